Source: an optimization exercise on an open RTL-to-GDS flow (aim: small area, a short achievable clock period and few clock cycles per item). Production flows keep margins and buffers that such runs may drop.
Where RTL was checked, it was by simulation tests only, not by an equivalence proof against the original.
Runs are listed by start time; runs that overlapped did not see each other's results, and the first one shown may already differ from the original design.
Not every run is shown, and edits may drop behaviour that the tests do not exercise.
No functional check of the RTL was part of runs 2 to 6, 8, 9, 16, 18 and 22.

===== design/flow/run.sh =====
#!/bin/bash
# synth_recipe.tcl (not shown) runs the flow's synth.tcl, then flattens the netlist and writes it again
# the make line also repeats each setting of config.mk as NAME=value (left out here)
make -C /OpenROAD-flow-scripts/flow DESIGN_CONFIG=/design/flow/config.mk WORK_HOME=/design/flow/orfs CLKGATE_MAP_FILE= SYNTH_SCRIPT=/design/flow/synth_recipe.tcl finish

===== design/flow/config.mk =====
export PLATFORM = sky130hd
export DESIGN_NAME = divider_400bit
export DESIGN_NICKNAME = divider_400bit
export VERILOG_FILES = /design/flow/design.v
export SDC_FILE = /design/flow/constraint.sdc
export NUM_CORES = 4
export LEC_CHECK = 0
export CAP_MARGIN = 20
export CORE_MARGIN = 2
export CORE_UTILIZATION = 40
export SLEW_MARGIN = 20

===== design/flow/constraint.sdc =====
create_clock -name core_clock -period 40.0 [get_ports {clk}]
set_input_delay 8.0000 -clock core_clock [delete_from_list [all_inputs] [get_ports {clk}]]
set_output_delay 8.0000 -clock core_clock [all_outputs]
set_load 0.01 [all_outputs]

===== design/flow/design.v =====
module divider_400bit (
    input wire clk,
    input wire rst,
    input wire start,
    input wire [399:0] dividend,
    input wire [7:0] divisor,
    output reg [399:0] quotient,
    output reg done
);
    reg [7:0] residue;     
    reg [5:0] index;        
    reg working;            
    reg [15:0] current;     
    always @(posedge clk or posedge rst) begin
        if (rst) begin
            quotient <= 400'd0;
            residue <= 8'd0;
            index <= 0;
            working <= 0;
            done <= 0;
        end else begin
            if (start && !working) begin
                quotient <= 400'd0;
                residue <= 8'd0;
                index <= 0;
                working <= 1;
                done <= 0;
            end else if (working) begin
                current = {residue, dividend[399 - 8*index -: 8]};
                quotient[399 - 8*index -: 8] <= current / divisor;
                residue <= current % divisor;   
                if (index == 49) begin
                    working <= 0;
                    done <= 1;
                end else begin
                    index <= index + 1;
                end
            end else begin
                done <= 0;
            end
        end
    end
endmodule

==> results.toml, run 1 <==
[place]
placed_area_sq_um = 35900
hpwl_mm = 95.0
gp_congestion = 0.982
preCtsSetupSlack_ps = -490
numPortBuffers = 811

[worst_setup_path]
arrival_ps = 38680
cp.required_ps = 40480
setup.worst_path.start_class = "primary input"
r2r_slack_ps = 9480
max_stage_delay_ps = 600
endpoint_kind = "flip-flop"
worst-setup-path-type = "primary input to flip-flop"
crit_slowest_cell = "or4_4"
cp_max_fo = 11
cpMostUsedCell = "o21a_1"
worstReg2RegStart = "residue[7]$_DFFE_PP0P_"
critPathLaunch = "divisor[7]"

[finish]
drive_gt1_frac = 0.0990
multi_input_comb_area_sq_um = 15900
syn_to_final_growth_pct = 41.1
finalCoreUtilization = 0.573
nets = 4318
fillerInstances = 5811
layout.area.seq_sq_um = 10400
design_area_sq_um = 37900

[synth]
yosysTopAreaCellShare = 0.388
ys_types = 99
synth_fp_nets = 3575
synth-edff-count = 0
synth_top_cell_by_area = "dfrtp_1"
synth-simple-area-share = 0.181
ys_ff_latch = 416
ys_async_sr_fraction = 1.00
synth_xor_area_frac = 0.0176
yosysSeqAreaShare = 0.388
synthMuxAreaShare = 0.117
ys.flop_type = "dfrtp_1"
synthCells = 3049
synthAdderAreaFrac = 0.0539
synth_compound_area_frac = 0.206
netlist_area_sq_um = 26800
ys_warn_count = 1
yosys-top-cells-area = "dfrtp_1 (39%), mux4_2 (8.6%), nand2_1 (8.4%)"
synth.avg_cell_area_sq_um = 8.80
synth_top_family_by_area = "compound AO/OA/AOI/OAI gates"

[drt]
viasPerCell = 5.90
drt-initial-drc-count = 2666
final_antenna_net_count = 0
routed_wirelength_mm = 124
vias = 27741
drc = 0
wl_per_cell_microns = 26.4
first_pass_iters = 6

[global_routing]
grt_pass1_wl_mm = 181
antenna_found_initial = 12
gr-total-overflow = 0
grt_pass1_vias = 27090
grtUsageTotal = 0.349
grt_max_degree = 145

[floorplan]
die-area_sq_um = 69200
ios = 812
core_sq_um = 66100
start_util = 0.406
row_count = 94
die_x_microns = 263
die_h_microns = 263

[timing]
finalSetupViolations = 0
drv_slew = 0
hold_viol_final = 0
relSlewSlack = 0.260
period_minus_slack_ps = 38210
fin_worst_skew_ps = 53.4
setup_slack_ps = 1790
clock.fmax_mhz = 26.2
tightest_slew_ps = 1100
fin_crit_sh = 0.955

[clock_tree]
cts-buffers-inserted = 47
clk_root_buffer_cell = "clkbuf_16"
cts_buffer_depth = 3
clkSinkCount = 416
clk_latency_ps = 630
path_clk_slew_ps = 60
cts.htree.levels = 2
cts_tree = "done"

[hold_path]
min-delay-start = "quotient[344]$_DFFE_PP0P_"
hold_class = "flip-flop to flip-flop"

[outcome]
outcome = "finished clean"

[run]
cap_violations = 0
worst max-delay path: cells and delay by family:
kind	cells	cell delay, ps
fa+ha+maj	15	4830
compound gates	75	15320
mux	9	2930
buf+inv	7	1230
simple gates	31	6280
registers in the layout, summed over array words and instances (netlist names):
| register | flops |
|---|---|
| index | 6 |
| done | 1 |
| residue | 8 |
| working | 1 |
| quotient | 400 |
stage by stage:
step,setup TNS [ps],instances,hold slack [ps]
2_1_floorplan,0,3049,501
3_3_place_gp,0,4599,460
3_5_place_dp,-22020,4599,466
4_1_cts,0,4686,479
5_1_grt,-5370,4705,500
6_report,0,4705,478
path summary, 6_finish.rpt:
path / endpoint / cells after the start
max in group asynchronous: quotient[80]$_DFFE_PP0P_ / 5
max: residue[4]$_DFFE_PP0P_ / 137
min in group asynchronous: quotient[277]$_DFFE_PP0P_ / 2
min reg2reg: quotient[344]$_DFFE_PP0P_ / 2
min: quotient[344]$_DFFE_PP0P_ / 2
max reg2reg: residue[4]$_DFFE_PP0P_ / 136
layout make-up:
cell class | instances | share of cell area
well taps | 864 | 0.0285
repair buffers | 874 | 0.228
clock inverters | 20 | 0.00714
clock buffers | 67 | 0.0362
inverters | 53 | 0.00571
multi-input cells | 2400 | 0.419
flip-flops and latches | 416 | 0.275
diodes | 11 | 0.000727
placed cells by master (no fill, tap or decap), drive strengths merged, types with 11 or more instances in the layout:
cell type,netlist,final
buf,47,63
nand3,56,56
nor3,58,58
nor4,12,12
o22ai,11,11
mux4,102,102
o21a,47,47
or3,16,16
and3,11,11
nand2b,19,19
nand2,605,605
o211ai,23,23
clkdlybuf4s50,0,810
mux2,36,36
o21ai,415,415
nor2b,16,16
dfrtp,416,416
inv,52,55
a21o,18,18
xnor2,31,31
a21oi,232,232
or2,11,11
a211oi,16,16
clkinv,1,14
o311ai,30,30
and2,13,13
diode,0,11
nor2,259,259
mux2i,44,44
clkbuf,133,67
nand4,17,17
ha,114,114
xor2,22,22
o31ai,47,47
what timing repair did:
action	CTS	global route
gates resized for setup	0	56
setup buffers	0	8
endpoints found under the hold margin	0	0
setup endpoints to repair	0	105
hold buffers	0	0
synth_stat cells, drive strengths merged (13+ instances only):
| master | number |
|---|---|
| and2 | 13 |
| o311ai | 30 |
| o31ai | 47 |
| mux2i | 44 |
| o21a | 47 |
| buf | 47 |
| mux2 | 36 |
| nand2 | 605 |
| nor2 | 259 |
| nand2b | 19 |
| dfrtp | 416 |
| ha | 114 |
| nor3 | 58 |
| a21oi | 232 |
| nand3 | 56 |
| xnor2 | 31 |
| nand4 | 17 |
| o211ai | 23 |
| o21ai | 415 |
| or3 | 16 |
| clkbuf | 133 |
| a21o | 18 |
| xor2 | 22 |
| mux4 | 102 |
| nor2b | 16 |
| a211oi | 16 |
| inv | 52 |
kinds of logic (layout without fill, tap and decap cells):
logic type      count (synthesis)  in the layout
simple gates                 1126           1126
compound gates                924            924
flops                         416            416
buf+inv                       233           1014
mux                           182            182
fa+ha+maj                     115            115
xor+xnor                       53             53
other cells                     0             11
routing by layer:
| metal | part of all wire | vias up | track usage | wire, microns |
|---|---|---|---|---|
| li1 | - | 12511 | - | - |
| met1 | 0.38 | 13691 | 0.417 | 47700 |
| met2 | 0.48 | 1247 | 0.590 | 59300 |
| met3 | 0.061 | 292 | 0.0510 | 7590 |
| met4 | 0.077 | 0 | 0.222 | 9600 |
| met5 | 0 | - | 0 | 0 |
Testbench counts, summed over its fixed seeds: cycles 16,320, items 320.
Power of run 1 is left out: the tool's default activity adds up to more than one toggle a clock period on the data nets, which glitch-free logic cannot reach.
==> run 2: changes to the inputs <==
==> design/flow/design.v (replaced) <==
module divider_400bit (
    input wire clk,
    input wire rst,
    input wire start,
    input wire [399:0] dividend,
    input wire [7:0] divisor,
    output reg [399:0] quotient,
    output reg done
);
    reg busy;
    reg [5:0] idx;           
    reg [8:0] chunk;          
    reg [7:0] rem;                
    reg [10:0] m1;           
    reg [10:0] m2;           
    reg [10:0] m3;           
    reg [10:0] m4;           
    reg [10:0] m5;           
    reg [10:0] m6;           
    reg [10:0] m7;           
    wire [404:0] dpad = {{5{1'b0}}, dividend};
    reg [8:0] nchunk;
    integer j;
    always @* begin
        nchunk = 9'd0;
        for (j = 0; j < 45; j = j + 1)
            if (idx == j) nchunk = nchunk | dpad[404 - 9*j -: 9];
    end
    wire [7:0] dv = divisor;
    wire [7:0] r0 = rem;
    wire [10:0] t0 = {r0, chunk[8:6]};
    wire [11:0] df0_1 = {1'b0, t0} - {1'b0, m1};
    wire [11:0] df0_2 = {1'b0, t0} - {1'b0, m2};
    wire [11:0] df0_3 = {1'b0, t0} - {1'b0, m3};
    wire [11:0] df0_4 = {1'b0, t0} - {1'b0, m4};
    wire [11:0] df0_5 = {1'b0, t0} - {1'b0, m5};
    wire [11:0] df0_6 = {1'b0, t0} - {1'b0, m6};
    wire [11:0] df0_7 = {1'b0, t0} - {1'b0, m7};
    reg [7:0] r1; reg [2:0] q0;
    always @* begin
        r1 = t0[7:0]; q0 = 3'd0;
        if (!df0_1[11]) begin r1 = df0_1[7:0]; q0 = 3'd1; end
        if (!df0_2[11]) begin r1 = df0_2[7:0]; q0 = 3'd2; end
        if (!df0_3[11]) begin r1 = df0_3[7:0]; q0 = 3'd3; end
        if (!df0_4[11]) begin r1 = df0_4[7:0]; q0 = 3'd4; end
        if (!df0_5[11]) begin r1 = df0_5[7:0]; q0 = 3'd5; end
        if (!df0_6[11]) begin r1 = df0_6[7:0]; q0 = 3'd6; end
        if (!df0_7[11]) begin r1 = df0_7[7:0]; q0 = 3'd7; end
    end
    wire [10:0] t1 = {r1, chunk[5:3]};
    wire [11:0] df1_1 = {1'b0, t1} - {1'b0, m1};
    wire [11:0] df1_2 = {1'b0, t1} - {1'b0, m2};
    wire [11:0] df1_3 = {1'b0, t1} - {1'b0, m3};
    wire [11:0] df1_4 = {1'b0, t1} - {1'b0, m4};
    wire [11:0] df1_5 = {1'b0, t1} - {1'b0, m5};
    wire [11:0] df1_6 = {1'b0, t1} - {1'b0, m6};
    wire [11:0] df1_7 = {1'b0, t1} - {1'b0, m7};
    reg [7:0] r2; reg [2:0] q1;
    always @* begin
        r2 = t1[7:0]; q1 = 3'd0;
        if (!df1_1[11]) begin r2 = df1_1[7:0]; q1 = 3'd1; end
        if (!df1_2[11]) begin r2 = df1_2[7:0]; q1 = 3'd2; end
        if (!df1_3[11]) begin r2 = df1_3[7:0]; q1 = 3'd3; end
        if (!df1_4[11]) begin r2 = df1_4[7:0]; q1 = 3'd4; end
        if (!df1_5[11]) begin r2 = df1_5[7:0]; q1 = 3'd5; end
        if (!df1_6[11]) begin r2 = df1_6[7:0]; q1 = 3'd6; end
        if (!df1_7[11]) begin r2 = df1_7[7:0]; q1 = 3'd7; end
    end
    wire [10:0] t2 = {r2, chunk[2:0]};
    wire [11:0] df2_1 = {1'b0, t2} - {1'b0, m1};
    wire [11:0] df2_2 = {1'b0, t2} - {1'b0, m2};
    wire [11:0] df2_3 = {1'b0, t2} - {1'b0, m3};
    wire [11:0] df2_4 = {1'b0, t2} - {1'b0, m4};
    wire [11:0] df2_5 = {1'b0, t2} - {1'b0, m5};
    wire [11:0] df2_6 = {1'b0, t2} - {1'b0, m6};
    wire [11:0] df2_7 = {1'b0, t2} - {1'b0, m7};
    reg [7:0] r3; reg [2:0] q2;
    always @* begin
        r3 = t2[7:0]; q2 = 3'd0;
        if (!df2_1[11]) begin r3 = df2_1[7:0]; q2 = 3'd1; end
        if (!df2_2[11]) begin r3 = df2_2[7:0]; q2 = 3'd2; end
        if (!df2_3[11]) begin r3 = df2_3[7:0]; q2 = 3'd3; end
        if (!df2_4[11]) begin r3 = df2_4[7:0]; q2 = 3'd4; end
        if (!df2_5[11]) begin r3 = df2_5[7:0]; q2 = 3'd5; end
        if (!df2_6[11]) begin r3 = df2_6[7:0]; q2 = 3'd6; end
        if (!df2_7[11]) begin r3 = df2_7[7:0]; q2 = 3'd7; end
    end
    wire [8:0] qk = {q0, q1, q2};
    always @(posedge clk) begin
        if (busy) begin
            quotient <= {quotient[390:0], qk};
            rem <= r3;
            chunk <= nchunk;
        end else if (start) begin
            rem <= 8'd0;
            chunk <= nchunk;
            m1 <= (11'd1 * {{3{1'b0}}, dv});
            m2 <= (11'd2 * {{3{1'b0}}, dv});
            m3 <= (11'd3 * {{3{1'b0}}, dv});
            m4 <= (11'd4 * {{3{1'b0}}, dv});
            m5 <= (11'd5 * {{3{1'b0}}, dv});
            m6 <= (11'd6 * {{3{1'b0}}, dv});
            m7 <= (11'd7 * {{3{1'b0}}, dv});
        end
    end
    always @(posedge clk or posedge rst) begin
        if (rst) begin
            busy <= 1'b0; done <= 1'b0; idx <= 0;
        end else begin
            done <= 1'b0;
            if (busy) begin
                if (idx == 6'd45) begin busy <= 1'b0; done <= 1'b1; idx <= 0; end
                else idx <= idx + 1'b1;
            end else if (start) begin
                busy <= 1'b1; idx <= 1;
            end
        end
    end
endmodule
==> run 2 against run 1 <==
Effect of this change: flip-flop and latch count is 44 higher; first-iteration DRC count up 2.4%; still clean; utilization is 0.88 points higher; register-to-register slack gained 21000 ps; setup slack better by 28000 ps; synthesized area fell by 4.8%; maximum frequency increased to 3.7 times the previous value; synthesized cell count down 32%.
==> results.toml, run 2 <==
[floorplan]
start_util = 0.405
die-area_sq_um = 65900
core_sq_um = 63100
row_count = 92
die_x_microns = 257
ios = 812
die_h_microns = 257

[synth]
ys.flop_type = "edfxtp_1"
yosys-top-cells-area = "edfxtp_1 (53%), ha_1 (10%), a22oi_1 (2.9%)"
synth.most_common_cell = "edfxtp_1"
synth_top_cell_by_area = "edfxtp_1"
synth-edff-count = 452
ys_ff_latch = 460
yosysTopAreaCellShare = 0.531
synthCells = 2062
synth_common_cells = "edfxtp_1 (452), ha_1 (213), nor2_1 (123)"
yosysSeqAreaShare = 0.539
synth_fp_nets = 2711
ys_warn_count = 1
ys_types = 83
netlist_area_sq_um = 25600
synth.avg_cell_area_sq_um = 12.4
ys_async_sr_fraction = 0.0174

[global_routing]
grt_pass1_wl_mm = 172
grt_max_degree = 214
gr-total-overflow = 0
antenna_found_initial = 28
grtUsageTotal = 0.367
grt_pass1_vias = 22447

[finish]
final_cell_mix = "clkdlybuf4s50_1 (811), edfxtp_1 (452), ha_1 (213)"
largest_reg_flops = 400
fillerInstances = 5283
syn_to_final_growth_pct = 43.6
multi_input_comb_area_sq_um = 11300
regMostFlops = "quotient"
nets = 3595
layout_commonest_cell = "clkdlybuf4s50_1"
top_regs = "quotient x400, m7 x11, m5 x10"
drive_gt1_frac = 0.0516
layout.area.seq_sq_um = 13800

[timing]
tightest_slew_ps = 1130
relSlewSlack = 0.247
fin_worst_skew_ps = 31.3
rsz0062_at_grt = "no"
period_minus_slack_ps = 10430
finalSetupViolations = 0
fin_crit_sh = 0.261
hold_viol_final = 0
clock.fmax_mhz = 95.9
drv_slew = 0
fin_setup_tns_ps = 0

[drt]
drc = 0
wl_met3_mm = 11.8
top_layer = "met5"
drt-initial-drc-count = 2729
final_antenna_net_count = 0
routed_wirelength_mm = 125
wl_met2_mm = 58.9
vias = 23289
wl_per_cell_microns = 32.4
viasPerCell = 6.04
met1Wirelength_mm = 47.5
first_pass_iters = 6

[clock_tree]
cts.htree.levels = 2
hold_buffers = 0
cts_buffer_depth = 3
clk_root_buffer_cell = "clkbuf_16"
clkSinkCount = 460
path_clk_slew_ps = 60
cts_tree = "done"
ctsResizeCount = 0
cts-buffers-inserted = 48
cts_setup_buffers = 0
clk_latency_ps = 610

[place]
hpwl_mm = 101
gp_congestion = 1.06
numPortBuffers = 811

[worst_setup_path]
worst-setup-path-type = "primary input to flip-flop"
cp.required_ps = 40460
critPathLaunch = "divisor[2]"
endpoint_kind = "flip-flop"
path_cells = "clkdlybuf4s50_1 > fa_1 > ha_1 > inv_1 > fa_1 > inv_1 > a21oi_1 > o21ai_0 > a21oi_1 > o21bai_1 > a21o_1 > a21o_1"
timing.rr.end = "rem[6]$_SDFFCE_PN0P_"
arrival_ps = 10890
setup.worst_path.start_class = "primary input"
r2r_slack_ps = 30040
crit_slowest_cell = "clkdlybuf4s50_1"
cp-endpoint = "m7[10]$_DFFE_PP_"
worstReg2RegStart = "m5[1]$_DFFE_PP_"
r2r_cells = 32
max_stage_delay_ps = 630
cp_max_fo = 9

[outcome]
outcome = "finished clean"

[run]
cap_violations = 0

[hold_path]
hold_class = "flip-flop to flip-flop"
-- run 2: cell types whose count changed after synthesis, sizes merged, moves of 40 or more --
cell    previous run  this run
a21oi            232       102
a221oi             6        54
a22o               3        50
a22oi              4       100
buf               47         7
clkbuf           133        21
dfrtp            416         8
edfxtp             0       452
ha               114       213
inv               52       105
mux4             102         0
nand2            605        80
nor2             259       123
o21ai            415       101
-- run 2: how the worst min path moves through the flow --
stage,cells after the start,from,endpoint,slack [ps]
after floorplan,1,idx[5]$_DFFE_PP0P_,idx[5]$_DFFE_PP0P_,480
after global placement,0,quotient[56]$_DFFE_PP_,quotient[65]$_DFFE_PP_,430
after detailed placement,0,quotient[224]$_DFFE_PP_,quotient[233]$_DFFE_PP_,430
after CTS,0,quotient[255]$_DFFE_PP_,quotient[264]$_DFFE_PP_,440
after global routing,0,quotient[255]$_DFFE_PP_,quotient[264]$_DFFE_PP_,450
final,0,quotient[255]$_DFFE_PP_,quotient[264]$_DFFE_PP_,430
-- run 2: stage by stage --
step                      instances  cell area, sq um   util  hold WS (ps)  setup slack, ps
after floorplan                2062             25600      -           484            28570
after global placement         3741             35000  0.555           429            28940
after detailed placement       3741             35000  0.555           430            28990
after CTS                      3830             36600  0.580           436            29580
after global routing           3850             36700  0.582           448            29360
final                          3854             36700  0.582           426            29570
-- run 2: kinds of logic after synthesis --
kind of cell / count (synthesis) / share of synthesized area
DFF: 460 / 0.539
adders and majority gates: 238 / 0.124
buffers and inverters: 134 / 0.0206
muxes: 19 / 0.00788
and+or+nand+nor: 441 / 0.0858
AOI/OAI and AO/OA: 673 / 0.190
xor gates and xnor gates: 97 / 0.0332
-- run 2: layer usage --
metal / vias up / track usage
li1: 9985 / -
met3: 282 / 0.0889
met5: - / 0
met1: 11587 / 0.453
met4: 4 / 0.176
met2: 1431 / 0.603
-- run 2: area by class of cell --
type                    instances  area share
flip-flops and latches        460       0.375
clock buffers                  54      0.0339
repair buffers                862       0.233
diodes                         23     0.00157
multi-input cells            1468       0.307
clock inverters                35     0.00961
well taps                     846      0.0288
inverters                     106      0.0108
-- run 2: critical path: cells and delay by family --
kind	cells	cell delay, ps
AO/OA/AOI/OAI	6	890
buffers and inverters	3	780
adder cells (fa/ha/maj)	3	1220
Power of run 2 is left out for the same reason.
==> run 3: changes to the inputs <==
==> design/flow/flow/run.sh (new file) <==
#!/bin/bash
# Own layout flow: the standard flow (standard.sh) with smaller port buffers,
# a lighter clock tree and a timing-repair margin. Every tool's output goes to a log
# file in this folder (make_*.log) and ORFS's own logs under orfs/logs/.
set -euo pipefail
cd "$(dirname "$0")/.."
# Port buffers: one small buffer on every input and output port.
export BUFFER_PORTS_ARGS="-buffer_cell sky130_fd_sc_hd__buf_2"
# Clock tree: smaller clock buffers, bigger sink clusters, no dummy loads.
export CTS_ARGS="-sink_clustering_enable -repair_clock_nets -buf_list {sky130_fd_sc_hd__clkbuf_4 sky130_fd_sc_hd__clkbuf_8} -sink_clustering_size 20 -sink_clustering_max_diameter 100 -dont_use_dummy_load"
# Timing repair aims for this much setup slack (ns) at the design's clock period.
export SETUP_SLACK_MARGIN=0
export TNS_END_PERCENT=100
bash standard.sh finish > make_finish.log 2>&1
==> design/flow/standard.sh (new file) <==
#!/bin/bash
# synth_recipe.tcl (not shown) runs the flow's synth.tcl, then flattens the netlist and writes it again
# the make line also repeats each setting of config.mk as NAME=value (left out here)
make -C /OpenROAD-flow-scripts/flow DESIGN_CONFIG=/design/flow/config.mk WORK_HOME=/design/flow/orfs CLKGATE_MAP_FILE= SYNTH_SCRIPT=/design/flow/synth_recipe.tcl "${@:-finish}"
removed: design/flow/run.sh
==> run 3 against run 2 <==
Effect of this change: still clean; first-iteration DRC count shrank 10%; flip-flop and latch count is the same; cell count shrank 1.3%; setup slack gained 500 ps; routed wire length shrank 2.9%; utilization shrank 8.3 points; clock skew grew 50 ps; highest routed layer unchanged.
==> results.toml, run 3 <==
[synth]
yosys-top-cells-area = "edfxtp_1 (53%), ha_1 (10%), a22oi_1 (2.9%)"
synth_common_cells = "edfxtp_1 (452), ha_1 (213), nor2_1 (123)"
synth-edff-count = 452
synth.most_common_cell = "edfxtp_1"
yosysSeqAreaShare = 0.539
ys_types = 83
synth_fp_nets = 2711
ys_async_sr_fraction = 0.0174
yosysTopAreaCellShare = 0.531
ys.flop_type = "edfxtp_1"
netlist_area_sq_um = 25600
synth_top_cell_by_area = "edfxtp_1"
synthCells = 2062
synth.avg_cell_area_sq_um = 12.4
ys_ff_latch = 460
ys_warn_count = 1

[clock_tree]
clk_root_buffer_cell = "clkbuf_8"
path_clk_slew_ps = 120
cts_setup_buffers = 0
ctsResizeCount = 0
cts.htree.levels = 1
hold_buffers = 0
cts-buffers-inserted = 30
clkSinkCount = 460
cts_tree = "done"
clk_latency_ps = 660
cts_buffer_depth = 3

[timing]
drv_slew = 0
fin_setup_tns_ps = 0
fin_crit_sh = 0.248
fin_worst_skew_ps = 81.0
hold_viol_final = 0
tightest_slew_ps = 1160
clock.fmax_mhz = 101
finalSetupViolations = 0
period_minus_slack_ps = 9930
rsz0062_at_grt = "no"
setup_slack_ps = 30070
relSlewSlack = 0.222

[worst_setup_path]
arrival_ps = 10300
crit_slowest_cell = "edfxtp_1"
cpMostUsedCell = "a21o_1"
setup.worst_path.start_class = "flip-flop"
crit_buf_inv = 4
max_stage_delay_ps = 920
cp_max_fo = 13
cpLargestDelayFamily = "compound AO/OA/AOI/OAI gates"
worst-setup-path-type = "flip-flop to flip-flop"
endpoint_kind = "flip-flop"
cp.required_ps = 40370

[finish]
syn_to_final_growth_pct = 23.1
final_cell_mix = "buf_2 (811), edfxtp_1 (452), ha_1 (213)"
layout_commonest_cell = "buf_2"
drive_gt1_frac = 0.316
fillerInstances = 5832
nets = 3579
largest_reg_flops = 400
top_regs = "quotient x400, m7 x11, m5 x10"
regMostFlops = "quotient"

[drt]
routed_wirelength_mm = 121
viasPerCell = 5.97
wl_per_cell_microns = 31.9
first_pass_iters = 8
final_antenna_net_count = 0
drc = 0
drt-initial-drc-count = 2454
vias = 22709

[global_routing]
grt_max_degree = 176
antenna_found_initial = 38
grtUsageTotal = 0.355
grt_pass1_vias = 22173
gr-total-overflow = 0
grt_pass1_wl_mm = 167

[floorplan]
core_sq_um = 63100
die-area_sq_um = 65900
start_util = 0.405
row_count = 92
die_x_microns = 257
die_h_microns = 257
ios = 812

[place]
numPortBuffers = 811
hpwl_mm = 99.8
preCtsSetupSlack_ps = 29570
gp_congestion = 1.09

[run]
cap_violations = 0

[hold_path]
hold_class = "flip-flop to flip-flop"

[outcome]
outcome = "finished clean"
run 3: final timing paths:
path	endpoint	slack (ps)	depth (start not counted)	from
hold reg to reg	quotient[94]$_DFFE_PP_	410	0	quotient[85]$_DFFE_PP_
setup / recovery	rem[4]$_SDFFCE_PN0P_	30070	32	m7[0]$_DFFE_PP_
max in group asynchronous	busy$_DFF_PP0_	32360	2	rst
min in group asynchronous	idx[5]$_DFFE_PP0P_	7380	2	rst
setup reg to reg	rem[4]$_SDFFCE_PN0P_	30070	32	m7[0]$_DFFE_PP_
hold / removal	quotient[94]$_DFFE_PP_	410	0	quotient[85]$_DFFE_PP_
run 3: cells by family after synthesis:
kind of cell    synth area share
fa+ha+maj                  0.124
xor+xnor                  0.0332
mux                      0.00788
simple gates              0.0858
compound gates             0.190
buf+inv                   0.0206
flops                      0.539
run 3: routing by layer:
layer  global-route usage  share of wire  routed length [microns]
met5                    0        0.00050                       61
met4                0.204          0.066                     8050
met3               0.0957           0.10                    12300
met2                0.564           0.45                    55000
met1                0.436           0.38                    46000
run 3: per-stage QoR:
stage                     instances  area, sq um  utilization  hold slack, ps
final                          3805        31500        0.499             410
after global routing           3797        31500        0.499             413
after CTS                      3773        31400        0.497             399
after detailed placement       3743        31000        0.491             426
after global placement         3743        31000        0.491             425
after floorplan                2062        25600            -             484
run 3: cell type report:
class	instances	area, sq um	share of cell area
diodes	31	77.6	0.00246
clock buffers	30	413	0.0131
repair buffers	864	4480	0.142
multi-input cells	1468	11300	0.358
inverters	106	398	0.0126
well taps	846	1060	0.0336
flip-flops and latches	460	13800	0.438
Power of run 3 is left out for the same reason.
==> run 4: changes to the inputs <==
==> design/flow/flow/run.sh (replaced) <==
#!/bin/bash
# Own layout flow: the standard flow (standard.sh) with smaller port buffers,
# a lighter clock tree and a timing-repair margin. Every tool's output goes to a log
# file in this folder (make_*.log) and ORFS's own logs under orfs/logs/.
set -euo pipefail
cd "$(dirname "$0")/.."
# Port buffers: one small buffer on every input and output port.
export BUFFER_PORTS_ARGS="-buffer_cell sky130_fd_sc_hd__buf_2"
# Clock tree: smaller clock buffers, bigger sink clusters, no dummy loads.
export CTS_ARGS="-sink_clustering_enable -repair_clock_nets -buf_list {sky130_fd_sc_hd__clkbuf_8} -sink_clustering_size 12 -sink_clustering_max_diameter 60 -dont_use_dummy_load"
# Timing repair aims for this much setup slack (ns) at the design's clock period.
export SETUP_SLACK_MARGIN=32
export TNS_END_PERCENT=100
bash standard.sh finish > make_finish.log 2>&1
==> run 4 against run 3 <==
Effect of this change: synthesized cell count unchanged; sequential share of layout area shrank 7.3 points; first-iteration DRC count up 11%; maximum frequency increased by 4.5%; cell count is 12% higher; critical endpoint is now m7[10]$_DFFE_PP_.
==> results.toml, run 4 <==
[floorplan]
row_count = 92
die_h_microns = 257
ios = 812
die-area_sq_um = 65900
start_util = 0.405
die_x_microns = 257
core_sq_um = 63100

[timing]
fin_crit_sh = 0.238
clock.fmax_mhz = 105
period_minus_slack_ps = 9500
rsz0062_at_grt = "yes"
finalSetupViolations = 0
drv_slew = 0
hold_viol_final = 0
tightest_slew_ps = 1250
fin_worst_skew_ps = 74.1
fin_setup_tns_ps = 0
relSlewSlack = 0.165
setup_slack_ps = 30500
holdWs_ps = 423

[finish]
layout_commonest_cell = "buf_2"
syn_to_final_growth_pct = 47.7
regMostFlops = "quotient"
largest_reg_flops = 400
nets = 4060
drive_gt1_frac = 0.475
final_cell_mix = "buf_2 (694), buf_4 (458), edfxtp_1 (452)"
finalCoreUtilization = 0.599
top_regs = "quotient x400, m7 x11, m5 x10"

[drt]
final_antenna_net_count = 0
drt-initial-drc-count = 2713
first_pass_iters = 7
drc = 0
vias = 25361
routed_wirelength_mm = 134
wl_per_cell_microns = 31.3
viasPerCell = 5.93

[global_routing]
antenna_found_initial = 28
grt_pass1_wl_mm = 179
grtUsageTotal = 0.381
grt_max_degree = 172
gr-total-overflow = 0
grt_pass1_vias = 24357

[synth]
ys_ff_latch = 460
yosys-top-cells-area = "edfxtp_1 (53%), ha_1 (10%), a22oi_1 (2.9%)"
synth_compound_area_frac = 0.190
synth_common_cells = "edfxtp_1 (452), ha_1 (213), nor2_1 (123)"
synth_top_cell_by_area = "edfxtp_1"
synthMuxAreaShare = 0.00788
synthCells = 2062
ys_async_sr_fraction = 0.0174
yosysSeqAreaShare = 0.539
ys_warn_count = 1
ys.flop_type = "edfxtp_1"
synth.most_common_cell = "edfxtp_1"
synthAdderAreaFrac = 0.124
yosysTopAreaCellShare = 0.531
netlist_area_sq_um = 25600
synth.avg_cell_area_sq_um = 12.4
synth-simple-area-share = 0.0858
synth_top_family_by_area = "compound AO/OA/AOI/OAI gates"
synth_fp_nets = 2711
synth-edff-count = 452
ys_types = 83
synth_xor_area_frac = 0.0332

[hold_path]
min-delay-start = "quotient[136]$_DFFE_PP_"
hold_class = "flip-flop to flip-flop"
hold_end = "quotient[145]$_DFFE_PP_"
hold_path_depth = 0

[worst_setup_path]
crit_buf_inv = 3
cp_max_fo = 3
max_stage_delay_ps = 520
path_depth = 12
cp.required_ps = 40420
crit_slowest_cell = "fa_1"
worst-setup-path-type = "primary input to flip-flop"
setup.worst_path.start_class = "primary input"
arrival_ps = 9920
r2r_cells = 33
cpLargestDelayFamily = "adder cells"
worstReg2RegStart = "rem[1]$_SDFFCE_PN0P_"
timing.rr.end = "rem[5]$_SDFFCE_PN0P_"
path_cells = "buf_12 > fa_1 > ha_4 > inv_2 > fa_2 > inv_2 > a21oi_2 > o21ai_2 > a21oi_2 > o21bai_2 > a21o_1 > a21o_1"
r2r_slack_ps = 32220
endpoint_kind = "flip-flop"

[place]
hpwl_mm = 102
preCtsSetupSlack_ps = 29500
gp_congestion = 1.10
numPortBuffers = 811

[clock_tree]
cts-buffers-inserted = 49
cts_tree = "done"
cts.htree.levels = 2
cts_buffer_depth = 3
clk_latency_ps = 650
clk_root_buffer_cell = "clkbuf_8"
clkSinkCount = 460
path_clk_slew_ps = 90

[run]
cap_violations = 0

[outcome]
outcome = "finished clean"
run 4: cell count changes in the layout (fill, tap and decap cells not counted), sizes merged:
cell      previous run  this run
buf                864      1322
clkbuf              30        50
clkinvlp             0        11
diode               31        22
inv                105        97
clkinv               1         0
nor2b               37        38
run 4: metrics by stage:
stage                     cell area [sq um]  cells
after floorplan                       25900   2062
after global placement                31300   3742
after detailed placement              31300   3742
after CTS                             35400   4092
after global routing                  37700   4266
final                                 37800   4277
run 4: worst max path at each step:
stage / slack (ps) / end / from
after global routing: 30420 / m7[10]$_DFFE_PP_ / divisor[2]
after detailed placement: 29500 / m7[9]$_DFFE_PP_ / divisor[1]
final: 30500 / m7[10]$_DFFE_PP_ / divisor[2]
after floorplan: 30040 / m7[10]$_DFFE_PP_ / divisor[2]
after CTS: 30520 / m7[10]$_DFFE_PP_ / divisor[0]
after global placement: 29560 / m7[9]$_DFFE_PP_ / divisor[1]
run 4: cells by family after synthesis:
logic type	after synthesis
and+or+nand+nor	441
AOI/OAI and AO/OA	673
DFF	460
xor gates and xnor gates	97
muxes	19
buffers and inverters	134
adders and majority gates	238
run 4: repair_timing:
item	4_1_cts	5_1_grt
cloned	6	1
pin swaps	75	83
buffers inserted	295	161
hold buffers	0	0
gates resized for setup	259	233
setup endpoints to repair	506	507
run 4: cell type report:
type	count	area [sq um]
Fill cell	5119	25300
Sequential cell	460	13800
Multi-Input combinational cell	1469	12600
Timing Repair Buffer	1323	9070
Tap cell	846	1060
Clock buffer	49	674
Inverter	106	460
Antenna cell	22	55.1
Timing Repair inverter	2	22.5
run 4: routing by layer:
layer,GRT usage,wire [microns]
met5,0,71
met4,0.262,11300
met3,0.109,13100
met2,0.619,62100
met1,0.436,47100
run 4: worst register-to-register path: cells and delay by family (launching register included):
family,cells,cell delay [ps]
AO/OA/AOI/OAI,20,4380
AND/OR/NAND/NOR,5,830
buffers and inverters,4,710
flip-flops,1,570
multiplexers,1,270
adder cells (fa/ha/maj),3,900
Power of run 4 is left out for the same reason.
==> run 5: changes to the inputs <==
==> design/flow/flow/run.sh (replaced) <==
#!/bin/bash
# Own layout flow: the standard flow (standard.sh) with smaller port buffers,
# a lighter clock tree and a timing-repair margin. Every tool's output goes to a log
# file in this folder (make_*.log) and ORFS's own logs under orfs/logs/.
set -euo pipefail
cd "$(dirname "$0")/.."
# Port buffers: one small buffer on every input and output port.
export BUFFER_PORTS_ARGS="-buffer_cell sky130_fd_sc_hd__buf_1"
# Clock tree: smaller clock buffers, bigger sink clusters, no dummy loads.
export CTS_ARGS="-sink_clustering_enable -repair_clock_nets -buf_list {sky130_fd_sc_hd__clkbuf_8} -sink_clustering_size 15 -sink_clustering_max_diameter 80 -dont_use_dummy_load"
# Timing repair aims for this much setup slack (ns) at the design's clock period.
export SETUP_SLACK_MARGIN=31
export TNS_END_PERCENT=100
bash standard.sh finish > make_finish.log 2>&1
==> run 5 against run 4 <==
Effect of this change: still clean on timing, DRC and antenna; clock skew increased by 22 ps; critical path depth stayed put; flip-flop and latch count stayed put; cell area shrank 7.3%; critical endpoint unchanged.
==> results.toml, run 5 <==
[outcome]
outcome = "finished clean"

[synth]
synth.avg_cell_area_sq_um = 12.4
ys_types = 83
synth_fp_nets = 2711
ys.flop_type = "edfxtp_1"
yosysTopAreaCellShare = 0.531
yosys-top-cells-area = "edfxtp_1 (53%), ha_1 (10%), a22oi_1 (2.9%)"
ys_warn_count = 1
synth_top_cell_by_area = "edfxtp_1"
synthCells = 2062
ys_ff_latch = 460
synth_common_cells = "edfxtp_1 (452), ha_1 (213), nor2_1 (123)"
yosysSeqAreaShare = 0.539
ys_async_sr_fraction = 0.0174
netlist_area_sq_um = 25600
synth.most_common_cell = "edfxtp_1"
synth-edff-count = 452

[worst_setup_path]
setup.worst_path.start_class = "primary input"
arrival_ps = 10000
r2r_cells = 33
crit_slowest_cell = "fa_1"
max_stage_delay_ps = 570
cp.required_ps = 40530
cp_max_fo = 4
endpoint_kind = "flip-flop"
worstReg2RegStart = "m3[5]$_DFFE_PP_"
cpLargestDelayFamily = "adder cells"
worst-setup-path-type = "primary input to flip-flop"
crit_buf_inv = 3
critPathLaunch = "divisor[1]"
path_cells = "buf_12 > fa_1 > ha_4 > inv_2 > fa_2 > inv_2 > a21oi_2 > o21ai_2 > a21oi_2 > o21bai_2 > a21o_1 > a21o_1"
path_depth = 12

[floorplan]
core_sq_um = 63100
die_h_microns = 257
row_count = 92
die-area_sq_um = 65900
die_x_microns = 257
start_util = 0.405
ios = 812

[global_routing]
grtUsageTotal = 0.368
grt_pass1_vias = 23567
grt_max_degree = 91
gr-total-overflow = 0
grt_pass1_wl_mm = 173
antenna_found_initial = 35

[drt]
routed_wirelength_mm = 129
wl_per_cell_microns = 30.9
vias = 24895
first_pass_iters = 9
viasPerCell = 5.94
drc = 0
final_antenna_net_count = 0
drt-initial-drc-count = 2992

[hold_path]
hold_class = "flip-flop to flip-flop"
hold_path_depth = 0
min-delay-start = "quotient[220]$_DFFE_PP_"

[clock_tree]
cts_tree = "done"
cts_buffer_depth = 3
clkSinkCount = 460
clk_latency_ps = 650
hold_buffers = 0
path_clk_slew_ps = 100
clk_root_buffer_cell = "clkbuf_8"
cts.htree.levels = 2
cts-buffers-inserted = 41

[finish]
drive_gt1_frac = 0.293
final_cell_mix = "edfxtp_1 (452), buf_1 (432), buf_4 (411)"
nets = 3965
syn_to_final_growth_pct = 36.9
layout_commonest_cell = "edfxtp_1"
regMostFlops = "quotient"
top_regs = "quotient x400, m7 x11, m5 x10"
largest_reg_flops = 400

[place]
gp_congestion = 1.06
numPortBuffers = 811
hpwl_mm = 101

[timing]
rsz0062_at_grt = "yes"
hold_viol_final = 0
period_minus_slack_ps = 9470
drv_slew = 0
fin_setup_tns_ps = 0
clock.fmax_mhz = 106
relSlewSlack = 0.187
fin_worst_skew_ps = 96.3
finalSetupViolations = 0
fin_crit_sh = 0.237
tightest_slew_ps = 1220

[run]
cap_violations = 0
run 5: cells by family after synthesis:
| kind of cell | synth area share |
|---|---|
| xor+xnor | 0.0332 |
| fa+ha+maj | 0.124 |
| flops | 0.539 |
| simple gates | 0.0858 |
| compound gates | 0.190 |
| buf+inv | 0.0206 |
| mux | 0.00788 |
run 5: path summary, 6_finish.rpt:
path	to	slack, ps
setup reg to reg	rem[2]$_SDFFCE_PN0P_	31170
min in group asynchronous	busy$_DFF_PP0_	7480
hold reg to reg	quotient[229]$_DFFE_PP_	440
hold / removal	quotient[229]$_DFFE_PP_	440
max in group asynchronous	done$_DFF_PP0_	32220
setup / recovery	m7[10]$_DFFE_PP_	30530
run 5: repair_timing:
item / in CTS / in global routing
pin swaps: 40 / 25
resized for setup: 283 / 324
endpoints found under the hold margin: 0 / 0
cloned: 0 / 1
buffers inserted: 252 / 125
setup endpoints to repair: 436 / 436
run 5: per-stage QoR:
stage               worst slack [ps]   util  hold WS, ps  area [sq um]  cells
floorplan                      30040      -          484         25800   2062
global placement               29280  0.478          428         30100   3741
detailed placement             29290  0.478          432         30100   3741
CTS                            30540  0.528          439         33300   4034
global route                   30450  0.554          454         35000   4184
finish                         30530  0.555          438         35000   4189
run 5: area by class of cell:
class,instances,area (sq um)
Antenna cell,29,72.6
Timing Repair Buffer,1238,7310
Sequential cell,460,13800
Inverter,106,445
Multi-Input combinational cell,1469,11800
Tap cell,846,1060
Fill cell,5368,28100
Clock buffer,41,564
run 5: per-layer routing:
metal  track usage  part of all wire
met5             0           0.00046
met4         0.208             0.066
met3        0.0989              0.10
met2         0.577              0.45
met1         0.460              0.38
Power of run 5 is left out for the same reason.
==> run 6: changes to the inputs <==
==> design/flow/design.v (replaced) <==
module divider_400bit (
    input wire clk,
    input wire rst,
    input wire start,
    input wire [399:0] dividend,
    input wire [7:0] divisor,
    output reg [399:0] quotient,
    output reg done
);
    reg busy;                     
    reg setup;                    
    reg [5:0] idx;             
    reg [8:0] chunk;            
    reg [7:0] rem;                
    reg [7:0] dvs;                
    reg [10:0] mul3;            
    reg [10:0] mul5;            
    reg [10:0] mul7;            
    wire [404:0] dpad = {5'd0, dividend};
    reg [8:0] nchunk;
    integer j;
    always @* begin
        nchunk = 9'd0;
        for (j = 0; j < 45; j = j + 1)
            nchunk = nchunk | (dpad[404 - 9*j -: 9] & {9{idx == j}});
    end
    wire [7:0] r0 = rem;
    wire [10:0] t0 = {r0, chunk[8:6]};
    wire [11:0] df0_1 = {1'b0, t0} - {1'b0, {3'd0, dvs}};
    wire [11:0] df0_2 = {1'b0, t0} - {1'b0, ({3'd0, dvs} << 1)};
    wire [11:0] df0_3 = {1'b0, t0} - {1'b0, mul3};
    wire [11:0] df0_4 = {1'b0, t0} - {1'b0, ({3'd0, dvs} << 2)};
    wire [11:0] df0_5 = {1'b0, t0} - {1'b0, mul5};
    wire [11:0] df0_6 = {1'b0, t0} - {1'b0, (mul3 << 1)};
    wire [11:0] df0_7 = {1'b0, t0} - {1'b0, mul7};
    reg [7:0] r1;
    reg [2:0] q0;
    always @* begin
        r1 = t0[7:0];
        q0 = 3'd0;
        if (!df0_1[11]) begin r1 = df0_1[7:0]; q0 = 3'd1; end
        if (!df0_2[11]) begin r1 = df0_2[7:0]; q0 = 3'd2; end
        if (!df0_3[11]) begin r1 = df0_3[7:0]; q0 = 3'd3; end
        if (!df0_4[11]) begin r1 = df0_4[7:0]; q0 = 3'd4; end
        if (!df0_5[11]) begin r1 = df0_5[7:0]; q0 = 3'd5; end
        if (!df0_6[11]) begin r1 = df0_6[7:0]; q0 = 3'd6; end
        if (!df0_7[11]) begin r1 = df0_7[7:0]; q0 = 3'd7; end
    end
    wire [10:0] t1 = {r1, chunk[5:3]};
    wire [11:0] df1_1 = {1'b0, t1} - {1'b0, {3'd0, dvs}};
    wire [11:0] df1_2 = {1'b0, t1} - {1'b0, ({3'd0, dvs} << 1)};
    wire [11:0] df1_3 = {1'b0, t1} - {1'b0, mul3};
    wire [11:0] df1_4 = {1'b0, t1} - {1'b0, ({3'd0, dvs} << 2)};
    wire [11:0] df1_5 = {1'b0, t1} - {1'b0, mul5};
    wire [11:0] df1_6 = {1'b0, t1} - {1'b0, (mul3 << 1)};
    wire [11:0] df1_7 = {1'b0, t1} - {1'b0, mul7};
    reg [7:0] r2;
    reg [2:0] q1;
    always @* begin
        r2 = t1[7:0];
        q1 = 3'd0;
        if (!df1_1[11]) begin r2 = df1_1[7:0]; q1 = 3'd1; end
        if (!df1_2[11]) begin r2 = df1_2[7:0]; q1 = 3'd2; end
        if (!df1_3[11]) begin r2 = df1_3[7:0]; q1 = 3'd3; end
        if (!df1_4[11]) begin r2 = df1_4[7:0]; q1 = 3'd4; end
        if (!df1_5[11]) begin r2 = df1_5[7:0]; q1 = 3'd5; end
        if (!df1_6[11]) begin r2 = df1_6[7:0]; q1 = 3'd6; end
        if (!df1_7[11]) begin r2 = df1_7[7:0]; q1 = 3'd7; end
    end
    wire [10:0] t2 = {r2, chunk[2:0]};
    wire [11:0] df2_1 = {1'b0, t2} - {1'b0, {3'd0, dvs}};
    wire [11:0] df2_2 = {1'b0, t2} - {1'b0, ({3'd0, dvs} << 1)};
    wire [11:0] df2_3 = {1'b0, t2} - {1'b0, mul3};
    wire [11:0] df2_4 = {1'b0, t2} - {1'b0, ({3'd0, dvs} << 2)};
    wire [11:0] df2_5 = {1'b0, t2} - {1'b0, mul5};
    wire [11:0] df2_6 = {1'b0, t2} - {1'b0, (mul3 << 1)};
    wire [11:0] df2_7 = {1'b0, t2} - {1'b0, mul7};
    reg [7:0] r3;
    reg [2:0] q2;
    always @* begin
        r3 = t2[7:0];
        q2 = 3'd0;
        if (!df2_1[11]) begin r3 = df2_1[7:0]; q2 = 3'd1; end
        if (!df2_2[11]) begin r3 = df2_2[7:0]; q2 = 3'd2; end
        if (!df2_3[11]) begin r3 = df2_3[7:0]; q2 = 3'd3; end
        if (!df2_4[11]) begin r3 = df2_4[7:0]; q2 = 3'd4; end
        if (!df2_5[11]) begin r3 = df2_5[7:0]; q2 = 3'd5; end
        if (!df2_6[11]) begin r3 = df2_6[7:0]; q2 = 3'd6; end
        if (!df2_7[11]) begin r3 = df2_7[7:0]; q2 = 3'd7; end
    end
    wire [8:0] qk = {q0, q1, q2};
    always @(posedge clk) begin
        if (start && !busy) begin
            dvs <= divisor;
            rem <= 8'd0;
        end
        if (setup) begin
            mul3 <= 11'd3 * {3'd0, dvs};
            mul5 <= 11'd5 * {3'd0, dvs};
            mul7 <= 11'd7 * {3'd0, dvs};
        end
        if (setup || busy) chunk <= nchunk;
        if (busy && !setup) begin
            quotient <= {quotient[390:0], qk};
            rem <= r3;
        end
    end
    always @(posedge clk or posedge rst) begin
        if (rst) begin
            busy <= 1'b0;
            setup <= 1'b0;
            done <= 1'b0;
            idx <= 6'd0;
        end else begin
            done <= 1'b0;
            setup <= 1'b0;
            if (busy) begin
                if (idx == 6'd45) begin
                    busy <= 1'b0;
                    done <= 1'b1;
                    idx <= 6'd0;
                end else begin
                    idx <= idx + 1'b1;
                end
            end else if (start) begin
                busy <= 1'b1;
                setup <= 1'b1;
            end
        end
    end
endmodule
--- a/design/flow/flow/run.sh
+++ b/design/flow/flow/run.sh
@@ -9,6 +9,6 @@
 # Clock tree: smaller clock buffers, bigger sink clusters, no dummy loads.
 export CTS_ARGS="-sink_clustering_enable -repair_clock_nets -buf_list {sky130_fd_sc_hd__clkbuf_8} -sink_clustering_size 15 -sink_clustering_max_diameter 80 -dont_use_dummy_load"
 # Timing repair aims for this much setup slack (ns) at the design's clock period.
-export SETUP_SLACK_MARGIN=31
-export TNS_END_PERCENT=100
+export SETUP_SLACK_MARGIN=30
+export TNS_END_PERCENT=20
 bash standard.sh finish > make_finish.log 2>&1
==> run 6 against run 5 <==
Effect of this change: utilization shrank 7.0 points; clock skew fell by 39 ps; highest routed layer is now met4; first-iteration DRC count is 9.8% lower; synthesized cell count is 2.9% higher; die area rose by 2.1%; still clean on timing, DRC and antenna; routed wire length is 7.7% lower; critical path type unchanged; clock-buffer cell count unchanged; via count is 5.9% lower; synthesized area rose by 2.1%; flip-flop and latch count up 3.
==> results.toml, run 6 <==
[outcome]
outcome = "finished clean"

[clock_tree]
cts_tree = "done"
hold_buffers = 0
clkSinkCount = 463
cts_buffer_depth = 3
cts-buffers-inserted = 41
path_clk_slew_ps = 90
clk_latency_ps = 610
cts.htree.levels = 2
clk_root_buffer_cell = "clkbuf_8"

[floorplan]
ios = 812
start_util = 0.405
die_h_microns = 259
row_count = 93
die-area_sq_um = 67300
core_sq_um = 64500
die_x_microns = 259

[drt]
wl_met3_mm = 11.5
wl_per_cell_microns = 30.8
drc = 0
first_pass_iters = 8
drt-initial-drc-count = 2699
met1Wirelength_mm = 44.4
viasPerCell = 6.02
vias = 23417
routed_wirelength_mm = 120
wl_met2_mm = 54.1
final_antenna_net_count = 0
top_layer = "met4"

[synth]
yosys-top-cells-area = "edfxtp_1 (52%), ha_1 (11%), a22oi_1 (3.3%)"
ys_types = 91
ys_warn_count = 1
synth_fp_nets = 2781
synth.avg_cell_area_sq_um = 12.3
yosysTopAreaCellShare = 0.522
ys_async_sr_fraction = 0.0194
yosysSeqAreaShare = 0.531
ys_ff_latch = 463
ys.flop_type = "edfxtp_1"
netlist_area_sq_um = 26100
synth_common_cells = "edfxtp_1 (454), ha_1 (221), nor2_1 (123)"
synth-edff-count = 454
synth_top_cell_by_area = "edfxtp_1"
synth.most_common_cell = "edfxtp_1"
synthCells = 2121

[global_routing]
grt_max_degree = 194
grtUsageTotal = 0.343
grt_pass1_vias = 22724
gr-total-overflow = 0
antenna_found_initial = 18
grt_pass1_wl_mm = 164

[finish]
final_cell_mix = "buf_1 (811), edfxtp_1 (454), ha_1 (221)"
nets = 3677
regMostFlops = "quotient"
top_regs = "quotient x400, mul7 x11, mul5 x10"
largest_reg_flops = 400
drive_gt1_frac = 0.0504
syn_to_final_growth_pct = 19.8
layout_commonest_cell = "buf_1"

[worst_setup_path]
setup.worst_path.start_class = "primary input"
cp_max_fo = 1
worstReg2RegStart = "mul7[1]$_DFFE_PP_"
endpoint_kind = "flip-flop"
cp.required_ps = 40220
worst-setup-path-type = "primary input to flip-flop"
r2r_cells = 35
r2r_slack_ps = 30510
timing.rr.end = "quotient[0]$_SDFFCE_PN1P_"
arrival_ps = 10140
critPathLaunch = "dividend[277]"

[timing]
clock.fmax_mhz = 101
fin_worst_skew_ps = 57.6
finalSetupViolations = 0
drv_slew = 0
hold_viol_final = 0
fin_setup_tns_ps = 0
rsz0062_at_grt = "no"
period_minus_slack_ps = 9920
relSlewSlack = 0.120
tightest_slew_ps = 1320
fin_crit_sh = 0.248

[hold_path]
hold_path_depth = 0
hold_end = "quotient[33]$_DFFE_PP_"
hold_class = "flip-flop to flip-flop"
min-delay-start = "quotient[24]$_DFFE_PP_"

[place]
hpwl_mm = 96.6
gp_congestion = 1.10
numPortBuffers = 811

[run]
cap_violations = 0
run 6: cell count changes after synthesis, sizes merged, moves of 7 or more:
| cell | change |
|---|---|
| a21oi | +16 |
| and3 | +8 |
| nand2 | +12 |
| o21a | -15 |
| nand3b | +8 |
| a22oi | +15 |
| nor3 | +12 |
| ha | +8 |
| mux2i | -10 |
| nor2b | +7 |
run 6: layer usage:
metal | vias up | track usage
li1 | 10222 | -
met2 | 1461 | 0.543
met5 | - | 0
met3 | 353 | 0.0870
met1 | 11381 | 0.410
met4 | 0 | 0.238
run 6: layout make-up:
class,instances,area [sq um]
antenna,17,42.5
clock buffer,41,564
fill,6046,33200
inverter,102,405
multi-input combinational,1533,11800
sequential,463,13900
tap,855,1070
timing repair buffer,876,3530
run 6: cells by family (layout without fill, tap and decap cells):
group | after synthesis | after routing | synth area share
simple gates | 488 | 488 | 0.0968
compound gates | 692 | 692 | 0.191
buf+inv | 125 | 1019 | 0.0185
xor+xnor | 95 | 95 | 0.0319
flops | 463 | 463 | 0.531
other cells | 0 | 17 | 0
mux | 9 | 9 | 0.00359
fa+ha+maj | 249 | 249 | 0.127
run 6: what timing repair did:
| action | in CTS | in global routing |
|---|---|---|
| buffers inserted | 0 | 2 |
| setup endpoints to repair | 0 | 8 |
| gates resized for setup | 0 | 4 |
run 6: how the worst max path moves through the flow:
stage | cells past startpoint | endpoint
floorplan | 4 | chunk[2]$_DFFE_PP_
global placement | 5 | chunk[8]$_DFFE_PP_
detailed placement | 6 | chunk[7]$_DFFE_PP_
CTS | 5 | chunk[8]$_DFFE_PP_
global route | 35 | rem[7]$_SDFFCE_PN0P_
finish | 6 | chunk[7]$_DFFE_PP_
run 6: per-stage QoR:
stage	setup WS (ps)	util	hold WS (ps)	cells	instance area, sq um
floorplan	30750	-	484	2121	26100
global placement	29650	0.475	429	3825	30600
detailed placement	29700	0.475	429	3825	30600
CTS	30350	0.484	420	3866	31200
global route	30020	0.485	436	3883	31300
finish	30080	0.485	424	3887	31300
run 6: worst max-delay path: stages:
cell      delay, ps
buf_1            90
a22o_1          220
a221oi_1        230
nand3_1         200
nor4_1          970
nand4_1         420
Power of run 6 is left out for the same reason.
==> run 7: changes to the inputs <==
--- a/design/flow/design.v
+++ b/design/flow/design.v
@@ -90,20 +90,14 @@
     end
     wire [8:0] qk = {q0, q1, q2};
     always @(posedge clk) begin
-        if (start && !busy) begin
-            dvs <= divisor;
-            rem <= 8'd0;
-        end
-        if (setup) begin
-            mul3 <= 11'd3 * {3'd0, dvs};
-            mul5 <= 11'd5 * {3'd0, dvs};
-            mul7 <= 11'd7 * {3'd0, dvs};
-        end
-        if (setup || busy) chunk <= nchunk;
-        if (busy && !setup) begin
+        dvs <= divisor;
+        mul3 <= 11'd3 * {3'd0, dvs};
+        mul5 <= 11'd5 * {3'd0, dvs};
+        mul7 <= 11'd7 * {3'd0, dvs};
+        chunk <= nchunk;
+        rem <= (busy && !setup) ? r3 : 8'd0;
+        if (busy)
             quotient <= {quotient[390:0], qk};
-            rem <= r3;
-        end
     end
     always @(posedge clk or posedge rst) begin
         if (rst) begin
==> run 7 against run 6 <==
Effect of this change: routed wire length up 2.8%; maximum frequency grew 3.3%; non-clock buffer count down 4; critical path depth unchanged; first-iteration DRC count shrank 3.7%; worst hold slack worse by 22 ps; register-to-register slack better by 130 ps; cell count about the same; cell area is 2.2% lower; highest routed layer is now met5.
==> results.toml, run 7 <==
[worst_setup_path]
setup.worst_path.start_class = "primary input"
critPathLaunch = "dividend[216]"
cpLargestDelayFamily = "simple AND/OR/NAND/NOR gates"
worstReg2RegStart = "dvs[7]$_DFF_P_"
arrival_ps = 10040
max_stage_delay_ps = 930
crit_buf_inv = 1
path_cells = "buf_1 > a22o_1 > a221oi_1 > nand4_1 > nor3_1 > nand2_1"
crit_slowest_cell = "nor3_1"
cp_max_fo = 1
endpoint_kind = "flip-flop"
cp.required_ps = 40430
worst-setup-path-type = "primary input to flip-flop"

[floorplan]
die-area_sq_um = 65800
die_x_microns = 257
core_sq_um = 63100
die_h_microns = 257
row_count = 92
start_util = 0.405
ios = 812

[finish]
syn_to_final_growth_pct = 19.8
top_regs = "quotient x400, mul7 x11, mul5 x10"
nets = 3692
largest_reg_flops = 400
layout.area.seq_sq_um = 13300
final_cell_mix = "buf_1 (811), edfxtp_1 (400), ha_1 (221)"
fillerInstances = 5995
layout_commonest_cell = "buf_1"
design_area_sq_um = 30600
regMostFlops = "quotient"
drive_gt1_frac = 0.0488
final_cells = 3884
multi_input_comb_area_sq_um = 11800

[clock_tree]
cts_buffer_depth = 3
cts.htree.levels = 2
clkSinkCount = 463
clk_root_buffer_cell = "clkbuf_8"
cts-buffers-inserted = 37
cts_tree = "done"
path_clk_slew_ps = 100
clk_latency_ps = 610

[drt]
routed_wirelength_mm = 123
viasPerCell = 6.01
final_antenna_net_count = 0
first_pass_iters = 6
drc = 0
vias = 23338
wl_per_cell_microns = 31.7
drt-initial-drc-count = 2598

[global_routing]
antenna_found_initial = 13
gr-total-overflow = 0
grt_pass1_vias = 23094
grtUsageTotal = 0.361
grt_max_degree = 92
grt_pass1_wl_mm = 169

[synth]
ys_warn_count = 1
synth.avg_cell_area_sq_um = 11.9
ys.flop_type = "edfxtp_1"
yosys-top-cells-area = "edfxtp_1 (47%), ha_1 (11%), dfxtp_1 (4.2%)"
ys_types = 88
synthCells = 2150
yosysTopAreaCellShare = 0.471
synth_top_cell_by_area = "edfxtp_1"
yosysSeqAreaShare = 0.522
synth-edff-count = 400
synth_common_cells = "edfxtp_1 (400), ha_1 (221), nor2_1 (146)"
netlist_area_sq_um = 25500
ys_ff_latch = 463
ys_async_sr_fraction = 0.0194
synth_fp_nets = 2810
synth.most_common_cell = "edfxtp_1"

[timing]
fin_worst_skew_ps = 66.8
drv_slew = 0
clock.fmax_mhz = 104
fin_crit_sh = 0.240
period_minus_slack_ps = 9600
relSlewSlack = 0.183
finalSetupViolations = 0
hold_viol_final = 0
rsz0062_at_grt = "no"
tightest_slew_ps = 1220
fin_setup_tns_ps = 0

[hold_path]
min-delay-start = "quotient[147]$_DFFE_PP_"
hold_class = "flip-flop to flip-flop"

[place]
gp_congestion = 1.11
hpwl_mm = 100
dpl.cell_count = 3835
numPortBuffers = 811
placed_area_sq_um = 30000

[run]
cap_violations = 0

[outcome]
outcome = "finished clean"
[run 7: changes by cell type in the layout (fill, tap and decap cells not counted), sizes merged, moves of 10 or more]
cell | before | now
dfxtp | 0 | 54
a221oi | 51 | 35
a21oi | 118 | 108
nand2 | 92 | 109
a22o | 44 | 31
nor2 | 125 | 147
edfxtp | 454 | 400
xnor2 | 62 | 52
a22oi | 115 | 137
a21o | 56 | 46
o21ai | 96 | 115
[run 7: cell type report]
class,instances,area share
sequential,463,0.436
multi-input combinational,1556,0.385
timing repair buffer,872,0.115
tap,846,0.0346
clock buffer,37,0.0167
inverter,102,0.0126
antenna,8,0.000655
[run 7: cell families (layout without fill, tap and decap cells)]
family / Yosys count / in the layout / share of synthesized area
simple gates: 526 / 526 / 0.104
buf+inv: 131 / 1011 / 0.0199
xor+xnor: 80 / 80 / 0.0275
mux: 15 / 15 / 0.00598
fa+ha+maj: 249 / 249 / 0.130
compound gates: 686 / 686 / 0.190
other cells: 0 / 8 / 0
flops: 463 / 463 / 0.522
[run 7: metal layers]
layer  routed length (microns)  global-route usage
met3                     12200               0.102
met1                     44500               0.415
met4                      9510               0.237
met2                     56700               0.590
met5                        31                   0
[run 7: metrics by stage]
step | hold WS (ps) | worst slack [ps] | util
3_5_place_dp | 432 | 30080 | 0.475
3_3_place_gp | 426 | 30000 | 0.475
6_report | 403 | 30400 | 0.485
5_1_grt | 421 | 30050 | 0.485
4_1_cts | 405 | 30420 | 0.483
2_1_floorplan | 484 | 30030 | -
[run 7: final timing paths]
kind                                            to  slack [ps]  depth (start not counted)
max in group asynchronous           busy$_DFF_PP0_       32270                          2
max                               chunk[0]$_DFF_P_       30400                          6
min                        quotient[156]$_DFFE_PP_         400                          0
min in group asynchronous          setup$_DFF_PP0_        7370                          2
min reg2reg                quotient[156]$_DFFE_PP_         400                          0
max reg2reg                      rem[5]$_SDFF_PN0_       30640                         34
[run 7: repair_timing]
item | CTS | global route
hold buffers | 0 | 0
resized for setup | 0 | 8
buffers inserted | 0 | 4
endpoints found under the setup margin | 0 | 11
Testbench counts for the RTL of run 7, summed over its fixed seeds: cycles 15,040, items 320.
Power of run 7 is left out for the same reason.
==> run 8: changes to the inputs <==
==> design/flow/design.v (replaced) <==
module divider_400bit (
    input wire clk,
    input wire rst,
    input wire start,
    input wire [399:0] dividend,
    input wire [7:0] divisor,
    output reg [399:0] quotient,
    output reg done
);
    reg busy;                     
    reg setup;                    
    reg [4:0] idx;             
    reg [13:0] chunk;            
    reg [7:0] rem;                
    reg [7:0] dvs;                
    reg [9:0] mul3;            
    wire [405:0] dpad = {6'd0, dividend};
    reg [13:0] nchunk;
    integer j;
    always @* begin
        nchunk = 14'd0;
        for (j = 0; j < 29; j = j + 1)
            nchunk = nchunk | (dpad[405 - 14*j -: 14] & {14{idx == j}});
    end
    wire [7:0] r0 = rem;
    wire [9:0] t0 = {r0, chunk[13:12]};
    wire [10:0] df0_1 = {1'b0, t0} - {1'b0, {2'd0, dvs}};
    wire [10:0] df0_2 = {1'b0, t0} - {1'b0, ({2'd0, dvs} << 1)};
    wire [10:0] df0_3 = {1'b0, t0} - {1'b0, mul3};
    reg [7:0] r1;
    reg [1:0] q0;
    always @* begin
        r1 = t0[7:0];
        q0 = 2'd0;
        if (!df0_1[10]) begin r1 = df0_1[7:0]; q0 = 2'd1; end
        if (!df0_2[10]) begin r1 = df0_2[7:0]; q0 = 2'd2; end
        if (!df0_3[10]) begin r1 = df0_3[7:0]; q0 = 2'd3; end
    end
    wire [9:0] t1 = {r1, chunk[11:10]};
    wire [10:0] df1_1 = {1'b0, t1} - {1'b0, {2'd0, dvs}};
    wire [10:0] df1_2 = {1'b0, t1} - {1'b0, ({2'd0, dvs} << 1)};
    wire [10:0] df1_3 = {1'b0, t1} - {1'b0, mul3};
    reg [7:0] r2;
    reg [1:0] q1;
    always @* begin
        r2 = t1[7:0];
        q1 = 2'd0;
        if (!df1_1[10]) begin r2 = df1_1[7:0]; q1 = 2'd1; end
        if (!df1_2[10]) begin r2 = df1_2[7:0]; q1 = 2'd2; end
        if (!df1_3[10]) begin r2 = df1_3[7:0]; q1 = 2'd3; end
    end
    wire [9:0] t2 = {r2, chunk[9:8]};
    wire [10:0] df2_1 = {1'b0, t2} - {1'b0, {2'd0, dvs}};
    wire [10:0] df2_2 = {1'b0, t2} - {1'b0, ({2'd0, dvs} << 1)};
    wire [10:0] df2_3 = {1'b0, t2} - {1'b0, mul3};
    reg [7:0] r3;
    reg [1:0] q2;
    always @* begin
        r3 = t2[7:0];
        q2 = 2'd0;
        if (!df2_1[10]) begin r3 = df2_1[7:0]; q2 = 2'd1; end
        if (!df2_2[10]) begin r3 = df2_2[7:0]; q2 = 2'd2; end
        if (!df2_3[10]) begin r3 = df2_3[7:0]; q2 = 2'd3; end
    end
    wire [9:0] t3 = {r3, chunk[7:6]};
    wire [10:0] df3_1 = {1'b0, t3} - {1'b0, {2'd0, dvs}};
    wire [10:0] df3_2 = {1'b0, t3} - {1'b0, ({2'd0, dvs} << 1)};
    wire [10:0] df3_3 = {1'b0, t3} - {1'b0, mul3};
    reg [7:0] r4;
    reg [1:0] q3;
    always @* begin
        r4 = t3[7:0];
        q3 = 2'd0;
        if (!df3_1[10]) begin r4 = df3_1[7:0]; q3 = 2'd1; end
        if (!df3_2[10]) begin r4 = df3_2[7:0]; q3 = 2'd2; end
        if (!df3_3[10]) begin r4 = df3_3[7:0]; q3 = 2'd3; end
    end
    wire [9:0] t4 = {r4, chunk[5:4]};
    wire [10:0] df4_1 = {1'b0, t4} - {1'b0, {2'd0, dvs}};
    wire [10:0] df4_2 = {1'b0, t4} - {1'b0, ({2'd0, dvs} << 1)};
    wire [10:0] df4_3 = {1'b0, t4} - {1'b0, mul3};
    reg [7:0] r5;
    reg [1:0] q4;
    always @* begin
        r5 = t4[7:0];
        q4 = 2'd0;
        if (!df4_1[10]) begin r5 = df4_1[7:0]; q4 = 2'd1; end
        if (!df4_2[10]) begin r5 = df4_2[7:0]; q4 = 2'd2; end
        if (!df4_3[10]) begin r5 = df4_3[7:0]; q4 = 2'd3; end
    end
    wire [9:0] t5 = {r5, chunk[3:2]};
    wire [10:0] df5_1 = {1'b0, t5} - {1'b0, {2'd0, dvs}};
    wire [10:0] df5_2 = {1'b0, t5} - {1'b0, ({2'd0, dvs} << 1)};
    wire [10:0] df5_3 = {1'b0, t5} - {1'b0, mul3};
    reg [7:0] r6;
    reg [1:0] q5;
    always @* begin
        r6 = t5[7:0];
        q5 = 2'd0;
        if (!df5_1[10]) begin r6 = df5_1[7:0]; q5 = 2'd1; end
        if (!df5_2[10]) begin r6 = df5_2[7:0]; q5 = 2'd2; end
        if (!df5_3[10]) begin r6 = df5_3[7:0]; q5 = 2'd3; end
    end
    wire [9:0] t6 = {r6, chunk[1:0]};
    wire [10:0] df6_1 = {1'b0, t6} - {1'b0, {2'd0, dvs}};
    wire [10:0] df6_2 = {1'b0, t6} - {1'b0, ({2'd0, dvs} << 1)};
    wire [10:0] df6_3 = {1'b0, t6} - {1'b0, mul3};
    reg [7:0] r7;
    reg [1:0] q6;
    always @* begin
        r7 = t6[7:0];
        q6 = 2'd0;
        if (!df6_1[10]) begin r7 = df6_1[7:0]; q6 = 2'd1; end
        if (!df6_2[10]) begin r7 = df6_2[7:0]; q6 = 2'd2; end
        if (!df6_3[10]) begin r7 = df6_3[7:0]; q6 = 2'd3; end
    end
    wire [13:0] qk = {q0, q1, q2, q3, q4, q5, q6};
    always @(posedge clk) begin
        dvs <= divisor;
        mul3 <= 10'd3 * {2'd0, dvs};
        chunk <= nchunk;
        rem <= (busy && !setup) ? r7 : 8'd0;
        if (busy)
            quotient <= {quotient[385:0], qk};
    end
    always @(posedge clk or posedge rst) begin
        if (rst) begin
            busy <= 1'b0;
            setup <= 1'b0;
            done <= 1'b0;
            idx <= 5'd0;
        end else begin
            done <= 1'b0;
            setup <= 1'b0;
            if (busy) begin
                if (idx == 5'd29) begin
                    busy <= 1'b0;
                    done <= 1'b1;
                    idx <= 5'd0;
                end else begin
                    idx <= idx + 1'b1;
                end
            end else if (start) begin
                busy <= 1'b1;
                setup <= 1'b1;
            end
        end
    end
endmodule
--- a/design/flow/flow/run.sh
+++ b/design/flow/flow/run.sh
@@ -9,6 +9,9 @@
 # Clock tree: smaller clock buffers, bigger sink clusters, no dummy loads.
 export CTS_ARGS="-sink_clustering_enable -repair_clock_nets -buf_list {sky130_fd_sc_hd__clkbuf_8} -sink_clustering_size 15 -sink_clustering_max_diameter 80 -dont_use_dummy_load"
 # Timing repair aims for this much setup slack (ns) at the design's clock period.
-export SETUP_SLACK_MARGIN=30
+export SETUP_SLACK_MARGIN=30.5
 export TNS_END_PERCENT=20
+# Synthesis: leave adders as plain gates for ABC (no full/half-adder cells); the
+# registers are the standard synthesis's.
+export ADDER_MAP_FILE=
 bash standard.sh finish > make_finish.log 2>&1
--- a/design/flow/config.mk
+++ b/design/flow/config.mk
@@ -5,6 +5,7 @@
 export SDC_FILE = /design/flow/constraint.sdc
 export NUM_CORES = 4
 export LEC_CHECK = 0
+export ABC_AREA = 1
 export CAP_MARGIN = 20
 export CORE_MARGIN = 2
 export CORE_UTILIZATION = 40
==> run 8 against run 7 <==
Effect of this change: cell count up 32%; flip-flop and latch count is 15 lower; die area grew 3.9%; worst hold slack worse by 14 ps; clock-buffer cell count increased by 4; global-route usage shrank 5.6 points; synthesized cell count increased by 52%; setup slack lost 840 ps; utilization rose by 6.1 points.
==> results.toml, run 8 <==
[timing]
setup_slack_ps = 29560
fin_setup_tns_ps = 0
fin_worst_skew_ps = 79.0
relSlewSlack = 0.280
drv_slew = 0
period_minus_slack_ps = 10440
hold_viol_final = 0
rsz0062_at_grt = "yes"
clock.fmax_mhz = 95.8
finalSetupViolations = 0
tightest_slew_ps = 1080
fin_crit_sh = 0.261

[worst_setup_path]
max_stage_delay_ps = 370
path_cells = "buf_6 > nand2_2 > nand2_1 > a221oi_2 > nand2_1 > a221oi_2 > nand3_2 > a221oi_4 > nand2_1 > a221oi_2 > nand4_1 > a221oi_2 > nand4_1 > a221oi_2 > nand3_1 > a221oi_2 > nand2_1"
cpLargestDelayFamily = "compound AO/OA/AOI/OAI gates"
arrival_ps = 10960
crit_slowest_cell = "nand4_1"
setup.worst_path.start_class = "primary input"
cp_max_fo = 1
worst-setup-path-type = "primary input to flip-flop"
r2r_slack_ps = 30710
cpMostUsedCell = "a221oi_2"
endpoint_kind = "flip-flop"
cp.required_ps = 40520
crit_buf_inv = 1

[floorplan]
row_count = 94
ios = 812
die_h_microns = 262
die-area_sq_um = 68400
core_sq_um = 65700
start_util = 0.404
die_x_microns = 262

[finish]
layout_commonest_cell = "nand2_1"
fillerInstances = 6266
nets = 4682
layout.area.seq_sq_um = 13100
multi_input_comb_area_sq_um = 14800
drive_gt1_frac = 0.241
final_cell_mix = "nand2_1 (932), buf_1 (809), edfxtp_1 (400)"
largest_reg_flops = 400
top_regs = "quotient x400, chunk x14, mul3 x10"
finalCoreUtilization = 0.546
regMostFlops = "quotient"
syn_to_final_growth_pct = 35.3

[run]
cap_violations = 0

[synth]
yosysTopAreaCellShare = 0.453
synthCells = 3262
ys_async_sr_fraction = 0.0179
synth-edff-count = 400
yosys-top-cells-area = "edfxtp_1 (45%), nand2_1 (16%), nand3_1 (7.3%)"
ys_ff_latch = 448
synth_common_cells = "nand2_1 (1118), edfxtp_1 (400), nand3_1 (389)"
netlist_area_sq_um = 26500
ys.flop_type = "edfxtp_1"
synth_fp_nets = 3673
ys_types = 53
synth.avg_cell_area_sq_um = 8.13
yosysSeqAreaShare = 0.490
synth.most_common_cell = "nand2_1"
ys_warn_count = 1
synth_top_cell_by_area = "edfxtp_1"

[drt]
final_antenna_net_count = 0
first_pass_iters = 6
drc = 0
viasPerCell = 5.48
vias = 28164
routed_wirelength_mm = 115
wl_per_cell_microns = 22.5
drt-initial-drc-count = 2948

[clock_tree]
cts.htree.levels = 2
cts-buffers-inserted = 41
clk_root_buffer_cell = "clkbuf_8"
cts_tree = "done"
hold_buffers = 0
clkSinkCount = 448
path_clk_slew_ps = 90
cts_buffer_depth = 3
clk_latency_ps = 640

[place]
numPortBuffers = 811
gp_congestion = 1.06
preCtsSetupSlack_ps = 28280
hpwl_mm = 84.6

[global_routing]
grtUsageTotal = 0.305
antenna_found_initial = 10
top_usage_layer = "met2"
gr-total-overflow = 0
grt_pass1_vias = 24752
met3_usage = 0.0661
grt_pass1_wl_mm = 155
grt_max_degree = 163
grtUsageMet1 = 0.397
use_met2 = 0.488

[outcome]
outcome = "finished clean"

[hold_path]
hold_class = "flip-flop to flip-flop"
[run 8: changes by cell type in the layout (fill, tap and decap cells not counted), sizes merged, moves of 28 or more]
cell,delta
nand2,+1132
nand3,+413
ha,-221
inv,+189
buf,+154
a22oi,-136
nor2,+118
a21o,-45
nor2b,-45
a221oi,+40
nand2b,-31
o21ai,-31
o21a,-30
fa,-28
[run 8: logic make-up (layout without fill, tap and decap cells)]
logic type	after synthesis	count (layout)	synth area share
xor gates and xnor gates	74	74	0.0244
DFF	448	448	0.490
other	0	9	0
and+or+nand+nor	2041	2058	0.348
buffers and inverters	380	1370	0.0603
AOI/OAI and AO/OA	319	319	0.0769
[run 8: layer usage]
layer / part of all wire / up-vias
met5: 0.00030 / -
li1: - / 13099
met2: 0.45 / 1566
met1: 0.38 / 13140
met4: 0.058 / 6
met3: 0.10 / 353
[run 8: what timing repair did]
| item | in CTS | in global routing |
|---|---|---|
| cloned | 0 | 23 |
| buffers inserted | 0 | 173 |
| endpoints found under the setup margin | 23 | 25 |
| resized for setup | 70 | 696 |
| pin swaps | 25 | 177 |
[run 8: worst reg2reg max path: cells and delay by family, from the launching register on]
family / cells / cell delay, ps
AND/OR/NAND/NOR: 67 / 7280
buffers and inverters: 13 / 1460
flip-flops: 1 / 340
AO/OA/AOI/OAI: 2 / 160
[run 8: through the flow]
step           instances  area, sq um  hold WS, ps
2_1_floorplan       3262        26600          359
3_5_place_dp        4896        30600          429
3_3_place_gp        4896        30600          426
4_1_cts             4937        31500          383
6_report            5142        35900          389
5_1_grt             5136        35900          386
[run 8: worst paths after layout]
path | start | endpoint | depth (start not counted)
setup / recovery | dividend[385] | chunk[7]$_DFF_P_ | 17
hold / removal | quotient[21]$_DFFE_PP_ | quotient[35]$_DFFE_PP_ | 0
setup reg to reg | dvs[7]$_DFF_P_ | rem[5]$_SDFF_PN0_ | 82
hold reg to reg | quotient[21]$_DFFE_PP_ | quotient[35]$_DFFE_PP_ | 0
max in group asynchronous | rst | busy$_DFF_PP0_ | 2
min in group asynchronous | rst | done$_DFF_PP0_ | 2
[run 8: final cells by class]
cell class / count / share of cell area
clock buffer: 41 / 0.0157
multi-input combinational: 2451 / 0.413
antenna: 9 / 0.000627
inverter: 297 / 0.0364
timing repair inverter: 1 / 0.000314
timing repair buffer: 1031 / 0.139
sequential: 448 / 0.364
tap: 864 / 0.0301
Power of run 8 is left out for the same reason.
==> run 9: changes to the inputs <==
==> design/flow/design.v (replaced) <==
module divider_400bit (
    input wire clk,
    input wire rst,
    input wire start,
    input wire [399:0] dividend,
    input wire [7:0] divisor,
    output reg [399:0] quotient,
    output reg done
);
    reg busy;                     
    reg setup;                    
    reg [4:0] idx;             
    reg [14:0] chunk;            
    reg [7:0] rem;                
    reg [7:0] dvs;                
    reg [10:0] mul3;            
    reg [10:0] mul5;            
    reg [10:0] mul7;            
    wire [404:0] dpad = {5'd0, dividend};
    reg [14:0] nchunk;
    integer j;
    always @* begin
        nchunk = 15'd0;
        for (j = 0; j < 27; j = j + 1)
            nchunk = nchunk | (dpad[404 - 15*j -: 15] & {15{idx == j}});
    end
    wire [7:0] r0 = rem;
    wire [10:0] t0 = {r0, chunk[14:12]};
    wire [11:0] df0_1 = {1'b0, t0} - {1'b0, {3'd0, dvs}};
    wire [11:0] df0_2 = {1'b0, t0} - {1'b0, ({3'd0, dvs} << 1)};
    wire [11:0] df0_3 = {1'b0, t0} - {1'b0, mul3};
    wire [11:0] df0_4 = {1'b0, t0} - {1'b0, ({3'd0, dvs} << 2)};
    wire [11:0] df0_5 = {1'b0, t0} - {1'b0, mul5};
    wire [11:0] df0_6 = {1'b0, t0} - {1'b0, (mul3 << 1)};
    wire [11:0] df0_7 = {1'b0, t0} - {1'b0, mul7};
    reg [7:0] r1;
    reg [2:0] q0;
    always @* begin
        r1 = t0[7:0];
        q0 = 3'd0;
        if (!df0_1[11]) begin r1 = df0_1[7:0]; q0 = 3'd1; end
        if (!df0_2[11]) begin r1 = df0_2[7:0]; q0 = 3'd2; end
        if (!df0_3[11]) begin r1 = df0_3[7:0]; q0 = 3'd3; end
        if (!df0_4[11]) begin r1 = df0_4[7:0]; q0 = 3'd4; end
        if (!df0_5[11]) begin r1 = df0_5[7:0]; q0 = 3'd5; end
        if (!df0_6[11]) begin r1 = df0_6[7:0]; q0 = 3'd6; end
        if (!df0_7[11]) begin r1 = df0_7[7:0]; q0 = 3'd7; end
    end
    wire [10:0] t1 = {r1, chunk[11:9]};
    wire [11:0] df1_1 = {1'b0, t1} - {1'b0, {3'd0, dvs}};
    wire [11:0] df1_2 = {1'b0, t1} - {1'b0, ({3'd0, dvs} << 1)};
    wire [11:0] df1_3 = {1'b0, t1} - {1'b0, mul3};
    wire [11:0] df1_4 = {1'b0, t1} - {1'b0, ({3'd0, dvs} << 2)};
    wire [11:0] df1_5 = {1'b0, t1} - {1'b0, mul5};
    wire [11:0] df1_6 = {1'b0, t1} - {1'b0, (mul3 << 1)};
    wire [11:0] df1_7 = {1'b0, t1} - {1'b0, mul7};
    reg [7:0] r2;
    reg [2:0] q1;
    always @* begin
        r2 = t1[7:0];
        q1 = 3'd0;
        if (!df1_1[11]) begin r2 = df1_1[7:0]; q1 = 3'd1; end
        if (!df1_2[11]) begin r2 = df1_2[7:0]; q1 = 3'd2; end
        if (!df1_3[11]) begin r2 = df1_3[7:0]; q1 = 3'd3; end
        if (!df1_4[11]) begin r2 = df1_4[7:0]; q1 = 3'd4; end
        if (!df1_5[11]) begin r2 = df1_5[7:0]; q1 = 3'd5; end
        if (!df1_6[11]) begin r2 = df1_6[7:0]; q1 = 3'd6; end
        if (!df1_7[11]) begin r2 = df1_7[7:0]; q1 = 3'd7; end
    end
    wire [10:0] t2 = {r2, chunk[8:6]};
    wire [11:0] df2_1 = {1'b0, t2} - {1'b0, {3'd0, dvs}};
    wire [11:0] df2_2 = {1'b0, t2} - {1'b0, ({3'd0, dvs} << 1)};
    wire [11:0] df2_3 = {1'b0, t2} - {1'b0, mul3};
    wire [11:0] df2_4 = {1'b0, t2} - {1'b0, ({3'd0, dvs} << 2)};
    wire [11:0] df2_5 = {1'b0, t2} - {1'b0, mul5};
    wire [11:0] df2_6 = {1'b0, t2} - {1'b0, (mul3 << 1)};
    wire [11:0] df2_7 = {1'b0, t2} - {1'b0, mul7};
    reg [7:0] r3;
    reg [2:0] q2;
    always @* begin
        r3 = t2[7:0];
        q2 = 3'd0;
        if (!df2_1[11]) begin r3 = df2_1[7:0]; q2 = 3'd1; end
        if (!df2_2[11]) begin r3 = df2_2[7:0]; q2 = 3'd2; end
        if (!df2_3[11]) begin r3 = df2_3[7:0]; q2 = 3'd3; end
        if (!df2_4[11]) begin r3 = df2_4[7:0]; q2 = 3'd4; end
        if (!df2_5[11]) begin r3 = df2_5[7:0]; q2 = 3'd5; end
        if (!df2_6[11]) begin r3 = df2_6[7:0]; q2 = 3'd6; end
        if (!df2_7[11]) begin r3 = df2_7[7:0]; q2 = 3'd7; end
    end
    wire [10:0] t3 = {r3, chunk[5:3]};
    wire [11:0] df3_1 = {1'b0, t3} - {1'b0, {3'd0, dvs}};
    wire [11:0] df3_2 = {1'b0, t3} - {1'b0, ({3'd0, dvs} << 1)};
    wire [11:0] df3_3 = {1'b0, t3} - {1'b0, mul3};
    wire [11:0] df3_4 = {1'b0, t3} - {1'b0, ({3'd0, dvs} << 2)};
    wire [11:0] df3_5 = {1'b0, t3} - {1'b0, mul5};
    wire [11:0] df3_6 = {1'b0, t3} - {1'b0, (mul3 << 1)};
    wire [11:0] df3_7 = {1'b0, t3} - {1'b0, mul7};
    reg [7:0] r4;
    reg [2:0] q3;
    always @* begin
        r4 = t3[7:0];
        q3 = 3'd0;
        if (!df3_1[11]) begin r4 = df3_1[7:0]; q3 = 3'd1; end
        if (!df3_2[11]) begin r4 = df3_2[7:0]; q3 = 3'd2; end
        if (!df3_3[11]) begin r4 = df3_3[7:0]; q3 = 3'd3; end
        if (!df3_4[11]) begin r4 = df3_4[7:0]; q3 = 3'd4; end
        if (!df3_5[11]) begin r4 = df3_5[7:0]; q3 = 3'd5; end
        if (!df3_6[11]) begin r4 = df3_6[7:0]; q3 = 3'd6; end
        if (!df3_7[11]) begin r4 = df3_7[7:0]; q3 = 3'd7; end
    end
    wire [10:0] t4 = {r4, chunk[2:0]};
    wire [11:0] df4_1 = {1'b0, t4} - {1'b0, {3'd0, dvs}};
    wire [11:0] df4_2 = {1'b0, t4} - {1'b0, ({3'd0, dvs} << 1)};
    wire [11:0] df4_3 = {1'b0, t4} - {1'b0, mul3};
    wire [11:0] df4_4 = {1'b0, t4} - {1'b0, ({3'd0, dvs} << 2)};
    wire [11:0] df4_5 = {1'b0, t4} - {1'b0, mul5};
    wire [11:0] df4_6 = {1'b0, t4} - {1'b0, (mul3 << 1)};
    wire [11:0] df4_7 = {1'b0, t4} - {1'b0, mul7};
    reg [7:0] r5;
    reg [2:0] q4;
    always @* begin
        r5 = t4[7:0];
        q4 = 3'd0;
        if (!df4_1[11]) begin r5 = df4_1[7:0]; q4 = 3'd1; end
        if (!df4_2[11]) begin r5 = df4_2[7:0]; q4 = 3'd2; end
        if (!df4_3[11]) begin r5 = df4_3[7:0]; q4 = 3'd3; end
        if (!df4_4[11]) begin r5 = df4_4[7:0]; q4 = 3'd4; end
        if (!df4_5[11]) begin r5 = df4_5[7:0]; q4 = 3'd5; end
        if (!df4_6[11]) begin r5 = df4_6[7:0]; q4 = 3'd6; end
        if (!df4_7[11]) begin r5 = df4_7[7:0]; q4 = 3'd7; end
    end
    wire [14:0] qk = {q0, q1, q2, q3, q4};
    always @(posedge clk) begin
        dvs <= divisor;
        mul3 <= 11'd3 * {3'd0, dvs};
        mul5 <= 11'd5 * {3'd0, dvs};
        mul7 <= 11'd7 * {3'd0, dvs};
        chunk <= nchunk;
        rem <= (busy && !setup) ? r5 : 8'd0;
        if (busy)
            quotient <= {quotient[384:0], qk};
    end
    always @(posedge clk or posedge rst) begin
        if (rst) begin
            busy <= 1'b0;
            setup <= 1'b0;
            done <= 1'b0;
            idx <= 5'd0;
        end else begin
            done <= 1'b0;
            setup <= 1'b0;
            if (busy) begin
                if (idx == 5'd27) begin
                    busy <= 1'b0;
                    done <= 1'b1;
                    idx <= 5'd0;
                end else begin
                    idx <= idx + 1'b1;
                end
            end else if (start) begin
                busy <= 1'b1;
                setup <= 1'b1;
            end
        end
    end
endmodule
==> run 9 against run 8 <==
Effect of this change: still clean on timing, DRC and antenna; cell area up 6.9%; routed wire length up 28%; die area increased by 22%; sequential share of layout area is 1.4 points lower; clock-buffer cell count decreased by 3; setup slack improved by 180 ps.
==> results.toml, run 9 <==
[timing]
drv_slew = 0
fin_worst_skew_ps = 79.4
relSlewSlack = 0.260
finalSetupViolations = 0
fin_setup_tns_ps = 0
rsz0062_at_grt = "yes"
clock.fmax_mhz = 97.4
period_minus_slack_ps = 10270
fin_crit_sh = 0.257
tightest_slew_ps = 1110
hold_viol_final = 0

[clock_tree]
cts_buffer_depth = 3
cts-buffers-inserted = 38
path_clk_slew_ps = 100
hold_buffers = 0
cts.htree.levels = 2
clk_latency_ps = 660
clk_root_buffer_cell = "clkbuf_8"
cts_tree = "done"
clkSinkCount = 468

[synth]
synthAdderAreaFrac = 0.000347
netlist_area_sq_um = 32500
synth_common_cells = "nand2_1 (1467), nor2_1 (410), nand3_1 (402)"
synth.most_common_cell = "nand2_1"
ys_types = 66
synthMuxAreaShare = 0
ys.flop_type = "edfxtp_1"
yosys-top-cells-area = "edfxtp_1 (37%), nand2_1 (17%), nand3_1 (6.2%)"
synth-simple-area-share = 0.363
synth.avg_cell_area_sq_um = 7.45
synth_top_family_by_area = "simple AND/OR/NAND/NOR gates"
synth_top_cell_by_area = "edfxtp_1"
yosysSeqAreaShare = 0.413
yosysTopAreaCellShare = 0.370
ys_warn_count = 1
synth-edff-count = 400
synthCells = 4358
synth_fp_nets = 4769
ys_ff_latch = 468
ys_async_sr_fraction = 0.0171
synth_compound_area_frac = 0.104
synth_xor_area_frac = 0.0494

[worst_setup_path]
cp_max_fo = 1
worst-setup-path-type = "primary input to flip-flop"
arrival_ps = 10810
r2r_slack_ps = 31030
crit_buf_inv = 1
r2r_cells = 60
cpLargestDelayFamily = "compound AO/OA/AOI/OAI gates"
cp.required_ps = 40540
worstReg2RegStart = "mul3[3]$_DFF_P_"
path_cells = "buf_4 > a221oi_2 > nand4_1 > a31oi_1 > nand3_1 > a221oi_2 > nand4_1 > a221o_1 > a221oi_2 > nand4_1 > a221oi_2 > nand4_1"
timing.rr.end = "rem[5]$_SDFF_PN0_"
max_stage_delay_ps = 410
crit_slowest_cell = "a221o_1"
endpoint_kind = "flip-flop"
setup.worst_path.start_class = "primary input"

[place]
gp_congestion = 1.01
numPortBuffers = 811
hpwl_mm = 114
placed_area_sq_um = 36500

[floorplan]
core_sq_um = 80400
ios = 812
die-area_sq_um = 83500
row_count = 104
die_x_microns = 289
start_util = 0.404
die_h_microns = 289

[finish]
top_regs = "quotient x400, chunk x15, mul7 x11"
layout_commonest_cell = "nand2_1"
syn_to_final_growth_pct = 18.2
fillerInstances = 8324
design_area_sq_um = 38400
nets = 5586
drive_gt1_frac = 0.119
regMostFlops = "quotient"
final_cell_mix = "nand2_1 (1455), buf_1 (807), edfxtp_1 (400)"
largest_reg_flops = 400
multi_input_comb_area_sq_um = 17600
layout.area.seq_sq_um = 13500

[drt]
wl_per_cell_microns = 23.7
final_antenna_net_count = 0
first_pass_iters = 8
routed_wirelength_mm = 148
drc = 0
viasPerCell = 5.54
vias = 34611
drt-initial-drc-count = 3378

[global_routing]
grtUsageTotal = 0.336
grt_pass1_vias = 31620
antenna_found_initial = 20
gr-total-overflow = 0
grt_max_degree = 84
grt_pass1_wl_mm = 206

[hold_path]
hold_path_depth = 0
hold_class = "flip-flop to flip-flop"
hold_end = "quotient[306]$_DFFE_PP_"
min-delay-start = "quotient[291]$_DFFE_PP_"

[run]
cap_violations = 0

[outcome]
outcome = "finished clean"
[run 9: cell families after synthesis]
kind of cell | after synthesis
AO/OA/AOI/OAI | 545
buffers and inverters | 514
XOR/XNOR | 183
flip-flops | 468
adder cells (fa/ha/maj) | 1
AND/OR/NAND/NOR | 2647
[run 9: how the worst max path moves through the flow]
stage,startpoint,endpoint,slack (ps),cells past startpoint
2_1_floorplan,dividend[373],chunk[13]$_DFF_P_,29880,14
3_3_place_gp,dividend[390],chunk[0]$_DFF_P_,28960,14
3_5_place_dp,dividend[375],chunk[0]$_DFF_P_,28900,12
4_1_cts,dividend[390],chunk[0]$_DFF_P_,29910,14
5_1_grt,dividend[360],chunk[0]$_DFF_P_,29580,14
6_report,dividend[375],chunk[0]$_DFF_P_,29730,12
[run 9: repair_timing]
action	CTS	global route
pin swaps	29	22
cloned	0	7
buffers inserted	0	42
resized for setup	49	177
setup endpoints to repair	26	26
[run 9: final cells by class]
class                           count  area share
Tap cell                         1060      0.0345
Clock buffer                       38      0.0136
Multi-Input combinational cell   3381       0.458
Antenna cell                       14    0.000913
Timing Repair Buffer              908       0.103
Sequential cell                   468       0.350
Inverter                          378      0.0397
[run 9: stage by stage]
stage                     setup WS [ps]  hold WS, ps  utilization  std cells
after floorplan                   29880          351            -       4358
after global placement            28960          425        0.453       6146
after detailed placement          28900          430        0.453       6146
after CTS                         29910          424        0.463       6184
after global routing              29580          434        0.477       6244
final                             29730          422        0.477       6247
[run 9: layer usage]
metal  GRT usage  vias up  wire, microns
met5           0        -             11
met4       0.209        2          10300
met3      0.0695      367          15200
met2       0.537     1860          66400
met1       0.415    16143          56100
li1            -    16239              -
Power of run 9 is left out for the same reason.
==> run 10: changes to the inputs <==
==> design/flow/design.v (replaced) <==
module divider_400bit (
    input wire clk,
    input wire rst,
    input wire start,
    input wire [399:0] dividend,
    input wire [7:0] divisor,
    output reg [399:0] quotient,
    output reg done
);
    reg busy;                     
    reg [4:0] idx;             
    reg [13:0] chunk;            
    reg [7:0] rem;                
    reg [7:0] dvs;                
    reg [9:0] mul3;            
    wire [13:0] nchunk;
    wire [28:0] sel;             
    genvar g;
    for (g = 0; g < 29; g = g + 1) begin : sel_
        assign sel[g] = idx == g;
    end
    div400_chunk_mux chunk_mux (.dividend(dividend), .sel(sel), .chunk(nchunk));
    wire [7:0] r0 = rem;
    wire [9:0] t0 = {r0, chunk[13:12]};
    wire [10:0] df0_1 = {1'b0, t0} - {1'b0, {2'd0, dvs}};
    wire [10:0] df0_2 = {1'b0, t0} - {1'b0, ({2'd0, dvs} << 1)};
    wire [10:0] df0_3 = {1'b0, t0} - {1'b0, mul3};
    reg [7:0] r1;
    reg [1:0] q0;
    always @* begin
        r1 = t0[7:0];
        q0 = 2'd0;
        if (!df0_1[10]) begin r1 = df0_1[7:0]; q0 = 2'd1; end
        if (!df0_2[10]) begin r1 = df0_2[7:0]; q0 = 2'd2; end
        if (!df0_3[10]) begin r1 = df0_3[7:0]; q0 = 2'd3; end
    end
    wire [9:0] t1 = {r1, chunk[11:10]};
    wire [10:0] df1_1 = {1'b0, t1} - {1'b0, {2'd0, dvs}};
    wire [10:0] df1_2 = {1'b0, t1} - {1'b0, ({2'd0, dvs} << 1)};
    wire [10:0] df1_3 = {1'b0, t1} - {1'b0, mul3};
    reg [7:0] r2;
    reg [1:0] q1;
    always @* begin
        r2 = t1[7:0];
        q1 = 2'd0;
        if (!df1_1[10]) begin r2 = df1_1[7:0]; q1 = 2'd1; end
        if (!df1_2[10]) begin r2 = df1_2[7:0]; q1 = 2'd2; end
        if (!df1_3[10]) begin r2 = df1_3[7:0]; q1 = 2'd3; end
    end
    wire [9:0] t2 = {r2, chunk[9:8]};
    wire [10:0] df2_1 = {1'b0, t2} - {1'b0, {2'd0, dvs}};
    wire [10:0] df2_2 = {1'b0, t2} - {1'b0, ({2'd0, dvs} << 1)};
    wire [10:0] df2_3 = {1'b0, t2} - {1'b0, mul3};
    reg [7:0] r3;
    reg [1:0] q2;
    always @* begin
        r3 = t2[7:0];
        q2 = 2'd0;
        if (!df2_1[10]) begin r3 = df2_1[7:0]; q2 = 2'd1; end
        if (!df2_2[10]) begin r3 = df2_2[7:0]; q2 = 2'd2; end
        if (!df2_3[10]) begin r3 = df2_3[7:0]; q2 = 2'd3; end
    end
    wire [9:0] t3 = {r3, chunk[7:6]};
    wire [10:0] df3_1 = {1'b0, t3} - {1'b0, {2'd0, dvs}};
    wire [10:0] df3_2 = {1'b0, t3} - {1'b0, ({2'd0, dvs} << 1)};
    wire [10:0] df3_3 = {1'b0, t3} - {1'b0, mul3};
    reg [7:0] r4;
    reg [1:0] q3;
    always @* begin
        r4 = t3[7:0];
        q3 = 2'd0;
        if (!df3_1[10]) begin r4 = df3_1[7:0]; q3 = 2'd1; end
        if (!df3_2[10]) begin r4 = df3_2[7:0]; q3 = 2'd2; end
        if (!df3_3[10]) begin r4 = df3_3[7:0]; q3 = 2'd3; end
    end
    wire [9:0] t4 = {r4, chunk[5:4]};
    wire [10:0] df4_1 = {1'b0, t4} - {1'b0, {2'd0, dvs}};
    wire [10:0] df4_2 = {1'b0, t4} - {1'b0, ({2'd0, dvs} << 1)};
    wire [10:0] df4_3 = {1'b0, t4} - {1'b0, mul3};
    reg [7:0] r5;
    reg [1:0] q4;
    always @* begin
        r5 = t4[7:0];
        q4 = 2'd0;
        if (!df4_1[10]) begin r5 = df4_1[7:0]; q4 = 2'd1; end
        if (!df4_2[10]) begin r5 = df4_2[7:0]; q4 = 2'd2; end
        if (!df4_3[10]) begin r5 = df4_3[7:0]; q4 = 2'd3; end
    end
    wire [9:0] t5 = {r5, chunk[3:2]};
    wire [10:0] df5_1 = {1'b0, t5} - {1'b0, {2'd0, dvs}};
    wire [10:0] df5_2 = {1'b0, t5} - {1'b0, ({2'd0, dvs} << 1)};
    wire [10:0] df5_3 = {1'b0, t5} - {1'b0, mul3};
    reg [7:0] r6;
    reg [1:0] q5;
    always @* begin
        r6 = t5[7:0];
        q5 = 2'd0;
        if (!df5_1[10]) begin r6 = df5_1[7:0]; q5 = 2'd1; end
        if (!df5_2[10]) begin r6 = df5_2[7:0]; q5 = 2'd2; end
        if (!df5_3[10]) begin r6 = df5_3[7:0]; q5 = 2'd3; end
    end
    wire [9:0] t6 = {r6, chunk[1:0]};
    wire [10:0] df6_1 = {1'b0, t6} - {1'b0, {2'd0, dvs}};
    wire [10:0] df6_2 = {1'b0, t6} - {1'b0, ({2'd0, dvs} << 1)};
    wire [10:0] df6_3 = {1'b0, t6} - {1'b0, mul3};
    reg [7:0] r7;
    reg [1:0] q6;
    always @* begin
        r7 = t6[7:0];
        q6 = 2'd0;
        if (!df6_1[10]) begin r7 = df6_1[7:0]; q6 = 2'd1; end
        if (!df6_2[10]) begin r7 = df6_2[7:0]; q6 = 2'd2; end
        if (!df6_3[10]) begin r7 = df6_3[7:0]; q6 = 2'd3; end
    end
    wire [13:0] qk = {q0, q1, q2, q3, q4, q5, q6};
    always @(posedge clk) begin
        dvs <= divisor;
        mul3 <= 10'd3 * {2'd0, divisor};
        chunk <= nchunk;
        rem <= busy ? r7 : 8'd0;
        if (busy)
            quotient <= {quotient[385:0], qk};
    end
    always @(posedge clk or posedge rst) begin
        if (rst) begin
            busy <= 1'b0;
            done <= 1'b0;
            idx <= 5'd0;
        end else begin
            done <= 1'b0;
            if (busy) begin
                if (idx == 5'd29) begin
                    busy <= 1'b0;
                    done <= 1'b1;
                    idx <= 5'd0;
                end else begin
                    idx <= idx + 1'b1;
                end
            end else if (start) begin
                busy <= 1'b1;
                idx <= 5'd1;
            end
        end
    end
endmodule
module div400_chunk_mux (
    input wire [399:0] dividend,
    input wire [28:0] sel,
    output wire [13:0] chunk
);
    wire [405:0] dpad = {6'd0, dividend};
    genvar b, j;
    generate
        for (b = 0; b < 14; b = b + 1) begin : bit_
            wire [28:0] hit;
            for (j = 0; j < 29; j = j + 1) begin : chunk_
                assign hit[j] = dpad[405 - 14*j - (13 - b)] & sel[j];
            end
            assign chunk[b] = |hit;
        end
    endgenerate
endmodule
--- a/design/flow/flow/run.sh
+++ b/design/flow/flow/run.sh
@@ -9,8 +9,8 @@
 # Clock tree: smaller clock buffers, bigger sink clusters, no dummy loads.
 export CTS_ARGS="-sink_clustering_enable -repair_clock_nets -buf_list {sky130_fd_sc_hd__clkbuf_8} -sink_clustering_size 15 -sink_clustering_max_diameter 80 -dont_use_dummy_load"
 # Timing repair aims for this much setup slack (ns) at the design's clock period.
-export SETUP_SLACK_MARGIN=30.5
-export TNS_END_PERCENT=20
+export SETUP_SLACK_MARGIN=30.2
+export TNS_END_PERCENT=10
 # Synthesis: leave adders as plain gates for ABC (no full/half-adder cells); the
 # registers are the standard synthesis's.
 export ADDER_MAP_FILE=
--- a/design/flow/config.mk
+++ b/design/flow/config.mk
@@ -10,3 +10,4 @@
 export CORE_MARGIN = 2
 export CORE_UTILIZATION = 40
 export SLEW_MARGIN = 20
+export SYNTH_HIERARCHICAL = 1
==> run 10 against run 9 <==
Effect of this change: still clean; synthesized cell count is 18% lower; clock-buffer cell count up 2; utilization increased by 1.7 points; register-to-register slack worse by 310 ps; critical path type is now flip-flop to output pin; highest routed layer unchanged.
==> results.toml, run 10 <==
[timing]
relSlewSlack = 0.226
fin_setup_tns_ps = 0
clock.fmax_mhz = 107
finalSetupViolations = 0
fin_crit_sh = 0.234
hold_viol_final = 0
rsz0062_at_grt = "yes"
fin_worst_skew_ps = 62.5
holdWs_ps = 431
period_minus_slack_ps = 9360
tightest_slew_ps = 1160
drv_slew = 0

[place]
hpwl_mm = 85.8
numPortBuffers = 811
gp_congestion = 0.993
placed_area_sq_um = 31600

[synth]
ys.flop_type = "edfxtp_1"
synthCells = 3560
ys_async_sr_fraction = 0.0157
ys_types = 57
synth_top_cell_by_area = "edfxtp_1"
synth.avg_cell_area_sq_um = 7.79
synth-edff-count = 400
synth_common_cells = "nand2_1 (1436), edfxtp_1 (400), nand3_1 (352)"
yosysTopAreaCellShare = 0.433
ys_warn_count = 7
synth_fp_nets = 3971
yosys-top-cells-area = "edfxtp_1 (43%), nand2_1 (19%), nand3_1 (6.3%)"
netlist_area_sq_um = 27700
synth.most_common_cell = "nand2_1"
yosysSeqAreaShare = 0.467
ys_ff_latch = 446

[finish]
top_regs = "quotient x400, chunk x14, mul3 x10"
multi_input_comb_area_sq_um = 14000
layout_commonest_cell = "nand2_1"
final_cell_mix = "nand2_1 (1360), buf_1 (811), edfxtp_1 (400)"
design_area_sq_um = 33900
drive_gt1_frac = 0.161
layout.area.seq_sq_um = 13000
nets = 4872
syn_to_final_growth_pct = 22.3
largest_reg_flops = 400
regMostFlops = "quotient"
fillerInstances = 7048

[drt]
first_pass_iters = 8
routed_wirelength_mm = 110
final_antenna_net_count = 0
drt-initial-drc-count = 2599
viasPerCell = 5.16
wl_per_cell_microns = 20.5
drc = 0
vias = 27831

[worst_setup_path]
cp.required_ps = 32000
worst-setup-path-type = "flip-flop to output pin"
max_stage_delay_ps = 540
crit_buf_inv = 1
setup.worst_path.start_class = "flip-flop"
cp_max_fo = 2
arrival_ps = 1360
endpoint_kind = "output pin"
crit_slowest_cell = "edfxtp_1"
path_cells = "buf_1"
cpLargestDelayFamily = "flip-flops"

[global_routing]
antenna_found_initial = 6
grtUsageTotal = 0.293
grt_max_degree = 83
grt_pass1_vias = 25595
grt_pass1_wl_mm = 156
gr-total-overflow = 0

[outcome]
outcome = "finished clean"

[clock_tree]
cts_buffer_depth = 3
hold_buffers = 0
cts.htree.levels = 2
cts-buffers-inserted = 40
cts_tree = "done"
clk_root_buffer_cell = "clkbuf_8"
clk_latency_ps = 620
path_clk_slew_ps = 90
clkSinkCount = 446

[floorplan]
ios = 812
die-area_sq_um = 71500
start_util = 0.405
die_h_microns = 267
core_sq_um = 68600
die_x_microns = 267
row_count = 96

[hold_path]
hold_class = "flip-flop to flip-flop"

[run]
cap_violations = 0
## run 10: worst paths after layout
check,from,end,slack (ps),depth (start not counted)
worst max-delay path,quotient[0]$_SDFFCE_PN1P_,quotient[0],30640,1
worst min-delay path,quotient[226]$_DFFE_PP_,quotient[240]$_DFFE_PP_,430,0
min in group asynchronous,rst,done$_DFF_PP0_,7330,2
worst min register to register,quotient[226]$_DFFE_PP_,quotient[240]$_DFFE_PP_,430,0
worst max register to register,mul3[6]$_DFF_P_,rem[3]$_SDFF_PN0_,30720,79
max in group asynchronous,rst,idx[2]$_DFFE_PP0P_,32340,2
## run 10: layer usage
metal  wire length (microns)  up-vias  track usage
met5                      27        -            0
met4                    4920        4        0.128
met3                    9210      199       0.0514
met2                   52700     1300        0.495
met1                   43600    12944        0.367
li1                        -    13384            -
## run 10: area by class of cell
class / count / area share
clock buffers: 40 / 0.0162
diodes: 3 / 0.000221
inverters: 274 / 0.0336
flip-flops and latches: 446 / 0.383
well taps: 931 / 0.0343
repair buffers: 918 / 0.119
multi-input cells: 2781 / 0.414
## run 10: timing repair
action | CTS | global route
endpoints found under the setup margin | 10 | 10
pin swaps | 0 | 79
resized for setup | 24 | 283
setup buffers | 0 | 69
gates cloned | 0 | 10
## run 10: Yosys stat by module (local to each module, per instance)
module            cells inside  copies in the design  area [sq um]
divider_400bit            2723                     1         24400
div400_chunk_mux           837                     1          3370
## run 10: cell families (layout without fill, tap and decap cells)
logic type | Yosys count | after routing | synth area share
AOI/OAI and AO/OA | 218 | 218 | 0.0450
xor gates and xnor gates | 68 | 68 | 0.0215
buffers and inverters | 343 | 1232 | 0.0619
DFF | 446 | 446 | 0.467
other | 0 | 3 | 0
and+or+nand+nor | 2485 | 2495 | 0.404
## run 10: metrics by stage
step / std cells / utilization / setup WS, ps
6_report: 5393 / 0.495 / 30640
5_1_grt: 5393 / 0.495 / 30080
4_1_cts: 5311 / 0.470 / 30210
3_5_place_dp: 5271 / 0.461 / 29520
3_3_place_gp: 5270 / 0.461 / 29440
2_1_floorplan: 3560 / - / 30910
## run 10: worst register-to-register path, delay by kind of cell, from the launching register on
family	cells	cell delay [ps]
simple gates	64	7070
compound gates	2	310
buf+inv	13	1430
flops	1	470
Testbench counts for the RTL of run 10, summed over its fixed seeds: cycles 9,600, items 320.
Power of run 10 is left out for the same reason.
==> run 11: changes to the inputs <==
==> design/flow/design.v (replaced) <==
module divider_400bit (
    input wire clk,
    input wire rst,
    input wire start,
    input wire [399:0] dividend,
    input wire [7:0] divisor,
    output reg [399:0] quotient,
    output reg done
);
    reg busy;                     
    reg [5:0] idx;             
    reg [11:0] chunk;            
    reg [7:0] rem;                
    reg [7:0] dvs;                
    reg [9:0] mul3;            
    wire [11:0] nchunk;
    wire [33:0] sel;             
    genvar g;
    for (g = 0; g < 34; g = g + 1) begin : sel_
        assign sel[g] = idx == g;
    end
    div400_chunk_mux chunk_mux (.dividend(dividend), .sel(sel), .chunk(nchunk));
    wire [7:0] r0 = rem;
    wire [9:0] t0 = {r0, chunk[11:10]};
    wire [10:0] df0_1 = {1'b0, t0} - {1'b0, {2'd0, dvs}};
    wire [10:0] df0_2 = {1'b0, t0} - {1'b0, ({2'd0, dvs} << 1)};
    wire [10:0] df0_3 = {1'b0, t0} - {1'b0, mul3};
    reg [7:0] r1;
    reg [1:0] q0;
    always @* begin
        r1 = t0[7:0];
        q0 = 2'd0;
        if (!df0_1[10]) begin r1 = df0_1[7:0]; q0 = 2'd1; end
        if (!df0_2[10]) begin r1 = df0_2[7:0]; q0 = 2'd2; end
        if (!df0_3[10]) begin r1 = df0_3[7:0]; q0 = 2'd3; end
    end
    wire [9:0] t1 = {r1, chunk[9:8]};
    wire [10:0] df1_1 = {1'b0, t1} - {1'b0, {2'd0, dvs}};
    wire [10:0] df1_2 = {1'b0, t1} - {1'b0, ({2'd0, dvs} << 1)};
    wire [10:0] df1_3 = {1'b0, t1} - {1'b0, mul3};
    reg [7:0] r2;
    reg [1:0] q1;
    always @* begin
        r2 = t1[7:0];
        q1 = 2'd0;
        if (!df1_1[10]) begin r2 = df1_1[7:0]; q1 = 2'd1; end
        if (!df1_2[10]) begin r2 = df1_2[7:0]; q1 = 2'd2; end
        if (!df1_3[10]) begin r2 = df1_3[7:0]; q1 = 2'd3; end
    end
    wire [9:0] t2 = {r2, chunk[7:6]};
    wire [10:0] df2_1 = {1'b0, t2} - {1'b0, {2'd0, dvs}};
    wire [10:0] df2_2 = {1'b0, t2} - {1'b0, ({2'd0, dvs} << 1)};
    wire [10:0] df2_3 = {1'b0, t2} - {1'b0, mul3};
    reg [7:0] r3;
    reg [1:0] q2;
    always @* begin
        r3 = t2[7:0];
        q2 = 2'd0;
        if (!df2_1[10]) begin r3 = df2_1[7:0]; q2 = 2'd1; end
        if (!df2_2[10]) begin r3 = df2_2[7:0]; q2 = 2'd2; end
        if (!df2_3[10]) begin r3 = df2_3[7:0]; q2 = 2'd3; end
    end
    wire [9:0] t3 = {r3, chunk[5:4]};
    wire [10:0] df3_1 = {1'b0, t3} - {1'b0, {2'd0, dvs}};
    wire [10:0] df3_2 = {1'b0, t3} - {1'b0, ({2'd0, dvs} << 1)};
    wire [10:0] df3_3 = {1'b0, t3} - {1'b0, mul3};
    reg [7:0] r4;
    reg [1:0] q3;
    always @* begin
        r4 = t3[7:0];
        q3 = 2'd0;
        if (!df3_1[10]) begin r4 = df3_1[7:0]; q3 = 2'd1; end
        if (!df3_2[10]) begin r4 = df3_2[7:0]; q3 = 2'd2; end
        if (!df3_3[10]) begin r4 = df3_3[7:0]; q3 = 2'd3; end
    end
    wire [9:0] t4 = {r4, chunk[3:2]};
    wire [10:0] df4_1 = {1'b0, t4} - {1'b0, {2'd0, dvs}};
    wire [10:0] df4_2 = {1'b0, t4} - {1'b0, ({2'd0, dvs} << 1)};
    wire [10:0] df4_3 = {1'b0, t4} - {1'b0, mul3};
    reg [7:0] r5;
    reg [1:0] q4;
    always @* begin
        r5 = t4[7:0];
        q4 = 2'd0;
        if (!df4_1[10]) begin r5 = df4_1[7:0]; q4 = 2'd1; end
        if (!df4_2[10]) begin r5 = df4_2[7:0]; q4 = 2'd2; end
        if (!df4_3[10]) begin r5 = df4_3[7:0]; q4 = 2'd3; end
    end
    wire [9:0] t5 = {r5, chunk[1:0]};
    wire [10:0] df5_1 = {1'b0, t5} - {1'b0, {2'd0, dvs}};
    wire [10:0] df5_2 = {1'b0, t5} - {1'b0, ({2'd0, dvs} << 1)};
    wire [10:0] df5_3 = {1'b0, t5} - {1'b0, mul3};
    reg [7:0] r6;
    reg [1:0] q5;
    always @* begin
        r6 = t5[7:0];
        q5 = 2'd0;
        if (!df5_1[10]) begin r6 = df5_1[7:0]; q5 = 2'd1; end
        if (!df5_2[10]) begin r6 = df5_2[7:0]; q5 = 2'd2; end
        if (!df5_3[10]) begin r6 = df5_3[7:0]; q5 = 2'd3; end
    end
    wire [11:0] qk = {q0, q1, q2, q3, q4, q5};
    always @(posedge clk) begin
        dvs <= divisor;
        mul3 <= 10'd3 * {2'd0, divisor};
        chunk <= nchunk;
        rem <= busy ? r6 : 8'd0;
        if (busy)
            quotient <= {quotient[387:0], qk};
    end
    always @(posedge clk or posedge rst) begin
        if (rst) begin
            busy <= 1'b0;
            done <= 1'b0;
            idx <= 6'd0;
        end else begin
            done <= 1'b0;
            if (busy) begin
                if (idx == 6'd34) begin
                    busy <= 1'b0;
                    done <= 1'b1;
                    idx <= 6'd0;
                end else begin
                    idx <= idx + 1'b1;
                end
            end else if (start) begin
                busy <= 1'b1;
                idx <= 6'd1;
            end
        end
    end
endmodule
module div400_chunk_mux (
    input wire [399:0] dividend,
    input wire [33:0] sel,
    output wire [11:0] chunk
);
    wire [407:0] dpad = {8'd0, dividend};
    genvar b, j;
    generate
        for (b = 0; b < 12; b = b + 1) begin : bit_
            wire [33:0] hit;
            for (j = 0; j < 34; j = j + 1) begin : chunk_
                assign hit[j] = dpad[407 - 12*j - (11 - b)] & sel[j];
            end
            assign chunk[b] = |hit;
        end
    endgenerate
endmodule
--- a/design/flow/flow/run.sh
+++ b/design/flow/flow/run.sh
@@ -9,7 +9,7 @@
 # Clock tree: smaller clock buffers, bigger sink clusters, no dummy loads.
 export CTS_ARGS="-sink_clustering_enable -repair_clock_nets -buf_list {sky130_fd_sc_hd__clkbuf_8} -sink_clustering_size 15 -sink_clustering_max_diameter 80 -dont_use_dummy_load"
 # Timing repair aims for this much setup slack (ns) at the design's clock period.
-export SETUP_SLACK_MARGIN=30.2
+export SETUP_SLACK_MARGIN=30.4
 export TNS_END_PERCENT=10
 # Synthesis: leave adders as plain gates for ABC (no full/half-adder cells); the
 # registers are the standard synthesis's.
==> run 11 against run 10 <==
Effect of this change: synthesized cell count shrank 11%; die area shrank 7.4%; cell count shrank 10%; non-clock buffer count shrank 73; routed wire length shrank 3.5%; global-route usage grew 1.7 points; sequential share of layout area grew 4.8 points; via count shrank 9.2%; clock skew is essentially flat; synthesized area shrank 7.5%; utilization shrank 2.0 points; cell area shrank 11%; critical endpoint is now quotient[46]; highest routed layer is now met4.
==> results.toml, run 11 <==
[outcome]
outcome = "finished clean"

[timing]
tightest_slew_ps = 1180
hold_viol_final = 0
rsz0062_at_grt = "no"
clock.fmax_mhz = 106
fin_crit_sh = 0.236
period_minus_slack_ps = 9420
fin_worst_skew_ps = 62.2
setup_slack_ps = 30580
relSlewSlack = 0.213
fin_setup_tns_ps = 0
drv_slew = 0
finalSetupViolations = 0

[place]
gp_congestion = 0.990
preCtsSetupSlack_ps = 30170
dpl.cell_count = 4800
hpwl_mm = 86.3
numPortBuffers = 811

[synth]
synth.avg_cell_area_sq_um = 8.09
yosysSeqAreaShare = 0.505
ys_async_sr_fraction = 0.0180
synth_fp_nets = 3585
yosys-top-cells-area = "edfxtp_1 (47%), nand2_1 (19%), nand3_1 (5.9%)"
ys_warn_count = 7
synthCells = 3174
synth_common_cells = "nand2_1 (1273), edfxtp_1 (400), nor2_1 (312)"
ys.flop_type = "edfxtp_1"
ys_types = 53
ys_ff_latch = 445
synth-edff-count = 400
yosysTopAreaCellShare = 0.468
synth_top_cell_by_area = "edfxtp_1"
synth.most_common_cell = "nand2_1"
netlist_area_sq_um = 25700

[worst_setup_path]
crit_slowest_cell = "edfxtp_1"
path_depth = 1
arrival_ps = 1420
crit_buf_inv = 1
path_cells = "buf_1"
cpLargestDelayFamily = "flip-flops"
setup.worst_path.start_class = "flip-flop"
cp.required_ps = 32000
r2r_slack_ps = 31030
worst-setup-path-type = "flip-flop to output pin"
cp_max_fo = 2
endpoint_kind = "output pin"
max_stage_delay_ps = 590
r2r_cells = 60

[drt]
wl_per_cell_microns = 22.0
vias = 25275
first_pass_iters = 6
viasPerCell = 5.22
final_antenna_net_count = 0
drt-initial-drc-count = 2420
routed_wirelength_mm = 107
drc = 0

[hold_path]
hold_path_depth = 0
hold_class = "flip-flop to flip-flop"

[finish]
regMostFlops = "quotient"
final_cell_mix = "nand2_1 (1273), buf_1 (811), edfxtp_1 (400)"
layout_commonest_cell = "nand2_1"
nets = 4408
top_regs = "quotient x400, chunk x12, mul3 x10"
drive_gt1_frac = 0.0901
fillerInstances = 6529
largest_reg_flops = 400
final_cells = 4844
syn_to_final_growth_pct = 17.1

[clock_tree]
hold_buffers = 0
path_clk_slew_ps = 90
cts-buffers-inserted = 37
cts.htree.levels = 2
cts_tree = "done"
clkSinkCount = 445
cts_buffer_depth = 3
clk_root_buffer_cell = "clkbuf_8"
clk_latency_ps = 620

[floorplan]
die-area_sq_um = 66200
core_sq_um = 63300
die_x_microns = 257
ios = 812
row_count = 92
start_util = 0.406
die_h_microns = 257

[global_routing]
grt_pass1_vias = 23191
grtUsageTotal = 0.310
grt_max_degree = 204
antenna_found_initial = 2
grt_pass1_wl_mm = 152
gr-total-overflow = 0

[run]
cap_violations = 0
run 11: repair_timing:
item,4_1_cts,5_1_grt
endpoints found under the setup margin,0,10
buffers inserted,0,4
gates resized for setup,0,15
hold endpoints to repair,0,0
run 11: path summary, 6_finish.rpt:
| path | startpoint | to |
|---|---|---|
| setup reg to reg | mul3[4]$_DFF_P_ | rem[0]$_SDFF_PN0_ |
| setup / recovery | quotient[46]$_DFFE_PP_ | quotient[46] |
| max in group asynchronous | rst | busy$_DFF_PP0_ |
| hold / removal | quotient[368]$_DFFE_PP_ | quotient[380]$_DFFE_PP_ |
| min in group asynchronous | rst | idx[0]$_DFFE_PP0P_ |
| hold reg to reg | quotient[368]$_DFFE_PP_ | quotient[380]$_DFFE_PP_ |
run 11: per-module statistics from Yosys, one instance, submodules excluded:
module            times used  area [sq um]  cells  flops+latches
div400_chunk_mux           1          3390    816              0
divider_400bit             1         22300   2358            445
run 11: layout make-up:
type                    instances  area [sq um]  area share
flip-flops and latches        445         13000       0.431
multi-input cells            2425         11300       0.375
repair buffers                845          3320       0.110
well taps                     846          1060      0.0352
inverters                     243           926      0.0308
clock buffers                  37           509      0.0169
diodes                          3          7.51    0.000250
run 11: metal layers:
metal  vias up  wire length [microns]  GRT usage
met3       213                   9620     0.0605
met4         0                   5680      0.144
li1      12002                      -          -
met2      1323                  49400      0.512
met5         -                      0          0
met1     11737                  42000      0.392
run 11: metrics by stage:
stage / utilization / instance area, sq um / hold slack (ps)
2_1_floorplan: - / 25700 / 475
3_3_place_gp: 0.465 / 29500 / 426
3_5_place_dp: 0.465 / 29500 / 429
4_1_cts: 0.473 / 30000 / 398
5_1_grt: 0.475 / 30100 / 418
6_report: 0.475 / 30100 / 405
run 11: logic make-up (layout without fill, tap and decap cells):
logic type,count (synthesis),after routing,synth area share
and+or+nand+nor,2162,2162,0.372
DFF,445,445,0.505
buffers and inverters,304,1125,0.0574
AOI/OAI and AO/OA,198,198,0.0438
xor gates and xnor gates,65,65,0.0222
other,0,3,0
Testbench counts for the RTL of run 11, summed over its fixed seeds: cycles 11,200, items 320.
Power of run 11 is left out for the same reason.
==> run 12: changes to the inputs <==
--- a/design/flow/config.mk
+++ b/design/flow/config.mk
@@ -8,6 +8,6 @@
 export ABC_AREA = 1
 export CAP_MARGIN = 20
 export CORE_MARGIN = 2
-export CORE_UTILIZATION = 40
+export CORE_UTILIZATION = 65
 export SLEW_MARGIN = 20
 export SYNTH_HIERARCHICAL = 1
==> run 12 against run 11 <==
Effect of this change: the flow now stops in 3_2_place_iop; synthesized area stayed put; synthesized cell count is the same.
==> results.toml, run 12 <==
[synth]
synth.avg_cell_area_sq_um = 8.09
yosysTopAreaCellShare = 0.468
synthCells = 3174
synth_top_family_by_area = "simple AND/OR/NAND/NOR gates"
ys_types = 53
synth_fp_nets = 3585
ys_warn_count = 7
synth.most_common_cell = "nand2_1"
yosysSeqAreaShare = 0.505
synth_compound_area_frac = 0.0438
synth-edff-count = 400
ys_ff_latch = 445
ys_async_sr_fraction = 0.0180
yosys-top-cells-area = "edfxtp_1 (47%), nand2_1 (19%), nand3_1 (5.9%)"
synth_xor_area_frac = 0.0222
ys.flop_type = "edfxtp_1"
synthAdderAreaFrac = 0
synth-simple-area-share = 0.372
netlist_area_sq_um = 25700
synthMuxAreaShare = 0
synth_common_cells = "nand2_1 (1273), edfxtp_1 (400), nor2_1 (312)"
synth_top_cell_by_area = "edfxtp_1"

[outcome]
outcome = "stopped before the end"
haltStage = "3_2_place_iop"
stop_error = "[ERROR PPL-0024] Number of IO pins (812) exceeds maximum number of available positions (728). Increase the die perimeter from 810.96um to 1104.32um."

[floorplan]
die_h_microns = 203
die_x_microns = 203
start_util = 0.661
row_count = 72
[run 12: cell counts after synthesis]
No cell type changed its count.
[run 12: logic make-up after synthesis]
group / after synthesis
simple gates: 2162
compound gates: 198
buf+inv: 304
flops: 445
xor+xnor: 65
[run 12: per-module statistics from Yosys (local to each module, per instance)]
| module | flip-flops and latches | times used |
|---|---|---|
| divider_400bit | 445 | 1 |
| div400_chunk_mux | 0 | 1 |
==> run 13: changes to the inputs <==
==> design/flow/design.v: back to that of run 10 <==
==> design/flow/flow/run.sh (replaced) <==
#!/bin/bash
# Own layout flow: the standard flow (standard.sh) with smaller port buffers, a
# lighter clock tree, adders left as plain gates for ABC, and a timing-repair margin
# up to clock tree synthesis only. Every tool's output goes to a log file in this
# folder (make_*.log) and ORFS's own logs under orfs/logs/.
set -euo pipefail
cd "$(dirname "$0")/.."
# Port buffers: one small buffer on every input and output port.
export BUFFER_PORTS_ARGS="-buffer_cell sky130_fd_sc_hd__buf_1"
# Clock tree: smaller clock buffers, bigger sink clusters, no dummy loads.
export CTS_ARGS="-sink_clustering_enable -repair_clock_nets -buf_list {sky130_fd_sc_hd__clkbuf_8} -sink_clustering_size 15 -sink_clustering_max_diameter 80 -dont_use_dummy_load"
# Synthesis: leave adders as plain gates for ABC (no full/half-adder cells); the
# registers are the standard synthesis's.
export ADDER_MAP_FILE=
export TNS_END_PERCENT=10
# Up to and including clock tree synthesis, timing repair aims for this much setup
# slack (ns) at the design's clock period; after it, for none beyond the constraints.
SETUP_SLACK_MARGIN=30.4 bash standard.sh cts > make_cts.log 2>&1
SETUP_SLACK_MARGIN=0 bash standard.sh finish > make_finish.log 2>&1
--- a/design/flow/config.mk
+++ b/design/flow/config.mk
@@ -8,6 +8,6 @@
 export ABC_AREA = 1
 export CAP_MARGIN = 20
 export CORE_MARGIN = 2
-export CORE_UTILIZATION = 65
+export CORE_UTILIZATION = 40
 export SLEW_MARGIN = 20
 export SYNTH_HIERARCHICAL = 1
==> run 13 against run 12 <==
Effect of this change: now clean on timing, DRC and antenna; synthesized cell count up 12%; synthesized area up 8.1%.
==> results.toml, run 13 <==
[global_routing]
grt_max_degree = 83
grtUsageTotal = 0.293
antenna_found_initial = 6
gr-total-overflow = 0
grt_pass1_vias = 25615
grt_pass1_wl_mm = 157

[timing]
fin_worst_skew_ps = 60.5
fin_crit_sh = 0.246
relSlewSlack = 0.231
finalSetupViolations = 0
rsz0062_at_grt = "no"
clock.fmax_mhz = 101
period_minus_slack_ps = 9850
drv_slew = 0
tightest_slew_ps = 1150
hold_viol_final = 0
fin_setup_tns_ps = 0

[finish]
layout_commonest_cell = "nand2_1"
top_regs = "quotient x400, chunk x14, mul3 x10"
syn_to_final_growth_pct = 16.7
regMostFlops = "quotient"
fillerInstances = 7163
nets = 4800
drive_gt1_frac = 0.112
largest_reg_flops = 400
final_cell_mix = "nand2_1 (1434), buf_1 (811), edfxtp_1 (400)"

[run]
cap_violations = 0

[worst_setup_path]
worst-setup-path-type = "flip-flop to flip-flop"
endpoint_kind = "flip-flop"
cp_max_fo = 16
cp.required_ps = 40480
cpMostUsedCell = "nand2_1"
setup.worst_path.start_class = "flip-flop"
crit_slowest_cell = "dfxtp_1"
max_stage_delay_ps = 370
arrival_ps = 10330

[synth]
synth-edff-count = 400
synth_common_cells = "nand2_1 (1436), edfxtp_1 (400), nand3_1 (352)"
synthCells = 3560
ys_async_sr_fraction = 0.0157
yosysSeqAreaShare = 0.467
synth_top_cell_by_area = "edfxtp_1"
ys_types = 57
ys_ff_latch = 446
netlist_area_sq_um = 27700
synth_fp_nets = 3971
ys_warn_count = 7
synth.most_common_cell = "nand2_1"
synth.avg_cell_area_sq_um = 7.79
yosysTopAreaCellShare = 0.433
yosys-top-cells-area = "edfxtp_1 (43%), nand2_1 (19%), nand3_1 (6.3%)"
ys.flop_type = "edfxtp_1"

[floorplan]
core_sq_um = 68600
die_h_microns = 267
row_count = 96
die-area_sq_um = 71500
die_x_microns = 267
ios = 812
start_util = 0.405

[clock_tree]
path_clk_slew_ps = 100
cts.htree.levels = 2
clk_latency_ps = 610
cts_tree = "done"
clk_root_buffer_cell = "clkbuf_8"
clkSinkCount = 446
cts_buffer_depth = 3
cts-buffers-inserted = 40

[place]
numPortBuffers = 811
hpwl_mm = 85.8
gp_congestion = 0.993

[drt]
vias = 27218
drt-initial-drc-count = 2470
viasPerCell = 5.12
drc = 0
wl_per_cell_microns = 20.4
final_antenna_net_count = 0
first_pass_iters = 8
routed_wirelength_mm = 108

[hold_path]
hold_class = "flip-flop to flip-flop"

[outcome]
outcome = "finished clean"
[run 13: area by class of cell]
cell class	instances	area (sq um)	area share
flip-flops and latches	446	13000	0.401
clock buffers	40	551	0.0170
inverters	274	1080	0.0333
repair buffers	856	3430	0.106
multi-input cells	2771	13200	0.407
diodes	3	7.51	0.000232
well taps	931	1160	0.0360
[run 13: Yosys stat by module, one instance, submodules excluded]
module | cells inside | flip-flops and latches | times used | area, sq um
divider_400bit | 2723 | 446 | 1 | 24400
div400_chunk_mux | 837 | 0 | 1 | 3370
[run 13: cell families (layout without fill, tap and decap cells)]
group / Yosys count / after routing / share of synthesized area
and+or+nand+nor: 2485 / 2485 / 0.404
xor gates and xnor gates: 68 / 68 / 0.0215
other: 0 / 3 / 0
AOI/OAI and AO/OA: 218 / 218 / 0.0450
buffers and inverters: 343 / 1170 / 0.0619
DFF: 446 / 446 / 0.467
[run 13: path summary, 6_finish.rpt]
path                                         startpoint                       to  slack [ps]  cells after the start
min in group asynchronous                           rst           done$_DFF_PP0_        7340                      2
max in group asynchronous                           rst       idx[2]$_DFFE_PP0P_       32330                      2
worst min register to register  quotient[226]$_DFFE_PP_  quotient[240]$_DFFE_PP_         430                      0
worst min-delay path            quotient[226]$_DFFE_PP_  quotient[240]$_DFFE_PP_         430                      0
worst max register to register           dvs[1]$_DFF_P_        rem[7]$_SDFF_PN0_       30150                     74
worst max-delay path                     dvs[1]$_DFF_P_        rem[7]$_SDFF_PN0_       30150                     74
[run 13: worst max-delay path, delay by kind of cell, from the launching register on]
kind,cells,cell delay (ps)
simple gates,64,7860
buf+inv,7,910
compound gates,3,500
flops,1,370
[run 13: metrics by stage]
stage	instances	utilization	cell area [sq um]	setup WS [ps]	hold WS (ps)
3_3_place_gp	5270	0.461	31600	29440	426
6_report	5321	0.472	32400	30150	429
3_5_place_dp	5271	0.461	31600	29520	429
2_1_floorplan	3560	-	27700	30910	475
5_1_grt	5321	0.472	32400	29160	432
4_1_cts	5318	0.472	32400	30410	428
[run 13: what timing repair did]
| item | in CTS | in global routing |
|---|---|---|
| hold buffers | 0 | 0 |
| gates resized for setup | 31 | 0 |
| setup endpoints to repair | 10 | 0 |
| setup buffers | 7 | 0 |
[run 13: per-layer routing]
metal,vias to the layer above,part of all wire,GRT usage
li1,13196,-,-
met1,12582,0.40,0.368
met2,1229,0.48,0.497
met3,207,0.082,0.0508
met4,4,0.046,0.125
met5,-,0.00025,0
Testbench counts for the RTL of run 13, summed over its fixed seeds: cycles 9,600, items 320.
Power of run 13 is left out for the same reason.
==> run 14: changes to the inputs <==
==> design/flow/flow/run.sh (replaced) <==
#!/bin/bash
# Own layout flow: the standard flow (standard.sh) with smaller port buffers,
# a lighter clock tree and a timing-repair margin. Every tool's output goes to a log
# file in this folder (make_*.log) and ORFS's own logs under orfs/logs/.
set -euo pipefail
cd "$(dirname "$0")/.."
# Port buffers: one small buffer on every input and output port.
export BUFFER_PORTS_ARGS="-buffer_cell sky130_fd_sc_hd__buf_1"
# Clock tree: smaller clock buffers, bigger sink clusters, no dummy loads.
export CTS_ARGS="-sink_clustering_enable -repair_clock_nets -buf_list {sky130_fd_sc_hd__clkbuf_8} -sink_clustering_size 15 -sink_clustering_max_diameter 80 -dont_use_dummy_load"
# Timing repair aims for this much setup slack (ns) at the design's clock period.
export SETUP_SLACK_MARGIN=30.2
export TNS_END_PERCENT=10
# Synthesis: leave adders as plain gates for ABC (no full/half-adder cells); the
# registers are the standard synthesis's.
export ADDER_MAP_FILE=
bash standard.sh finish > make_finish.log 2>&1
--- a/design/flow/config.mk
+++ b/design/flow/config.mk
@@ -10,4 +10,3 @@
 export CORE_MARGIN = 2
 export CORE_UTILIZATION = 40
 export SLEW_MARGIN = 20
-export SYNTH_HIERARCHICAL = 1
==> run 14 against run 13 <==
Effect of this change: still clean; synthesized area is 5.0% lower; sequential share of layout area is 1.3 points lower; worst hold slack worse by 38 ps; cell count is 8.3% lower; critical path type is now primary input to flip-flop.
==> results.toml, run 14 <==
[outcome]
outcome = "finished clean"

[place]
preCtsSetupSlack_ps = 29750
gp_congestion = 0.999
hpwl_mm = 88.8
numPortBuffers = 811

[floorplan]
die_h_microns = 261
die-area_sq_um = 68000
core_sq_um = 65500
ios = 812
row_count = 94
die_x_microns = 261
start_util = 0.402

[synth]
synthAdderAreaFrac = 0
synth_fp_nets = 3481
synth-simple-area-share = 0.335
synth_compound_area_frac = 0.0979
synth-edff-count = 400
ys.flop_type = "edfxtp_1"
yosys-top-cells-area = "edfxtp_1 (46%), nand2_1 (13%), nand3_1 (6.6%)"
synth.most_common_cell = "nand2_1"
synth_xor_area_frac = 0.0233
ys_ff_latch = 446
synth_top_family_by_area = "simple AND/OR/NAND/NOR gates"
synth_common_cells = "nand2_1 (931), edfxtp_1 (400), nand3_1 (349)"
yosysTopAreaCellShare = 0.456
ys_types = 59
synthCells = 3070
netlist_area_sq_um = 26400
yosysSeqAreaShare = 0.492
synth_top_cell_by_area = "edfxtp_1"
synthMuxAreaShare = 0
synth.avg_cell_area_sq_um = 8.58
ys_warn_count = 1
ys_async_sr_fraction = 0.0157

[global_routing]
grt_max_degree = 87
grtUsageTotal = 0.315
antenna_found_initial = 12
gr-total-overflow = 0
grt_pass1_vias = 24180
grt_pass1_wl_mm = 157

[worst_setup_path]
arrival_ps = 9880
critPathLaunch = "dividend[29]"
worstReg2RegStart = "mul3[6]$_DFF_P_"
setup.worst_path.start_class = "primary input"
r2r_cells = 78
r2r_slack_ps = 30590
crit_slowest_cell = "a221oi_1"
path_depth = 7
endpoint_kind = "flip-flop"
timing.rr.end = "rem[7]$_SDFF_PN0_"
cpLargestDelayFamily = "compound AO/OA/AOI/OAI gates"
worst-setup-path-type = "primary input to flip-flop"
max_stage_delay_ps = 820
cp-endpoint = "chunk[1]$_DFF_P_"
cp.required_ps = 40410
crit_buf_inv = 2
cp_max_fo = 1
path_cells = "buf_1 > inv_1 > nor2_1 > a221oi_1 > nand4_1 > nor4_1 > nand3_1"

[hold_path]
hold_class = "flip-flop to flip-flop"

[drt]
drc = 0
final_antenna_net_count = 0
viasPerCell = 5.53
routed_wirelength_mm = 115
vias = 26956
drt-initial-drc-count = 2652
wl_per_cell_microns = 23.7
first_pass_iters = 6

[finish]
layout_commonest_cell = "buf_1"
regMostFlops = "quotient"
syn_to_final_growth_pct = 27.4
fillerInstances = 6406
top_regs = "quotient x400, chunk x14, mul3 x10"
final_cell_mix = "buf_1 (811), nand2_1 (807), edfxtp_1 (400)"
nets = 4415
drive_gt1_frac = 0.194
largest_reg_flops = 400

[clock_tree]
clk_latency_ps = 620
cts.htree.levels = 2
clkSinkCount = 446
clk_root_buffer_cell = "clkbuf_8"
path_clk_slew_ps = 90
cts_buffer_depth = 3
cts-buffers-inserted = 38
hold_buffers = 0
cts_tree = "done"

[timing]
fin_worst_skew_ps = 68.3
hold_viol_final = 0
clock.fmax_mhz = 106
relSlewSlack = 0.272
period_minus_slack_ps = 9470
rsz0062_at_grt = "no"
drv_slew = 0
setup_slack_ps = 30530
fin_setup_tns_ps = 0
tightest_slew_ps = 1090
fin_crit_sh = 0.237
finalSetupViolations = 0

[run]
cap_violations = 0
-- run 14: area by class of cell --
type,count,area [sq um],area share
repair buffers,953,4360,0.130
multi-input cells,2309,13400,0.400
well taps,864,1080,0.0322
clock buffers,38,523,0.0156
diodes,11,27.5,0.000820
inverters,255,1140,0.0340
repair inverters,1,11.3,0.000335
flip-flops and latches,446,13000,0.388
-- run 14: worst min path at each step --
stage / start / to / slack (ps) / cells after the start
6_report: quotient[342]$_DFFE_PP_ / quotient[356]$_DFFE_PP_ / 390 / 0
5_1_grt: quotient[342]$_DFFE_PP_ / quotient[356]$_DFFE_PP_ / 410 / 0
4_1_cts: quotient[342]$_DFFE_PP_ / quotient[356]$_DFFE_PP_ / 400 / 0
3_5_place_dp: quotient[270]$_DFFE_PP_ / quotient[284]$_DFFE_PP_ / 430 / 0
3_3_place_gp: quotient[241]$_DFFE_PP_ / quotient[255]$_DFFE_PP_ / 420 / 0
2_1_floorplan: chunk[0]$_DFF_P_ / rem[0]$_SDFF_PN0_ / 470 / 2
-- run 14: per-layer routing --
| layer | vias up | global-route usage | wire length [microns] |
|---|---|---|---|
| met5 | - | 0 | 0 |
| met4 | 0 | 0.185 | 7590 |
| met3 | 298 | 0.0515 | 9220 |
| li1 | 12489 | - | - |
| met2 | 1410 | 0.526 | 54500 |
| met1 | 12759 | 0.386 | 44200 |
-- run 14: kinds of logic (layout without fill, tap and decap cells) --
family / Yosys count / in the layout
compound gates: 372 / 372
other cells: 0 / 11
flops: 446 / 446
simple gates: 1857 / 1867
buf+inv: 325 / 1247
xor+xnor: 70 / 70
-- run 14: stage by stage --
step	hold WS, ps	area [sq um]	utilization	std cells
after global routing	410	33600	0.513	4876
after floorplan	475	26400	-	3070
final	391	33600	0.513	4877
after detailed placement	430	30400	0.464	4715
after CTS	398	31100	0.475	4756
after global placement	425	30400	0.464	4714
-- run 14: timing repair --
item                                   CTS  global route
buffers inserted                         3            98
endpoints found under the hold margin    0             0
pin swaps                                1            94
gates cloned                             0            12
setup endpoints to repair               10            10
gates resized for setup                 45           394
Power of run 14 is left out for the same reason.
==> run 15: changes to the inputs <==
--- a/design/flow/flow/run.sh
+++ b/design/flow/flow/run.sh
@@ -7,7 +7,7 @@
 # Port buffers: one small buffer on every input and output port.
 export BUFFER_PORTS_ARGS="-buffer_cell sky130_fd_sc_hd__buf_1"
 # Clock tree: smaller clock buffers, bigger sink clusters, no dummy loads.
-export CTS_ARGS="-sink_clustering_enable -repair_clock_nets -buf_list {sky130_fd_sc_hd__clkbuf_8} -sink_clustering_size 15 -sink_clustering_max_diameter 80 -dont_use_dummy_load"
+export CTS_ARGS="-sink_clustering_enable -repair_clock_nets -buf_list {sky130_fd_sc_hd__clkbuf_16} -sink_clustering_size 30 -sink_clustering_max_diameter 100 -dont_use_dummy_load"
 # Timing repair aims for this much setup slack (ns) at the design's clock period.
 export SETUP_SLACK_MARGIN=30.2
 export TNS_END_PERCENT=10
==> run 15 against run 14 <==
Effect of this change: still clean on timing, DRC and antenna; non-clock buffer count up 7; clock-buffer cell count down 17; first-iteration DRC count increased by 0.34%; critical path type unchanged; critical endpoint unchanged.
==> results.toml, run 15 <==
[outcome]
outcome = "finished clean"

[finish]
layout_commonest_cell = "buf_1"
nets = 4404
final_cell_mix = "buf_1 (811), nand2_1 (808), edfxtp_1 (400)"
syn_to_final_growth_pct = 27.4
regMostFlops = "quotient"
finalCoreUtilization = 0.512
design_area_sq_um = 33600
top_regs = "quotient x400, chunk x14, mul3 x10"
largest_reg_flops = 400
drive_gt1_frac = 0.192
layout.area.seq_sq_um = 13000
multi_input_comb_area_sq_um = 13400
fillerInstances = 6357

[timing]
rsz0062_at_grt = "no"
fin_worst_skew_ps = 59.4
hold_viol_final = 0
period_minus_slack_ps = 9530
holdWs_ps = 409
clock.fmax_mhz = 105
drv_slew = 0
tightest_slew_ps = 1090
finalSetupViolations = 0
fin_crit_sh = 0.238
fin_setup_tns_ps = 0
relSlewSlack = 0.274

[clock_tree]
path_clk_slew_ps = 100
clk_latency_ps = 580
hold_buffers = 0
cts_tree = "done"
clkSinkCount = 446
clk_root_buffer_cell = "clkbuf_16"
cts_buffer_depth = 3
cts.htree.levels = 1
cts-buffers-inserted = 21

[worst_setup_path]
critPathLaunch = "dividend[99]"
setup.worst_path.start_class = "primary input"
timing.rr.end = "rem[7]$_SDFF_PN0_"
cp_max_fo = 1
cp.required_ps = 40390
worst-setup-path-type = "primary input to flip-flop"
endpoint_kind = "flip-flop"
arrival_ps = 9920
r2r_cells = 81
r2r_slack_ps = 30550
worstReg2RegStart = "dvs[6]$_DFF_P_"

[run]
cap_violations = 0

[hold_path]
hold_end = "quotient[162]$_DFFE_PP_"
min-delay-start = "quotient[148]$_DFFE_PP_"
hold_path_depth = 0
hold_class = "flip-flop to flip-flop"

[global_routing]
grt_pass1_vias = 23964
grt_pass1_wl_mm = 156
grt_max_degree = 87
gr-total-overflow = 0
grtUsageTotal = 0.312
antenna_found_initial = 14

[synth]
yosysTopAreaCellShare = 0.456
synth.most_common_cell = "nand2_1"
yosys-top-cells-area = "edfxtp_1 (46%), nand2_1 (13%), nand3_1 (6.6%)"
ys_async_sr_fraction = 0.0157
synth-edff-count = 400
ys_ff_latch = 446
netlist_area_sq_um = 26400
ys_types = 59
synth_common_cells = "nand2_1 (931), edfxtp_1 (400), nand3_1 (349)"
synth_top_cell_by_area = "edfxtp_1"
ys.flop_type = "edfxtp_1"
synth_fp_nets = 3481
synthCells = 3070
ys_warn_count = 1
yosysSeqAreaShare = 0.492
synth.avg_cell_area_sq_um = 8.58

[drt]
wl_per_cell_microns = 23.6
first_pass_iters = 5
drt-initial-drc-count = 2661
routed_wirelength_mm = 115
final_antenna_net_count = 0
drc = 0
viasPerCell = 5.52
vias = 26850

[floorplan]
die_h_microns = 261
die-area_sq_um = 68000
row_count = 94
die_x_microns = 261
core_sq_um = 65500
start_util = 0.402
ios = 812

[place]
numPortBuffers = 811
gp_congestion = 0.999
hpwl_mm = 88.8
placed_area_sq_um = 30400
==> run 15: cell type report <==
class	instances	share of cell area
Antenna cell	9	0.000671
Clock buffer	21	0.0157
Inverter	255	0.0341
Multi-Input combinational cell	2308	0.399
Sequential cell	446	0.388
Tap cell	864	0.0322
Timing Repair Buffer	960	0.130
Timing Repair inverter	1	0.000336
==> run 15: layer usage <==
metal  global-route usage  part of all wire
met2                0.522              0.47
met4                0.176             0.066
met1                0.382              0.38
met5                    0           0.00045
met3               0.0533             0.080
==> run 15: kinds of logic (layout without fill, tap and decap cells) <==
kind of cell / after synthesis / count (layout) / share of synthesized area
flip-flops: 446 / 446 / 0.492
buffers and inverters: 325 / 1237 / 0.0515
other: 0 / 9 / 0
AND/OR/NAND/NOR: 1857 / 1866 / 0.335
AO/OA/AOI/OAI: 372 / 372 / 0.0979
XOR/XNOR: 70 / 70 / 0.0233
==> run 15: critical path: stages <==
cell	delay (ps)
buf_1	100
a22oi_1	720
nand3_1	470
nor4_1	450
nand3_1	160
==> run 15: worst max-delay path by stage <==
stage                                     end  slack [ps]  cells after the start
finish                       chunk[1]$_DFF_P_       30470                      5
global route                rem[7]$_SDFF_PN0_       30110                     88
CTS                 quotient[1]$_SDFFCE_PN1P_       30200                     79
detailed placement  quotient[1]$_SDFFCE_PN1P_       29750                     71
global placement            rem[7]$_SDFF_PN0_       29790                     75
floorplan                    chunk[6]$_DFF_P_       30860                      4
==> run 15: timing repair <==
action	in CTS	in global routing
gates resized for setup	24	416
cloned	0	11
pin swaps	0	93
setup buffers	0	108
setup endpoints to repair	10	10
==> run 15: per-stage QoR <==
| step | instances | worst slack [ps] |
|---|---|---|
| finish | 4864 | 30470 |
| global route | 4863 | 30110 |
| CTS | 4736 | 30200 |
| detailed placement | 4715 | 29750 |
| global placement | 4714 | 29790 |
| floorplan | 3070 | 30860 |
Power of run 15 is left out for the same reason.
==> run 16: changes to the inputs <==
==> design/flow/design.v (replaced) <==
module divider_400bit (
    input wire clk,
    input wire rst,
    input wire start,
    input wire [399:0] dividend,
    input wire [7:0] divisor,
    output reg [399:0] quotient,
    output reg done
);
    reg busy;                     
    reg [4:0] idx;             
    reg [14:0] chunk;            
    reg [7:0] rem;                
    reg [7:0] dvs;                
    reg [10:0] mul3;            
    reg [10:0] mul5;            
    reg [10:0] mul7;            
    wire [14:0] nchunk;
    wire [26:0] sel;             
    genvar g;
    for (g = 0; g < 27; g = g + 1) begin : sel_
        assign sel[g] = idx == g;
    end
    div400_chunk_mux chunk_mux (.dividend(dividend), .sel(sel), .chunk(nchunk));
    wire [7:0] r0 = rem;
    wire [10:0] t0 = {r0, chunk[14:12]};
    wire [11:0] df0_1 = {1'b0, t0} - {1'b0, {3'd0, dvs}};
    wire [11:0] df0_2 = {1'b0, t0} - {1'b0, ({3'd0, dvs} << 1)};
    wire [11:0] df0_3 = {1'b0, t0} - {1'b0, mul3};
    wire [11:0] df0_4 = {1'b0, t0} - {1'b0, ({3'd0, dvs} << 2)};
    wire [11:0] df0_5 = {1'b0, t0} - {1'b0, mul5};
    wire [11:0] df0_6 = {1'b0, t0} - {1'b0, (mul3 << 1)};
    wire [11:0] df0_7 = {1'b0, t0} - {1'b0, mul7};
    reg [7:0] r1;
    reg [2:0] q0;
    always @* begin
        r1 = t0[7:0];
        q0 = 3'd0;
        if (!df0_1[11]) begin r1 = df0_1[7:0]; q0 = 3'd1; end
        if (!df0_2[11]) begin r1 = df0_2[7:0]; q0 = 3'd2; end
        if (!df0_3[11]) begin r1 = df0_3[7:0]; q0 = 3'd3; end
        if (!df0_4[11]) begin r1 = df0_4[7:0]; q0 = 3'd4; end
        if (!df0_5[11]) begin r1 = df0_5[7:0]; q0 = 3'd5; end
        if (!df0_6[11]) begin r1 = df0_6[7:0]; q0 = 3'd6; end
        if (!df0_7[11]) begin r1 = df0_7[7:0]; q0 = 3'd7; end
    end
    wire [10:0] t1 = {r1, chunk[11:9]};
    wire [11:0] df1_1 = {1'b0, t1} - {1'b0, {3'd0, dvs}};
    wire [11:0] df1_2 = {1'b0, t1} - {1'b0, ({3'd0, dvs} << 1)};
    wire [11:0] df1_3 = {1'b0, t1} - {1'b0, mul3};
    wire [11:0] df1_4 = {1'b0, t1} - {1'b0, ({3'd0, dvs} << 2)};
    wire [11:0] df1_5 = {1'b0, t1} - {1'b0, mul5};
    wire [11:0] df1_6 = {1'b0, t1} - {1'b0, (mul3 << 1)};
    wire [11:0] df1_7 = {1'b0, t1} - {1'b0, mul7};
    reg [7:0] r2;
    reg [2:0] q1;
    always @* begin
        r2 = t1[7:0];
        q1 = 3'd0;
        if (!df1_1[11]) begin r2 = df1_1[7:0]; q1 = 3'd1; end
        if (!df1_2[11]) begin r2 = df1_2[7:0]; q1 = 3'd2; end
        if (!df1_3[11]) begin r2 = df1_3[7:0]; q1 = 3'd3; end
        if (!df1_4[11]) begin r2 = df1_4[7:0]; q1 = 3'd4; end
        if (!df1_5[11]) begin r2 = df1_5[7:0]; q1 = 3'd5; end
        if (!df1_6[11]) begin r2 = df1_6[7:0]; q1 = 3'd6; end
        if (!df1_7[11]) begin r2 = df1_7[7:0]; q1 = 3'd7; end
    end
    wire [10:0] t2 = {r2, chunk[8:6]};
    wire [11:0] df2_1 = {1'b0, t2} - {1'b0, {3'd0, dvs}};
    wire [11:0] df2_2 = {1'b0, t2} - {1'b0, ({3'd0, dvs} << 1)};
    wire [11:0] df2_3 = {1'b0, t2} - {1'b0, mul3};
    wire [11:0] df2_4 = {1'b0, t2} - {1'b0, ({3'd0, dvs} << 2)};
    wire [11:0] df2_5 = {1'b0, t2} - {1'b0, mul5};
    wire [11:0] df2_6 = {1'b0, t2} - {1'b0, (mul3 << 1)};
    wire [11:0] df2_7 = {1'b0, t2} - {1'b0, mul7};
    reg [7:0] r3;
    reg [2:0] q2;
    always @* begin
        r3 = t2[7:0];
        q2 = 3'd0;
        if (!df2_1[11]) begin r3 = df2_1[7:0]; q2 = 3'd1; end
        if (!df2_2[11]) begin r3 = df2_2[7:0]; q2 = 3'd2; end
        if (!df2_3[11]) begin r3 = df2_3[7:0]; q2 = 3'd3; end
        if (!df2_4[11]) begin r3 = df2_4[7:0]; q2 = 3'd4; end
        if (!df2_5[11]) begin r3 = df2_5[7:0]; q2 = 3'd5; end
        if (!df2_6[11]) begin r3 = df2_6[7:0]; q2 = 3'd6; end
        if (!df2_7[11]) begin r3 = df2_7[7:0]; q2 = 3'd7; end
    end
    wire [10:0] t3 = {r3, chunk[5:3]};
    wire [11:0] df3_1 = {1'b0, t3} - {1'b0, {3'd0, dvs}};
    wire [11:0] df3_2 = {1'b0, t3} - {1'b0, ({3'd0, dvs} << 1)};
    wire [11:0] df3_3 = {1'b0, t3} - {1'b0, mul3};
    wire [11:0] df3_4 = {1'b0, t3} - {1'b0, ({3'd0, dvs} << 2)};
    wire [11:0] df3_5 = {1'b0, t3} - {1'b0, mul5};
    wire [11:0] df3_6 = {1'b0, t3} - {1'b0, (mul3 << 1)};
    wire [11:0] df3_7 = {1'b0, t3} - {1'b0, mul7};
    reg [7:0] r4;
    reg [2:0] q3;
    always @* begin
        r4 = t3[7:0];
        q3 = 3'd0;
        if (!df3_1[11]) begin r4 = df3_1[7:0]; q3 = 3'd1; end
        if (!df3_2[11]) begin r4 = df3_2[7:0]; q3 = 3'd2; end
        if (!df3_3[11]) begin r4 = df3_3[7:0]; q3 = 3'd3; end
        if (!df3_4[11]) begin r4 = df3_4[7:0]; q3 = 3'd4; end
        if (!df3_5[11]) begin r4 = df3_5[7:0]; q3 = 3'd5; end
        if (!df3_6[11]) begin r4 = df3_6[7:0]; q3 = 3'd6; end
        if (!df3_7[11]) begin r4 = df3_7[7:0]; q3 = 3'd7; end
    end
    wire [10:0] t4 = {r4, chunk[2:0]};
    wire [11:0] df4_1 = {1'b0, t4} - {1'b0, {3'd0, dvs}};
    wire [11:0] df4_2 = {1'b0, t4} - {1'b0, ({3'd0, dvs} << 1)};
    wire [11:0] df4_3 = {1'b0, t4} - {1'b0, mul3};
    wire [11:0] df4_4 = {1'b0, t4} - {1'b0, ({3'd0, dvs} << 2)};
    wire [11:0] df4_5 = {1'b0, t4} - {1'b0, mul5};
    wire [11:0] df4_6 = {1'b0, t4} - {1'b0, (mul3 << 1)};
    wire [11:0] df4_7 = {1'b0, t4} - {1'b0, mul7};
    reg [7:0] r5;
    reg [2:0] q4;
    always @* begin
        r5 = t4[7:0];
        q4 = 3'd0;
        if (!df4_1[11]) begin r5 = df4_1[7:0]; q4 = 3'd1; end
        if (!df4_2[11]) begin r5 = df4_2[7:0]; q4 = 3'd2; end
        if (!df4_3[11]) begin r5 = df4_3[7:0]; q4 = 3'd3; end
        if (!df4_4[11]) begin r5 = df4_4[7:0]; q4 = 3'd4; end
        if (!df4_5[11]) begin r5 = df4_5[7:0]; q4 = 3'd5; end
        if (!df4_6[11]) begin r5 = df4_6[7:0]; q4 = 3'd6; end
        if (!df4_7[11]) begin r5 = df4_7[7:0]; q4 = 3'd7; end
    end
    wire [14:0] qk = {q0, q1, q2, q3, q4};
    always @(posedge clk) begin
        dvs <= divisor;
        mul3 <= 11'd3 * {3'd0, divisor};
        mul5 <= 11'd5 * {3'd0, divisor};
        mul7 <= 11'd7 * {3'd0, divisor};
        chunk <= nchunk;
        rem <= busy ? r5 : 8'd0;
        if (busy)
            quotient <= {quotient[384:0], qk};
    end
    always @(posedge clk or posedge rst) begin
        if (rst) begin
            busy <= 1'b0;
            done <= 1'b0;
            idx <= 5'd0;
        end else begin
            done <= 1'b0;
            if (busy) begin
                if (idx == 5'd27) begin
                    busy <= 1'b0;
                    done <= 1'b1;
                    idx <= 5'd0;
                end else begin
                    idx <= idx + 1'b1;
                end
            end else if (start) begin
                busy <= 1'b1;
                idx <= 5'd1;
            end
        end
    end
endmodule
module div400_chunk_mux (
    input wire [399:0] dividend,
    input wire [26:0] sel,
    output wire [14:0] chunk
);
    wire [404:0] dpad = {5'd0, dividend};
    genvar b, j;
    generate
        for (b = 0; b < 15; b = b + 1) begin : bit_
            wire [26:0] hit;
            for (j = 0; j < 27; j = j + 1) begin : chunk_
                assign hit[j] = dpad[404 - 15*j - (14 - b)] & sel[j];
            end
            assign chunk[b] = |hit;
        end
    endgenerate
endmodule
--- a/design/flow/flow/run.sh
+++ b/design/flow/flow/run.sh
@@ -7,7 +7,7 @@
 # Port buffers: one small buffer on every input and output port.
 export BUFFER_PORTS_ARGS="-buffer_cell sky130_fd_sc_hd__buf_1"
 # Clock tree: smaller clock buffers, bigger sink clusters, no dummy loads.
-export CTS_ARGS="-sink_clustering_enable -repair_clock_nets -buf_list {sky130_fd_sc_hd__clkbuf_16} -sink_clustering_size 30 -sink_clustering_max_diameter 100 -dont_use_dummy_load"
+export CTS_ARGS="-sink_clustering_enable -repair_clock_nets -buf_list {sky130_fd_sc_hd__clkbuf_8} -sink_clustering_size 15 -sink_clustering_max_diameter 80 -dont_use_dummy_load"
 # Timing repair aims for this much setup slack (ns) at the design's clock period.
 export SETUP_SLACK_MARGIN=30.2
 export TNS_END_PERCENT=10
==> run 16 against run 15 <==
Effect of this change: first-iteration DRC count is 18% higher; highest routed layer unchanged; cell area is 9.4% higher; non-clock buffer count is 94 lower; critical path type unchanged; critical path depth is 2 higher; synthesized area is 20% higher; via count is 23% higher; sequential share of layout area is 2.4 points lower; clock-buffer cell count is 17 higher; still clean on timing, DRC and antenna; critical endpoint is now chunk[7]$_DFF_P_.
==> results.toml, run 16 <==
[place]
numPortBuffers = 811
preCtsSetupSlack_ps = 29700
dpl.cell_count = 5937
placed_area_sq_um = 35800
gp_congestion = 1.07
hpwl_mm = 105

[floorplan]
die_h_microns = 286
ios = 812
start_util = 0.403
die-area_sq_um = 81600
row_count = 103
die_x_microns = 286
core_sq_um = 78700

[timing]
fin_worst_skew_ps = 78.5
setup_slack_ps = 30310
fin_setup_tns_ps = 0
finalSetupViolations = 0
clock.fmax_mhz = 103
relSlewSlack = 0.280
drv_slew = 0
tightest_slew_ps = 1080
hold_viol_final = 0
fin_crit_sh = 0.242
period_minus_slack_ps = 9690
rsz0062_at_grt = "yes"

[synth]
yosys-top-cells-area = "edfxtp_1 (38%), nand2_1 (17%), nand3_1 (5.3%)"
ys.flop_type = "edfxtp_1"
netlist_area_sq_um = 31700
synth.avg_cell_area_sq_um = 7.65
synth-edff-count = 400
synth_top_cell_by_area = "edfxtp_1"
synthCells = 4147
ys_warn_count = 1
ys_async_sr_fraction = 0.0151
synth_common_cells = "nand2_1 (1402), edfxtp_1 (400), nor2_1 (360)"
ys_types = 74
yosysSeqAreaShare = 0.421
ys_ff_latch = 465
synth.most_common_cell = "nand2_1"
synth_fp_nets = 4558
yosysTopAreaCellShare = 0.379

[worst_setup_path]
arrival_ps = 10180
r2r_slack_ps = 30930
endpoint_kind = "flip-flop"
worstReg2RegStart = "dvs[4]$_DFF_P_"
path_cells = "buf_1 > a22o_1 > a221oi_1 > nand3_1 > a2111oi_0 > buf_4 > nand4_1"
cp.required_ps = 40490
setup.worst_path.start_class = "primary input"
crit_slowest_cell = "a2111oi_0"
timing.rr.end = "quotient[1]$_SDFFCE_PN1P_"
cp_max_fo = 1
worst-setup-path-type = "primary input to flip-flop"
max_stage_delay_ps = 920
r2r_cells = 66

[global_routing]
grt_pass1_wl_mm = 194
antenna_found_initial = 8
grt_pass1_vias = 30069
grtUsageTotal = 0.320
gr-total-overflow = 0
grt_max_degree = 171

[finish]
regMostFlops = "quotient"
final_cells = 5985
layout_commonest_cell = "nand2_1"
nets = 5342
fillerInstances = 8097
drive_gt1_frac = 0.0994
top_regs = "quotient x400, chunk x15, mul7 x11"
design_area_sq_um = 36700
largest_reg_flops = 400
final_cell_mix = "nand2_1 (1398), buf_1 (808), edfxtp_1 (400)"
syn_to_final_growth_pct = 15.8

[hold_path]
min-delay-start = "quotient[9]$_SDFFCE_PN1P_"
hold_class = "flip-flop to flip-flop"
hold_end = "quotient[24]$_DFFE_PP_"
hold_path_depth = 0

[drt]
wl_per_cell_microns = 22.9
vias = 32931
first_pass_iters = 9
final_antenna_net_count = 0
drt-initial-drc-count = 3142
routed_wirelength_mm = 137
viasPerCell = 5.50
drc = 0

[clock_tree]
cts.htree.levels = 2
clk_latency_ps = 640
cts_buffer_depth = 3
clk_root_buffer_cell = "clkbuf_8"
clkSinkCount = 465
cts-buffers-inserted = 38
cts_tree = "done"
path_clk_slew_ps = 100

[outcome]
outcome = "finished clean"

[run]
cap_violations = 0
## run 16: cell count changes in the layout (fill, tap and decap cells not counted), moves of 30 or more
cell / delta
nand2_1: +590
nor2_1: +167
nand2_2: -128
a21oi_1: +122
buf_4: -85
xor2_1: +85
inv_1: +62
inv_2: +46
clkbuf_8: +41
nand2_4: -36
xnor2_1: +32
dfxtp_1: +31
o21ai_0: +30
## run 16: critical path, delay by kind of cell
kind / cells / cell delay, ps
and+or+nand+nor: 2 / 400
AOI/OAI and AO/OA: 3 / 1450
buffers and inverters: 2 / 330
## run 16: area by class of cell
class | instances | area, sq um | share of cell area
multi-input combinational | 3199 | 16500 | 0.450
antenna | 6 | 15.0 | 0.000409
clock buffer | 38 | 523 | 0.0142
timing repair buffer | 866 | 3550 | 0.0967
inverter | 361 | 1420 | 0.0386
tap | 1050 | 1310 | 0.0358
sequential | 465 | 13400 | 0.364
## run 16: kinds of logic (layout without fill, tap and decap cells)
kind of cell / Yosys count / in the layout / share of synthesized area
buf+inv: 483 / 1265 / 0.0659
flops: 465 / 465 / 0.421
xor+xnor: 190 / 190 / 0.0534
simple gates: 2463 / 2463 / 0.349
fa+ha+maj: 4 / 4 / 0.00134
other cells: 0 / 6 / 0
compound gates: 542 / 542 / 0.110
## run 16: per-layer routing
metal  track usage  vias to the layer above  share of wire
met5             0                        -        0.00027
met4         0.209                        6          0.073
met3        0.0595                      409          0.092
met2         0.530                     1821           0.46
met1         0.380                    15209           0.37
li1              -                    15486              -
## run 16: what timing repair did
action,in CTS,in global routing
resized for setup,0,90
hold buffers,0,0
setup endpoints to repair,0,12
buffers inserted,0,4
## run 16: per-stage QoR
| stage | utilization | hold WS [ps] |
|---|---|---|
| detailed placement | 0.455 | 430 |
| global route | 0.466 | 418 |
| CTS | 0.461 | 413 |
| global placement | 0.455 | 425 |
| floorplan | - | 475 |
| finish | 0.466 | 416 |
## run 16: worst max-delay path by stage
stage | from | end | slack (ps) | cells past startpoint
floorplan | divisor[3] | mul7[9]$_DFF_P_ | 30130 | 15
global placement | dividend[112] | chunk[7]$_DFF_P_ | 29790 | 7
finish | dividend[112] | chunk[7]$_DFF_P_ | 30310 | 7
CTS | mul5[1]$_DFF_P_ | quotient[1]$_SDFFCE_PN1P_ | 30280 | 62
detailed placement | dividend[112] | chunk[7]$_DFF_P_ | 29700 | 7
global route | mul7[10]$_DFF_P_ | rem[5]$_SDFF_PN0_ | 30050 | 69
Power of run 16 is left out for the same reason.
==> run 17: changes to the inputs <==
==> design/flow/design.v: back to that of run 10 <==
--- a/design/flow/config.mk
+++ b/design/flow/config.mk
@@ -8,5 +8,6 @@
 export ABC_AREA = 1
 export CAP_MARGIN = 20
 export CORE_MARGIN = 2
-export CORE_UTILIZATION = 40
+export CORE_UTILIZATION = 50
+export PLACE_DENSITY = 0.75
 export SLEW_MARGIN = 20
==> run 17 against run 16 <==
Effect of this change: still clean on timing, DRC and antenna; setup slack gained 32 ps; clock skew shrank 32 ps; maximum frequency grew 0.34%; flip-flop and latch count shrank 19; worst hold slack gained 2.3 ps; critical path depth shrank 2; cell area shrank 14%; non-clock buffer count grew 9; global-route usage grew 8.1 points; via count shrank 18%; utilization grew 13 points; largest cell class is now registers; highest routed layer unchanged.
==> results.toml, run 17 <==
[outcome]
outcome = "finished clean"

[floorplan]
row_count = 84
ios = 812
die_h_microns = 234
start_util = 0.504
core_sq_um = 52300
die-area_sq_um = 54600
die_x_microns = 234

[timing]
hold_viol_final = 0
rsz0062_at_grt = "yes"
finalSetupViolations = 0
fin_crit_sh = 0.241
fin_setup_tns_ps = 0
fin_worst_skew_ps = 46.1
tightest_slew_ps = 1130
holdWs_ps = 418
relSlewSlack = 0.243
clock.fmax_mhz = 104
drv_slew = 0
period_minus_slack_ps = 9660

[synth]
ys_async_sr_fraction = 0.0157
ys_ff_latch = 446
ys.flop_type = "edfxtp_1"
synth.avg_cell_area_sq_um = 8.58
synth_fp_nets = 3481
synthCells = 3070
synth_common_cells = "nand2_1 (931), edfxtp_1 (400), nand3_1 (349)"
yosysTopAreaCellShare = 0.456
yosysSeqAreaShare = 0.492
synth-edff-count = 400
ys_types = 59
yosys-top-cells-area = "edfxtp_1 (46%), nand2_1 (13%), nand3_1 (6.6%)"
netlist_area_sq_um = 26400
ys_warn_count = 1
synth.most_common_cell = "nand2_1"
synth_top_cell_by_area = "edfxtp_1"

[global_routing]
antenna_found_initial = 18
grtUsageTotal = 0.401
grt_max_degree = 82
grt_pass1_wl_mm = 158
gr-total-overflow = 0
grt_pass1_vias = 24112

[worst_setup_path]
endpoint_kind = "flip-flop"
arrival_ps = 10130
cp.required_ps = 40470
cp_max_fo = 1
worst-setup-path-type = "primary input to flip-flop"
setup.worst_path.start_class = "primary input"

[clock_tree]
cts.htree.levels = 2
path_clk_slew_ps = 100
clkSinkCount = 446
hold_buffers = 0
cts_buffer_depth = 3
cts-buffers-inserted = 37
cts_tree = "done"
clk_root_buffer_cell = "clkbuf_8"
clk_latency_ps = 600

[place]
numPortBuffers = 811
placed_area_sq_um = 30200
gp_congestion = 1.08
hpwl_mm = 90.8

[finish]
final_cell_mix = "nand2_1 (915), buf_1 (811), edfxtp_1 (400)"
fillerInstances = 4830
top_regs = "quotient x400, chunk x14, mul3 x10"
layout_commonest_cell = "nand2_1"
nets = 4328
largest_reg_flops = 400
drive_gt1_frac = 0.130
syn_to_final_growth_pct = 19.3
layout.area.seq_sq_um = 13000
regMostFlops = "quotient"
design_area_sq_um = 31400
multi_input_comb_area_sq_um = 12300

[drt]
first_pass_iters = 9
vias = 26893
final_antenna_net_count = 0
drc = 0
wl_per_cell_microns = 24.8
routed_wirelength_mm = 115
drt-initial-drc-count = 3037
viasPerCell = 5.82

[run]
cap_violations = 0

[hold_path]
hold_class = "flip-flop to flip-flop"
==> run 17: metrics by stage <==
step | std cells | util | worst slack [ps]
5_1_grt | 4608 | 0.600 | 29700
3_5_place_dp | 4537 | 0.577 | 29850
3_3_place_gp | 4536 | 0.576 | 29340
6_report | 4621 | 0.601 | 30340
2_1_floorplan | 3070 | - | 30860
4_1_cts | 4574 | 0.587 | 30210
==> run 17: final timing paths <==
path / end / slack, ps / start / cells after the start
min in group asynchronous: done$_DFF_PP0_ / 7480 / rst / 2
worst max-delay path: chunk[13]$_DFF_P_ / 30340 / dividend[125] / 5
worst max register to register: quotient[1]$_SDFFCE_PN1P_ / 30360 / dvs[6]$_DFF_P_ / 77
max in group asynchronous: busy$_DFF_PP0_ / 32280 / rst / 2
worst min register to register: quotient[22]$_DFFE_PP_ / 420 / quotient[8]$_SDFFCE_PN1P_ / 0
worst min-delay path: quotient[22]$_DFFE_PP_ / 420 / quotient[8]$_SDFFCE_PN1P_ / 0
==> run 17: repair_timing <==
action | CTS | global route
setup endpoints to repair | 10 | 10
resized for setup | 19 | 118
hold endpoints to repair | 0 | 0
gates cloned | 0 | 4
pin swaps | 0 | 12
setup buffers | 0 | 23
==> run 17: cells by family after synthesis <==
kind of cell | after synthesis | share of synthesized area
XOR/XNOR | 70 | 0.0233
AO/OA/AOI/OAI | 372 | 0.0979
flip-flops | 446 | 0.492
buffers and inverters | 325 | 0.0515
AND/OR/NAND/NOR | 1857 | 0.335
==> run 17: per-layer routing <==
metal | vias up | GRT usage | share of wire | routed length [microns]
met5 | - | 0 | 0.00067 | 77
met1 | 12413 | 0.483 | 0.36 | 41000
li1 | 12326 | - | - | -
met3 | 409 | 0.111 | 0.11 | 12700
met4 | 10 | 0.299 | 0.086 | 9840
met2 | 1735 | 0.613 | 0.44 | 50900
==> run 17: worst max-delay path, stage by stage <==
cell      delay (ps)
buf_1            210
a22o_1           300
a221oi_1         840
nand4_1          220
or4_1            540
==> run 17: cell type report <==
type                       instances  share of cell area
tap                              688              0.0274
sequential                       446               0.414
multi-input combinational       2302               0.392
clock buffer                      37              0.0162
timing repair buffer             875               0.115
antenna                           18             0.00143
inverter                         255              0.0334
Testbench counts for the RTL of run 17, summed over its fixed seeds: cycles 9,600, items 320.
Power of run 17 is left out for the same reason.
==> run 18: changes to the inputs <==
--- a/design/flow/design.v
+++ b/design/flow/design.v
@@ -152,11 +152,25 @@
     genvar b, j;
     generate
         for (b = 0; b < 14; b = b + 1) begin : bit_
-            wire [28:0] hit;
-            for (j = 0; j < 29; j = j + 1) begin : chunk_
-                assign hit[j] = dpad[405 - 14*j - (13 - b)] & sel[j];
+            wire [29:0] hit;
+            wire [14:0] pn;
+            wire [15:0] pnx;
+            wire [3:0] gp;
+            for (j = 0; j < 30; j = j + 1) begin : chunk_
+                if (j < 29) begin : real_
+                    assign hit[j] = dpad[405 - 14*j - (13 - b)] & sel[j];
+                end else begin : none_
+                    assign hit[j] = 1'b0;
+                end
             end
-            assign chunk[b] = |hit;
+            for (j = 0; j < 15; j = j + 1) begin : pair_
+                assign pn[j] = ~(hit[2*j] | hit[2*j+1]);
+            end
+            assign pnx = {{1{1'b1}}, pn};
+            for (j = 0; j < 4; j = j + 1) begin : grp_
+                assign gp[j] = ~&pnx[4*j +: 4];
+            end
+            assign chunk[b] = |gp;
         end
     endgenerate
 endmodule
--- a/design/flow/config.mk
+++ b/design/flow/config.mk
@@ -8,6 +8,6 @@
 export ABC_AREA = 1
 export CAP_MARGIN = 20
 export CORE_MARGIN = 2
-export CORE_UTILIZATION = 50
-export PLACE_DENSITY = 0.75
+export CORE_UTILIZATION = 46
+export PLACE_DENSITY = 0.7
 export SLEW_MARGIN = 20
==> run 18 against run 17 <==
Effect of this change: still clean on timing, DRC and antenna; synthesized cell count up 1.7%; sequential share of layout area fell by 1.3 points; clock skew grew 8.0 ps; utilization down 2.4 points; global-route usage shrank 3.7 points; die area up 7.9%; routed wire length grew 0.15%; register-to-register slack improved by 200 ps; critical path type unchanged; critical endpoint is now chunk[11]$_DFF_P_; highest routed layer unchanged.
==> results.toml, run 18 <==
[place]
gp_congestion = 1.06
hpwl_mm = 89.5
placed_area_sq_um = 30100
numPortBuffers = 811

[finish]
fillerInstances = 5238
nets = 4432
top_regs = "quotient x400, chunk x14, mul3 x10"
final_cell_mix = "nand2_1 (941), buf_1 (811), edfxtp_1 (400)"
syn_to_final_growth_pct = 24.1
regMostFlops = "quotient"
drive_gt1_frac = 0.157
layout_commonest_cell = "nand2_1"
design_area_sq_um = 32500
largest_reg_flops = 400

[timing]
fin_crit_sh = 0.243
hold_viol_final = 0
relSlewSlack = 0.129
tightest_slew_ps = 1310
clock.fmax_mhz = 103
fin_worst_skew_ps = 54.1
holdWs_ps = 417
rsz0062_at_grt = "no"
period_minus_slack_ps = 9720
fin_setup_tns_ps = 0
drv_slew = 0
finalSetupViolations = 0

[global_routing]
grt_max_degree = 180
grt_pass1_wl_mm = 158
antenna_found_initial = 17
gr-total-overflow = 0
grtUsageTotal = 0.364
grt_pass1_vias = 24036

[drt]
wl_per_cell_microns = 24.0
viasPerCell = 5.72
first_pass_iters = 10
drt-initial-drc-count = 3342
final_antenna_net_count = 0
vias = 27412
routed_wirelength_mm = 115
drc = 0

[worst_setup_path]
endpoint_kind = "flip-flop"
arrival_ps = 10160
setup.worst_path.start_class = "primary input"
cp_max_fo = 1
worst-setup-path-type = "primary input to flip-flop"
cp.required_ps = 40440

[synth]
yosys-top-cells-area = "edfxtp_1 (46%), nand2_1 (15%), nand3_1 (7.2%)"
ys_async_sr_fraction = 0.0157
ys.flop_type = "edfxtp_1"
ys_types = 64
synth_fp_nets = 3532
ys_ff_latch = 446
synthCells = 3121
synth_top_cell_by_area = "edfxtp_1"
synth-edff-count = 400
yosysSeqAreaShare = 0.495
synth.avg_cell_area_sq_um = 8.39
yosysTopAreaCellShare = 0.459
synth_common_cells = "nand2_1 (1029), edfxtp_1 (400), nand3_1 (375)"
synth.most_common_cell = "nand2_1"
netlist_area_sq_um = 26200
ys_warn_count = 1

[clock_tree]
cts_tree = "done"
hold_buffers = 0
clk_latency_ps = 620
cts_buffer_depth = 3
clkSinkCount = 446
cts-buffers-inserted = 39
path_clk_slew_ps = 110
clk_root_buffer_cell = "clkbuf_8"
cts.htree.levels = 2

[floorplan]
row_count = 87
ios = 812
die_h_microns = 243
core_sq_um = 56400
die_x_microns = 243
die-area_sq_um = 58800
start_util = 0.464

[run]
cap_violations = 0

[outcome]
outcome = "finished clean"

[hold_path]
hold_class = "flip-flop to flip-flop"
run 18: cell count changes in the layout (fill, tap and decap cells not counted), moves of 9 or more:
cell,previous run,this run
buf_4,50,95
nand2_2,158,196
nand2_1,915,941
a22o_1,53,28
nor2_4,10,32
inv_2,46,33
nand3_1,345,358
a221oi_1,62,51
nand2_4,28,38
nor2_1,209,200
xor2_1,53,44
run 18: cells by family (layout without fill, tap and decap cells):
logic type / count (synthesis) / in the layout / synth area share
buffers and inverters: 321 / 1210 / 0.0509
AOI/OAI and AO/OA: 328 / 328 / 0.0844
other: 0 / 14 / 0
and+or+nand+nor: 1961 / 1970 / 0.347
DFF: 446 / 446 / 0.495
xor gates and xnor gates: 65 / 65 / 0.0220
run 18: path summary, 6_finish.rpt:
check | from | to | slack [ps] | cells past startpoint
hold reg to reg | quotient[9]$_SDFFCE_PN1P_ | quotient[23]$_DFFE_PP_ | 420 | 0
setup reg to reg | dvs[6]$_DFF_P_ | quotient[1]$_SDFFCE_PN1P_ | 30560 | 73
min in group asynchronous | rst | idx[2]$_DFFE_PP0P_ | 7460 | 2
max in group asynchronous | rst | busy$_DFF_PP0_ | 32250 | 2
setup / recovery | dividend[165] | chunk[11]$_DFF_P_ | 30280 | 7
hold / removal | quotient[9]$_SDFFCE_PN1P_ | quotient[23]$_DFFE_PP_ | 420 | 0
run 18: area by class of cell:
type,instances,area [sq um],share of cell area
Clock buffer,39,537,0.0165
Tap cell,756,946,0.0291
Inverter,247,1050,0.0322
Timing Repair Buffer,924,4100,0.126
Multi-Input combinational cell,2363,12800,0.394
Antenna cell,14,35.0,0.00108
Sequential cell,446,13000,0.401
run 18: metal layers:
| metal | part of all wire | up-vias | routed length [microns] | track usage |
|---|---|---|---|---|
| met3 | 0.10 | 396 | 11800 | 0.0778 |
| met2 | 0.46 | 1796 | 52500 | 0.590 |
| met4 | 0.077 | 2 | 8860 | 0.222 |
| met1 | 0.36 | 12723 | 41500 | 0.446 |
| li1 | - | 12495 | - | - |
| met5 | 0.00015 | - | 17 | 0 |
run 18: per-stage QoR:
stage / instances / util / worst slack [ps]
floorplan: 3121 / - / 30820
global placement: 4649 / 0.533 / 29760
detailed placement: 4650 / 0.533 / 29740
CTS: 4689 / 0.544 / 30210
global route: 4784 / 0.576 / 30010
finish: 4789 / 0.576 / 30280
run 18: what timing repair did:
action / 4_1_cts / 5_1_grt
resized for setup: 19 / 307
cloned: 0 / 11
setup endpoints to repair: 10 / 11
setup buffers: 0 / 75
pin swaps: 0 / 52
run 18: critical path, cell delays in order:
cell and delay (ps):
buf_1 70, nand2_1 90, nand3_1 80, a221oi_1 870, nand3_1 180, a2111oi_0 590
nand4_1 270
Power of run 18 is left out for the same reason.
==> run 19: changes to the inputs <==
--- a/design/flow/design.v
+++ b/design/flow/design.v
@@ -152,25 +152,11 @@
     genvar b, j;
     generate
         for (b = 0; b < 14; b = b + 1) begin : bit_
-            wire [29:0] hit;
-            wire [14:0] pn;
-            wire [15:0] pnx;
-            wire [3:0] gp;
-            for (j = 0; j < 30; j = j + 1) begin : chunk_
-                if (j < 29) begin : real_
-                    assign hit[j] = dpad[405 - 14*j - (13 - b)] & sel[j];
-                end else begin : none_
-                    assign hit[j] = 1'b0;
-                end
+            wire [28:0] hit;
+            for (j = 0; j < 29; j = j + 1) begin : chunk_
+                assign hit[j] = dpad[405 - 14*j - (13 - b)] & sel[j];
             end
-            for (j = 0; j < 15; j = j + 1) begin : pair_
-                assign pn[j] = ~(hit[2*j] | hit[2*j+1]);
-            end
-            assign pnx = {{1{1'b1}}, pn};
-            for (j = 0; j < 4; j = j + 1) begin : grp_
-                assign gp[j] = ~&pnx[4*j +: 4];
-            end
-            assign chunk[b] = |gp;
+            assign chunk[b] = |hit;
         end
     endgenerate
 endmodule
==> run 19 against run 18 <==
Effect of this change: sequential share of layout area down 0.079 points; non-clock buffer count decreased by 5; critical path depth is 1 lower; flip-flop and latch count did not move; clock-buffer cell count fell by 2; setup slack better by 180 ps; clock skew up 22 ps; routed wire length decreased by 1.4%; worst hold slack got worse by 18 ps; cell area rose by 0.15%; critical path type unchanged; highest routed layer is now met4.
==> results.toml, run 19 <==
[floorplan]
ios = 812
row_count = 87
core_sq_um = 56500
die-area_sq_um = 59200
die_x_microns = 243
die_h_microns = 243
start_util = 0.466

[worst_setup_path]
cp.required_ps = 40360
arrival_ps = 9900
path_cells = "buf_1 > a22o_1 > a221oi_1 > nand4_1 > a2111oi_2 > nand4_1"
worst-setup-path-type = "primary input to flip-flop"
crit_buf_inv = 1
cpLargestDelayFamily = "compound AO/OA/AOI/OAI gates"
cp_max_fo = 1
crit_slowest_cell = "a2111oi_2"
endpoint_kind = "flip-flop"
cpMostUsedCell = "nand4_1"
setup.worst_path.start_class = "primary input"
max_stage_delay_ps = 680

[finish]
final_cells = 4727
syn_to_final_growth_pct = 23.5
layout_commonest_cell = "nand2_1"
final_cell_mix = "nand2_1 (853), buf_1 (811), edfxtp_1 (400)"
finalCoreUtilization = 0.576
largest_reg_flops = 400
regMostFlops = "quotient"
nets = 4377
top_regs = "quotient x400, chunk x14, mul3 x10"
drive_gt1_frac = 0.168

[run]
cap_violations = 0

[synth]
yosysTopAreaCellShare = 0.456
yosys-top-cells-area = "edfxtp_1 (46%), nand2_1 (13%), nand3_1 (6.6%)"
ys_types = 59
ys_warn_count = 1
ys_async_sr_fraction = 0.0157
netlist_area_sq_um = 26400
synth-edff-count = 400
synth.most_common_cell = "nand2_1"
synth_fp_nets = 3481
synth_top_cell_by_area = "edfxtp_1"
ys.flop_type = "edfxtp_1"
synth.avg_cell_area_sq_um = 8.58
synth_common_cells = "nand2_1 (931), edfxtp_1 (400), nand3_1 (349)"
yosysSeqAreaShare = 0.492
ys_ff_latch = 446
synthCells = 3070

[clock_tree]
clk_root_buffer_cell = "clkbuf_8"
cts_buffer_depth = 3
cts-buffers-inserted = 37
clk_latency_ps = 610
cts_tree = "done"
cts.htree.levels = 2
clkSinkCount = 446
path_clk_slew_ps = 100

[global_routing]
grt_pass1_wl_mm = 156
gr-total-overflow = 0
grt_pass1_vias = 23776
grtUsageTotal = 0.358
grt_max_degree = 175
antenna_found_initial = 7

[drt]
drc = 0
drt-initial-drc-count = 2995
wl_per_cell_microns = 23.9
first_pass_iters = 6
viasPerCell = 5.71
routed_wirelength_mm = 113
final_antenna_net_count = 0
vias = 26984

[timing]
finalSetupViolations = 0
rsz0062_at_grt = "no"
fin_crit_sh = 0.238
period_minus_slack_ps = 9540
fin_worst_skew_ps = 76.3
drv_slew = 0
hold_viol_final = 0
tightest_slew_ps = 1080
relSlewSlack = 0.280
fin_setup_tns_ps = 0
clock.fmax_mhz = 105

[place]
numPortBuffers = 811
hpwl_mm = 87.8
gp_congestion = 1.04
dpl.cell_count = 4602

[outcome]
outcome = "finished clean"

[hold_path]
hold_class = "flip-flop to flip-flop"
run 19: what timing repair did:
item | 4_1_cts | 5_1_grt
setup buffers | 0 | 71
gates resized for setup | 14 | 287
gates cloned | 0 | 9
endpoints found under the setup margin | 10 | 10
hold buffers | 0 | 0
pin swaps | 0 | 80
run 19: layer usage:
| layer | GRT usage | vias up | routed length [microns] |
|---|---|---|---|
| li1 | - | 12410 | - |
| met3 | 0.0781 | 322 | 12000 |
| met5 | 0 | - | 0 |
| met1 | 0.447 | 12595 | 41500 |
| met2 | 0.582 | 1657 | 52400 |
| met4 | 0.191 | 0 | 7100 |
run 19: cell type report:
type	instances	area, sq um
Fill cell	5255	24000
Sequential cell	446	13000
Multi-Input combinational cell	2307	12900
Timing Repair Buffer	919	4020
Inverter	255	1080
Tap cell	756	946
Clock buffer	37	509
Antenna cell	7	17.5
run 19: worst paths after layout:
kind	depth (start not counted)	slack [ps]	to	from
max reg2reg	75	30730	rem[5]$_SDFF_PN0_	dvs[7]$_DFF_P_
min reg2reg	0	400	quotient[26]$_DFFE_PP_	quotient[12]$_SDFFCE_PN1P_
max in group asynchronous	2	32470	busy$_DFF_PP0_	rst
min	0	400	quotient[26]$_DFFE_PP_	quotient[12]$_SDFFCE_PN1P_
min in group asynchronous	2	7290	idx[0]$_DFFE_PP0P_	rst
max	6	30460	chunk[9]$_DFF_P_	dividend[135]
run 19: cells by family after synthesis:
group | synth area share
simple gates | 0.335
buf+inv | 0.0515
flops | 0.492
xor+xnor | 0.0233
compound gates | 0.0979
run 19: through the flow:
stage,hold slack (ps),instance area (sq um),setup slack (ps)
2_1_floorplan,475,26400,30860
3_5_place_dp,429,30300,29870
4_1_cts,403,30800,30200
5_1_grt,398,32500,30110
3_3_place_gp,425,30200,29560
6_report,399,32500,30460
Testbench counts for the RTL of run 19, summed over its fixed seeds: cycles 9,600, items 320.
Power of run 19 is left out for the same reason.
==> run 20: changes to the inputs <==
==> design/flow/flow/run.sh (replaced) <==
#!/bin/bash
# Own layout flow: the standard flow (standard.sh) with smaller port buffers, a
# lighter clock tree, adders left as plain gates for ABC, and a timing-repair margin
# up to clock tree synthesis only. Every tool's output goes to a log file in this
# folder (make_*.log) and ORFS's own logs under orfs/logs/.
set -euo pipefail
cd "$(dirname "$0")/.."
# Port buffers: one small buffer on every input and output port.
export BUFFER_PORTS_ARGS="-buffer_cell sky130_fd_sc_hd__buf_1"
# Clock tree: smaller clock buffers, bigger sink clusters, no dummy loads.
export CTS_ARGS="-sink_clustering_enable -repair_clock_nets -buf_list {sky130_fd_sc_hd__clkbuf_8} -sink_clustering_size 15 -sink_clustering_max_diameter 80 -dont_use_dummy_load"
# Synthesis: leave adders as plain gates for ABC (no full/half-adder cells); the
# registers are the standard synthesis's.
export ADDER_MAP_FILE=
export TNS_END_PERCENT=10
# Up to and including clock tree synthesis, timing repair aims for this much setup
# slack (ns) at the design's clock period; after it, for none beyond the constraints.
SETUP_SLACK_MARGIN=30.2 bash standard.sh cts > make_cts.log 2>&1
SETUP_SLACK_MARGIN=0 bash standard.sh finish > make_finish.log 2>&1
==> run 20 against run 19 <==
Effect of this change: still clean; clock skew is 2.3 ps lower; setup slack worse by 560 ps; worst hold slack better by 2.6 ps; synthesized cell count unchanged; utilization decreased by 3.0 points.
==> results.toml, run 20 <==
[worst_setup_path]
cp_max_fo = 15
crit_slowest_cell = "dfxtp_1"
worstReg2RegStart = "mul3[6]$_DFF_P_"
cpMostUsedCell = "nand2_1"
crit_buf_inv = 5
arrival_ps = 10630
r2r_cells = 68
endpoint_kind = "flip-flop"
cpLargestDelayFamily = "simple AND/OR/NAND/NOR gates"
r2r_slack_ps = 29900
worst-setup-path-type = "flip-flop to flip-flop"
timing.rr.end = "rem[0]$_SDFF_PN0_"
critPathLaunch = "mul3[6]$_DFF_P_"
path_depth = 68
setup.worst_path.start_class = "flip-flop"
max_stage_delay_ps = 770
cp-endpoint = "rem[0]$_SDFF_PN0_"
cp.required_ps = 40530

[place]
hpwl_mm = 87.8
gp_congestion = 1.04
numPortBuffers = 811

[finish]
multi_input_comb_area_sq_um = 12100
final_cell_mix = "nand2_1 (931), buf_1 (811), edfxtp_1 (400)"
drive_gt1_frac = 0.110
regMostFlops = "quotient"
top_regs = "quotient x400, chunk x14, mul3 x10"
syn_to_final_growth_pct = 17.0
nets = 4297
largest_reg_flops = 400
layout_commonest_cell = "nand2_1"
layout.area.seq_sq_um = 13000
fillerInstances = 5449

[timing]
finalSetupViolations = 0
fin_setup_tns_ps = 0
relSlewSlack = 0.295
fin_crit_sh = 0.252
fin_worst_skew_ps = 74.0
period_minus_slack_ps = 10100
rsz0062_at_grt = "no"
hold_viol_final = 0
clock.fmax_mhz = 99.1
drv_slew = 0
tightest_slew_ps = 1050

[synth]
yosysTopAreaCellShare = 0.456
synth_common_cells = "nand2_1 (931), edfxtp_1 (400), nand3_1 (349)"
ys_ff_latch = 446
ys_async_sr_fraction = 0.0157
synthCells = 3070
synth-edff-count = 400
yosys-top-cells-area = "edfxtp_1 (46%), nand2_1 (13%), nand3_1 (6.6%)"
ys_types = 59
synth_fp_nets = 3481
yosysSeqAreaShare = 0.492
ys.flop_type = "edfxtp_1"
netlist_area_sq_um = 26400
synth.most_common_cell = "nand2_1"
synth_top_cell_by_area = "edfxtp_1"
ys_warn_count = 1
synth.avg_cell_area_sq_um = 8.58

[floorplan]
start_util = 0.466
die_h_microns = 243
die-area_sq_um = 59200
ios = 812
die_x_microns = 243
row_count = 87
core_sq_um = 56500

[drt]
final_antenna_net_count = 0
wl_per_cell_microns = 23.8
vias = 26377
routed_wirelength_mm = 111
drc = 0
viasPerCell = 5.68
first_pass_iters = 6
drt-initial-drc-count = 3115

[global_routing]
grt_pass1_wl_mm = 156
grt_pass1_vias = 23776
gr-total-overflow = 0
grt_max_degree = 175
grtUsageTotal = 0.358
antenna_found_initial = 7

[clock_tree]
clkSinkCount = 446
cts_buffer_depth = 3
clk_root_buffer_cell = "clkbuf_8"
cts.htree.levels = 2
cts-buffers-inserted = 37
path_clk_slew_ps = 100
clk_latency_ps = 610
cts_tree = "done"

[run]
cap_violations = 0

[hold_path]
hold_class = "flip-flop to flip-flop"

[outcome]
outcome = "finished clean"
==> run 20: changes by cell type in the layout (fill, tap and decap cells not counted), sizes merged <==
| cell | change |
|---|---|
| inv | +1 |
| clkinv | -1 |
| clkbuf | -1 |
| nor2 | -4 |
| nand3 | -4 |
| buf | -71 |
==> run 20: cell type report <==
cell class / count / share of cell area
Clock buffer: 37 / 0.0165
Inverter: 255 / 0.0319
Sequential cell: 446 / 0.421
Multi-Input combinational cell: 2299 / 0.391
Antenna cell: 7 / 0.000568
Tap cell: 756 / 0.0307
Timing Repair Buffer: 847 / 0.108
==> run 20: worst register-to-register path: cells and delay by family (launching register included) <==
family                 cells  cell delay, ps
AO/OA/AOI/OAI             10            1960
buffers and inverters      5             660
flip-flops                 1             770
AND/OR/NAND/NOR           53            6660
==> run 20: per-layer routing <==
metal | track usage | vias up | part of all wire
met5 | 0 | - | 0
met4 | 0.191 | 0 | 0.061
met3 | 0.0781 | 276 | 0.10
met2 | 0.582 | 1605 | 0.46
met1 | 0.447 | 12284 | 0.37
li1 | - | 12212 | -
==> run 20: worst min path at each step <==
stage	start	endpoint	slack, ps	cells past startpoint
floorplan	chunk[0]$_DFF_P_	rem[0]$_SDFF_PN0_	470	2
global placement	quotient[199]$_DFFE_PP_	quotient[213]$_DFFE_PP_	420	0
detailed placement	quotient[134]$_DFFE_PP_	quotient[148]$_DFFE_PP_	430	0
CTS	quotient[12]$_SDFFCE_PN1P_	quotient[26]$_DFFE_PP_	400	0
global route	quotient[12]$_SDFFCE_PN1P_	quotient[26]$_DFFE_PP_	400	0
finish	quotient[12]$_SDFFCE_PN1P_	quotient[26]$_DFFE_PP_	400	0
==> run 20: cells by family after synthesis <==
group / after synthesis / share of synthesized area
XOR/XNOR: 70 / 0.0233
buffers and inverters: 325 / 0.0515
AO/OA/AOI/OAI: 372 / 0.0979
flip-flops: 446 / 0.492
AND/OR/NAND/NOR: 1857 / 0.335
==> run 20: per-stage QoR <==
stage / hold slack (ps) / cell area, sq um / setup slack, ps / std cells / util
after floorplan: 475 / 26400 / 30860 / 3070 / -
after global placement: 425 / 30200 / 29560 / 4601 / 0.535
after detailed placement: 429 / 30300 / 29870 / 4602 / 0.536
after CTS: 403 / 30800 / 30200 / 4639 / 0.546
after global routing: 398 / 30800 / 28990 / 4646 / 0.546
final: 402 / 30800 / 29900 / 4647 / 0.546
==> run 20: what timing repair did <==
action                                  in CTS  in global routing
buffers inserted                             0                  0
gates resized for setup                     14                  0
hold buffers                                 0                  0
endpoints found under the setup margin      10                  0
Power of run 20 is left out for the same reason.
==> run 21: changes to the inputs <==
==> design/flow/flow/run.sh (replaced) <==
#!/bin/bash
# Own layout flow: the standard flow (standard.sh) with smaller port buffers,
# a lighter clock tree and a timing-repair margin. Every tool's output goes to a log
# file in this folder (make_*.log) and ORFS's own logs under orfs/logs/.
set -euo pipefail
cd "$(dirname "$0")/.."
# Port buffers: one small buffer on every input and output port.
export BUFFER_PORTS_ARGS="-buffer_cell sky130_fd_sc_hd__buf_1"
# Clock tree: smaller clock buffers, bigger sink clusters, no dummy loads.
export CTS_ARGS="-sink_clustering_enable -repair_clock_nets -buf_list {sky130_fd_sc_hd__clkbuf_8} -sink_clustering_size 15 -sink_clustering_max_diameter 80 -dont_use_dummy_load"
# Timing repair aims for this much setup slack (ns) at the design's clock period.
export SETUP_SLACK_MARGIN=30.8
export TNS_END_PERCENT=3
# Synthesis: leave adders as plain gates for ABC (no full/half-adder cells); the
# registers are the standard synthesis's.
export ADDER_MAP_FILE=
bash standard.sh finish > make_finish.log 2>&1
==> run 21 against run 20 <==
Effect of this change: clock skew down 5.0 ps; global-route usage up 0.55 points; largest cell class is now multi-input gates; still clean on timing, DRC and antenna; synthesized cell count unchanged; worst hold slack better by 0.71 ps; sequential share of layout area down 5.7 points; non-clock buffer count up 206; setup slack better by 740 ps; cell count up 4.7%; flip-flop and latch count unchanged; first-iteration DRC count up 15%.
==> results.toml, run 21 <==
[floorplan]
die_x_microns = 243
start_util = 0.466
core_sq_um = 56500
ios = 812
die-area_sq_um = 59200
die_h_microns = 243
row_count = 87

[global_routing]
grt_pass1_vias = 24181
grtUsageMet1 = 0.449
met3_usage = 0.0836
grt_pass1_wl_mm = 158
grt_max_degree = 175
antenna_found_initial = 8
top_usage_layer = "met2"
gr-total-overflow = 0
use_met2 = 0.584
grtUsageTotal = 0.364

[synth]
ys_warn_count = 1
yosys-top-cells-area = "edfxtp_1 (46%), nand2_1 (13%), nand3_1 (6.6%)"
ys_ff_latch = 446
synth_fp_nets = 3481
netlist_area_sq_um = 26400
ys.flop_type = "edfxtp_1"
synth_common_cells = "nand2_1 (931), edfxtp_1 (400), nand3_1 (349)"
synthCells = 3070
ys_async_sr_fraction = 0.0157
synth_top_cell_by_area = "edfxtp_1"
synth.avg_cell_area_sq_um = 8.58
synth-edff-count = 400
yosysSeqAreaShare = 0.492
yosysTopAreaCellShare = 0.456
synth.most_common_cell = "nand2_1"
ys_types = 59

[timing]
fin_worst_skew_ps = 69.0
relSlewSlack = 0.284
tightest_slew_ps = 1070
period_minus_slack_ps = 9350
hold_viol_final = 0
fin_setup_tns_ps = 0
drv_slew = 0
clock.fmax_mhz = 107
finalSetupViolations = 0
fin_crit_sh = 0.234
rsz0062_at_grt = "yes"

[drt]
routed_wirelength_mm = 120
final_antenna_net_count = 0
drt-initial-drc-count = 3567
first_pass_iters = 9
viasPerCell = 5.85
drc = 0
wl_per_cell_microns = 24.6
vias = 28442

[worst_setup_path]
r2r_slack_ps = 30800
arrival_ps = 9810
r2r_cells = 76
critPathLaunch = "dividend[227]"
timing.rr.end = "rem[1]$_SDFF_PN0_"
worstReg2RegStart = "dvs[7]$_DFF_P_"
worst-setup-path-type = "primary input to flip-flop"
cp_max_fo = 1
cp.required_ps = 40450
setup.worst_path.start_class = "primary input"
endpoint_kind = "flip-flop"

[place]
hpwl_mm = 87.8
gp_congestion = 1.04
numPortBuffers = 811

[hold_path]
hold_class = "flip-flop to flip-flop"
hold_end = "quotient[26]$_DFFE_PP_"
hold_path_depth = 0
min-delay-start = "quotient[12]$_SDFFCE_PN1P_"

[finish]
syn_to_final_growth_pct = 36.1
regMostFlops = "quotient"
largest_reg_flops = 400
nets = 4517
final_cell_mix = "buf_1 (809), nand2_1 (692), edfxtp_1 (400)"
drive_gt1_frac = 0.267
layout_commonest_cell = "buf_1"
top_regs = "quotient x400, chunk x14, mul3 x10"

[clock_tree]
clkSinkCount = 446
cts.htree.levels = 2
clk_latency_ps = 620
path_clk_slew_ps = 100
cts_tree = "done"
cts-buffers-inserted = 37
clk_root_buffer_cell = "clkbuf_8"
cts_buffer_depth = 3

[outcome]
outcome = "finished clean"

[run]
cap_violations = 0
==> run 21: cell types whose count changed in the layout (fill, tap and decap cells not counted), moves of 17 or more <==
cell,previous run,this run
nor2_4,5,46
nor2_2,30,49
buf_4,31,202
a21oi_1,87,60
nor2_1,217,163
nand2_1,931,692
nand2_4,28,135
nand3_4,10,49
dfxtp_1,33,15
nand2_2,142,259
a21oi_4,0,17
buf_6,3,20
nand3_2,33,64
nand3_1,349,285
==> run 21: what timing repair did <==
item	4_1_cts	5_1_grt
hold buffers	0	0
buffers inserted	25	181
endpoints found under the setup margin	175	232
gates cloned	7	8
pin swaps	15	235
resized for setup	125	702
==> run 21: how the worst max path moves through the flow <==
| stage | end | slack (ps) | depth (start not counted) |
|---|---|---|---|
| after global routing | rem[2]$_SDFF_PN0_ | 30230 | 78 |
| after detailed placement | rem[0]$_SDFF_PN0_ | 29870 | 70 |
| after global placement | chunk[9]$_DFF_P_ | 29560 | 6 |
| final | chunk[3]$_DFF_P_ | 30650 | 5 |
| after floorplan | chunk[6]$_DFF_P_ | 30860 | 4 |
| after CTS | quotient[1] | 30670 | 1 |
==> run 21: cells by family after synthesis <==
group	share of synthesized area
AOI/OAI and AO/OA	0.0979
xor gates and xnor gates	0.0233
buffers and inverters	0.0515
DFF	0.492
and+or+nand+nor	0.335
==> run 21: layout make-up <==
type,count,area (sq um)
fillers,4739,20600
multi-input cells,2311,15000
flip-flops and latches,446,13000
repair buffers,1053,5190
inverters,255,1180
well taps,756,946
clock buffers,37,509
repair inverters,2,18.8
diodes,5,12.5
==> run 21: metal layers <==
layer / up-vias / routed length [microns]
met5: - / 27
met4: 4 / 9640
met3: 494 / 13400
met2: 1956 / 55000
met1: 13301 / 41800
li1: 12687 / -
==> run 21: metrics by stage <==
| stage | setup WS, ps | instance area (sq um) | util | hold WS, ps | instances |
|---|---|---|---|---|---|
| 2_1_floorplan | 30860 | 26400 | - | 475 | 3070 |
| 3_3_place_gp | 29560 | 30200 | 0.535 | 425 | 4601 |
| 3_5_place_dp | 29870 | 30300 | 0.536 | 429 | 4602 |
| 4_1_cts | 30670 | 31600 | 0.559 | 403 | 4671 |
| 5_1_grt | 30230 | 35900 | 0.635 | 398 | 4864 |
| 6_report | 30650 | 35900 | 0.635 | 403 | 4865 |
==> run 21: critical path, stage by stage <==
cell and delay (ps):
buf_1 80, a22o_1 220, a221oi_1 530, nand4_1 460, or4_1 500
Power of run 21 is left out for the same reason.
==> run 22: changes to the inputs <==
--- a/design/flow/design.v
+++ b/design/flow/design.v
@@ -9,19 +9,19 @@
 );
     reg busy;                     
     reg [4:0] idx;             
-    reg [13:0] chunk;            
+    reg [15:0] chunk;            
     reg [7:0] rem;                
     reg [7:0] dvs;                
     reg [9:0] mul3;            
-    wire [13:0] nchunk;
-    wire [28:0] sel;             
+    wire [15:0] nchunk;
+    wire [24:0] sel;             
     genvar g;
-    for (g = 0; g < 29; g = g + 1) begin : sel_
+    for (g = 0; g < 25; g = g + 1) begin : sel_
         assign sel[g] = idx == g;
     end
     div400_chunk_mux chunk_mux (.dividend(dividend), .sel(sel), .chunk(nchunk));
     wire [7:0] r0 = rem;
-    wire [9:0] t0 = {r0, chunk[13:12]};
+    wire [9:0] t0 = {r0, chunk[15:14]};
     wire [10:0] df0_1 = {1'b0, t0} - {1'b0, {2'd0, dvs}};
     wire [10:0] df0_2 = {1'b0, t0} - {1'b0, ({2'd0, dvs} << 1)};
     wire [10:0] df0_3 = {1'b0, t0} - {1'b0, mul3};
@@ -34,7 +34,7 @@
         if (!df0_2[10]) begin r1 = df0_2[7:0]; q0 = 2'd2; end
         if (!df0_3[10]) begin r1 = df0_3[7:0]; q0 = 2'd3; end
     end
-    wire [9:0] t1 = {r1, chunk[11:10]};
+    wire [9:0] t1 = {r1, chunk[13:12]};
     wire [10:0] df1_1 = {1'b0, t1} - {1'b0, {2'd0, dvs}};
     wire [10:0] df1_2 = {1'b0, t1} - {1'b0, ({2'd0, dvs} << 1)};
     wire [10:0] df1_3 = {1'b0, t1} - {1'b0, mul3};
@@ -47,7 +47,7 @@
         if (!df1_2[10]) begin r2 = df1_2[7:0]; q1 = 2'd2; end
         if (!df1_3[10]) begin r2 = df1_3[7:0]; q1 = 2'd3; end
     end
-    wire [9:0] t2 = {r2, chunk[9:8]};
+    wire [9:0] t2 = {r2, chunk[11:10]};
     wire [10:0] df2_1 = {1'b0, t2} - {1'b0, {2'd0, dvs}};
     wire [10:0] df2_2 = {1'b0, t2} - {1'b0, ({2'd0, dvs} << 1)};
     wire [10:0] df2_3 = {1'b0, t2} - {1'b0, mul3};
@@ -60,7 +60,7 @@
         if (!df2_2[10]) begin r3 = df2_2[7:0]; q2 = 2'd2; end
         if (!df2_3[10]) begin r3 = df2_3[7:0]; q2 = 2'd3; end
     end
-    wire [9:0] t3 = {r3, chunk[7:6]};
+    wire [9:0] t3 = {r3, chunk[9:8]};
     wire [10:0] df3_1 = {1'b0, t3} - {1'b0, {2'd0, dvs}};
     wire [10:0] df3_2 = {1'b0, t3} - {1'b0, ({2'd0, dvs} << 1)};
     wire [10:0] df3_3 = {1'b0, t3} - {1'b0, mul3};
@@ -73,7 +73,7 @@
         if (!df3_2[10]) begin r4 = df3_2[7:0]; q3 = 2'd2; end
         if (!df3_3[10]) begin r4 = df3_3[7:0]; q3 = 2'd3; end
     end
-    wire [9:0] t4 = {r4, chunk[5:4]};
+    wire [9:0] t4 = {r4, chunk[7:6]};
     wire [10:0] df4_1 = {1'b0, t4} - {1'b0, {2'd0, dvs}};
     wire [10:0] df4_2 = {1'b0, t4} - {1'b0, ({2'd0, dvs} << 1)};
     wire [10:0] df4_3 = {1'b0, t4} - {1'b0, mul3};
@@ -86,7 +86,7 @@
         if (!df4_2[10]) begin r5 = df4_2[7:0]; q4 = 2'd2; end
         if (!df4_3[10]) begin r5 = df4_3[7:0]; q4 = 2'd3; end
     end
-    wire [9:0] t5 = {r5, chunk[3:2]};
+    wire [9:0] t5 = {r5, chunk[5:4]};
     wire [10:0] df5_1 = {1'b0, t5} - {1'b0, {2'd0, dvs}};
     wire [10:0] df5_2 = {1'b0, t5} - {1'b0, ({2'd0, dvs} << 1)};
     wire [10:0] df5_3 = {1'b0, t5} - {1'b0, mul3};
@@ -99,7 +99,7 @@
         if (!df5_2[10]) begin r6 = df5_2[7:0]; q5 = 2'd2; end
         if (!df5_3[10]) begin r6 = df5_3[7:0]; q5 = 2'd3; end
     end
-    wire [9:0] t6 = {r6, chunk[1:0]};
+    wire [9:0] t6 = {r6, chunk[3:2]};
     wire [10:0] df6_1 = {1'b0, t6} - {1'b0, {2'd0, dvs}};
     wire [10:0] df6_2 = {1'b0, t6} - {1'b0, ({2'd0, dvs} << 1)};
     wire [10:0] df6_3 = {1'b0, t6} - {1'b0, mul3};
@@ -112,14 +112,27 @@
         if (!df6_2[10]) begin r7 = df6_2[7:0]; q6 = 2'd2; end
         if (!df6_3[10]) begin r7 = df6_3[7:0]; q6 = 2'd3; end
     end
-    wire [13:0] qk = {q0, q1, q2, q3, q4, q5, q6};
+    wire [9:0] t7 = {r7, chunk[1:0]};
+    wire [10:0] df7_1 = {1'b0, t7} - {1'b0, {2'd0, dvs}};
+    wire [10:0] df7_2 = {1'b0, t7} - {1'b0, ({2'd0, dvs} << 1)};
+    wire [10:0] df7_3 = {1'b0, t7} - {1'b0, mul3};
+    reg [7:0] r8;
+    reg [1:0] q7;
+    always @* begin
+        r8 = t7[7:0];
+        q7 = 2'd0;
+        if (!df7_1[10]) begin r8 = df7_1[7:0]; q7 = 2'd1; end
+        if (!df7_2[10]) begin r8 = df7_2[7:0]; q7 = 2'd2; end
+        if (!df7_3[10]) begin r8 = df7_3[7:0]; q7 = 2'd3; end
+    end
+    wire [15:0] qk = {q0, q1, q2, q3, q4, q5, q6, q7};
     always @(posedge clk) begin
         dvs <= divisor;
         mul3 <= 10'd3 * {2'd0, divisor};
         chunk <= nchunk;
-        rem <= busy ? r7 : 8'd0;
+        rem <= busy ? r8 : 8'd0;
         if (busy)
-            quotient <= {quotient[385:0], qk};
+            quotient <= {quotient[383:0], qk};
     end
     always @(posedge clk or posedge rst) begin
         if (rst) begin
@@ -129,7 +142,7 @@
         end else begin
             done <= 1'b0;
             if (busy) begin
-                if (idx == 5'd29) begin
+                if (idx == 5'd25) begin
                     busy <= 1'b0;
                     done <= 1'b1;
                     idx <= 5'd0;
@@ -145,16 +158,16 @@
 endmodule
 module div400_chunk_mux (
     input wire [399:0] dividend,
-    input wire [28:0] sel,
-    output wire [13:0] chunk
+    input wire [24:0] sel,
+    output wire [15:0] chunk
 );
-    wire [405:0] dpad = {6'd0, dividend};
+    wire [399:0] dpad = dividend;
     genvar b, j;
     generate
-        for (b = 0; b < 14; b = b + 1) begin : bit_
-            wire [28:0] hit;
-            for (j = 0; j < 29; j = j + 1) begin : chunk_
-                assign hit[j] = dpad[405 - 14*j - (13 - b)] & sel[j];
+        for (b = 0; b < 16; b = b + 1) begin : bit_
+            wire [24:0] hit;
+            for (j = 0; j < 25; j = j + 1) begin : chunk_
+                assign hit[j] = dpad[399 - 16*j - (15 - b)] & sel[j];
             end
             assign chunk[b] = |hit;
         end
--- a/design/flow/flow/run.sh
+++ b/design/flow/flow/run.sh
@@ -9,8 +9,8 @@
 # Clock tree: smaller clock buffers, bigger sink clusters, no dummy loads.
 export CTS_ARGS="-sink_clustering_enable -repair_clock_nets -buf_list {sky130_fd_sc_hd__clkbuf_8} -sink_clustering_size 15 -sink_clustering_max_diameter 80 -dont_use_dummy_load"
 # Timing repair aims for this much setup slack (ns) at the design's clock period.
-export SETUP_SLACK_MARGIN=30.8
-export TNS_END_PERCENT=3
+export SETUP_SLACK_MARGIN=29.5
+export TNS_END_PERCENT=5
 # Synthesis: leave adders as plain gates for ABC (no full/half-adder cells); the
 # registers are the standard synthesis's.
 export ADDER_MAP_FILE=
==> run 22 against run 21 <==
Effect of this change: global-route usage shrank 1.6 points; clock-buffer cell count up 4; setup slack lost 1400 ps; synthesized cell count grew 10%; clock skew rose by 21 ps; register-to-register slack got worse by 1500 ps; flip-flop and latch count up 2; first-iteration DRC count fell by 24%; utilization is 8.5 points lower; maximum frequency decreased by 13%; critical endpoint is now rem[6]$_SDFF_PN0_.
==> results.toml, run 22 <==
[finish]
multi_input_comb_area_sq_um = 14000
design_area_sq_um = 33700
syn_to_final_growth_pct = 19.0
layout.area.seq_sq_um = 13000
fillerInstances = 5894
finalCoreUtilization = 0.550
top_regs = "quotient x400, chunk x16, mul3 x10"
layout_commonest_cell = "nand2_1"
largest_reg_flops = 400
final_cell_mix = "nand2_1 (963), buf_1 (811), edfxtp_1 (400)"
nets = 4669
regMostFlops = "quotient"
drive_gt1_frac = 0.162

[synth]
yosys-top-cells-area = "edfxtp_1 (42%), nand2_1 (13%), nand3_1 (7.0%)"
synth.most_common_cell = "nand2_1"
synthCells = 3379
yosysSeqAreaShare = 0.459
yosysTopAreaCellShare = 0.423
ys_async_sr_fraction = 0.0156
synth_common_cells = "nand2_1 (984), edfxtp_1 (400), nand3_1 (395)"
synth.avg_cell_area_sq_um = 8.39
ys_warn_count = 1
netlist_area_sq_um = 28400
ys_types = 72
ys.flop_type = "edfxtp_1"
synth_top_cell_by_area = "edfxtp_1"
synth_fp_nets = 3790
ys_ff_latch = 448
synth-edff-count = 400

[global_routing]
grt_pass1_vias = 26313
grt_max_degree = 88
antenna_found_initial = 12
gr-total-overflow = 0
grtUsageTotal = 0.348
grt_pass1_wl_mm = 164

[floorplan]
die-area_sq_um = 63700
die_x_microns = 252
ios = 812
row_count = 91
start_util = 0.462
core_sq_um = 61400
die_h_microns = 252

[timing]
hold_viol_final = 0
fin_worst_skew_ps = 89.8
drv_slew = 0
fin_setup_tns_ps = 0
finalSetupViolations = 0
fin_crit_sh = 0.268
relSlewSlack = 0.171
rsz0062_at_grt = "yes"
clock.fmax_mhz = 93.3
period_minus_slack_ps = 10720
tightest_slew_ps = 1240

[drt]
vias = 28860
drt-initial-drc-count = 2709
first_pass_iters = 6
drc = 0
routed_wirelength_mm = 116
viasPerCell = 5.71
final_antenna_net_count = 0
wl_per_cell_microns = 23.0

[worst_setup_path]
worstReg2RegStart = "mul3[3]$_DFF_P_"
path_depth = 92
r2r_cells = 92
arrival_ps = 11230
critPathLaunch = "mul3[3]$_DFF_P_"
r2r_slack_ps = 29280
cp-endpoint = "rem[6]$_SDFF_PN0_"
worst-setup-path-type = "flip-flop to flip-flop"
max_stage_delay_ps = 360
cp_max_fo = 10
cpMostUsedCell = "nand2_1"
timing.rr.end = "rem[6]$_SDFF_PN0_"
crit_buf_inv = 8
cp.required_ps = 40520
endpoint_kind = "flip-flop"
crit_slowest_cell = "dfxtp_1"
cpLargestDelayFamily = "simple AND/OR/NAND/NOR gates"
setup.worst_path.start_class = "flip-flop"

[place]
placed_area_sq_um = 32200
gp_congestion = 1.07
numPortBuffers = 811
hpwl_mm = 90.7

[clock_tree]
cts.htree.levels = 2
clk_latency_ps = 680
clk_root_buffer_cell = "clkbuf_8"
cts_tree = "done"
cts-buffers-inserted = 41
clkSinkCount = 448
cts_buffer_depth = 3
path_clk_slew_ps = 100
hold_buffers = 0

[outcome]
outcome = "finished clean"

[hold_path]
hold_class = "flip-flop to flip-flop"

[run]
cap_violations = 0
==> run 22: cell count changes after synthesis, moves of 11 or more <==
cell     previous run  this run
nand2_1           931       984
nand2_2           142       213
inv_1             189       221
buf_6               5        23
nand2_4            28        45
nand3_1           349       395
o21ai_0            55        67
a22oi_1             7        18
nand3_2            35        48
a32o_1             17         1
==> run 22: area by class of cell <==
cell class / instances / area share
sequential: 448 / 0.386
timing repair inverter: 1 / 0.000148
timing repair buffer: 907 / 0.117
antenna: 9 / 0.000667
clock buffer: 41 / 0.0167
tap: 790 / 0.0293
inverter: 296 / 0.0367
multi-input combinational: 2563 / 0.413
==> run 22: per-stage QoR <==
step           hold slack (ps)  cells  worst slack (ps)
2_1_floorplan              475   3379             30060
3_3_place_gp               425   4951             28170
3_5_place_dp               429   4951             28180
4_1_cts                    389   5016             29500
5_1_grt                    396   5053             28540
6_report                   387   5055             29280
==> run 22: worst min-delay path by stage <==
stage | slack [ps] | start | endpoint | cells after the start
detailed placement | 430 | quotient[160]$_DFFE_PP_ | quotient[176]$_DFFE_PP_ | 0
finish | 390 | quotient[19]$_DFFE_PP_ | quotient[35]$_DFFE_PP_ | 0
global placement | 420 | quotient[274]$_DFFE_PP_ | quotient[290]$_DFFE_PP_ | 0
CTS | 390 | quotient[19]$_DFFE_PP_ | quotient[35]$_DFFE_PP_ | 0
global route | 400 | quotient[19]$_DFFE_PP_ | quotient[35]$_DFFE_PP_ | 0
floorplan | 470 | chunk[0]$_DFF_P_ | rem[0]$_SDFF_PN0_ | 2
==> run 22: logic make-up (layout without fill, tap and decap cells) <==
family | Yosys count | count (layout) | synth area share
simple gates | 2074 | 2079 | 0.358
flops | 448 | 448 | 0.459
compound gates | 415 | 415 | 0.100
buf+inv | 373 | 1245 | 0.0621
xor+xnor | 69 | 69 | 0.0213
other cells | 0 | 9 | 0
==> run 22: worst register-to-register path, delay by kind of cell (launching register included) <==
family / cells / cell delay [ps]
simple gates: 80 / 8780
buf+inv: 8 / 910
compound gates: 4 / 580
flops: 1 / 360
==> run 22: routing by layer <==
layer | global-route usage | part of all wire | vias up
met1 | 0.397 | 0.35 | 13418
met2 | 0.566 | 0.46 | 1711
met3 | 0.0704 | 0.095 | 368
met5 | 0 | 0.00012 | -
met4 | 0.284 | 0.091 | 2
li1 | - | - | 13361
==> run 22: timing repair <==
| action | 4_1_cts | 5_1_grt |
|---|---|---|
| pin swaps | 8 | 14 |
| setup endpoints to repair | 12 | 10 |
| setup buffers | 18 | 29 |
| gates resized for setup | 82 | 53 |
| cloned | 6 | 1 |
Power of run 22 is left out for the same reason.
==> run 23: changes to the inputs <==
==> design/flow/design.v: back to that of run 10 <==
--- a/design/flow/flow/run.sh
+++ b/design/flow/flow/run.sh
@@ -7,9 +7,9 @@
 # Port buffers: one small buffer on every input and output port.
 export BUFFER_PORTS_ARGS="-buffer_cell sky130_fd_sc_hd__buf_1"
 # Clock tree: smaller clock buffers, bigger sink clusters, no dummy loads.
-export CTS_ARGS="-sink_clustering_enable -repair_clock_nets -buf_list {sky130_fd_sc_hd__clkbuf_8} -sink_clustering_size 15 -sink_clustering_max_diameter 80 -dont_use_dummy_load"
+export CTS_ARGS="-sink_clustering_enable -repair_clock_nets -buf_list {sky130_fd_sc_hd__clkbuf_4 sky130_fd_sc_hd__clkbuf_8} -sink_clustering_size 10 -sink_clustering_max_diameter 60 -dont_use_dummy_load"
 # Timing repair aims for this much setup slack (ns) at the design's clock period.
-export SETUP_SLACK_MARGIN=29.5
+export SETUP_SLACK_MARGIN=30.5
 export TNS_END_PERCENT=5
 # Synthesis: leave adders as plain gates for ABC (no full/half-adder cells); the
 # registers are the standard synthesis's.
==> run 23 against run 22 <==
Effect of this change: largest cell class is now registers; global-route usage is 1.3 points higher; flip-flop and latch count is 2 lower; clock skew is 44 ps lower; synthesized area is 7.1% lower; routed wire length is 3.4% lower; maximum frequency is 11% higher; utilization is 1.6 points higher.
==> results.toml, run 23 <==
[outcome]
outcome = "finished clean"

[drt]
drt-initial-drc-count = 2995
vias = 26660
routed_wirelength_mm = 112
first_pass_iters = 7
wl_per_cell_microns = 23.9
viasPerCell = 5.67
final_antenna_net_count = 0
drc = 0

[floorplan]
start_util = 0.466
die_x_microns = 243
die-area_sq_um = 59200
die_h_microns = 243
ios = 812
core_sq_um = 56500
row_count = 87

[place]
numPortBuffers = 811
placed_area_sq_um = 30300
gp_congestion = 1.04
hpwl_mm = 87.8

[clock_tree]
cts_tree = "done"
clk_latency_ps = 650
clkSinkCount = 446
cts_buffer_depth = 3
cts.htree.levels = 2
path_clk_slew_ps = 80
cts-buffers-inserted = 54
clk_root_buffer_cell = "clkbuf_8"

[timing]
rsz0062_at_grt = "yes"
period_minus_slack_ps = 9650
tightest_slew_ps = 1090
clock.fmax_mhz = 104
fin_setup_tns_ps = 0
finalSetupViolations = 0
fin_crit_sh = 0.241
fin_worst_skew_ps = 45.3
relSlewSlack = 0.272
hold_viol_final = 0
drv_slew = 0

[finish]
nets = 4354
final_cell_mix = "nand2_1 (908), buf_1 (811), edfxtp_1 (400)"
syn_to_final_growth_pct = 21.2
design_area_sq_um = 31900
regMostFlops = "quotient"
top_regs = "quotient x400, chunk x14, mul3 x10"
drive_gt1_frac = 0.138
largest_reg_flops = 400
layout_commonest_cell = "nand2_1"

[worst_setup_path]
cp_max_fo = 1
endpoint_kind = "flip-flop"
arrival_ps = 10030
path_cells = "buf_1 > a22o_1 > a221oi_1 > nand4_1 > a2111oi_2 > nand4_1"
max_stage_delay_ps = 810
r2r_cells = 79
cpMostUsedCell = "nand4_1"
cp.required_ps = 40380
worst-setup-path-type = "primary input to flip-flop"
setup.worst_path.start_class = "primary input"
crit_slowest_cell = "a2111oi_2"

[global_routing]
grt_max_degree = 175
grtUsageTotal = 0.360
grt_pass1_wl_mm = 157
antenna_found_initial = 6
gr-total-overflow = 0
grt_pass1_vias = 23997

[hold_path]
hold_class = "flip-flop to flip-flop"
hold_path_depth = 0

[synth]
synth_common_cells = "nand2_1 (931), edfxtp_1 (400), nand3_1 (349)"
yosysTopAreaCellShare = 0.456
synthCells = 3070
yosysSeqAreaShare = 0.492
ys_types = 59
synth.avg_cell_area_sq_um = 8.58
ys_ff_latch = 446
synth-edff-count = 400
netlist_area_sq_um = 26400
synth_top_cell_by_area = "edfxtp_1"
synth.most_common_cell = "nand2_1"
ys_async_sr_fraction = 0.0157
ys.flop_type = "edfxtp_1"
ys_warn_count = 1
yosys-top-cells-area = "edfxtp_1 (46%), nand2_1 (13%), nand3_1 (6.6%)"
synth_fp_nets = 3481

[run]
cap_violations = 0
run 23: path summary, 6_finish.rpt:
check	start	to	slack, ps
setup reg to reg	dvs[7]$_DFF_P_	rem[7]$_SDFF_PN0_	30490
min in group asynchronous	rst	busy$_DFF_PP0_	7260
max in group asynchronous	rst	done$_DFF_PP0_	32490
setup / recovery	dividend[135]	chunk[9]$_DFF_P_	30350
hold / removal	quotient[12]$_SDFFCE_PN1P_	quotient[26]$_DFFE_PP_	420
hold reg to reg	quotient[12]$_SDFFCE_PN1P_	quotient[26]$_DFFE_PP_	420
run 23: critical path, delay by kind of cell:
kind	cells	cell delay [ps]
simple gates	2	500
buf+inv	1	110
compound gates	3	1410
run 23: cell type report:
type                    count  area [sq um]
fillers                  5316         24500
flip-flops and latches    446         13000
multi-input cells        2303         12400
repair buffers            883          3740
inverters                 255          1060
well taps                 756           946
clock buffers              54           743
diodes                      5          12.5
run 23: cells by family (layout without fill, tap and decap cells):
logic type | after synthesis | in the layout | synth area share
AND/OR/NAND/NOR | 1857 | 1861 | 0.335
flip-flops | 446 | 446 | 0.492
buffers and inverters | 325 | 1192 | 0.0515
AO/OA/AOI/OAI | 372 | 372 | 0.0979
XOR/XNOR | 70 | 70 | 0.0233
other | 0 | 5 | 0
run 23: stage by stage:
step / utilization / worst slack [ps] / cells / hold slack [ps]
after floorplan: - / 30860 / 3070 / 475
after global placement: 0.535 / 29560 / 4601 / 425
after detailed placement: 0.536 / 29870 / 4602 / 429
after CTS: 0.553 / 30500 / 4660 / 424
after global routing: 0.566 / 29740 / 4702 / 422
final: 0.566 / 30350 / 4702 / 422
run 23: repair_timing:
action | 4_1_cts | 5_1_grt
gates resized for setup | 44 | 113
gates cloned | 1 | 4
endpoints found under the setup margin | 10 | 11
buffers inserted | 3 | 33
pin swaps | 3 | 26
hold buffers | 0 | 0
run 23: layer usage:
layer | vias to the layer above | GRT usage | wire length, microns
met5 | - | 0 | 0
met1 | 12446 | 0.444 | 42000
met4 | 0 | 0.194 | 6680
met2 | 1578 | 0.583 | 52200
li1 | 12341 | - | -
met3 | 295 | 0.0899 | 11300
Testbench counts for the RTL of run 23, summed over its fixed seeds: cycles 9,600, items 320.
Power of run 23 is left out for the same reason.
==> run 24: changes to the inputs <==
--- a/design/flow/flow/run.sh
+++ b/design/flow/flow/run.sh
@@ -7,9 +7,9 @@
 # Port buffers: one small buffer on every input and output port.
 export BUFFER_PORTS_ARGS="-buffer_cell sky130_fd_sc_hd__buf_1"
 # Clock tree: smaller clock buffers, bigger sink clusters, no dummy loads.
-export CTS_ARGS="-sink_clustering_enable -repair_clock_nets -buf_list {sky130_fd_sc_hd__clkbuf_4 sky130_fd_sc_hd__clkbuf_8} -sink_clustering_size 10 -sink_clustering_max_diameter 60 -dont_use_dummy_load"
+export CTS_ARGS="-sink_clustering_enable -repair_clock_nets -buf_list {sky130_fd_sc_hd__clkbuf_8} -sink_clustering_size 15 -sink_clustering_max_diameter 80 -dont_use_dummy_load"
 # Timing repair aims for this much setup slack (ns) at the design's clock period.
-export SETUP_SLACK_MARGIN=30.5
+export SETUP_SLACK_MARGIN=30.4
 export TNS_END_PERCENT=5
 # Synthesis: leave adders as plain gates for ABC (no full/half-adder cells); the
 # registers are the standard synthesis's.
--- a/design/flow/config.mk
+++ b/design/flow/config.mk
@@ -8,6 +8,6 @@
 export ABC_AREA = 1
 export CAP_MARGIN = 20
 export CORE_MARGIN = 2
-export CORE_UTILIZATION = 46
-export PLACE_DENSITY = 0.7
+export CORE_UTILIZATION = 48
+export PLACE_DENSITY = 0.72
 export SLEW_MARGIN = 20
==> run 24 against run 23 <==
Effect of this change: global-route usage increased by 1.6 points; clock-buffer cell count decreased by 17; register-to-register slack got worse by 100 ps; clock skew increased by 17 ps; sequential share of layout area increased by 0.61 points; critical path depth increased by 71; cell area decreased by 1.6%; via count increased by 0.36%; highest routed layer is now met5.
==> results.toml, run 24 <==
[synth]
synth.avg_cell_area_sq_um = 8.58
synth.most_common_cell = "nand2_1"
synth_common_cells = "nand2_1 (931), edfxtp_1 (400), nand3_1 (349)"
synth_top_cell_by_area = "edfxtp_1"
yosysTopAreaCellShare = 0.456
ys_warn_count = 1
ys.flop_type = "edfxtp_1"
ys_ff_latch = 446
yosys-top-cells-area = "edfxtp_1 (46%), nand2_1 (13%), nand3_1 (6.6%)"
synth_fp_nets = 3481
netlist_area_sq_um = 26400
synthCells = 3070
synth-edff-count = 400
yosysSeqAreaShare = 0.492
ys_async_sr_fraction = 0.0157
ys_types = 59

[global_routing]
grtUsageTotal = 0.377
grt_max_degree = 198
grt_pass1_wl_mm = 157
antenna_found_initial = 6
gr-total-overflow = 0
grt_pass1_vias = 24443

[worst_setup_path]
max_stage_delay_ps = 370
crit_slowest_cell = "nor3_4"
cp.required_ps = 40480
cp_max_fo = 18
cpMostUsedCell = "nand2_1"
worst-setup-path-type = "flip-flop to flip-flop"
setup.worst_path.start_class = "flip-flop"
endpoint_kind = "flip-flop"
arrival_ps = 10090

[finish]
top_regs = "quotient x400, chunk x14, mul3 x10"
drive_gt1_frac = 0.128
syn_to_final_growth_pct = 19.3
regMostFlops = "quotient"
largest_reg_flops = 400
layout_commonest_cell = "nand2_1"
final_cell_mix = "nand2_1 (912), buf_1 (811), edfxtp_1 (400)"
nets = 4320

[clock_tree]
cts.htree.levels = 2
clkSinkCount = 446
path_clk_slew_ps = 110
clk_root_buffer_cell = "clkbuf_8"
cts_tree = "done"
cts-buffers-inserted = 37
cts_buffer_depth = 3
clk_latency_ps = 640

[place]
preCtsSetupSlack_ps = 29900
gp_congestion = 1.04
numPortBuffers = 811
hpwl_mm = 87.7

[floorplan]
die_x_microns = 238
start_util = 0.488
core_sq_um = 54000
die-area_sq_um = 56800
ios = 812
die_h_microns = 238
row_count = 85

[timing]
finalSetupViolations = 0
tightest_slew_ps = 1140
fin_crit_sh = 0.240
fin_worst_skew_ps = 62.6
clock.fmax_mhz = 104
period_minus_slack_ps = 9610
rsz0062_at_grt = "yes"
setup_slack_ps = 30390
hold_viol_final = 0
fin_setup_tns_ps = 0
relSlewSlack = 0.242
drv_slew = 0

[drt]
routed_wirelength_mm = 111
viasPerCell = 5.80
drc = 0
drt-initial-drc-count = 2761
first_pass_iters = 8
vias = 26756
final_antenna_net_count = 0
wl_per_cell_microns = 24.1

[outcome]
outcome = "finished clean"

[hold_path]
hold_class = "flip-flop to flip-flop"

[run]
cap_violations = 0
==> run 24: stage by stage <==
stage | hold WS [ps] | std cells | instance area (sq um) | utilization
2_1_floorplan | 475 | 3070 | 26400 | -
3_3_place_gp | 426 | 4540 | 30200 | 0.558
3_5_place_dp | 430 | 4541 | 30200 | 0.559
4_1_cts | 438 | 4583 | 30900 | 0.572
5_1_grt | 446 | 4606 | 31400 | 0.582
6_report | 424 | 4610 | 31400 | 0.582
==> run 24: logic make-up (layout without fill, tap and decap cells) <==
family | after synthesis | count (layout) | share of synthesized area
buf+inv | 325 | 1160 | 0.0515
other cells | 0 | 7 | 0
simple gates | 1857 | 1859 | 0.335
xor+xnor | 70 | 70 | 0.0233
flops | 446 | 446 | 0.492
compound gates | 372 | 372 | 0.0979
==> run 24: path summary, 6_finish.rpt <==
| check | start | end | slack [ps] | cells after the start |
|---|---|---|---|---|
| min in group asynchronous | rst | idx[2]$_DFFE_PP0P_ | 7430 | 2 |
| max reg2reg | dvs[7]$_DFF_P_ | rem[0]$_SDFF_PN0_ | 30390 | 77 |
| max | dvs[7]$_DFF_P_ | rem[0]$_SDFF_PN0_ | 30390 | 77 |
| min reg2reg | quotient[76]$_DFFE_PP_ | quotient[90]$_DFFE_PP_ | 420 | 0 |
| max in group asynchronous | rst | idx[1]$_DFFE_PP0P_ | 32330 | 2 |
| min | quotient[76]$_DFFE_PP_ | quotient[90]$_DFFE_PP_ | 420 | 0 |
==> run 24: layout make-up <==
class	count	area, sq um
tap	696	871
multi-input combinational	2301	12400
inverter	255	1070
timing repair buffer	868	3600
sequential	446	13000
fill	5006	22600
antenna	7	17.5
clock buffer	37	509
==> run 24: worst max-delay path, delay by kind of cell (launching register included) <==
kind,cells,cell delay [ps]
AOI/OAI and AO/OA,2,230
buffers and inverters,9,1100
DFF,1,340
and+or+nand+nor,66,7770
==> run 24: routing by layer <==
metal / global-route usage / vias to the layer above / part of all wire
met3: 0.0959 / 354 / 0.11
met5: 0 / - / 0.00012
met4: 0.260 / 2 / 0.079
met2: 0.598 / 1637 / 0.45
li1: - / 12291 / -
met1: 0.450 / 12472 / 0.36
==> run 24: repair_timing <==
item	CTS	global route
gates resized for setup	40	105
cloned	1	1
setup buffers	4	19
endpoints found under the setup margin	10	10
pin swaps	4	15
hold buffers	0	0
Power of run 24 is left out for the same reason.
==> run 25: changes to the inputs <==
--- a/design/flow/flow/run.sh
+++ b/design/flow/flow/run.sh
@@ -9,7 +9,7 @@
 # Clock tree: smaller clock buffers, bigger sink clusters, no dummy loads.
 export CTS_ARGS="-sink_clustering_enable -repair_clock_nets -buf_list {sky130_fd_sc_hd__clkbuf_8} -sink_clustering_size 15 -sink_clustering_max_diameter 80 -dont_use_dummy_load"
 # Timing repair aims for this much setup slack (ns) at the design's clock period.
-export SETUP_SLACK_MARGIN=30.4
+export SETUP_SLACK_MARGIN=30.5
 export TNS_END_PERCENT=5
 # Synthesis: leave adders as plain gates for ABC (no full/half-adder cells); the
 # registers are the standard synthesis's.
--- a/design/flow/config.mk
+++ b/design/flow/config.mk
@@ -8,6 +8,6 @@
 export ABC_AREA = 1
 export CAP_MARGIN = 20
 export CORE_MARGIN = 2
-export CORE_UTILIZATION = 48
-export PLACE_DENSITY = 0.72
+export CORE_UTILIZATION = 46
+export PLACE_DENSITY = 0.7
 export SLEW_MARGIN = 20
==> run 25 against run 24 <==
Effect of this change: utilization fell by 1.8 points; setup slack got worse by 6.0 ps; still clean; first-iteration DRC count rose by 23%; non-clock buffer count rose by 21; critical endpoint is now chunk[9]$_DFF_P_; flip-flop and latch count did not move; clock skew rose by 12 ps; critical path depth fell by 71; synthesized cell count did not move; cell count rose by 1.8%; register-to-register slack improved by 110 ps; via count fell by 0.16%.
==> results.toml, run 25 <==
[outcome]
outcome = "finished clean"

[drt]
drt-initial-drc-count = 3389
viasPerCell = 5.69
routed_wirelength_mm = 112
final_antenna_net_count = 0
drc = 0
vias = 26713
wl_per_cell_microns = 23.9
first_pass_iters = 7

[run]
cap_violations = 0

[timing]
hold_viol_final = 0
fin_setup_tns_ps = 0
clock.fmax_mhz = 104
fin_crit_sh = 0.240
relSlewSlack = 0.278
period_minus_slack_ps = 9620
drv_slew = 0
finalSetupViolations = 0
rsz0062_at_grt = "yes"
fin_worst_skew_ps = 74.5
tightest_slew_ps = 1080

[worst_setup_path]
path_cells = "buf_1 > a22o_1 > a221oi_1 > nand4_1 > a2111oi_2 > nand4_1"
arrival_ps = 9980
cp.required_ps = 40360
max_stage_delay_ps = 750
crit_slowest_cell = "a2111oi_2"
cpMostUsedCell = "nand4_1"
endpoint_kind = "flip-flop"
crit_buf_inv = 1
cp_max_fo = 1
cpLargestDelayFamily = "compound AO/OA/AOI/OAI gates"
setup.worst_path.start_class = "primary input"
worst-setup-path-type = "primary input to flip-flop"

[floorplan]
row_count = 87
core_sq_um = 56500
die-area_sq_um = 59200
die_x_microns = 243
start_util = 0.466
die_h_microns = 243
ios = 812

[finish]
syn_to_final_growth_pct = 20.9
final_cell_mix = "nand2_1 (903), buf_1 (811), edfxtp_1 (400)"
top_regs = "quotient x400, chunk x14, mul3 x10"
largest_reg_flops = 400
regMostFlops = "quotient"
layout.area.seq_sq_um = 13000
layout_commonest_cell = "nand2_1"
nets = 4344
fillerInstances = 5338
multi_input_comb_area_sq_um = 12500
drive_gt1_frac = 0.139

[synth]
synth_top_cell_by_area = "edfxtp_1"
ys.flop_type = "edfxtp_1"
yosysTopAreaCellShare = 0.456
synth.avg_cell_area_sq_um = 8.58
ys_ff_latch = 446
ys_async_sr_fraction = 0.0157
netlist_area_sq_um = 26400
synth-edff-count = 400
synthCells = 3070
ys_types = 59
synth_fp_nets = 3481
ys_warn_count = 1
yosysSeqAreaShare = 0.492
synth_common_cells = "nand2_1 (931), edfxtp_1 (400), nand3_1 (349)"
yosys-top-cells-area = "edfxtp_1 (46%), nand2_1 (13%), nand3_1 (6.6%)"
synth.most_common_cell = "nand2_1"

[clock_tree]
clkSinkCount = 446
cts_tree = "done"
cts_buffer_depth = 3
cts.htree.levels = 2
clk_root_buffer_cell = "clkbuf_8"
path_clk_slew_ps = 100
cts-buffers-inserted = 37
clk_latency_ps = 620

[global_routing]
grt_pass1_wl_mm = 157
grt_pass1_vias = 23894
antenna_found_initial = 8
grtUsageTotal = 0.359
gr-total-overflow = 0
grt_max_degree = 175

[place]
numPortBuffers = 811
hpwl_mm = 87.8
gp_congestion = 1.04

[hold_path]
hold_class = "flip-flop to flip-flop"
## run 25: cell counts after synthesis
No cell type changed its count.
## run 25: worst reg2reg max path, delay by kind of cell, from the launching register on
| family | cells | cell delay, ps |
|---|---|---|
| and+or+nand+nor | 60 | 7070 |
| AOI/OAI and AO/OA | 5 | 1080 |
| buffers and inverters | 7 | 880 |
| DFF | 1 | 380 |
## run 25: path summary, 6_finish.rpt
| kind | startpoint | to | slack (ps) | cells after the start |
|---|---|---|---|---|
| min reg2reg | quotient[12]$_SDFFCE_PN1P_ | quotient[26]$_DFFE_PP_ | 400 | 0 |
| max | dividend[135] | chunk[9]$_DFF_P_ | 30380 | 6 |
| min | quotient[12]$_SDFFCE_PN1P_ | quotient[26]$_DFFE_PP_ | 400 | 0 |
| min in group asynchronous | rst | idx[0]$_DFFE_PP0P_ | 7290 | 2 |
| max reg2reg | dvs[7]$_DFF_P_ | rem[7]$_SDFF_PN0_ | 30500 | 72 |
| max in group asynchronous | rst | busy$_DFF_PP0_ | 32470 | 2 |
## run 25: kinds of logic (layout without fill, tap and decap cells)
logic type,after synthesis,count (layout),share of synthesized area
flops,446,446,0.492
xor+xnor,70,70,0.0233
simple gates,1857,1862,0.335
compound gates,372,372,0.0979
other cells,0,8,0
buf+inv,325,1181,0.0515
## run 25: repair_timing
| action | 4_1_cts | 5_1_grt |
|---|---|---|
| hold buffers | 0 | 0 |
| resized for setup | 49 | 122 |
| buffers inserted | 3 | 38 |
| pin swaps | 4 | 29 |
| gates cloned | 2 | 4 |
| setup endpoints to repair | 10 | 10 |
## run 25: through the flow
step / hold WS [ps] / area [sq um] / utilization / setup WS (ps) / instances
floorplan: 475 / 26400 / - / 30860 / 3070
global placement: 425 / 30200 / 0.535 / 29560 / 4601
detailed placement: 429 / 30300 / 0.536 / 29870 / 4602
CTS: 403 / 31000 / 0.549 / 30530 / 4644
global route: 398 / 31800 / 0.564 / 29830 / 4694
finish: 402 / 31900 / 0.564 / 30380 / 4695
## run 25: layout make-up
cell class / count / area share
Sequential cell: 446 / 0.408
Multi-Input combinational cell: 2304 / 0.393
Timing Repair Buffer: 889 / 0.119
Inverter: 255 / 0.0332
Tap cell: 756 / 0.0297
Clock buffer: 37 / 0.0160
Antenna cell: 8 / 0.000629
## run 25: per-layer routing
layer	GRT usage	vias to the layer above	wire, microns
li1	-	12329	-
met1	0.448	12418	41300
met2	0.584	1655	52000
met3	0.0792	311	11600
met4	0.192	0	7130
met5	0	-	0
Power of run 25 is left out for the same reason.

## port drivers added, routing unchanged
No port has a modelled driver above. Below, the same layouts with a new extraction and two added sets of constraints.
Step 1, drivers: a clkbuf_16 drives clk and a buf_2 each remaining input, both assumed.
Step 2 also shifts input and output timing later by t, the mid clock arrival at the registers, as if the neighbouring blocks saw the same clock.
a / b / c = ideal ports / drivers / drivers and shift; a / b = the first two.
run	t, ns	setup slack, ns	worst hold slack (ns)	worst setup path at the end	cell pins on the clock port's net
run 1	0.671	1.794 / 1.840 / 1.169	0.478 / 0.478 / 0.478	input to register	1
run 2	0.663	29.570 / 29.613 / 28.950	0.426 / 0.426 / 0.426	input to register	1
run 3	0.708	30.072 / 30.072 / 29.533	0.410 / 0.410 / 0.410	input to register	1
run 4	0.686	30.500 / 30.518 / 29.832	0.423 / 0.423 / 0.423	input to register	1
run 5	0.657	30.528 / 30.540 / 29.883	0.438 / 0.438 / 0.438	input to register	1
run 6	0.648	30.083 / 30.110 / 29.462	0.424 / 0.424 / 0.424	input to register	1
run 7	0.652	30.397 / 30.441 / 29.789	0.403 / 0.403 / 0.403	input to register	1
run 8	0.658	29.556 / 29.577 / 28.919	0.389 / 0.389 / 0.389	input to register	1
run 9	0.685	29.733 / 29.753 / 29.068	0.422 / 0.422 / 0.422	input to register	1
run 10	0.647	30.644 / 30.584 / 30.187	0.431 / 0.431 / 0.431	input to register	1
run 11	0.655	30.579 / 30.519 / 30.189	0.405 / 0.405 / 0.405	input to register	1
run 13	0.647	30.145 / 30.145 / 30.145	0.429 / 0.429 / 0.429	register to register	1
run 14	0.651	30.532 / 30.553 / 29.902	0.391 / 0.391 / 0.391	input to register	1
run 15	0.611	30.472 / 30.478 / 29.867	0.409 / 0.409 / 0.409	input to register	1
run 16	0.663	30.312 / 30.344 / 29.681	0.416 / 0.416 / 0.416	input to register	1
run 17	0.639	30.345 / 30.357 / 29.741	0.418 / 0.418 / 0.418	input to register	1
run 18	0.643	30.277 / 30.301 / 29.658	0.417 / 0.417 / 0.417	input to register	1
run 19	0.637	30.461 / 30.499 / 29.861	0.399 / 0.399 / 0.399	input to register	1
run 20	0.640	29.905 / 29.905 / 29.792	0.402 / 0.402 / 0.402	input to register	1
run 21	0.649	30.649 / 30.610 / 30.025	0.403 / 0.403 / 0.403	input to register	1
run 22	0.678	29.280 / 29.280 / 29.280	0.387 / 0.387 / 0.387	register to register	1
run 23	0.691	30.355 / 30.395 / 29.704	0.422 / 0.422 / 0.422	input to register	1
run 24	0.660	30.388 / 30.388 / 29.871	0.424 / 0.424 / 0.424	input to register	1
run 25	0.641	30.382 / 30.422 / 29.780	0.402 / 0.402 / 0.402	input to register	1
After both steps setup and hold are still met in every run listed. The setup slack of run 4, which loses most, moves by +0.018 ns with the drivers and by -0.668 ns with both steps.
